Context: an optimization exercise on an open-source flow, tuned for small area, a short achievable clock period and few clock cycles. The choices shown serve that exercise and are no tape-out recipe.
In this exercise RTL edits were held to simulation tests only and were not proved equivalent to the original.
Order is by start time. A run may have started before the one above it ended, and the first run may already hold edits.
Some runs may be left out. An edit can pass the tests and still lose a function that they never use.
Power and IR drop assume default switching activity.

**flow/run.sh**
```bash
#!/bin/bash
# synth_recipe.tcl (not shown) runs the flow's synth.tcl, then flattens the netlist and writes it again
# the make line also repeats each setting of config.mk as NAME=value (left out here)
make -C /OpenROAD-flow-scripts/flow DESIGN_CONFIG=/design/flow/config.mk WORK_HOME=/design/flow/orfs CLKGATE_MAP_FILE= SYNTH_SCRIPT=/design/flow/synth_recipe.tcl finish
```
**flow/design.v**
```verilog
module RegisterFile(  
  input         clock,  
  input         reset,  
  input  [4:0]  io_ReadAddr1,  
  input  [4:0]  io_ReadAddr2,  
  input         io_WriteEnable,  
  input  [4:0]  io_WriteAddr,  
  input  [31:0] io_WriteData,  
  output [31:0] io_ReadData1,  
  output [31:0] io_ReadData2,  
  input  [4:0]  io__DebugAddr,  
  output [31:0] io__DebugData  
);
  reg [31:0] RegFile_0;  
  reg [31:0] RegFile_1;  
  reg [31:0] RegFile_2;  
  reg [31:0] RegFile_3;  
  reg [31:0] RegFile_4;  
  reg [31:0] RegFile_5;  
  reg [31:0] RegFile_6;  
  reg [31:0] RegFile_7;  
  reg [31:0] RegFile_8;  
  reg [31:0] RegFile_9;  
  reg [31:0] RegFile_10;  
  reg [31:0] RegFile_11;  
  reg [31:0] RegFile_12;  
  reg [31:0] RegFile_13;  
  reg [31:0] RegFile_14;  
  reg [31:0] RegFile_15;  
  reg [31:0] RegFile_16;  
  reg [31:0] RegFile_17;  
  reg [31:0] RegFile_18;  
  reg [31:0] RegFile_19;  
  reg [31:0] RegFile_20;  
  reg [31:0] RegFile_21;  
  reg [31:0] RegFile_22;  
  reg [31:0] RegFile_23;  
  reg [31:0] RegFile_24;  
  reg [31:0] RegFile_25;  
  reg [31:0] RegFile_26;  
  reg [31:0] RegFile_27;  
  reg [31:0] RegFile_28;  
  reg [31:0] RegFile_29;  
  reg [31:0] RegFile_30;  
  reg [31:0] RegFile_31;  
  wire  _T_262;  
  wire [31:0] _GEN_0;  
  wire [31:0] _GEN_1;  
  wire [31:0] _GEN_2;  
  wire [31:0] _GEN_3;  
  wire [31:0] _GEN_4;  
  wire [31:0] _GEN_5;  
  wire [31:0] _GEN_6;  
  wire [31:0] _GEN_7;  
  wire [31:0] _GEN_8;  
  wire [31:0] _GEN_9;  
  wire [31:0] _GEN_10;  
  wire [31:0] _GEN_11;  
  wire [31:0] _GEN_12;  
  wire [31:0] _GEN_13;  
  wire [31:0] _GEN_14;  
  wire [31:0] _GEN_15;  
  wire [31:0] _GEN_16;  
  wire [31:0] _GEN_17;  
  wire [31:0] _GEN_18;  
  wire [31:0] _GEN_19;  
  wire [31:0] _GEN_20;  
  wire [31:0] _GEN_21;  
  wire [31:0] _GEN_22;  
  wire [31:0] _GEN_23;  
  wire [31:0] _GEN_24;  
  wire [31:0] _GEN_25;  
  wire [31:0] _GEN_26;  
  wire [31:0] _GEN_27;  
  wire [31:0] _GEN_28;  
  wire [31:0] _GEN_29;  
  wire [31:0] _GEN_30;  
  wire [31:0] _GEN_31;  
  wire [31:0] _GEN_32;  
  wire [31:0] _GEN_33;  
  wire [31:0] _GEN_34;  
  wire [31:0] _GEN_35;  
  wire [31:0] _GEN_36;  
  wire [31:0] _GEN_37;  
  wire [31:0] _GEN_38;  
  wire [31:0] _GEN_39;  
  wire [31:0] _GEN_40;  
  wire [31:0] _GEN_41;  
  wire [31:0] _GEN_42;  
  wire [31:0] _GEN_43;  
  wire [31:0] _GEN_44;  
  wire [31:0] _GEN_45;  
  wire [31:0] _GEN_46;  
  wire [31:0] _GEN_47;  
  wire [31:0] _GEN_48;  
  wire [31:0] _GEN_49;  
  wire [31:0] _GEN_50;  
  wire [31:0] _GEN_51;  
  wire [31:0] _GEN_52;  
  wire [31:0] _GEN_53;  
  wire [31:0] _GEN_54;  
  wire [31:0] _GEN_55;  
  wire [31:0] _GEN_56;  
  wire [31:0] _GEN_57;  
  wire [31:0] _GEN_58;  
  wire [31:0] _GEN_59;  
  wire [31:0] _GEN_60;  
  wire [31:0] _GEN_61;  
  wire [31:0] _GEN_62;  
  wire [31:0] _GEN_63;  
  wire [31:0] _GEN_64;  
  wire [31:0] _GEN_65;  
  wire [31:0] _GEN_66;  
  wire [31:0] _GEN_67;  
  wire [31:0] _GEN_68;  
  wire [31:0] _GEN_69;  
  wire [31:0] _GEN_70;  
  wire [31:0] _GEN_71;  
  wire [31:0] _GEN_72;  
  wire [31:0] _GEN_73;  
  wire [31:0] _GEN_74;  
  wire [31:0] _GEN_75;  
  wire [31:0] _GEN_76;  
  wire [31:0] _GEN_77;  
  wire [31:0] _GEN_78;  
  wire [31:0] _GEN_79;  
  wire [31:0] _GEN_80;  
  wire [31:0] _GEN_81;  
  wire [31:0] _GEN_82;  
  wire [31:0] _GEN_83;  
  wire [31:0] _GEN_84;  
  wire [31:0] _GEN_85;  
  wire [31:0] _GEN_86;  
  wire [31:0] _GEN_87;  
  wire [31:0] _GEN_88;  
  wire [31:0] _GEN_89;  
  wire [31:0] _GEN_90;  
  wire [31:0] _GEN_91;  
  wire [31:0] _GEN_92;  
  wire [31:0] _GEN_93;  
  wire [31:0] _GEN_94;  
  wire [31:0] _GEN_95;  
  wire  _T_267;  
  wire [31:0] _GEN_97;  
  wire [31:0] _GEN_98;  
  wire [31:0] _GEN_99;  
  wire [31:0] _GEN_100;  
  wire [31:0] _GEN_101;  
  wire [31:0] _GEN_102;  
  wire [31:0] _GEN_103;  
  wire [31:0] _GEN_104;  
  wire [31:0] _GEN_105;  
  wire [31:0] _GEN_106;  
  wire [31:0] _GEN_107;  
  wire [31:0] _GEN_108;  
  wire [31:0] _GEN_109;  
  wire [31:0] _GEN_110;  
  wire [31:0] _GEN_111;  
  wire [31:0] _GEN_112;  
  wire [31:0] _GEN_113;  
  wire [31:0] _GEN_114;  
  wire [31:0] _GEN_115;  
  wire [31:0] _GEN_116;  
  wire [31:0] _GEN_117;  
  wire [31:0] _GEN_118;  
  wire [31:0] _GEN_119;  
  wire [31:0] _GEN_120;  
  wire [31:0] _GEN_121;  
  wire [31:0] _GEN_122;  
  wire [31:0] _GEN_123;  
  wire [31:0] _GEN_124;  
  wire [31:0] _GEN_125;  
  wire [31:0] _GEN_126;  
  wire [31:0] _GEN_127;  
  wire  _T_273;  
  wire [31:0] _GEN_130;  
  wire [31:0] _GEN_131;  
  wire [31:0] _GEN_132;  
  wire [31:0] _GEN_133;  
  wire [31:0] _GEN_134;  
  wire [31:0] _GEN_135;  
  wire [31:0] _GEN_136;  
  wire [31:0] _GEN_137;  
  wire [31:0] _GEN_138;  
  wire [31:0] _GEN_139;  
  wire [31:0] _GEN_140;  
  wire [31:0] _GEN_141;  
  wire [31:0] _GEN_142;  
  wire [31:0] _GEN_143;  
  wire [31:0] _GEN_144;  
  wire [31:0] _GEN_145;  
  wire [31:0] _GEN_146;  
  wire [31:0] _GEN_147;  
  wire [31:0] _GEN_148;  
  wire [31:0] _GEN_149;  
  wire [31:0] _GEN_150;  
  wire [31:0] _GEN_151;  
  wire [31:0] _GEN_152;  
  wire [31:0] _GEN_153;  
  wire [31:0] _GEN_154;  
  wire [31:0] _GEN_155;  
  wire [31:0] _GEN_156;  
  wire [31:0] _GEN_157;  
  wire [31:0] _GEN_158;  
  wire [31:0] _GEN_159;  
  wire [31:0] _GEN_160;  
  wire [31:0] _GEN_163;  
  wire [31:0] _GEN_164;  
  wire [31:0] _GEN_165;  
  wire [31:0] _GEN_166;  
  wire [31:0] _GEN_167;  
  wire [31:0] _GEN_168;  
  wire [31:0] _GEN_169;  
  wire [31:0] _GEN_170;  
  wire [31:0] _GEN_171;  
  wire [31:0] _GEN_172;  
  wire [31:0] _GEN_173;  
  wire [31:0] _GEN_174;  
  wire [31:0] _GEN_175;  
  wire [31:0] _GEN_176;  
  wire [31:0] _GEN_177;  
  wire [31:0] _GEN_178;  
  wire [31:0] _GEN_179;  
  wire [31:0] _GEN_180;  
  wire [31:0] _GEN_181;  
  wire [31:0] _GEN_182;  
  wire [31:0] _GEN_183;  
  wire [31:0] _GEN_184;  
  wire [31:0] _GEN_185;  
  wire [31:0] _GEN_186;  
  wire [31:0] _GEN_187;  
  wire [31:0] _GEN_188;  
  wire [31:0] _GEN_189;  
  wire [31:0] _GEN_190;  
  wire [31:0] _GEN_191;  
  wire [31:0] _GEN_192;  
  assign _T_262 = io_WriteAddr != 5'h0;  
  assign _GEN_0 = 5'h0 == io_WriteAddr ? io_WriteData : RegFile_0;  
  assign _GEN_1 = 5'h1 == io_WriteAddr ? io_WriteData : RegFile_1;  
  assign _GEN_2 = 5'h2 == io_WriteAddr ? io_WriteData : RegFile_2;  
  assign _GEN_3 = 5'h3 == io_WriteAddr ? io_WriteData : RegFile_3;  
  assign _GEN_4 = 5'h4 == io_WriteAddr ? io_WriteData : RegFile_4;  
  assign _GEN_5 = 5'h5 == io_WriteAddr ? io_WriteData : RegFile_5;  
  assign _GEN_6 = 5'h6 == io_WriteAddr ? io_WriteData : RegFile_6;  
  assign _GEN_7 = 5'h7 == io_WriteAddr ? io_WriteData : RegFile_7;  
  assign _GEN_8 = 5'h8 == io_WriteAddr ? io_WriteData : RegFile_8;  
  assign _GEN_9 = 5'h9 == io_WriteAddr ? io_WriteData : RegFile_9;  
  assign _GEN_10 = 5'ha == io_WriteAddr ? io_WriteData : RegFile_10;  
  assign _GEN_11 = 5'hb == io_WriteAddr ? io_WriteData : RegFile_11;  
  assign _GEN_12 = 5'hc == io_WriteAddr ? io_WriteData : RegFile_12;  
  assign _GEN_13 = 5'hd == io_WriteAddr ? io_WriteData : RegFile_13;  
  assign _GEN_14 = 5'he == io_WriteAddr ? io_WriteData : RegFile_14;  
  assign _GEN_15 = 5'hf == io_WriteAddr ? io_WriteData : RegFile_15;  
  assign _GEN_16 = 5'h10 == io_WriteAddr ? io_WriteData : RegFile_16;  
  assign _GEN_17 = 5'h11 == io_WriteAddr ? io_WriteData : RegFile_17;  
  assign _GEN_18 = 5'h12 == io_WriteAddr ? io_WriteData : RegFile_18;  
  assign _GEN_19 = 5'h13 == io_WriteAddr ? io_WriteData : RegFile_19;  
  assign _GEN_20 = 5'h14 == io_WriteAddr ? io_WriteData : RegFile_20;  
  assign _GEN_21 = 5'h15 == io_WriteAddr ? io_WriteData : RegFile_21;  
  assign _GEN_22 = 5'h16 == io_WriteAddr ? io_WriteData : RegFile_22;  
  assign _GEN_23 = 5'h17 == io_WriteAddr ? io_WriteData : RegFile_23;  
  assign _GEN_24 = 5'h18 == io_WriteAddr ? io_WriteData : RegFile_24;  
  assign _GEN_25 = 5'h19 == io_WriteAddr ? io_WriteData : RegFile_25;  
  assign _GEN_26 = 5'h1a == io_WriteAddr ? io_WriteData : RegFile_26;  
  assign _GEN_27 = 5'h1b == io_WriteAddr ? io_WriteData : RegFile_27;  
  assign _GEN_28 = 5'h1c == io_WriteAddr ? io_WriteData : RegFile_28;  
  assign _GEN_29 = 5'h1d == io_WriteAddr ? io_WriteData : RegFile_29;  
  assign _GEN_30 = 5'h1e == io_WriteAddr ? io_WriteData : RegFile_30;  
  assign _GEN_31 = 5'h1f == io_WriteAddr ? io_WriteData : RegFile_31;  
  assign _GEN_32 = _T_262 ? _GEN_0 : RegFile_0;  
  assign _GEN_33 = _T_262 ? _GEN_1 : RegFile_1;  
  assign _GEN_34 = _T_262 ? _GEN_2 : RegFile_2;  
  assign _GEN_35 = _T_262 ? _GEN_3 : RegFile_3;  
  assign _GEN_36 = _T_262 ? _GEN_4 : RegFile_4;  
  assign _GEN_37 = _T_262 ? _GEN_5 : RegFile_5;  
  assign _GEN_38 = _T_262 ? _GEN_6 : RegFile_6;  
  assign _GEN_39 = _T_262 ? _GEN_7 : RegFile_7;  
  assign _GEN_40 = _T_262 ? _GEN_8 : RegFile_8;  
  assign _GEN_41 = _T_262 ? _GEN_9 : RegFile_9;  
  assign _GEN_42 = _T_262 ? _GEN_10 : RegFile_10;  
  assign _GEN_43 = _T_262 ? _GEN_11 : RegFile_11;  
  assign _GEN_44 = _T_262 ? _GEN_12 : RegFile_12;  
  assign _GEN_45 = _T_262 ? _GEN_13 : RegFile_13;  
  assign _GEN_46 = _T_262 ? _GEN_14 : RegFile_14;  
  assign _GEN_47 = _T_262 ? _GEN_15 : RegFile_15;  
  assign _GEN_48 = _T_262 ? _GEN_16 : RegFile_16;  
  assign _GEN_49 = _T_262 ? _GEN_17 : RegFile_17;  
  assign _GEN_50 = _T_262 ? _GEN_18 : RegFile_18;  
  assign _GEN_51 = _T_262 ? _GEN_19 : RegFile_19;  
  assign _GEN_52 = _T_262 ? _GEN_20 : RegFile_20;  
  assign _GEN_53 = _T_262 ? _GEN_21 : RegFile_21;  
  assign _GEN_54 = _T_262 ? _GEN_22 : RegFile_22;  
  assign _GEN_55 = _T_262 ? _GEN_23 : RegFile_23;  
  assign _GEN_56 = _T_262 ? _GEN_24 : RegFile_24;  
  assign _GEN_57 = _T_262 ? _GEN_25 : RegFile_25;  
  assign _GEN_58 = _T_262 ? _GEN_26 : RegFile_26;  
  assign _GEN_59 = _T_262 ? _GEN_27 : RegFile_27;  
  assign _GEN_60 = _T_262 ? _GEN_28 : RegFile_28;  
  assign _GEN_61 = _T_262 ? _GEN_29 : RegFile_29;  
  assign _GEN_62 = _T_262 ? _GEN_30 : RegFile_30;  
  assign _GEN_63 = _T_262 ? _GEN_31 : RegFile_31;  
  assign _GEN_64 = io_WriteEnable ? _GEN_32 : RegFile_0;  
  assign _GEN_65 = io_WriteEnable ? _GEN_33 : RegFile_1;  
  assign _GEN_66 = io_WriteEnable ? _GEN_34 : RegFile_2;  
  assign _GEN_67 = io_WriteEnable ? _GEN_35 : RegFile_3;  
  assign _GEN_68 = io_WriteEnable ? _GEN_36 : RegFile_4;  
  assign _GEN_69 = io_WriteEnable ? _GEN_37 : RegFile_5;  
  assign _GEN_70 = io_WriteEnable ? _GEN_38 : RegFile_6;  
  assign _GEN_71 = io_WriteEnable ? _GEN_39 : RegFile_7;  
  assign _GEN_72 = io_WriteEnable ? _GEN_40 : RegFile_8;  
  assign _GEN_73 = io_WriteEnable ? _GEN_41 : RegFile_9;  
  assign _GEN_74 = io_WriteEnable ? _GEN_42 : RegFile_10;  
  assign _GEN_75 = io_WriteEnable ? _GEN_43 : RegFile_11;  
  assign _GEN_76 = io_WriteEnable ? _GEN_44 : RegFile_12;  
  assign _GEN_77 = io_WriteEnable ? _GEN_45 : RegFile_13;  
  assign _GEN_78 = io_WriteEnable ? _GEN_46 : RegFile_14;  
  assign _GEN_79 = io_WriteEnable ? _GEN_47 : RegFile_15;  
  assign _GEN_80 = io_WriteEnable ? _GEN_48 : RegFile_16;  
  assign _GEN_81 = io_WriteEnable ? _GEN_49 : RegFile_17;  
  assign _GEN_82 = io_WriteEnable ? _GEN_50 : RegFile_18;  
  assign _GEN_83 = io_WriteEnable ? _GEN_51 : RegFile_19;  
  assign _GEN_84 = io_WriteEnable ? _GEN_52 : RegFile_20;  
  assign _GEN_85 = io_WriteEnable ? _GEN_53 : RegFile_21;  
  assign _GEN_86 = io_WriteEnable ? _GEN_54 : RegFile_22;  
  assign _GEN_87 = io_WriteEnable ? _GEN_55 : RegFile_23;  
  assign _GEN_88 = io_WriteEnable ? _GEN_56 : RegFile_24;  
  assign _GEN_89 = io_WriteEnable ? _GEN_57 : RegFile_25;  
  assign _GEN_90 = io_WriteEnable ? _GEN_58 : RegFile_26;  
  assign _GEN_91 = io_WriteEnable ? _GEN_59 : RegFile_27;  
  assign _GEN_92 = io_WriteEnable ? _GEN_60 : RegFile_28;  
  assign _GEN_93 = io_WriteEnable ? _GEN_61 : RegFile_29;  
  assign _GEN_94 = io_WriteEnable ? _GEN_62 : RegFile_30;  
  assign _GEN_95 = io_WriteEnable ? _GEN_63 : RegFile_31;  
  assign _T_267 = io_ReadAddr1 != 5'h0;  
  assign _GEN_97 = 5'h1 == io_ReadAddr1 ? RegFile_1 : RegFile_0;  
  assign _GEN_98 = 5'h2 == io_ReadAddr1 ? RegFile_2 : _GEN_97;  
  assign _GEN_99 = 5'h3 == io_ReadAddr1 ? RegFile_3 : _GEN_98;  
  assign _GEN_100 = 5'h4 == io_ReadAddr1 ? RegFile_4 : _GEN_99;  
  assign _GEN_101 = 5'h5 == io_ReadAddr1 ? RegFile_5 : _GEN_100;  
  assign _GEN_102 = 5'h6 == io_ReadAddr1 ? RegFile_6 : _GEN_101;  
  assign _GEN_103 = 5'h7 == io_ReadAddr1 ? RegFile_7 : _GEN_102;  
  assign _GEN_104 = 5'h8 == io_ReadAddr1 ? RegFile_8 : _GEN_103;  
  assign _GEN_105 = 5'h9 == io_ReadAddr1 ? RegFile_9 : _GEN_104;  
  assign _GEN_106 = 5'ha == io_ReadAddr1 ? RegFile_10 : _GEN_105;  
  assign _GEN_107 = 5'hb == io_ReadAddr1 ? RegFile_11 : _GEN_106;  
  assign _GEN_108 = 5'hc == io_ReadAddr1 ? RegFile_12 : _GEN_107;  
  assign _GEN_109 = 5'hd == io_ReadAddr1 ? RegFile_13 : _GEN_108;  
  assign _GEN_110 = 5'he == io_ReadAddr1 ? RegFile_14 : _GEN_109;  
  assign _GEN_111 = 5'hf == io_ReadAddr1 ? RegFile_15 : _GEN_110;  
  assign _GEN_112 = 5'h10 == io_ReadAddr1 ? RegFile_16 : _GEN_111;  
  assign _GEN_113 = 5'h11 == io_ReadAddr1 ? RegFile_17 : _GEN_112;  
  assign _GEN_114 = 5'h12 == io_ReadAddr1 ? RegFile_18 : _GEN_113;  
  assign _GEN_115 = 5'h13 == io_ReadAddr1 ? RegFile_19 : _GEN_114;  
  assign _GEN_116 = 5'h14 == io_ReadAddr1 ? RegFile_20 : _GEN_115;  
  assign _GEN_117 = 5'h15 == io_ReadAddr1 ? RegFile_21 : _GEN_116;  
  assign _GEN_118 = 5'h16 == io_ReadAddr1 ? RegFile_22 : _GEN_117;  
  assign _GEN_119 = 5'h17 == io_ReadAddr1 ? RegFile_23 : _GEN_118;  
  assign _GEN_120 = 5'h18 == io_ReadAddr1 ? RegFile_24 : _GEN_119;  
  assign _GEN_121 = 5'h19 == io_ReadAddr1 ? RegFile_25 : _GEN_120;  
  assign _GEN_122 = 5'h1a == io_ReadAddr1 ? RegFile_26 : _GEN_121;  
  assign _GEN_123 = 5'h1b == io_ReadAddr1 ? RegFile_27 : _GEN_122;  
  assign _GEN_124 = 5'h1c == io_ReadAddr1 ? RegFile_28 : _GEN_123;  
  assign _GEN_125 = 5'h1d == io_ReadAddr1 ? RegFile_29 : _GEN_124;  
  assign _GEN_126 = 5'h1e == io_ReadAddr1 ? RegFile_30 : _GEN_125;  
  assign _GEN_127 = 5'h1f == io_ReadAddr1 ? RegFile_31 : _GEN_126;  
  assign _T_273 = io_ReadAddr2 != 5'h0;  
  assign _GEN_130 = 5'h1 == io_ReadAddr2 ? RegFile_1 : RegFile_0;  
  assign _GEN_131 = 5'h2 == io_ReadAddr2 ? RegFile_2 : _GEN_130;  
  assign _GEN_132 = 5'h3 == io_ReadAddr2 ? RegFile_3 : _GEN_131;  
  assign _GEN_133 = 5'h4 == io_ReadAddr2 ? RegFile_4 : _GEN_132;  
  assign _GEN_134 = 5'h5 == io_ReadAddr2 ? RegFile_5 : _GEN_133;  
  assign _GEN_135 = 5'h6 == io_ReadAddr2 ? RegFile_6 : _GEN_134;  
  assign _GEN_136 = 5'h7 == io_ReadAddr2 ? RegFile_7 : _GEN_135;  
  assign _GEN_137 = 5'h8 == io_ReadAddr2 ? RegFile_8 : _GEN_136;  
  assign _GEN_138 = 5'h9 == io_ReadAddr2 ? RegFile_9 : _GEN_137;  
  assign _GEN_139 = 5'ha == io_ReadAddr2 ? RegFile_10 : _GEN_138;  
  assign _GEN_140 = 5'hb == io_ReadAddr2 ? RegFile_11 : _GEN_139;  
  assign _GEN_141 = 5'hc == io_ReadAddr2 ? RegFile_12 : _GEN_140;  
  assign _GEN_142 = 5'hd == io_ReadAddr2 ? RegFile_13 : _GEN_141;  
  assign _GEN_143 = 5'he == io_ReadAddr2 ? RegFile_14 : _GEN_142;  
  assign _GEN_144 = 5'hf == io_ReadAddr2 ? RegFile_15 : _GEN_143;  
  assign _GEN_145 = 5'h10 == io_ReadAddr2 ? RegFile_16 : _GEN_144;  
  assign _GEN_146 = 5'h11 == io_ReadAddr2 ? RegFile_17 : _GEN_145;  
  assign _GEN_147 = 5'h12 == io_ReadAddr2 ? RegFile_18 : _GEN_146;  
  assign _GEN_148 = 5'h13 == io_ReadAddr2 ? RegFile_19 : _GEN_147;  
  assign _GEN_149 = 5'h14 == io_ReadAddr2 ? RegFile_20 : _GEN_148;  
  assign _GEN_150 = 5'h15 == io_ReadAddr2 ? RegFile_21 : _GEN_149;  
  assign _GEN_151 = 5'h16 == io_ReadAddr2 ? RegFile_22 : _GEN_150;  
  assign _GEN_152 = 5'h17 == io_ReadAddr2 ? RegFile_23 : _GEN_151;  
  assign _GEN_153 = 5'h18 == io_ReadAddr2 ? RegFile_24 : _GEN_152;  
  assign _GEN_154 = 5'h19 == io_ReadAddr2 ? RegFile_25 : _GEN_153;  
  assign _GEN_155 = 5'h1a == io_ReadAddr2 ? RegFile_26 : _GEN_154;  
  assign _GEN_156 = 5'h1b == io_ReadAddr2 ? RegFile_27 : _GEN_155;  
  assign _GEN_157 = 5'h1c == io_ReadAddr2 ? RegFile_28 : _GEN_156;  
  assign _GEN_158 = 5'h1d == io_ReadAddr2 ? RegFile_29 : _GEN_157;  
  assign _GEN_159 = 5'h1e == io_ReadAddr2 ? RegFile_30 : _GEN_158;  
  assign _GEN_160 = 5'h1f == io_ReadAddr2 ? RegFile_31 : _GEN_159;  
  assign _GEN_163 = 5'h1 == io__DebugAddr ? RegFile_1 : RegFile_0;  
  assign _GEN_164 = 5'h2 == io__DebugAddr ? RegFile_2 : _GEN_163;  
  assign _GEN_165 = 5'h3 == io__DebugAddr ? RegFile_3 : _GEN_164;  
  assign _GEN_166 = 5'h4 == io__DebugAddr ? RegFile_4 : _GEN_165;  
  assign _GEN_167 = 5'h5 == io__DebugAddr ? RegFile_5 : _GEN_166;  
  assign _GEN_168 = 5'h6 == io__DebugAddr ? RegFile_6 : _GEN_167;  
  assign _GEN_169 = 5'h7 == io__DebugAddr ? RegFile_7 : _GEN_168;  
  assign _GEN_170 = 5'h8 == io__DebugAddr ? RegFile_8 : _GEN_169;  
  assign _GEN_171 = 5'h9 == io__DebugAddr ? RegFile_9 : _GEN_170;  
  assign _GEN_172 = 5'ha == io__DebugAddr ? RegFile_10 : _GEN_171;  
  assign _GEN_173 = 5'hb == io__DebugAddr ? RegFile_11 : _GEN_172;  
  assign _GEN_174 = 5'hc == io__DebugAddr ? RegFile_12 : _GEN_173;  
  assign _GEN_175 = 5'hd == io__DebugAddr ? RegFile_13 : _GEN_174;  
  assign _GEN_176 = 5'he == io__DebugAddr ? RegFile_14 : _GEN_175;  
  assign _GEN_177 = 5'hf == io__DebugAddr ? RegFile_15 : _GEN_176;  
  assign _GEN_178 = 5'h10 == io__DebugAddr ? RegFile_16 : _GEN_177;  
  assign _GEN_179 = 5'h11 == io__DebugAddr ? RegFile_17 : _GEN_178;  
  assign _GEN_180 = 5'h12 == io__DebugAddr ? RegFile_18 : _GEN_179;  
  assign _GEN_181 = 5'h13 == io__DebugAddr ? RegFile_19 : _GEN_180;  
  assign _GEN_182 = 5'h14 == io__DebugAddr ? RegFile_20 : _GEN_181;  
  assign _GEN_183 = 5'h15 == io__DebugAddr ? RegFile_21 : _GEN_182;  
  assign _GEN_184 = 5'h16 == io__DebugAddr ? RegFile_22 : _GEN_183;  
  assign _GEN_185 = 5'h17 == io__DebugAddr ? RegFile_23 : _GEN_184;  
  assign _GEN_186 = 5'h18 == io__DebugAddr ? RegFile_24 : _GEN_185;  
  assign _GEN_187 = 5'h19 == io__DebugAddr ? RegFile_25 : _GEN_186;  
  assign _GEN_188 = 5'h1a == io__DebugAddr ? RegFile_26 : _GEN_187;  
  assign _GEN_189 = 5'h1b == io__DebugAddr ? RegFile_27 : _GEN_188;  
  assign _GEN_190 = 5'h1c == io__DebugAddr ? RegFile_28 : _GEN_189;  
  assign _GEN_191 = 5'h1d == io__DebugAddr ? RegFile_29 : _GEN_190;  
  assign _GEN_192 = 5'h1e == io__DebugAddr ? RegFile_30 : _GEN_191;  
  assign io_ReadData1 = _T_267 ? _GEN_127 : 32'h0;  
  assign io_ReadData2 = _T_273 ? _GEN_160 : 32'h0;  
  assign io__DebugData = 5'h1f == io__DebugAddr ? RegFile_31 : _GEN_192;  
  always @(posedge clock) begin
    if (reset) begin
      RegFile_0 <= 32'h0;
    end else begin
      if (io_WriteEnable) begin
        if (_T_262) begin
          if (5'h0 == io_WriteAddr) begin
            RegFile_0 <= io_WriteData;
          end
        end
      end
    end
    if (reset) begin
      RegFile_1 <= 32'h0;
    end else begin
      if (io_WriteEnable) begin
        if (_T_262) begin
          if (5'h1 == io_WriteAddr) begin
            RegFile_1 <= io_WriteData;
          end
        end
      end
    end
    if (reset) begin
      RegFile_2 <= 32'h0;
    end else begin
      if (io_WriteEnable) begin
        if (_T_262) begin
          if (5'h2 == io_WriteAddr) begin
            RegFile_2 <= io_WriteData;
          end
        end
      end
    end
    if (reset) begin
      RegFile_3 <= 32'h0;
    end else begin
      if (io_WriteEnable) begin
        if (_T_262) begin
          if (5'h3 == io_WriteAddr) begin
            RegFile_3 <= io_WriteData;
          end
        end
      end
    end
    if (reset) begin
      RegFile_4 <= 32'h0;
    end else begin
      if (io_WriteEnable) begin
        if (_T_262) begin
          if (5'h4 == io_WriteAddr) begin
            RegFile_4 <= io_WriteData;
          end
        end
      end
    end
    if (reset) begin
      RegFile_5 <= 32'h0;
    end else begin
      if (io_WriteEnable) begin
        if (_T_262) begin
          if (5'h5 == io_WriteAddr) begin
            RegFile_5 <= io_WriteData;
          end
        end
      end
    end
    if (reset) begin
      RegFile_6 <= 32'h0;
    end else begin
      if (io_WriteEnable) begin
        if (_T_262) begin
          if (5'h6 == io_WriteAddr) begin
            RegFile_6 <= io_WriteData;
          end
        end
      end
    end
    if (reset) begin
      RegFile_7 <= 32'h0;
    end else begin
      if (io_WriteEnable) begin
        if (_T_262) begin
          if (5'h7 == io_WriteAddr) begin
            RegFile_7 <= io_WriteData;
          end
        end
      end
    end
    if (reset) begin
      RegFile_8 <= 32'h0;
    end else begin
      if (io_WriteEnable) begin
        if (_T_262) begin
          if (5'h8 == io_WriteAddr) begin
            RegFile_8 <= io_WriteData;
          end
        end
      end
    end
    if (reset) begin
      RegFile_9 <= 32'h0;
    end else begin
      if (io_WriteEnable) begin
        if (_T_262) begin
          if (5'h9 == io_WriteAddr) begin
            RegFile_9 <= io_WriteData;
          end
        end
      end
    end
    if (reset) begin
      RegFile_10 <= 32'h0;
    end else begin
      if (io_WriteEnable) begin
        if (_T_262) begin
          if (5'ha == io_WriteAddr) begin
            RegFile_10 <= io_WriteData;
          end
        end
      end
    end
    if (reset) begin
      RegFile_11 <= 32'h0;
    end else begin
      if (io_WriteEnable) begin
        if (_T_262) begin
          if (5'hb == io_WriteAddr) begin
            RegFile_11 <= io_WriteData;
          end
        end
      end
    end
    if (reset) begin
      RegFile_12 <= 32'h0;
    end else begin
      if (io_WriteEnable) begin
        if (_T_262) begin
          if (5'hc == io_WriteAddr) begin
            RegFile_12 <= io_WriteData;
          end
        end
      end
    end
    if (reset) begin
      RegFile_13 <= 32'h0;
    end else begin
      if (io_WriteEnable) begin
        if (_T_262) begin
          if (5'hd == io_WriteAddr) begin
            RegFile_13 <= io_WriteData;
          end
        end
      end
    end
    if (reset) begin
      RegFile_14 <= 32'h0;
    end else begin
      if (io_WriteEnable) begin
        if (_T_262) begin
          if (5'he == io_WriteAddr) begin
            RegFile_14 <= io_WriteData;
          end
        end
      end
    end
    if (reset) begin
      RegFile_15 <= 32'h0;
    end else begin
      if (io_WriteEnable) begin
        if (_T_262) begin
          if (5'hf == io_WriteAddr) begin
            RegFile_15 <= io_WriteData;
          end
        end
      end
    end
    if (reset) begin
      RegFile_16 <= 32'h0;
    end else begin
      if (io_WriteEnable) begin
        if (_T_262) begin
          if (5'h10 == io_WriteAddr) begin
            RegFile_16 <= io_WriteData;
          end
        end
      end
    end
    if (reset) begin
      RegFile_17 <= 32'h0;
    end else begin
      if (io_WriteEnable) begin
        if (_T_262) begin
          if (5'h11 == io_WriteAddr) begin
            RegFile_17 <= io_WriteData;
          end
        end
      end
    end
    if (reset) begin
      RegFile_18 <= 32'h0;
    end else begin
      if (io_WriteEnable) begin
        if (_T_262) begin
          if (5'h12 == io_WriteAddr) begin
            RegFile_18 <= io_WriteData;
          end
        end
      end
    end
    if (reset) begin
      RegFile_19 <= 32'h0;
    end else begin
      if (io_WriteEnable) begin
        if (_T_262) begin
          if (5'h13 == io_WriteAddr) begin
            RegFile_19 <= io_WriteData;
          end
        end
      end
    end
    if (reset) begin
      RegFile_20 <= 32'h0;
    end else begin
      if (io_WriteEnable) begin
        if (_T_262) begin
          if (5'h14 == io_WriteAddr) begin
            RegFile_20 <= io_WriteData;
          end
        end
      end
    end
    if (reset) begin
      RegFile_21 <= 32'h0;
    end else begin
      if (io_WriteEnable) begin
        if (_T_262) begin
          if (5'h15 == io_WriteAddr) begin
            RegFile_21 <= io_WriteData;
          end
        end
      end
    end
    if (reset) begin
      RegFile_22 <= 32'h0;
    end else begin
      if (io_WriteEnable) begin
        if (_T_262) begin
          if (5'h16 == io_WriteAddr) begin
            RegFile_22 <= io_WriteData;
          end
        end
      end
    end
    if (reset) begin
      RegFile_23 <= 32'h0;
    end else begin
      if (io_WriteEnable) begin
        if (_T_262) begin
          if (5'h17 == io_WriteAddr) begin
            RegFile_23 <= io_WriteData;
          end
        end
      end
    end
    if (reset) begin
      RegFile_24 <= 32'h0;
    end else begin
      if (io_WriteEnable) begin
        if (_T_262) begin
          if (5'h18 == io_WriteAddr) begin
            RegFile_24 <= io_WriteData;
          end
        end
      end
    end
    if (reset) begin
      RegFile_25 <= 32'h0;
    end else begin
      if (io_WriteEnable) begin
        if (_T_262) begin
          if (5'h19 == io_WriteAddr) begin
            RegFile_25 <= io_WriteData;
          end
        end
      end
    end
    if (reset) begin
      RegFile_26 <= 32'h0;
    end else begin
      if (io_WriteEnable) begin
        if (_T_262) begin
          if (5'h1a == io_WriteAddr) begin
            RegFile_26 <= io_WriteData;
          end
        end
      end
    end
    if (reset) begin
      RegFile_27 <= 32'h0;
    end else begin
      if (io_WriteEnable) begin
        if (_T_262) begin
          if (5'h1b == io_WriteAddr) begin
            RegFile_27 <= io_WriteData;
          end
        end
      end
    end
    if (reset) begin
      RegFile_28 <= 32'h0;
    end else begin
      if (io_WriteEnable) begin
        if (_T_262) begin
          if (5'h1c == io_WriteAddr) begin
            RegFile_28 <= io_WriteData;
          end
        end
      end
    end
    if (reset) begin
      RegFile_29 <= 32'h0;
    end else begin
      if (io_WriteEnable) begin
        if (_T_262) begin
          if (5'h1d == io_WriteAddr) begin
            RegFile_29 <= io_WriteData;
          end
        end
      end
    end
    if (reset) begin
      RegFile_30 <= 32'h0;
    end else begin
      if (io_WriteEnable) begin
        if (_T_262) begin
          if (5'h1e == io_WriteAddr) begin
            RegFile_30 <= io_WriteData;
          end
        end
      end
    end
    if (reset) begin
      RegFile_31 <= 32'h0;
    end else begin
      if (io_WriteEnable) begin
        if (_T_262) begin
          if (5'h1f == io_WriteAddr) begin
            RegFile_31 <= io_WriteData;
          end
        end
      end
    end
  end
endmodule
module ALU(  
  input  [3:0]  io_ALUCtl,  
  input  [31:0] io_ALUOp1,  
  input  [31:0] io_ALUOp2,  
  output [31:0] io_ALUOut,  
  output        io_Zero  
);
  wire [31:0] _T_17;  
  wire [31:0] _T_18;  
  wire [31:0] _T_20;  
  wire [31:0] _T_21;  
  wire [32:0] _T_23;  
  wire [31:0] _T_24;  
  wire [31:0] _T_25;  
  wire [32:0] _T_27;  
  wire [31:0] _T_28;  
  wire [31:0] _T_29;  
  wire  _T_32;  
  wire [31:0] _T_34;  
  wire [31:0] _T_35;  
  wire [31:0] _T_37;  
  wire [31:0] _T_38;  
  wire [31:0] _T_42;  
  wire [31:0] _T_43;  
  wire  _T_44;  
  wire [31:0] _T_45;  
  wire  _T_46;  
  wire [31:0] _T_47;  
  wire  _T_48;  
  wire [31:0] _T_49;  
  wire  _T_50;  
  wire [31:0] _T_51;  
  wire  _T_52;  
  wire [31:0] _T_53;  
  wire  _T_54;  
  wire [31:0] _T_55;  
  wire  _T_56;  
  assign _T_17 = $signed(io_ALUOp1) & $signed(io_ALUOp2);  
  assign _T_18 = $signed(_T_17);  
  assign _T_20 = $signed(io_ALUOp1) | $signed(io_ALUOp2);  
  assign _T_21 = $signed(_T_20);  
  assign _T_23 = $signed(io_ALUOp1) + $signed(io_ALUOp2);  
  assign _T_24 = $signed(io_ALUOp1) + $signed(io_ALUOp2);  
  assign _T_25 = $signed(_T_24);  
  assign _T_27 = $signed(io_ALUOp1) - $signed(io_ALUOp2);  
  assign _T_28 = $signed(io_ALUOp1) - $signed(io_ALUOp2);  
  assign _T_29 = $signed(_T_28);  
  assign _T_32 = $signed(io_ALUOp1) < $signed(io_ALUOp2);  
  assign _T_34 = {31'h0,_T_32};  
  assign _T_35 = $signed(_T_34);  
  assign _T_37 = $signed(io_ALUOp1) ^ $signed(io_ALUOp2);  
  assign _T_38 = $signed(_T_37);  
  assign _T_42 = ~ _T_21;  
  assign _T_43 = $signed(_T_42);  
  assign _T_44 = 4'hc == io_ALUCtl;  
  assign _T_45 = _T_44 ? $signed(_T_43) : $signed(32'sh0);  
  assign _T_46 = 4'ha == io_ALUCtl;  
  assign _T_47 = _T_46 ? $signed(_T_38) : $signed(_T_45);  
  assign _T_48 = 4'h7 == io_ALUCtl;  
  assign _T_49 = _T_48 ? $signed(_T_35) : $signed(_T_47);  
  assign _T_50 = 4'h6 == io_ALUCtl;  
  assign _T_51 = _T_50 ? $signed(_T_29) : $signed(_T_49);  
  assign _T_52 = 4'h2 == io_ALUCtl;  
  assign _T_53 = _T_52 ? $signed(_T_25) : $signed(_T_51);  
  assign _T_54 = 4'h1 == io_ALUCtl;  
  assign _T_55 = _T_54 ? $signed(_T_21) : $signed(_T_53);  
  assign _T_56 = 4'h0 == io_ALUCtl;  
  assign io_ALUOut = _T_56 ? $signed(_T_18) : $signed(_T_55);  
  assign io_Zero = $signed(io_ALUOut) == $signed(32'sh0);  
endmodule
module SignedExtend(  
  input  [15:0] io_in,  
  output [31:0] io_out  
);
  assign io_out = {{16{io_in[15]}},io_in};  
endmodule
module DataPath(  
  input         clock,  
  input         reset,  
  input         io_PCWrite,  
  input         io_PCWriteCond,  
  input  [1:0]  io_PCSrc,  
  input         io_IRWrite,  
  input         io_InstructionOrData,  
  input         io_RegDst,  
  input         io_MemOrALUOut,  
  input         io_MemWrite,  
  input         io_ALUSrc1,  
  input  [1:0]  io_ALUSrc2,  
  input  [3:0]  io_ALUCtl,  
  input         io_RegWrite,  
  input         io_BeqOrBne,  
  input         io_SignedOrZero,  
  input         io_SizeSel,  
  input  [31:0] io_MemRData,
  output [31:0] io_MemAddr,
  output [31:0] io_MemWData,
  output        io_MemWE,
  output [5:0]  io_OpCode,  
  output [5:0]  io_Funct  
);
  wire [31:0] Memory_io_Addr;
  wire [31:0] Memory_io_WriteData;
  wire  Memory_io_SizeSel;
  wire [31:0] Memory_ReadWord;
  wire [31:0] Memory_io_ReadData;
  wire [31:0] Memory_WriteWord;
  wire  RegFile_clock;  
  wire  RegFile_reset;  
  wire [4:0] RegFile_io_ReadAddr1;  
  wire [4:0] RegFile_io_ReadAddr2;  
  wire  RegFile_io_WriteEnable;  
  wire [4:0] RegFile_io_WriteAddr;  
  wire [31:0] RegFile_io_WriteData;  
  wire [31:0] RegFile_io_ReadData1;  
  wire [31:0] RegFile_io_ReadData2;  
  wire [4:0] RegFile_io__DebugAddr;  
  wire [31:0] RegFile_io__DebugData;  
  wire [3:0] ALU_io_ALUCtl;  
  wire [31:0] ALU_io_ALUOp1;  
  wire [31:0] ALU_io_ALUOp2;  
  wire [31:0] ALU_io_ALUOut;  
  wire  ALU_io_Zero;  
  wire [15:0] SignedExtend_io_in;  
  wire [31:0] SignedExtend_io_out;  
  reg [31:0] PCReg;  
  reg [31:0] RegRead1Reg;  
  reg [31:0] RegRead2Reg;  
  reg [31:0] ALUOut;  
  wire [31:0] _T_75;  
  reg [31:0] MemDataReg;  
  reg [31:0] InstructionReg;  
  wire [4:0] RT;  
  wire [4:0] RD;  
  wire [15:0] Immediate;  
  wire [25:0] JumpAddr;  
  wire [31:0] _GEN_0;  
  wire [33:0] _GEN_2;  
  wire [33:0] BeqOffset;  
  wire  _T_79;  
  wire  _T_80;  
  wire  _T_81;  
  wire  PCWriteEnable;  
  wire [32:0] _T_85;  
  wire [31:0] _T_86;  
  wire [3:0] _T_90;  
  wire [27:0] _GEN_3;  
  wire [27:0] _T_91;  
  wire [31:0] _T_92;  
  wire  _T_93;  
  wire [31:0] _T_94;  
  wire  _T_95;  
  wire [31:0] _T_96;  
  wire  _T_97;  
  wire [31:0] _T_98;  
  wire [31:0] _GEN_1;  
  wire [4:0] _T_103;  
  wire  _T_104;  
  wire [31:0] _T_111;  
  wire  _T_112;  
  wire [31:0] _T_117;  
  wire [31:0] _T_119;  
  wire  _T_120;  
  wire [31:0] _T_121;  
  wire [31:0] _T_125;  
  wire [31:0] _T_128;  
  wire [31:0] _T_129;  
  wire [31:0] _T_130;  
  wire  _T_132;  
  wire [33:0] _T_133;  
  wire  _T_134;  
  wire [33:0] _T_135;  
  wire  _T_136;  
  wire [33:0] _T_137;  
  wire [31:0] _GEN_4;  
  RegisterFile RegFile (  
    .clock(RegFile_clock),
    .reset(RegFile_reset),
    .io_ReadAddr1(RegFile_io_ReadAddr1),
    .io_ReadAddr2(RegFile_io_ReadAddr2),
    .io_WriteEnable(RegFile_io_WriteEnable),
    .io_WriteAddr(RegFile_io_WriteAddr),
    .io_WriteData(RegFile_io_WriteData),
    .io_ReadData1(RegFile_io_ReadData1),
    .io_ReadData2(RegFile_io_ReadData2),
    .io__DebugAddr(RegFile_io__DebugAddr),
    .io__DebugData(RegFile_io__DebugData)
  );
  ALU ALU (  
    .io_ALUCtl(ALU_io_ALUCtl),
    .io_ALUOp1(ALU_io_ALUOp1),
    .io_ALUOp2(ALU_io_ALUOp2),
    .io_ALUOut(ALU_io_ALUOut),
    .io_Zero(ALU_io_Zero)
  );
  SignedExtend SignedExtend (  
    .io_in(SignedExtend_io_in),
    .io_out(SignedExtend_io_out)
  );
  assign _T_75 = $unsigned(ALUOut);  
  assign RT = InstructionReg[20:16];  
  assign RD = InstructionReg[15:11];  
  assign Immediate = InstructionReg[15:0];  
  assign JumpAddr = InstructionReg[25:0];  
  assign _GEN_0 = io_IRWrite ? Memory_io_ReadData : InstructionReg;  
  assign _GEN_2 = {{2{SignedExtend_io_out[31]}},SignedExtend_io_out};  
  assign BeqOffset = $signed(_GEN_2) << 2;  
  assign _T_79 = ~ ALU_io_Zero;  
  assign _T_80 = io_BeqOrBne ? ALU_io_Zero : _T_79;  
  assign _T_81 = io_PCWriteCond & _T_80;  
  assign PCWriteEnable = _T_81 | io_PCWrite;  
  assign _T_85 = PCReg + 32'h4;  
  assign _T_86 = PCReg + 32'h4;  
  assign _T_90 = PCReg[31:28];  
  assign _GEN_3 = {{2'd0}, JumpAddr};  
  assign _T_91 = _GEN_3 << 2;  
  assign _T_92 = {_T_90,_T_91};  
  assign _T_93 = 2'h1 == io_PCSrc;  
  assign _T_94 = _T_93 ? _T_92 : 32'h0;  
  assign _T_95 = 2'h2 == io_PCSrc;  
  assign _T_96 = _T_95 ? _T_75 : _T_94;  
  assign _T_97 = 2'h0 == io_PCSrc;  
  assign _T_98 = _T_97 ? _T_86 : _T_96;  
  assign _GEN_1 = PCWriteEnable ? _T_98 : PCReg;  
  assign _T_103 = io_RegDst ? RD : 5'h0;  
  assign _T_104 = 1'h0 == io_RegDst;  
  assign _T_111 = io_MemOrALUOut ? MemDataReg : 32'h0;  
  assign _T_112 = 1'h0 == io_MemOrALUOut;  
  assign _T_117 = $signed(RegRead1Reg);  
  assign _T_119 = $signed(PCReg);  
  assign _T_120 = 1'h0 == io_ALUSrc1;  
  assign _T_121 = _T_120 ? $signed(_T_119) : $signed(32'sh0);  
  assign _T_125 = $signed(RegRead2Reg);  
  assign _T_128 = {16'h0,Immediate};  
  assign _T_129 = $signed(_T_128);  
  assign _T_130 = io_SignedOrZero ? $signed(SignedExtend_io_out) : $signed(_T_129);  
  assign _T_132 = 2'h3 == io_ALUSrc2;  
  assign _T_133 = _T_132 ? $signed(BeqOffset) : $signed({{2{SignedExtend_io_out[31]}},SignedExtend_io_out});  
  assign _T_134 = 2'h2 == io_ALUSrc2;  
  assign _T_135 = _T_134 ? $signed({{2{_T_130[31]}},_T_130}) : $signed(_T_133);  
  assign _T_136 = 2'h0 == io_ALUSrc2;  
  assign _T_137 = _T_136 ? $signed({{2{_T_125[31]}},_T_125}) : $signed(_T_135);  
  assign io_OpCode = InstructionReg[31:26];  
  assign io_Funct = InstructionReg[5:0];  
  assign RegFile_clock = clock;  
  assign RegFile_reset = reset;  
  assign RegFile_io_ReadAddr1 = InstructionReg[25:21];  
  assign RegFile_io_ReadAddr2 = InstructionReg[20:16];  
  assign RegFile_io_WriteEnable = io_RegWrite;  
  assign RegFile_io_WriteAddr = _T_104 ? RT : _T_103;  
  assign RegFile_io_WriteData = _T_112 ? _T_75 : _T_111;  
  assign RegFile_io__DebugAddr = 5'h0;
  assign Memory_io_Addr = io_InstructionOrData ? PCReg : _T_75;  
  assign Memory_io_WriteData = RegRead2Reg;  
  assign Memory_io_SizeSel = io_SizeSel;  
  assign Memory_ReadWord = io_MemRData;
  assign Memory_io_ReadData = Memory_io_SizeSel ? (Memory_io_Addr[1] ? {16'h0, Memory_ReadWord[31:16]} : {16'h0, Memory_ReadWord[15:0]}) : Memory_ReadWord;
  assign Memory_WriteWord = Memory_io_SizeSel ? (Memory_io_Addr[1] ? {Memory_io_WriteData[15:0], Memory_ReadWord[15:0]} : {Memory_ReadWord[31:16], Memory_io_WriteData[15:0]}) : Memory_io_WriteData;
  assign io_MemAddr = Memory_io_Addr;
  assign io_MemWData = Memory_WriteWord;
  assign io_MemWE = io_MemWrite;  
  assign ALU_io_ALUCtl = io_ALUCtl;  
  assign ALU_io_ALUOp1 = io_ALUSrc1 ? $signed(_T_117) : $signed(_T_121);  
  assign _GEN_4 = _T_137[31:0];  
  assign ALU_io_ALUOp2 = $signed(_GEN_4);  
  assign SignedExtend_io_in = $signed(Immediate);  
  always @(posedge clock) begin
    if (reset) begin
      PCReg <= 32'h0;
    end else begin
      if (PCWriteEnable) begin
        if (_T_97) begin
          PCReg <= _T_86;
        end else begin
          if (_T_95) begin
            PCReg <= _T_75;
          end else begin
            if (_T_93) begin
              PCReg <= _T_92;
            end else begin
              PCReg <= 32'h0;
            end
          end
        end
      end
    end
    if (reset) begin
      RegRead1Reg <= 32'h0;
    end else begin
      RegRead1Reg <= RegFile_io_ReadData1;
    end
    if (reset) begin
      RegRead2Reg <= 32'h0;
    end else begin
      RegRead2Reg <= RegFile_io_ReadData2;
    end
    if (reset) begin
      ALUOut <= 32'sh0;
    end else begin
      ALUOut <= ALU_io_ALUOut;
    end
    MemDataReg <= Memory_io_ReadData;
    if (reset) begin
      InstructionReg <= 32'h0;
    end else begin
      if (io_IRWrite) begin
        InstructionReg <= Memory_io_ReadData;
      end
    end
  end
endmodule
module ControlUnit(  
  input        clock,  
  input        reset,  
  input  [5:0] io_OpCode,  
  output       io_PCWrite,  
  output       io_PCWriteCond,  
  output [1:0] io_PCSrc,  
  output       io_IRWrite,  
  output       io_InstructionOrData,  
  output       io_RegDst,  
  output       io_MemOrALUOut,  
  output       io_MemWrite,  
  output [1:0] io_ALUOp,  
  output       io_ALUSrc1,  
  output [1:0] io_ALUSrc2,  
  output       io_RegWrite,  
  output       io_BeqOrBne,  
  output       io_SignedOrZero,  
  output       io_SizeSel  
);
  reg [2:0] State;  
  wire  _T_62;  
  wire [2:0] _T_63;  
  wire  _T_64;  
  wire [2:0] _T_65;  
  wire  _T_66;  
  wire [2:0] _T_67;  
  wire  _T_86;  
  wire [2:0] _T_87;  
  wire  _T_88;  
  wire [2:0] _T_89;  
  wire  _T_90;  
  wire [2:0] _T_91;  
  wire  _T_92;  
  wire [2:0] _T_93;  
  wire  _T_94;  
  wire [2:0] _T_95;  
  wire  _T_96;  
  wire [2:0] _T_97;  
  wire  _T_98;  
  wire [2:0] _T_99;  
  wire  _T_100;  
  wire [2:0] _T_101;  
  wire  _T_104;  
  wire [2:0] _T_105;  
  wire  _T_106;  
  wire [2:0] _T_107;  
  wire  _T_108;  
  wire [2:0] _T_109;  
  wire  _T_110;  
  wire [2:0] _T_111;  
  wire  _T_112;  
  wire [2:0] _T_113;  
  wire  _T_114;  
  wire [2:0] NextState;  
  wire  _T_151;  
  wire  _T_157;  
  wire [1:0] _GEN_0;  
  wire [1:0] _GEN_4;  
  wire  _GEN_5;  
  wire  _GEN_7;  
  wire [1:0] _GEN_8;  
  wire  _GEN_9;  
  wire  _GEN_11;  
  wire [1:0] _GEN_12;  
  wire  _GEN_13;  
  wire  _GEN_15;  
  wire [1:0] _GEN_16;  
  wire  _GEN_17;  
  wire  _GEN_19;  
  wire [1:0] _GEN_21;  
  wire  _GEN_22;  
  wire  _GEN_24;  
  wire  _GEN_25;  
  wire [1:0] _GEN_26;  
  wire [1:0] _GEN_28;  
  wire  _GEN_29;  
  wire [1:0] _GEN_30;  
  wire  _GEN_31;  
  wire  _GEN_32;  
  wire  _GEN_33;  
  wire [1:0] _GEN_34;  
  wire  _GEN_35;  
  wire [1:0] _GEN_36;  
  wire  _GEN_37;  
  wire [1:0] _GEN_38;  
  wire  _GEN_39;  
  wire  _GEN_40;  
  wire [1:0] _GEN_41;  
  wire  _GEN_42;  
  wire [1:0] _GEN_43;  
  wire  _GEN_45;  
  wire  _GEN_46;  
  wire [1:0] _GEN_47;  
  wire  _GEN_48;  
  wire  _GEN_49;  
  wire [1:0] _GEN_50;  
  wire  _GEN_51;  
  wire [1:0] _GEN_52;  
  wire  _GEN_53;  
  wire  _GEN_54;  
  wire  _GEN_55;  
  wire [1:0] _GEN_56;  
  wire  _GEN_57;  
  wire  _GEN_58;  
  wire [1:0] _GEN_59;  
  wire  _GEN_60;  
  wire [1:0] _GEN_61;  
  wire  _GEN_62;  
  wire  _GEN_63;  
  wire  _GEN_64;  
  wire [1:0] _GEN_65;  
  wire  _GEN_66;  
  wire  _GEN_67;  
  wire [1:0] _GEN_68;  
  wire  _GEN_69;  
  wire [1:0] _GEN_70;  
  wire  _GEN_71;  
  wire  _GEN_72;  
  wire  _GEN_73;  
  wire [1:0] _GEN_74;  
  wire  _GEN_75;  
  wire  _GEN_76;  
  wire [1:0] _GEN_77;  
  wire  _GEN_78;  
  wire [1:0] _GEN_79;  
  wire  _GEN_80;  
  wire  _GEN_81;  
  wire  _GEN_82;  
  wire [1:0] _GEN_83;  
  wire  _GEN_84;  
  wire  _GEN_85;  
  wire  _GEN_87;  
  wire  _GEN_89;  
  wire  _GEN_91;  
  wire  _GEN_93;  
  wire  _GEN_95;  
  wire  _GEN_96;  
  wire  _GEN_98;  
  wire  _GEN_99;  
  wire  _GEN_100;  
  wire  _GEN_101;  
  wire  _GEN_102;  
  wire  _GEN_103;  
  wire  _GEN_104;  
  wire  _GEN_105;  
  wire  _GEN_107;  
  wire  _GEN_108;  
  wire  _GEN_109;  
  wire  _GEN_110;  
  wire  _GEN_111;  
  wire  _GEN_112;  
  wire  _GEN_113;  
  wire  _GEN_114;  
  wire  _GEN_115;  
  wire  _GEN_116;  
  wire  _GEN_117;  
  wire  _GEN_118;  
  wire  _GEN_119;  
  wire  _GEN_120;  
  wire  _GEN_121;  
  wire  _GEN_122;  
  wire  _GEN_124;  
  wire  _GEN_125;  
  wire  _GEN_126;  
  wire  _GEN_127;  
  wire  _GEN_128;  
  wire  _GEN_129;  
  wire  _GEN_130;  
  wire [1:0] _GEN_131;  
  wire  _GEN_132;  
  wire [1:0] _GEN_133;  
  wire  _GEN_134;  
  wire  _GEN_135;  
  wire  _GEN_136;  
  wire [1:0] _GEN_137;  
  wire  _GEN_138;  
  wire  _GEN_139;  
  wire  _GEN_140;  
  wire  _GEN_141;  
  wire  _GEN_142;  
  wire  _GEN_143;  
  wire  _GEN_144;  
  wire [1:0] _GEN_145;  
  wire  _GEN_146;  
  wire [1:0] _GEN_147;  
  wire  _GEN_148;  
  wire  _GEN_149;  
  wire  _GEN_150;  
  wire  _GEN_151;  
  wire [1:0] _GEN_152;  
  wire  _GEN_153;  
  wire  _GEN_154;  
  wire  _GEN_155;  
  wire  _GEN_156;  
  wire  _GEN_157;  
  wire  _GEN_158;  
  assign _T_62 = 6'h2 == io_OpCode;  
  assign _T_63 = _T_62 ? 3'h1 : 3'h4;  
  assign _T_64 = 6'h5 == io_OpCode;  
  assign _T_65 = _T_64 ? 3'h1 : _T_63;  
  assign _T_66 = 6'h4 == io_OpCode;  
  assign _T_67 = _T_66 ? 3'h1 : _T_65;  
  assign _T_86 = 6'h29 == io_OpCode;  
  assign _T_87 = _T_86 ? 3'h1 : 3'h5;  
  assign _T_88 = 6'h2b == io_OpCode;  
  assign _T_89 = _T_88 ? 3'h1 : _T_87;  
  assign _T_90 = 6'ha == io_OpCode;  
  assign _T_91 = _T_90 ? 3'h1 : _T_89;  
  assign _T_92 = 6'he == io_OpCode;  
  assign _T_93 = _T_92 ? 3'h1 : _T_91;  
  assign _T_94 = 6'hd == io_OpCode;  
  assign _T_95 = _T_94 ? 3'h1 : _T_93;  
  assign _T_96 = 6'h8 == io_OpCode;  
  assign _T_97 = _T_96 ? 3'h1 : _T_95;  
  assign _T_98 = 6'hc == io_OpCode;  
  assign _T_99 = _T_98 ? 3'h1 : _T_97;  
  assign _T_100 = 6'h0 == io_OpCode;  
  assign _T_101 = _T_100 ? 3'h1 : _T_99;  
  assign _T_104 = 3'h5 == State;  
  assign _T_105 = _T_104 ? 3'h1 : 3'h0;  
  assign _T_106 = 3'h4 == State;  
  assign _T_107 = _T_106 ? _T_101 : _T_105;  
  assign _T_108 = 3'h3 == State;  
  assign _T_109 = _T_108 ? _T_67 : _T_107;  
  assign _T_110 = 3'h2 == State;  
  assign _T_111 = _T_110 ? 3'h3 : _T_109;  
  assign _T_112 = 3'h1 == State;  
  assign _T_113 = _T_112 ? 3'h2 : _T_111;  
  assign _T_114 = 3'h0 == State;  
  assign NextState = _T_114 ? 3'h1 : _T_113;  
  assign _T_151 = 6'h23 == io_OpCode;  
  assign _T_157 = 6'h21 == io_OpCode;  
  assign _GEN_0 = _T_90 ? 2'h3 : 2'h0;  
  assign _GEN_4 = _T_92 ? 2'h3 : _GEN_0;  
  assign _GEN_5 = _T_92 ? 1'h1 : _T_90;  
  assign _GEN_7 = _T_92 ? 1'h0 : 1'h1;  
  assign _GEN_8 = _T_94 ? 2'h3 : _GEN_4;  
  assign _GEN_9 = _T_94 ? 1'h1 : _GEN_5;  
  assign _GEN_11 = _T_94 ? 1'h0 : _GEN_7;  
  assign _GEN_12 = _T_98 ? 2'h3 : _GEN_8;  
  assign _GEN_13 = _T_98 ? 1'h1 : _GEN_9;  
  assign _GEN_15 = _T_98 ? 1'h0 : _GEN_11;  
  assign _GEN_16 = _T_96 ? 2'h3 : _GEN_12;  
  assign _GEN_17 = _T_96 ? 1'h1 : _GEN_13;  
  assign _GEN_19 = _T_96 ? 1'h1 : _GEN_15;  
  assign _GEN_21 = _T_62 ? 2'h0 : _GEN_16;  
  assign _GEN_22 = _T_62 ? 1'h0 : _GEN_17;  
  assign _GEN_24 = _T_62 ? 1'h1 : _GEN_19;  
  assign _GEN_25 = _T_64 ? 1'h0 : 1'h1;  
  assign _GEN_26 = _T_64 ? 2'h1 : _GEN_21;  
  assign _GEN_28 = _T_64 ? 2'h2 : {{1'd0}, _T_62};  
  assign _GEN_29 = _T_64 ? 1'h1 : _GEN_22;  
  assign _GEN_30 = _T_64 ? 2'h0 : 2'h2;  
  assign _GEN_31 = _T_64 ? 1'h0 : _T_62;  
  assign _GEN_32 = _T_64 ? 1'h1 : _GEN_24;  
  assign _GEN_33 = _T_66 ? 1'h1 : _GEN_25;  
  assign _GEN_34 = _T_66 ? 2'h1 : _GEN_26;  
  assign _GEN_35 = _T_66 ? 1'h1 : _T_64;  
  assign _GEN_36 = _T_66 ? 2'h2 : _GEN_28;  
  assign _GEN_37 = _T_66 ? 1'h1 : _GEN_29;  
  assign _GEN_38 = _T_66 ? 2'h0 : _GEN_30;  
  assign _GEN_39 = _T_66 ? 1'h0 : _GEN_31;  
  assign _GEN_40 = _T_66 ? 1'h1 : _GEN_32;  
  assign _GEN_41 = _T_86 ? 2'h0 : _GEN_34;  
  assign _GEN_42 = _T_86 ? 1'h1 : _GEN_37;  
  assign _GEN_43 = _T_86 ? 2'h2 : _GEN_38;  
  assign _GEN_45 = _T_86 ? 1'h1 : _GEN_33;  
  assign _GEN_46 = _T_86 ? 1'h0 : _GEN_35;  
  assign _GEN_47 = _T_86 ? 2'h0 : _GEN_36;  
  assign _GEN_48 = _T_86 ? 1'h0 : _GEN_39;  
  assign _GEN_49 = _T_86 ? 1'h1 : _GEN_40;  
  assign _GEN_50 = _T_88 ? 2'h0 : _GEN_41;  
  assign _GEN_51 = _T_88 ? 1'h1 : _GEN_42;  
  assign _GEN_52 = _T_88 ? 2'h2 : _GEN_43;  
  assign _GEN_53 = _T_88 ? 1'h0 : _T_86;  
  assign _GEN_54 = _T_88 ? 1'h1 : _GEN_45;  
  assign _GEN_55 = _T_88 ? 1'h0 : _GEN_46;  
  assign _GEN_56 = _T_88 ? 2'h0 : _GEN_47;  
  assign _GEN_57 = _T_88 ? 1'h0 : _GEN_48;  
  assign _GEN_58 = _T_88 ? 1'h1 : _GEN_49;  
  assign _GEN_59 = _T_157 ? 2'h0 : _GEN_50;  
  assign _GEN_60 = _T_157 ? 1'h1 : _GEN_51;  
  assign _GEN_61 = _T_157 ? 2'h2 : _GEN_52;  
  assign _GEN_62 = _T_157 ? 1'h1 : _GEN_53;  
  assign _GEN_63 = _T_157 ? 1'h1 : _GEN_54;  
  assign _GEN_64 = _T_157 ? 1'h0 : _GEN_55;  
  assign _GEN_65 = _T_157 ? 2'h0 : _GEN_56;  
  assign _GEN_66 = _T_157 ? 1'h0 : _GEN_57;  
  assign _GEN_67 = _T_157 ? 1'h1 : _GEN_58;  
  assign _GEN_68 = _T_151 ? 2'h0 : _GEN_59;  
  assign _GEN_69 = _T_151 ? 1'h1 : _GEN_60;  
  assign _GEN_70 = _T_151 ? 2'h2 : _GEN_61;  
  assign _GEN_71 = _T_151 ? 1'h0 : _GEN_62;  
  assign _GEN_72 = _T_151 ? 1'h1 : _GEN_63;  
  assign _GEN_73 = _T_151 ? 1'h0 : _GEN_64;  
  assign _GEN_74 = _T_151 ? 2'h0 : _GEN_65;  
  assign _GEN_75 = _T_151 ? 1'h0 : _GEN_66;  
  assign _GEN_76 = _T_151 ? 1'h1 : _GEN_67;  
  assign _GEN_77 = _T_100 ? 2'h2 : _GEN_68;  
  assign _GEN_78 = _T_100 ? 1'h1 : _GEN_69;  
  assign _GEN_79 = _T_100 ? 2'h0 : _GEN_70;  
  assign _GEN_80 = _T_100 ? 1'h0 : _GEN_71;  
  assign _GEN_81 = _T_100 ? 1'h1 : _GEN_72;  
  assign _GEN_82 = _T_100 ? 1'h0 : _GEN_73;  
  assign _GEN_83 = _T_100 ? 2'h0 : _GEN_74;  
  assign _GEN_84 = _T_100 ? 1'h0 : _GEN_75;  
  assign _GEN_85 = _T_100 ? 1'h1 : _GEN_76;  
  assign _GEN_87 = _T_90 ? 1'h0 : 1'h1;  
  assign _GEN_89 = _T_92 ? 1'h0 : _GEN_87;  
  assign _GEN_91 = _T_94 ? 1'h0 : _GEN_89;  
  assign _GEN_93 = _T_98 ? 1'h0 : _GEN_91;  
  assign _GEN_95 = _T_96 ? 1'h0 : _GEN_93;  
  assign _GEN_96 = _T_157 ? 1'h0 : 1'h1;  
  assign _GEN_98 = _T_157 ? 1'h0 : _GEN_17;  
  assign _GEN_99 = _T_157 ? 1'h1 : _GEN_95;  
  assign _GEN_100 = _T_151 ? 1'h0 : _GEN_96;  
  assign _GEN_101 = _T_151 ? 1'h1 : _T_157;  
  assign _GEN_102 = _T_151 ? 1'h0 : _T_157;  
  assign _GEN_103 = _T_151 ? 1'h0 : _GEN_98;  
  assign _GEN_104 = _T_151 ? 1'h1 : _GEN_99;  
  assign _GEN_105 = _T_86 ? 1'h0 : _GEN_100;  
  assign _GEN_107 = _T_86 ? 1'h1 : _GEN_102;  
  assign _GEN_108 = _T_86 ? 1'h0 : _GEN_101;  
  assign _GEN_109 = _T_86 ? 1'h0 : _GEN_103;  
  assign _GEN_110 = _T_86 ? 1'h1 : _GEN_104;  
  assign _GEN_111 = _T_88 ? 1'h0 : _GEN_105;  
  assign _GEN_112 = _T_88 ? 1'h1 : _T_86;  
  assign _GEN_113 = _T_88 ? 1'h0 : _GEN_107;  
  assign _GEN_114 = _T_88 ? 1'h0 : _GEN_108;  
  assign _GEN_115 = _T_88 ? 1'h0 : _GEN_109;  
  assign _GEN_116 = _T_88 ? 1'h1 : _GEN_110;  
  assign _GEN_117 = _T_100 ? 1'h1 : _GEN_115;  
  assign _GEN_118 = _T_100 ? 1'h1 : _GEN_116;  
  assign _GEN_119 = _T_100 ? 1'h0 : _GEN_114;  
  assign _GEN_120 = _T_100 ? 1'h1 : _GEN_111;  
  assign _GEN_121 = _T_100 ? 1'h0 : _GEN_112;  
  assign _GEN_122 = _T_100 ? 1'h0 : _GEN_113;  
  assign _GEN_124 = _T_104 ? 1'h0 : 1'h1;  
  assign _GEN_125 = _T_106 ? _GEN_117 : _T_104;  
  assign _GEN_126 = _T_106 ? _GEN_118 : _GEN_124;  
  assign _GEN_127 = _T_106 ? _GEN_119 : _T_104;  
  assign _GEN_128 = _T_106 ? _GEN_120 : 1'h1;  
  assign _GEN_129 = _T_106 ? _GEN_121 : 1'h0;  
  assign _GEN_130 = _T_106 ? _GEN_122 : 1'h0;  
  assign _GEN_131 = _T_108 ? _GEN_77 : 2'h0;  
  assign _GEN_132 = _T_108 ? _GEN_78 : 1'h0;  
  assign _GEN_133 = _T_108 ? _GEN_79 : 2'h2;  
  assign _GEN_134 = _T_108 ? _GEN_80 : _GEN_130;  
  assign _GEN_135 = _T_108 ? _GEN_81 : 1'h1;  
  assign _GEN_136 = _T_108 ? _GEN_82 : 1'h0;  
  assign _GEN_137 = _T_108 ? _GEN_83 : 2'h0;  
  assign _GEN_138 = _T_108 ? _GEN_84 : 1'h0;  
  assign _GEN_139 = _T_108 ? _GEN_85 : 1'h1;  
  assign _GEN_140 = _T_108 ? 1'h0 : _GEN_125;  
  assign _GEN_141 = _T_108 ? 1'h1 : _GEN_126;  
  assign _GEN_142 = _T_108 ? 1'h0 : _GEN_127;  
  assign _GEN_143 = _T_108 ? 1'h1 : _GEN_128;  
  assign _GEN_144 = _T_108 ? 1'h0 : _GEN_129;  
  assign _GEN_145 = _T_110 ? 2'h0 : _GEN_131;  
  assign _GEN_146 = _T_110 ? 1'h0 : _GEN_132;  
  assign _GEN_147 = _T_110 ? 2'h3 : _GEN_133;  
  assign _GEN_148 = _T_110 ? 1'h1 : _GEN_139;  
  assign _GEN_149 = _T_110 ? 1'h0 : _GEN_134;  
  assign _GEN_150 = _T_110 ? 1'h1 : _GEN_135;  
  assign _GEN_151 = _T_110 ? 1'h0 : _GEN_136;  
  assign _GEN_152 = _T_110 ? 2'h0 : _GEN_137;  
  assign _GEN_153 = _T_110 ? 1'h0 : _GEN_138;  
  assign _GEN_154 = _T_110 ? 1'h0 : _GEN_140;  
  assign _GEN_155 = _T_110 ? 1'h1 : _GEN_141;  
  assign _GEN_156 = _T_110 ? 1'h0 : _GEN_142;  
  assign _GEN_157 = _T_110 ? 1'h1 : _GEN_143;  
  assign _GEN_158 = _T_110 ? 1'h0 : _GEN_144;  
  assign io_PCWrite = _T_112 ? 1'h1 : _GEN_153;  
  assign io_PCWriteCond = _T_112 ? 1'h0 : _GEN_151;  
  assign io_PCSrc = _T_112 ? 2'h0 : _GEN_152;  
  assign io_IRWrite = 3'h1 == State;  
  assign io_InstructionOrData = _T_112 ? 1'h1 : _GEN_157;  
  assign io_RegDst = _T_112 ? 1'h1 : _GEN_155;  
  assign io_MemOrALUOut = _T_112 ? 1'h0 : _GEN_156;  
  assign io_MemWrite = _T_112 ? 1'h0 : _GEN_158;  
  assign io_ALUOp = _T_112 ? 2'h0 : _GEN_145;  
  assign io_ALUSrc1 = _T_112 ? 1'h0 : _GEN_146;  
  assign io_ALUSrc2 = _T_112 ? 2'h2 : _GEN_147;  
  assign io_RegWrite = _T_112 ? 1'h0 : _GEN_154;  
  assign io_BeqOrBne = _T_112 ? 1'h1 : _GEN_150;  
  assign io_SignedOrZero = _T_112 ? 1'h1 : _GEN_148;  
  assign io_SizeSel = _T_112 ? 1'h0 : _GEN_149;  
  always @(posedge clock) begin
    if (reset) begin
      State <= 3'h0;
    end else begin
      if (_T_114) begin
        State <= 3'h1;
      end else begin
        if (_T_112) begin
          State <= 3'h2;
        end else begin
          if (_T_110) begin
            State <= 3'h3;
          end else begin
            if (_T_108) begin
              if (_T_66) begin
                State <= 3'h1;
              end else begin
                if (_T_64) begin
                  State <= 3'h1;
                end else begin
                  if (_T_62) begin
                    State <= 3'h1;
                  end else begin
                    State <= 3'h4;
                  end
                end
              end
            end else begin
              if (_T_106) begin
                if (_T_100) begin
                  State <= 3'h1;
                end else begin
                  if (_T_98) begin
                    State <= 3'h1;
                  end else begin
                    if (_T_96) begin
                      State <= 3'h1;
                    end else begin
                      if (_T_94) begin
                        State <= 3'h1;
                      end else begin
                        if (_T_92) begin
                          State <= 3'h1;
                        end else begin
                          if (_T_90) begin
                            State <= 3'h1;
                          end else begin
                            if (_T_88) begin
                              State <= 3'h1;
                            end else begin
                              if (_T_86) begin
                                State <= 3'h1;
                              end else begin
                                State <= 3'h5;
                              end
                            end
                          end
                        end
                      end
                    end
                  end
                end
              end else begin
                if (_T_104) begin
                  State <= 3'h1;
                end else begin
                  State <= 3'h0;
                end
              end
            end
          end
        end
      end
    end
  end
endmodule
module ALUControl(  
  input  [1:0] io_ALUOp,  
  input  [5:0] io_OpCode,  
  input  [5:0] io_Funct,  
  output [3:0] io_ALUCtl  
);
  wire  _T_34;  
  wire [3:0] _T_35;  
  wire  _T_36;  
  wire [3:0] _T_37;  
  wire  _T_38;  
  wire [3:0] _T_39;  
  wire  _T_40;  
  wire [3:0] _T_41;  
  wire  _T_42;  
  wire [3:0] _T_43;  
  wire  _T_44;  
  wire [3:0] _T_45;  
  wire  _T_46;  
  wire [3:0] _T_47;  
  wire  _T_60;  
  wire [3:0] _T_61;  
  wire  _T_62;  
  wire [3:0] _T_63;  
  wire  _T_64;  
  wire [3:0] _T_65;  
  wire  _T_66;  
  wire [3:0] _T_67;  
  wire  _T_68;  
  wire [3:0] _T_69;  
  wire  _T_70;  
  wire [3:0] _T_71;  
  wire  _T_72;  
  wire [3:0] _T_73;  
  wire  _T_74;  
  wire [3:0] _T_75;  
  wire  _T_76;  
  assign _T_34 = 6'h27 == io_Funct;  
  assign _T_35 = _T_34 ? 4'hc : 4'h2;  
  assign _T_36 = 6'h26 == io_Funct;  
  assign _T_37 = _T_36 ? 4'ha : _T_35;  
  assign _T_38 = 6'h2a == io_Funct;  
  assign _T_39 = _T_38 ? 4'h7 : _T_37;  
  assign _T_40 = 6'h25 == io_Funct;  
  assign _T_41 = _T_40 ? 4'h1 : _T_39;  
  assign _T_42 = 6'h24 == io_Funct;  
  assign _T_43 = _T_42 ? 4'h0 : _T_41;  
  assign _T_44 = 6'h22 == io_Funct;  
  assign _T_45 = _T_44 ? 4'h6 : _T_43;  
  assign _T_46 = 6'h20 == io_Funct;  
  assign _T_47 = _T_46 ? 4'h2 : _T_45;  
  assign _T_60 = 6'he == io_OpCode;  
  assign _T_61 = _T_60 ? 4'ha : 4'h0;  
  assign _T_62 = 6'ha == io_OpCode;  
  assign _T_63 = _T_62 ? 4'h7 : _T_61;  
  assign _T_64 = 6'h8 == io_OpCode;  
  assign _T_65 = _T_64 ? 4'h2 : _T_63;  
  assign _T_66 = 6'hd == io_OpCode;  
  assign _T_67 = _T_66 ? 4'h1 : _T_65;  
  assign _T_68 = 6'hc == io_OpCode;  
  assign _T_69 = _T_68 ? 4'h0 : _T_67;  
  assign _T_70 = 2'h3 == io_ALUOp;  
  assign _T_71 = _T_70 ? _T_69 : 4'h2;  
  assign _T_72 = 2'h2 == io_ALUOp;  
  assign _T_73 = _T_72 ? _T_47 : _T_71;  
  assign _T_74 = 2'h1 == io_ALUOp;  
  assign _T_75 = _T_74 ? 4'h6 : _T_73;  
  assign _T_76 = 2'h0 == io_ALUOp;  
  assign io_ALUCtl = _T_76 ? 4'h2 : _T_75;  
endmodule
module mips_mc (
  input         clock,
  input         reset,
  input  [31:0] mem_rdata,
  output [31:0] mem_addr,
  output [31:0] mem_wdata,
  output        mem_we
);
  wire [5:0] OpCode;
  wire [5:0] Funct;
  wire       PCWrite, PCWriteCond, IRWrite, InstructionOrData, RegDst;
  wire       MemOrALUOut, MemWrite, ALUSrc1, RegWrite, BeqOrBne;
  wire       SignedOrZero, SizeSel;
  wire [1:0] PCSrc, ALUSrc2, ALUOp;
  wire [3:0] ALUCtl;
  DataPath DP (
    .clock(clock),
    .reset(reset),
    .io_PCWrite(PCWrite),
    .io_PCWriteCond(PCWriteCond),
    .io_PCSrc(PCSrc),
    .io_IRWrite(IRWrite),
    .io_InstructionOrData(InstructionOrData),
    .io_RegDst(RegDst),
    .io_MemOrALUOut(MemOrALUOut),
    .io_MemWrite(MemWrite),
    .io_ALUSrc1(ALUSrc1),
    .io_ALUSrc2(ALUSrc2),
    .io_ALUCtl(ALUCtl),
    .io_RegWrite(RegWrite),
    .io_BeqOrBne(BeqOrBne),
    .io_SignedOrZero(SignedOrZero),
    .io_SizeSel(SizeSel),
    .io_MemRData(mem_rdata),
    .io_MemAddr(mem_addr),
    .io_MemWData(mem_wdata),
    .io_MemWE(mem_we),
    .io_OpCode(OpCode),
    .io_Funct(Funct)
  );
  ControlUnit CU (
    .clock(clock),
    .reset(reset),
    .io_OpCode(OpCode),
    .io_PCWrite(PCWrite),
    .io_PCWriteCond(PCWriteCond),
    .io_PCSrc(PCSrc),
    .io_IRWrite(IRWrite),
    .io_InstructionOrData(InstructionOrData),
    .io_RegDst(RegDst),
    .io_MemOrALUOut(MemOrALUOut),
    .io_MemWrite(MemWrite),
    .io_ALUOp(ALUOp),
    .io_ALUSrc1(ALUSrc1),
    .io_ALUSrc2(ALUSrc2),
    .io_RegWrite(RegWrite),
    .io_BeqOrBne(BeqOrBne),
    .io_SignedOrZero(SignedOrZero),
    .io_SizeSel(SizeSel)
  );
  ALUControl ALUCU (
    .io_ALUOp(ALUOp),
    .io_OpCode(OpCode),
    .io_Funct(Funct),
    .io_ALUCtl(ALUCtl)
  );
endmodule
```
**flow/config.mk**
```make
export PLATFORM = sky130hd
export DESIGN_NAME = mips_mc
export DESIGN_NICKNAME = mips_mc
export VERILOG_FILES = /design/flow/design.v
export SDC_FILE = /design/flow/constraint.sdc
export NUM_CORES = 4
export LEC_CHECK = 0
export CAP_MARGIN = 20
export CORE_MARGIN = 2
export CORE_UTILIZATION = 40
export SLEW_MARGIN = 20
```
**flow/constraint.sdc**
```tcl
create_clock -name core_clock -period 12.0 [get_ports {clock}]
set_input_delay 2.4000 -clock core_clock [delete_from_list [all_inputs] [get_ports {clock}]]
set_output_delay 2.4000 -clock core_clock [all_outputs]
set_load 0.01 [all_outputs]
```
==> results.sh, run 1 <==
export IMPL_status="finished clean"
export IMPL_drtIter0Drc=9761
export IMPL_grt_setup_unrepaired="false"
export IMPL_drt_pass1_iterations=10
export IMPL_cp_end_kind="flop"
export IMPL_setup_viol=0
export IMPL_fill_cells=15200
export IMPL_worst_pin_slew_ps=1290
export IMPL_max_freq_ghz=0.115
export IMPL_criticalPathCategory="flop to flop"
export IMPL_synth_top_cell_by_area="dfxtp_1"
export IMPL_die_w_um=396
export IMPL_min_period_over_period=0.725
export IMPL_r2r_start="DP.InstructionReg[26]"
export IMPL_cts_resized_gates=0
export IMPL_worstSetupStartpointType="flop"
export IMPL_finalWeightedCongestion=1.02
export IMPL_cts_buffer_depth=3
export IMPL_power_density_nw_per_um2=147
export IMPL_path_delay_family="compound AO/OA/AOI/OAI gates"
export IMPL_vias_per_cell=6.72
export IMPL_regToRegSetupSlack_ps=3300
export IMPL_hpwl_um=203000
export IMPL_cpPeakStageDelay_ps=1150
export IMPL_cts_sinks=1187
export IMPL_drive_above_1_share=0.0961
export IMPL_pin_count=99
export IMPL_crit_chain="nor4_2, nand2b_2, a41oi_4, buf_4, mux2i_1, inv_1, ha_1, nor2_1, nand2_1, a211o_1, a2111oi_1, o21ai_0, o2bb2ai_1, xnor2_1, o21bai_1, or4b_2, nor4_2, and4b_1, a2111oi_1, nor3_4, buf_4, mux2i_1, nor2_1"
export IMPL_cp_data_required_time_ps=12630
export IMPL_synth_area_per_cell_um2=8.08
export IMPL_total_power_mw=10.2
export IMPL_synth_top_area_frac=0.386
export IMPL_worst_r2r_endpoint="DP.PCReg[10]"
export IMPL_synth_cell_type_count=91
export IMPL_ir_drop_v=0.000111
export IMPL_clock_latency_ps=800
export IMPL_synth_warnings=3
export IMPL_area_growth_pct=12.6
export IMPL_cp_slowest_cell="a2111oi_1"
export IMPL_ctsHoldBuffers=0
export IMPL_grt_pass1_vias=58100
export IMPL_cts_setup_buffers=0
export IMPL_ant_nets=0
export IMPL_clkSlewWorstSetupHoldPaths_ps=60
export IMPL_cts_root_buf="clkbuf_16"
export IMPL_synth_common_cells="nor2_1 (1,421), dfxtp_1 (1,187), a211oi_1 (1,047)"
export IMPL_cp_num_buf_inv=3
export IMPL_ys_flop_type="dfxtp_1"
export IMPL_synth_edff_count=0
export IMPL_nNetsFinal=7454
export IMPL_relSlewSlack=0.137
export IMPL_track_usage=0.368
export IMPL_io_buffer_count=98
export IMPL_die_area_um2=157000
export IMPL_hold_end="DP.RegRead1Reg[30]"
export IMPL_rows=144
export IMPL_cts_buffers=132
export IMPL_antenna_found_initial=11
export IMPL_synth_seq_cells=1187
export IMPL_drv_cap=0
export IMPL_synthTopCellsByArea="dfxtp_1 (39%), a211oi_1 (13%), nor2_1 (8.7%), clkbuf_1 (4.3%), a21oi_1 (3.2%)"
export IMPL_reg2reg_depth=23
export IMPL_yosysSeqAreaShare=0.386
export IMPL_hold_depth=2
export IMPL_hp_class="flop to flop"
export IMPL_synth_most_common_cell="nor2_1"
export IMPL_htreeDepth=4
export IMPL_die_y_um=396
export IMPL_setup_tns_ps=0
export IMPL_vias=63600
export IMPL_wl_per_cell_um=31.8
export IMPL_critPathArrivalTime_ps=9330
export IMPL_grt_pass1_wl_um=429000
export IMPL_fin_crit_ps=8700
export IMPL_grt_start_max_net_pins=206
export IMPL_finClkSkew_ps=31.1
export IMPL_p_leak_nw=22.4
export IMPL_netlist_area_um2=61600
export IMPL_crit_fanout=40
export IMPL_slew_violations=0
export IMPL_drt_wl_total_um=301000
export IMPL_drc_errors=0
export IMPL_globalRouteOverflowTotal=0
export IMPL_cts_tree="built"
export IMPL_coreArea_um2=154000
export IMPL_netlist_instances=7622
export IMPL_finalHoldViolCount=0
export IMPL_initial_core_util=0.401
export IMPL_synthArstFlopShare=0
export IMPL_hp_start="DP.RegFile.RegFile_31[30]"
-- layout by cell type (no fill, tap or decap), types with 58 or more instances in the layout --
cell             count
dfxtp_1           1183
buf_4              217
a21oi_1            397
o221ai_1            58
mux2i_1            149
o22ai_1            177
inv_1              107
ha_1                97
o21ai_0            334
nor2_1            1348
a222oi_1            65
mux2_2             113
nand3_1            106
clkdlybuf4s50_1     97
a22o_1              70
a211oi_1          1046
a31oi_1             64
nand2_1            384
nor3_1              86
a221oi_1           119
a22oi_1            255
clkbuf_16          134
-- routing by layer --
layer | vias to the layer above | part of all wire | GRT usage
met2 | 4415 | 0.42 | 0.547
li1 | 27900 | - | -
met5 | - | 0.000076 | 0
met1 | 30200 | 0.39 | 0.474
met4 | 4 | 0.080 | 0.243
met3 | 1094 | 0.11 | 0.0862
-- layout make-up --
cell class	count	area, um2	area share
timing repair buffer	326	2870	0.0413
clock buffer	202	3870	0.0557
multi-input combinational	5565	35400	0.510
antenna	5	12.5	0.000180
sequential	1187	23800	0.343
tap	2044	2560	0.0369
inverter	109	409	0.00590
clock inverter	33	482	0.00694
-- per-stage QoR --
| step | hold WS [ps] | setup WS [ps] | utilization | std cells | cell area, um2 |
|---|---|---|---|---|---|
| after detailed placement | 478 | 3610 | 0.423 | 9228 | 65000 |
| after floorplan | 445 | 5350 | - | 7622 | 61600 |
| after CTS | 489 | 3600 | 0.451 | 9463 | 69300 |
| after global placement | 480 | 3730 | 0.423 | 9225 | 64900 |
| after global routing | 521 | 3130 | 0.452 | 9469 | 69400 |
| final | 492 | 3300 | 0.452 | 9471 | 69400 |
-- how the worst max path moves through the flow --
stage,from,to,slack (ps),depth (start not counted)
3_5_place_dp,DP.InstructionReg[26],DP.PCReg[12],3610,23
3_3_place_gp,DP.InstructionReg[26],DP.PCReg[14],3730,23
5_1_grt,DP.InstructionReg[26],DP.PCReg[12],3130,25
6_report,DP.InstructionReg[26],DP.PCReg[10],3300,23
2_1_floorplan,DP.InstructionReg[29],DP.PCReg[10],5350,26
4_1_cts,DP.InstructionReg[26],DP.PCReg[12],3600,23
-- where the power goes --
group | internal (mW) | leakage (nW) | switching (mW)
Combinational | 0.509 | 10.6 | 1.38
Clock | 2.37 | 2.12 | 1.78
Sequential | 3.99 | 9.58 | 0.133
Total | 6.88 | 22.4 | 3.29
-- cell families after synthesis --
logic type | after synthesis | synth area share
buffers and inverters | 870 | 0.0534
and+or+nand+nor | 2285 | 0.157
muxes | 312 | 0.0564
DFF | 1187 | 0.386
AOI/OAI and AO/OA | 2831 | 0.322
adders and majority gates | 99 | 0.0204
xor gates and xnor gates | 38 | 0.00540
-- worst register-to-register path: cells and delay by family (launching register included) --
| kind | cells | cell delay (ps) |
|---|---|---|
| fa+ha+maj | 1 | 460 |
| xor+xnor | 1 | 80 |
| compound gates | 7 | 2930 |
| flops | 1 | 460 |
| simple gates | 9 | 2910 |
| buf+inv | 3 | 1120 |
| mux | 2 | 610 |
Testbench counts, summed over its fixed seeds: cycles 211,209.
==> inputs of run 2 (changes only) <==
==> flow/design.v (replaced) <==
module mips_mc (
  input         clock,
  input         reset,
  input  [31:0] mem_rdata,
  output [31:0] mem_addr,
  output [31:0] mem_wdata,
  output        mem_we
);
  reg  [31:2] pc;           
  reg         v;            
  reg  [25:0] ir;           
  reg  [31:1] rs_oh, rt_oh;
  reg         c_sub, c_slt, c_and, c_or, c_xor, c_nor, c_imm, c_zext;
  reg         c_ld, c_lh, c_st, c_sh, c_beq, c_bne, c_j, c_wr;
  reg  [4:0]  dst;
  reg  [1:0]  mph;          
  reg  [31:0] maddr;
  reg  [31:0] wdat;
  reg         m_ld, m_lh, m_sh;
  reg  [4:0]  m_dst;
  reg  [1023:32] rf;        
  wire [31:0] in = mem_rdata;
  wire [5:0]  f_op = in[31:26];
  wire [5:0]  f_fn = in[5:0];
  wire        f_r  = (f_op == 6'h00);
  wire        f_slt = (f_r & (f_fn == 6'h2a)) | (f_op == 6'h0a);
  wire        f_sub = (f_r & (f_fn == 6'h22)) | f_slt;
  wire        f_and = (f_r & (f_fn == 6'h24)) | (f_op == 6'h0c);
  wire        f_or  = (f_r & (f_fn == 6'h25)) | (f_op == 6'h0d);
  wire        f_xor = (f_r & (f_fn == 6'h26)) | (f_op == 6'h0e);
  wire        f_nor = (f_r & (f_fn == 6'h27));
  wire        f_ld  = (f_op == 6'h23) | (f_op == 6'h21);
  wire        f_st  = (f_op == 6'h2b) | (f_op == 6'h29);
  wire        f_wr  = f_r | (f_op == 6'h08) | (f_op == 6'h0a) | (f_op == 6'h0c) |
                      (f_op == 6'h0d) | (f_op == 6'h0e);
  wire [31:0] f_rs_dec = 32'd1 << in[25:21];
  wire [31:0] f_rt_dec = 32'd1 << in[20:16];
  reg  [31:0] a, b;
  integer k;
  always @* begin
    a = 32'd0;
    b = 32'd0;
    for (k = 1; k < 32; k = k + 1) begin
      a = a | ({32{rs_oh[k]}} & rf[k*32 +: 32]);
      b = b | ({32{rt_oh[k]}} & rf[k*32 +: 32]);
    end
  end
  wire [31:0] imm  = {{16{ir[15] & ~c_zext}}, ir[15:0]};
  wire [31:0] opb  = c_imm ? imm : b;
  wire [31:0] sum  = a + (c_sub ? ~opb : opb) + {31'd0, c_sub};
  wire        lt   = (a[31] ^ opb[31]) ? a[31] : sum[31];
  wire [31:0] lres = ({32{c_and}} & (a & opb)) | ({32{c_or}} & (a | opb)) |
                     ({32{c_xor}} & (a ^ opb)) | ({32{c_nor}} & ~(a | opb));
  wire        c_log = c_and | c_or | c_xor | c_nor;
  wire [31:0] res  = c_slt ? {31'd0, lt} : c_log ? lres : sum;
  wire        mem_phase = (mph != 2'd0);
  wire        xgo   = v & ~mem_phase;           
  wire        eq    = (a == b);
  wire        taken = xgo & ((c_beq & eq) | (c_bne & ~eq));
  wire        jmp   = xgo & c_j;
  wire [31:2] jtgt  = {pc[31:28], ir[25:0]};
  wire [31:2] btgt  = pc + {{14{ir[15]}}, ir[15:0]};
  wire [31:2] faddr = jmp ? jtgt : pc;
  wire        wen_x = xgo & c_wr;
  wire        wen_m = (mph == 2'd1) & m_ld;
  wire [31:0] ldat  = m_lh ? (maddr[1] ? {16'd0, mem_rdata[31:16]} : {16'd0, mem_rdata[15:0]})
                           : mem_rdata;
  wire [31:0] wd    = reset ? 32'd0 : (mem_phase ? ldat : res);
  wire [4:0]  wdst  = mem_phase ? m_dst : dst;
  wire        wen   = wen_x | wen_m;
  integer i;
  always @(posedge clock) begin
    for (i = 1; i < 32; i = i + 1)
      if (reset | (wen & (wdst == i))) rf[i*32 +: 32] <= wd;
  end
  always @(posedge clock) begin
    if (reset) begin
      pc  <= 30'd0;
      v   <= 1'b0;
      mph <= 2'd0;
    end else if (mem_phase) begin
      if (mph == 2'd1 & m_sh) begin
        wdat <= maddr[1] ? {wdat[15:0], mem_rdata[15:0]} : {mem_rdata[31:16], wdat[15:0]};
        mph  <= 2'd2;
      end else begin
        mph  <= 2'd0;
      end
    end else begin
      pc    <= taken ? btgt : faddr + 30'd1;
      v     <= ~taken;
      ir    <= in[25:0];
      rs_oh <= f_rs_dec[31:1];
      rt_oh <= f_rt_dec[31:1];
      c_sub <= f_sub;  c_slt <= f_slt;
      c_and <= f_and;  c_or  <= f_or;  c_xor <= f_xor;  c_nor <= f_nor;
      c_imm <= ~f_r;
      c_zext <= (f_op == 6'h0c) | (f_op == 6'h0d) | (f_op == 6'h0e);
      c_ld  <= f_ld;   c_lh <= (f_op == 6'h21);
      c_st  <= f_st;   c_sh <= (f_op == 6'h29);
      c_beq <= (f_op == 6'h04);  c_bne <= (f_op == 6'h05);
      c_j   <= (f_op == 6'h02);
      c_wr  <= f_wr;
      dst   <= f_r ? in[15:11] : in[20:16];
      if (xgo & (c_ld | c_st)) begin
        mph   <= 2'd1;
        maddr <= sum;
        wdat  <= b;
        m_ld  <= c_ld;
        m_lh  <= c_lh;
        m_sh  <= c_sh;
        m_dst <= ir[20:16];
      end
    end
  end
  assign mem_addr  = mem_phase ? maddr : {faddr, 2'b00};
  assign mem_wdata = wdat;
  assign mem_we    = ((mph == 2'd1) & ~m_ld & ~m_sh) | (mph == 2'd2);
endmodule
==> run 2 against run 1 <==
Compared with the run above: still clean; flip-flop and latch count increased by 19; wire length decreased by 11%; hold slack got worse by 65 ps; register-to-register slack improved by 1600 ps; setup slack better by 1600 ps; die area shrank 7.4%; combinational power up about 20%; final cell count down 32%; sequential share of layout area grew 21 points; count of clock-buffer cells in the layout fell by 72; critical path depth decreased by 2.
==> results.sh, run 2 <==
export IMPL_slew_violations=0
export IMPL_grt_pass1_vias=43500
export IMPL_vias=47300
export IMPL_ant_nets=0
export IMPL_p_sw_frac=0.314
export IMPL_antenna_found_initial=6
export IMPL_nNetsFinal=4569
export IMPL_pin_count=99
export IMPL_drt_wl_total_um=268000
export IMPL_globalRouteOverflowTotal=0
export IMPL_io_buffer_count=98
export IMPL_placed_cell_area_um2=60900
export IMPL_placed_cells=6174
export IMPL_regToRegSetupSlack_ps=4880
export IMPL_synth_warnings=1
export IMPL_fin_crit_ps=7120
export IMPL_switching_power_mw=3.68
export IMPL_die_area_um2=146000
export IMPL_drtIter0Drc=11700
export IMPL_grt_setup_unrepaired="false"
export IMPL_fill_cells=12600
export IMPL_setup_viol=0
export IMPL_drt_pass1_iterations=12
export IMPL_rows=138
export IMPL_relSlewSlack=0.228
export IMPL_min_period_over_period=0.594
export IMPL_final_cell_mix="edfxtp_1 (1,173), a22oi_1 (640), nand3_1 (259)"
export IMPL_initial_core_util=0.403
export IMPL_cts_sinks=1206
export IMPL_cp_end_kind="flop"
export IMPL_ys_flop_type="edfxtp_1"
export IMPL_synthArstFlopShare=0
export IMPL_critPathArrivalTime_ps=7750
export IMPL_area_growth_pct=14.0
export IMPL_coreArea_um2=142000
export IMPL_worstSetupStartpointType="flop"
export IMPL_netlist_instances=4303
export IMPL_top_regs="rf: 992 flops, maddr: 32 flops, wdat: 32 flops"
export IMPL_drc_errors=0
export IMPL_wl_per_cell_um=41.8
export IMPL_ctsHoldBuffers=0
export IMPL_netlist_area_um2=57000
export IMPL_status="finished clean"
export IMPL_grt_start_max_net_pins=147
export IMPL_synthTopCellsByArea="edfxtp_1 (62%), a22oi_1 (8.4%), ha_1 (2.7%), nand3_1 (2.3%), a22o_1 (2.2%)"
export IMPL_worst_pin_slew_ps=1160
export IMPL_synth_cell_type_count=74
export IMPL_synth_area_per_cell_um2=13.2
export IMPL_p_comb_frac=0.194
export IMPL_track_usage=0.355
export IMPL_criticalPathCategory="flop to flop"
export IMPL_p_leak_nw=22.7
export IMPL_instances_no_fill=6408
export IMPL_clkSlewWorstSetupHoldPaths_ps=60
export IMPL_cts_tree="built"
export IMPL_cts_root_buf="clkbuf_16"
export IMPL_finClkSkew_ps=74.8
export IMPL_finalHoldViolCount=0
export IMPL_yosysSeqAreaShare=0.630
export IMPL_synth_top_area_frac=0.618
export IMPL_p_clk_frac=0.330
export IMPL_htreeDepth=3
export IMPL_cts_setup_buffers=0
export IMPL_p_seq_frac=0.476
export IMPL_drive_above_1_share=0.122
export IMPL_p_int_mw=8.03
export IMPL_die_y_um=382
export IMPL_fin_area_um2=65000
export IMPL_synth_edff_count=1173
export IMPL_total_power_mw=11.7
export IMPL_hp_class="flop to flop"
export IMPL_synth_common_cells="edfxtp_1 (1,173), a22oi_1 (640), nand3_1 (259)"
export IMPL_die_w_um=382
export IMPL_ir_drop_v=0.000142
export IMPL_largest_register="rf"
export IMPL_mostFrequentLayoutCell="edfxtp_1"
export IMPL_synth_seq_cells=1206
export IMPL_power_density_nw_per_um2=180
export IMPL_max_freq_ghz=0.140
export IMPL_cts_buffers=121
export IMPL_finalWeightedCongestion=0.977
export IMPL_largest_register_ffs=992
export IMPL_clock_latency_ps=800
export IMPL_vias_per_cell=7.39
export IMPL_synth_most_common_cell="edfxtp_1"
export IMPL_whs_ps=427
export IMPL_grt_pass1_wl_um=358000
export IMPL_drv_cap=0
export IMPL_cts_resized_gates=0
export IMPL_cp_data_required_time_ps=12630
export IMPL_setup_tns_ps=0
export IMPL_hpwl_um=153000
export IMPL_crit_fanout=21
export IMPL_synth_top_cell_by_area="edfxtp_1"
export IMPL_cts_buffer_depth=3
==> run 2: changes by cell type in the layout (fill, tap and decap cells not counted), moves of 153 or more <==
cell	change
a211oi_1	-1005
a21oi_1	-307
a22oi_1	+385
dfxtp_1	-1150
edfxtp_1	+1173
nand2_1	-189
nand3_1	+153
nor2_1	-1181
o21ai_0	-226
o22ai_1	-174
==> run 2: worst max-delay path, stage by stage, from the launching register on <==
cell,delay (ps)
edfxtp_1,850
buf_4,520
a222oi_1,330
nand3_1,120
or4_1,690
mux2_2,370
xor2_1,160
ha_1,390
nor2b_1,150
o21a_1,180
o21ai_0,200
a31oi_1,180
a211oi_1,270
buf_4,180
o21ai_0,180
o31ai_1,490
a211oi_1,160
o21ai_0,180
nand2b_1,110
and3_1,220
o31ai_4,750
buf_6,270
==> run 2: path summary, 6_finish.rpt <==
check | endpoint | depth (start not counted) | start
worst max-delay path | rf[158] | 21 | rt_oh[26]
worst min-delay path | m_sh | 0 | c_sh
worst max register to register | rf[158] | 21 | rt_oh[26]
worst min register to register | m_sh | 0 | c_sh
==> run 2: kinds of logic (layout without fill, tap and decap cells) <==
group | Yosys count | in the layout | share of synthesized area
flip-flops | 1206 | 1206 | 0.630
AO/OA/AOI/OAI | 1425 | 1425 | 0.191
multiplexers | 105 | 105 | 0.0190
other | 0 | 4 | 0
XOR/XNOR | 133 | 133 | 0.0204
buffers and inverters | 398 | 609 | 0.0308
adder cells (fa/ha/maj) | 126 | 126 | 0.0279
AND/OR/NAND/NOR | 910 | 910 | 0.0812
==> run 2: area by class of cell <==
| cell class | count | area (um2) | area share |
|---|---|---|---|
| inverters | 97 | 367 | 0.00564 |
| repair buffers | 284 | 2420 | 0.0372 |
| multi-input cells | 2699 | 19900 | 0.307 |
| well taps | 1890 | 2360 | 0.0364 |
| diodes | 4 | 10.0 | 0.000154 |
| clock inverters | 98 | 938 | 0.0144 |
| clock buffers | 130 | 3080 | 0.0474 |
| flip-flops and latches | 1206 | 35900 | 0.552 |
==> run 2: routing by layer <==
metal | track usage | up-vias | share of wire
met3 | 0.154 | 1472 | 0.18
met2 | 0.513 | 5219 | 0.41
li1 | - | 17800 | -
met4 | 0.202 | 2 | 0.079
met1 | 0.442 | 22800 | 0.34
met5 | 0.000992 | - | 0.000056
==> run 2: power groups by stage <==
stage / clock, mW / combinational [mW] / sequential, mW
detailed placement: 0 / 2.14 / 5.62
global route: 4.03 / 2.34 / 5.58
floorplan: 0 / 1.27 / 5.48
finish: 3.86 / 2.27 / 5.58
CTS: 3.86 / 2.14 / 5.54
global placement: 0 / 2.13 / 5.63
==> run 2: per-stage QoR <==
stage	setup slack [ps]	utilization
floorplan	4560	-
global placement	4970	0.430
detailed placement	4910	0.430
CTS	4910	0.459
global route	4740	0.459
finish	4880	0.459
Testbench counts for the RTL of run 2, summed over its fixed seeds: cycles 77,890.
==> inputs of run 3 (changes only) <==
==> flow/design.v (replaced) <==
module mips_mc (
  input         clock,
  input         reset,
  input  [31:0] mem_rdata,
  output [31:0] mem_addr,
  output [31:0] mem_wdata,
  output        mem_we
);
  reg  [31:2] pc;           
  reg  [31:2] ma;           
  reg         we_r;         
  reg         dv;
  reg  [31:0] d_ir;
  reg         xv;
  reg  [31:0] xa, xb, xsd;  
  reg  [31:2] x_bt;         
  reg  [4:0]  x_rs, x_rt, x_dst;
  reg         x_sub, x_slt, x_log, x_and, x_or, x_xor, x_nor, x_imm;
  reg         x_ld, x_lh, x_st, x_sh, x_beq, x_bne, x_wr, x_pt;
  reg  [1:0]  mph;          
  reg         ma1;          
  reg  [31:0] wdat;
  reg         m_ld, m_lh, m_sh;
  reg  [4:0]  m_dst;
  reg  [1023:32] rf;        
  reg         rst_q;        
  wire        stall = (mph != 2'd0);
  wire [5:0]  d_op  = d_ir[31:26];
  wire [5:0]  d_fn  = d_ir[5:0];
  wire [4:0]  d_rs  = d_ir[25:21];
  wire [4:0]  d_rt  = d_ir[20:16];
  wire        d_r   = (d_op == 6'h00);
  wire        d_slt = (d_r & (d_fn == 6'h2a)) | (d_op == 6'h0a);
  wire        d_sub = (d_r & (d_fn == 6'h22)) | d_slt;
  wire        d_and = (d_r & (d_fn == 6'h24)) | (d_op == 6'h0c);
  wire        d_or  = (d_r & (d_fn == 6'h25)) | (d_op == 6'h0d);
  wire        d_xor = (d_r & (d_fn == 6'h26)) | (d_op == 6'h0e);
  wire        d_nor = (d_r & (d_fn == 6'h27));
  wire        d_ld  = (d_op == 6'h23) | (d_op == 6'h21);
  wire        d_st  = (d_op == 6'h2b) | (d_op == 6'h29);
  wire        d_beq = (d_op == 6'h04);
  wire        d_bne = (d_op == 6'h05);
  wire        d_j   = (d_op == 6'h02);
  wire        d_zext = (d_op == 6'h0c) | (d_op == 6'h0d) | (d_op == 6'h0e);
  wire        d_imm = ~d_r & ~d_beq & ~d_bne;
  wire [4:0]  d_dst = d_r ? d_ir[15:11] : d_rt;
  wire        d_wr  = (d_r | (d_op == 6'h08) | (d_op == 6'h0a) | d_zext) & (d_dst != 5'd0);
  wire        d_pt  = (d_beq | d_bne) & (d_ir[15:4] == 12'hFFF);   
  wire [31:0] d_rs_dec = 32'd1 << d_rs;
  wire [31:0] d_rt_dec = 32'd1 << d_rt;
  reg  [31:0] ra, rb;
  integer k;
  always @* begin
    ra = 32'd0;
    rb = 32'd0;
    for (k = 1; k < 32; k = k + 1) begin
      ra = ra | ({32{d_rs_dec[k]}} & rf[k*32 +: 32]);
      rb = rb | ({32{d_rt_dec[k]}} & rf[k*32 +: 32]);
    end
  end
  wire [31:0] opbx = xb ^ {32{x_sub}};
  wire [32:0] s33  = {xa, 1'b1} + {opbx, x_sub};    
  wire [31:0] sum  = s33[32:1];
  wire        lt   = (xa[31] ^ xb[31]) ? xa[31] : sum[31];
  wire [31:0] lres = ({32{x_and}} & (xa & xb)) | ({32{x_or}} & (xa | xb)) |
                     ({32{x_xor}} & (xa ^ xb)) | ({32{x_nor}} & ~(xa | xb));
  wire [31:0] res  = x_slt ? {31'd0, lt} : x_log ? lres : sum;
  wire        xgo   = xv & ~stall;              
  wire        x_mem = xgo & (x_ld | x_st);      
  wire        eq    = (xa == xb);
  wire        btake = (x_beq & eq) | (x_bne & ~eq);
  wire        taken = xgo & (x_beq | x_bne) & (btake != x_pt);    
  wire        xwr   = xv & x_wr;                
  wire        byp_a  = xwr & (x_dst == d_rs);
  wire        byp_b  = xwr & (x_dst == d_rt);
  wire [31:0] imm    = {{16{d_ir[15] & ~d_zext}}, d_ir[15:0]};
  wire [31:0] da     = byp_a ? res : ra;
  wire [31:0] dsd    = byp_b ? res : rb;
  wire [31:0] db     = d_imm ? imm : dsd;
  wire [31:2] d_tgt  = pc + {{14{d_ir[15]}}, d_ir[15:0]};
  wire [31:2] d_alt  = d_pt ? pc : d_tgt;
  wire [31:2] resume = (dv & d_j)  ? {pc[31:28], d_ir[25:0]} :
                       (dv & d_pt) ? d_tgt : pc;
  wire [31:0] in    = mem_rdata;
  wire        f_j   = (in[31:26] == 6'h02);
  wire        f_pt  = ((in[31:26] == 6'h04) | (in[31:26] == 6'h05)) & (in[15:4] == 12'hFFF);
  wire [31:2] pc_seq = ma + 30'd1;
  wire [5:0]  f_lo   = {1'b0, ma[5:2], 1'b1} + {1'b0, in[3:0], 1'b1};
  wire [31:6] ma_hm1 = ma[31:6] - 26'd1;
  wire [31:2] f_tgt  = {f_lo[5] ? ma[31:6] : ma_hm1, f_lo[4:1]};
  wire [31:2] f_dest = f_j ? {pc_seq[31:28], in[25:0]} : f_tgt;
  wire        o_sel  = x_mem | taken;
  wire [31:2] o_addr = x_mem ? sum[31:2] : x_bt;
  wire [31:2] f_next = (f_j | f_pt) ? f_dest : pc_seq;
  wire [31:2] ma_nx  = o_sel ? o_addr : f_next;
  wire        wen_x = xgo & x_wr;
  wire        wen_m = (mph == 2'd1) & m_ld;
  wire [31:0] ldat  = m_lh ? (ma1 ? {16'd0, mem_rdata[31:16]} : {16'd0, mem_rdata[15:0]})
                           : mem_rdata;
  wire [31:0] wd    = rst_q ? 32'd0 : (stall ? ldat : res);
  wire [4:0]  wdst  = stall ? m_dst : x_dst;
  wire        wen   = wen_x | wen_m;
  integer i;
  always @(posedge clock) begin
    rst_q <= reset;
    for (i = 1; i < 32; i = i + 1)
      if (rst_q | (wen & (wdst == i))) rf[i*32 +: 32] <= wd;
  end
  wire        m_fix = (mph == 2'd1) & m_ld & (m_dst != 5'd0);
  always @(posedge clock) begin
    if (reset) begin
      pc   <= 30'd0;
      dv   <= 1'b0;
      xv   <= 1'b0;
      mph  <= 2'd0;
      ma   <= 30'd0;
      we_r <= 1'b0;
    end else if (stall) begin
      mph  <= (mph == 2'd1 & m_sh) ? 2'd2 : 2'd0;
      we_r <= (mph == 2'd1 & m_sh);
      if (~(mph == 2'd1 & m_sh)) ma <= resume;
    end else begin
      we_r <= x_mem & x_st & ~x_sh;
      ma   <= ma_nx;
      pc   <= pc_seq;
      dv   <= ~taken;
      xv   <= dv & ~taken & ~d_j;
      if (x_mem) mph <= 2'd1;
    end
  end
  always @(posedge clock) begin
    if (stall) begin
      if (mph == 2'd1 & m_sh)
        wdat <= ma1 ? {wdat[15:0], mem_rdata[15:0]} : {mem_rdata[31:16], wdat[15:0]};
      if (m_fix & (x_rs == m_dst)) xa <= ldat;
      if (m_fix & (x_rt == m_dst) & ~x_imm) xb <= ldat;
      if (m_fix & (x_rt == m_dst)) xsd <= ldat;
    end else begin
      d_ir  <= in;
      xa    <= da;
      xb    <= db;
      xsd   <= dsd;
      x_bt  <= d_alt;
      x_pt  <= d_pt;
      x_rs  <= d_rs;  x_rt <= d_rt;  x_dst <= d_dst;
      x_sub <= d_sub; x_slt <= d_slt;
      x_log <= d_and | d_or | d_xor | d_nor;
      x_and <= d_and; x_or <= d_or; x_xor <= d_xor; x_nor <= d_nor;
      x_imm <= d_imm;
      x_ld  <= d_ld;  x_lh <= (d_op == 6'h21); x_st <= d_st; x_sh <= (d_op == 6'h29);
      x_beq <= d_beq; x_bne <= d_bne;
      x_wr  <= d_wr;
      ma1   <= sum[1];
      wdat  <= xsd;
      m_ld  <= x_ld;
      m_lh  <= x_lh;
      m_sh  <= x_sh;
      m_dst <= x_rt;
    end
  end
  assign mem_addr  = {ma, 2'b00};
  assign mem_wdata = wdat;
  assign mem_we    = we_r;
endmodule
==> flow/flow/run.sh (new file) <==
#!/bin/bash
# Own flow: the standard ORFS layout (standard.sh: unchanged synthesis
# script, SDC and flow scripts), run with a tighter repair target so that
# the layout is optimised below the 12 ns constraint (repair_timing aims
# for SETUP_SLACK_MARGIN ns of setup slack), a denser core and larger clock
# tree clusters. make's full output goes to flow_make.log; ORFS keeps each
# step's log under orfs/logs/.
set -euo pipefail
cd "$(dirname "$0")/.."
bash standard.sh SETUP_SLACK_MARGIN=8 ABC_CLOCK_PERIOD_IN_PS=3500 \
  CORE_UTILIZATION=50 CTS_CLUSTER_SIZE=30 CTS_CLUSTER_DIAMETER=80 \
  finish > flow_make.log 2>&1
==> flow/standard.sh (new file) <==
#!/bin/bash
# synth_recipe.tcl (not shown) runs the flow's synth.tcl, then flattens the netlist and writes it again
# the make line also repeats each setting of config.mk as NAME=value (left out here)
make -C /OpenROAD-flow-scripts/flow DESIGN_CONFIG=/design/flow/config.mk WORK_HOME=/design/flow/orfs CLKGATE_MAP_FILE= SYNTH_SCRIPT=/design/flow/synth_recipe.tcl "${@:-finish}"
removed: flow/run.sh
==> run 3 against run 2 <==
Compared with the run above: highest routed layer unchanged; global-route usage grew 12 points; setup slack gained 2900 ps; critical endpoint is now xb[21]; sequential power is 28% higher; flip-flop and latch count is 82 higher; non-clock buffer count increased by 90.
==> results.sh, run 3 <==
export IMPL_clock_latency_ps=760
export IMPL_mostFrequentLayoutCell="edfxtp_1"
export IMPL_cp_end_kind="flop"
export IMPL_synth_top_cell_by_area="edfxtp_1"
export IMPL_ir_drop_v=0.000126
export IMPL_io_buffer_count=96
export IMPL_synth_common_cells="edfxtp_1 (1,222), a22oi_1 (878), nand2_1 (551)"
export IMPL_hp_class="flop to flop"
export IMPL_regToRegSetupSlack_ps=7820
export IMPL_max_freq_ghz=0.239
export IMPL_area_growth_pct=12.8
export IMPL_track_usage=0.475
export IMPL_drtIter0Drc=13300
export IMPL_p_seq_frac=0.538
export IMPL_cts_sinks=1288
export IMPL_setup_viol=0
export IMPL_drt_pass1_iterations=12
export IMPL_p_clk_frac=0.214
export IMPL_cts_buffers=67
export IMPL_antenna_found_initial=20
export IMPL_final_cell_mix="edfxtp_1 (1,222), a22oi_1 (878), nand2_1 (543)"
export IMPL_clkSlewWorstSetupHoldPaths_ps=100
export IMPL_cts_tree="built"
export IMPL_nNetsFinal=5576
export IMPL_crit_end="xb[21]"
export IMPL_synth_cell_type_count=93
export IMPL_pin_count=99
export IMPL_synth_area_per_cell_um2=11.9
export IMPL_initial_core_util=0.504
export IMPL_drv_cap=0
export IMPL_drive_above_1_share=0.135
export IMPL_crit_fanout=25
export IMPL_grt_pass1_wl_um=423000
export IMPL_hpwl_um=174000
export IMPL_timing_critical_path_from="d_ir[16]"
export IMPL_largest_register_ffs=992
export IMPL_synth_most_common_cell="edfxtp_1"
export IMPL_power_density_nw_per_um2=186
export IMPL_ant_nets=0
export IMPL_reg2reg_depth=11
export IMPL_synth_top_area_frac=0.580
export IMPL_placed_cell_area_um2=67100
export IMPL_vias_per_cell=7.92
export IMPL_largest_register="rf"
export IMPL_r2r_start="d_ir[16]"
export IMPL_globalRouteOverflowTotal=0
export IMPL_p_comb_frac=0.248
export IMPL_die_y_um=360
export IMPL_drt_wl_total_um=318000
export IMPL_cts_buffer_depth=3
export IMPL_min_period_over_period=0.348
export IMPL_netlist_instances=5331
export IMPL_wl_per_cell_um=44.6
export IMPL_fill_cells=10400
export IMPL_p_int_mw=8.55
export IMPL_vias=56400
export IMPL_grt_setup_unrepaired="true"
export IMPL_worstSetupStartpointType="flop"
export IMPL_setup_tns_ps=0
export IMPL_synth_edff_count=1222
export IMPL_ctsHoldBuffers=0
export IMPL_multi_input_area_um2=25000
export IMPL_ys_flop_type="edfxtp_1"
export IMPL_p_sw_frac=0.355
export IMPL_cp_data_required_time_ps=12430
export IMPL_rows=130
export IMPL_finClkSkew_ps=66.7
export IMPL_finalHoldViolCount=0
export IMPL_netlist_area_um2=63200
export IMPL_synth_warnings=1
export IMPL_regArea_um2=38100
export IMPL_slew_violations=0
export IMPL_relSlewSlack=0.190
export IMPL_fin_area_um2=71300
export IMPL_total_power_mw=13.2
export IMPL_fin_crit_ps=4180
export IMPL_worst_pin_slew_ps=1210
export IMPL_coreArea_um2=126000
export IMPL_worst_r2r_endpoint="xb[21]"
export IMPL_htreeDepth=3
export IMPL_die_area_um2=129000
export IMPL_die_w_um=360
export IMPL_finalWeightedCongestion=0.997
export IMPL_switching_power_mw=4.70
export IMPL_status="finished clean"
export IMPL_drc_errors=0
export IMPL_p_leak_nw=26.2
export IMPL_grt_start_max_net_pins=157
export IMPL_yosysSeqAreaShare=0.601
export IMPL_synth_seq_cells=1288
export IMPL_grt_pass1_vias=51000
export IMPL_synthTopCellsByArea="edfxtp_1 (58%), a22oi_1 (10%), nand2_1 (3.3%), ha_1 (2.6%), dfxtp_1 (2.1%)"
export IMPL_cts_root_buf="clkbuf_16"
export IMPL_criticalPathCategory="flop to flop"
export IMPL_synthArstFlopShare=0
export IMPL_critPathArrivalTime_ps=4610
## run 3: cell count changes after synthesis, sizes merged, moves of 67 or more
| cell | change |
|---|---|
| nand2 | +354 |
| a21oi | +67 |
| a221oi | -107 |
| a22oi | +238 |
| clkbuf | +122 |
| nand3 | -96 |
| a22o | -115 |
| nor2 | +69 |
| o21ai | +112 |
## run 3: what timing repair did
| item | CTS | global route |
|---|---|---|
| setup endpoints to repair | 1837 | 760 |
| cloned | 13 | 3 |
| buffers inserted | 95 | 14 |
| gates resized for setup | 255 | 92 |
| pin swaps | 37 | 17 |
## run 3: worst max-delay path: stages, from the launching register on
cell	delay (ps)
edfxtp_1	420
buf_12	170
or3b_2	570
nor2_4	440
buf_6	550
a22oi_1	220
nand3_1	140
nor3_1	70
a31oi_1	460
o21a_1	200
o21ai_0	110
o211ai_1	500
## run 3: area by class of cell
cell class / instances / share of cell area
sequential: 1288 / 0.534
multi-input combinational: 3558 / 0.350
timing repair buffer: 374 / 0.0472
tap: 1650 / 0.0289
clock buffer: 76 / 0.0253
inverter: 120 / 0.00686
clock inverter: 38 / 0.00637
antenna: 15 / 0.000526
## run 3: per-layer routing
layer / wire, um / up-vias / track usage
met5: 556 / - / 0.0141
met4: 29600 / 24 / 0.336
met3: 54400 / 1642 / 0.204
met2: 129000 / 6181 / 0.671
met1: 104000 / 27200 / 0.581
li1: - / 21400 / -
## run 3: worst min path at each step
stage	startpoint	end	slack [ps]	cells after the start
finish	x_lh	m_lh	440	0
global route	x_lh	m_lh	450	0
CTS	x_lh	m_lh	430	0
detailed placement	x_lh	m_lh	410	0
global placement	x_lh	m_lh	400	0
floorplan	x_lh	m_lh	400	0
## run 3: power by group through the flow
stage	clock network [mW]	registers, mW	logic [mW]
4_1_cts	2.81	7.06	2.99
3_5_place_dp	0	7.17	2.81
6_report	2.84	7.12	3.29
5_1_grt	2.96	7.17	3.34
3_3_place_gp	0	7.17	2.79
2_1_floorplan	0	6.93	1.47
## run 3: kinds of logic (layout without fill, tap and decap cells)
family | count (synthesis) | count (layout) | synth area share
mux | 76 | 76 | 0.0124
fa+ha+maj | 133 | 133 | 0.0266
flops | 1288 | 1288 | 0.601
compound gates | 1800 | 1806 | 0.204
simple gates | 1389 | 1395 | 0.105
other cells | 1 | 17 | 0.0000593
xor+xnor | 146 | 146 | 0.0202
buf+inv | 498 | 608 | 0.0309
## run 3: through the flow
stage                     hold slack, ps  setup WS [ps]  std cells   util
after floorplan                      400           7650       5332      -
after global placement               401           6320       6864  0.534
after detailed placement             412           6350       6865  0.534
after CTS                            434           7960       7087  0.564
after global routing                 449           7930       7107  0.568
final                                442           7820       7119  0.568
Testbench counts for the RTL of run 3, summed over its fixed seeds: cycles 80,319.
==> inputs of run 4 (changes only) <==
==> flow/flow/run.sh (replaced) <==
#!/bin/bash
# Own flow: the standard ORFS layout (standard.sh: unchanged synthesis
# script, SDC and flow scripts), run with a tighter repair target so that
# the layout is optimised below the 12 ns constraint (repair_timing aims
# for SETUP_SLACK_MARGIN ns of setup slack), a denser core, larger clock
# tree clusters and wider max-cap/max-slew margins for repair_design.
# make's full output goes to flow_make.log; ORFS keeps each step's log
# under orfs/logs/.
set -euo pipefail
cd "$(dirname "$0")/.."
bash standard.sh SETUP_SLACK_MARGIN=8 ABC_CLOCK_PERIOD_IN_PS=3500 \
  CORE_UTILIZATION=50 CTS_CLUSTER_SIZE=30 CTS_CLUSTER_DIAMETER=80 \
  CAP_MARGIN=40 SLEW_MARGIN=30 \
  finish > flow_make.log 2>&1
==> run 4 against run 3 <==
Compared with the run above: non-clock buffer count increased by 53; die area did not move; first-iteration DRC count is 1.5% higher; count of clock-buffer cells in the layout fell by 2; still clean; critical path type unchanged; setup slack lost 50 ps.
==> results.sh, run 4 <==
export IMPL_initial_core_util=0.504
export IMPL_wl_per_cell_um=44.5
export IMPL_synthTopCellsByArea="edfxtp_1 (58%), a22oi_1 (10%), nand2_1 (3.3%), ha_1 (2.6%), dfxtp_1 (2.1%)"
export IMPL_max_freq_ghz=0.237
export IMPL_ys_flop_type="edfxtp_1"
export IMPL_drt_pass1_iterations=12
export IMPL_multi_input_area_um2=24900
export IMPL_p_leak_nw=26.7
export IMPL_power_density_nw_per_um2=184
export IMPL_die_area_um2=129000
export IMPL_total_power_mw=13.3
export IMPL_ir_drop_v=0.000121
export IMPL_grt_start_max_net_pins=157
export IMPL_whs_ps=444
export IMPL_synth_common_cells="edfxtp_1 (1,222), a22oi_1 (878), nand2_1 (551)"
export IMPL_finClkSkew_ps=54.5
export IMPL_hold_depth=0
export IMPL_cts_sinks=1288
export IMPL_cts_root_buf="clkbuf_16"
export IMPL_hp_class="flop to flop"
export IMPL_drc_errors=0
export IMPL_globalRouteOverflowTotal=0
export IMPL_status="finished clean"
export IMPL_grt_pass1_wl_um=425000
export IMPL_reg2reg_depth=9
export IMPL_cp_slowest_cell="nor2_4"
export IMPL_yosys_area_share_simple=0.105
export IMPL_vias_per_cell=7.90
export IMPL_drt_wl_total_um=319000
export IMPL_grt_pass1_vias=51400
export IMPL_placed_cell_area_um2=68100
export IMPL_io_buffer_count=96
export IMPL_synthXorXnorAreaFrac=0.0202
export IMPL_cp_data_required_time_ps=12480
export IMPL_drtIter0Drc=13500
export IMPL_htreeDepth=3
export IMPL_path_delay_family="simple AND/OR/NAND/NOR gates"
export IMPL_clkSlewWorstSetupHoldPaths_ps=110
export IMPL_mostFrequentLayoutCell="edfxtp_1"
export IMPL_worst_pin_slew_ps=1090
export IMPL_vias=56700
export IMPL_criticalPathCategory="flop to flop"
export IMPL_critPathArrivalTime_ps=4700
export IMPL_crit_fanout=16
export IMPL_finalHoldViolCount=0
export IMPL_coreArea_um2=126000
export IMPL_synth_area_per_cell_um2=11.9
export IMPL_clock_latency_ps=750
export IMPL_synth_top_area_frac=0.580
export IMPL_synth_compound_area_frac=0.204
export IMPL_synth_seq_cells=1288
export IMPL_synth_most_common_cell="edfxtp_1"
export IMPL_fill_cells=10400
export IMPL_post_route_util=0.576
export IMPL_synth_edff_count=1222
export IMPL_hpwl_um=186000
export IMPL_cp_end_kind="flop"
export IMPL_drv_cap=0
export IMPL_antenna_found_initial=25
export IMPL_largest_register_ffs=992
export IMPL_synthArstFlopShare=0
export IMPL_fin_crit_ps=4230
export IMPL_cts_tree="built"
export IMPL_hold_end="m_lh"
export IMPL_cts_buffer_depth=3
export IMPL_pin_count=99
export IMPL_hp_start="x_lh"
export IMPL_die_y_um=360
export IMPL_placed_cells=6910
export IMPL_synth_cell_type_count=93
export IMPL_instances_no_fill=7170
export IMPL_cp_num_buf_inv=1
export IMPL_fin_area_um2=72300
export IMPL_rows=130
export IMPL_synthMuxAreaShare=0.0124
export IMPL_regToRegSetupSlack_ps=7770
export IMPL_ant_nets=0
export IMPL_setup_tns_ps=0
export IMPL_netlist_area_um2=63200
export IMPL_regArea_um2=38100
export IMPL_finalWeightedCongestion=0.997
export IMPL_min_period_over_period=0.352
export IMPL_ctsHoldBuffers=0
export IMPL_track_usage=0.476
export IMPL_drive_above_1_share=0.141
export IMPL_slew_violations=0
export IMPL_nNetsFinal=5627
export IMPL_crit_chain="nand2b_2, nor2_4, buf_4, a22oi_1, nand4_1, nor3_1, a21oi_2, o21ai_0, o21ai_0"
export IMPL_setup_viol=0
export IMPL_largest_register="rf"
export IMPL_grt_setup_unrepaired="true"
export IMPL_r2r_start="d_ir[25]"
export IMPL_synth_top_cell_by_area="edfxtp_1"
export IMPL_cts_buffers=68
export IMPL_worstSetupStartpointType="flop"
export IMPL_final_cell_mix="edfxtp_1 (1,222), a22oi_1 (878), nand2_1 (545)"
export IMPL_worst_r2r_endpoint="xa[10]"
export IMPL_synth_top_family_by_area="compound AO/OA/AOI/OAI gates"
export IMPL_cpPeakStageDelay_ps=730
export IMPL_fin_ws_ps=7770
export IMPL_area_growth_pct=14.3
export IMPL_synth_warnings=1
export IMPL_relSlewSlack=0.272
export IMPL_pre_cts_ws_ps=6390
export IMPL_die_w_um=360
export IMPL_worst_path_most_repeated_cell="o21ai_0"
export IMPL_synth_adder_area_share=0.0266
export IMPL_netlist_instances=5331
export IMPL_yosysSeqAreaShare=0.601
run 4: cell counts after synthesis:
No cell type changed its count.
run 4: repair_timing:
item / in CTS / in global routing
resized for setup: 232 / 75
pin swaps: 32 / 20
setup endpoints to repair: 1289 / 754
setup buffers: 86 / 20
cloned: 8 / 5
run 4: worst max-delay path by stage:
stage                  start  endpoint  slack (ps)  cells past startpoint
2_1_floorplan   mem_rdata[0]    ma[28]        7650                     12
3_3_place_gp   mem_rdata[27]    ma[13]        6320                     10
3_5_place_dp   mem_rdata[27]    ma[13]        6390                     10
4_1_cts         mem_rdata[0]    ma[28]        7980                     14
5_1_grt         mem_rdata[0]    ma[28]        7870                     14
6_report            d_ir[25]    xa[10]        7770                      9
run 4: cell type report:
type / instances / share of cell area
diodes: 13 / 0.000450
clock inverters: 43 / 0.00760
multi-input cells: 3555 / 0.345
inverters: 120 / 0.00677
clock buffers: 74 / 0.0249
flip-flops and latches: 1288 / 0.527
well taps: 1650 / 0.0286
repair buffers: 427 / 0.0598
run 4: routing by layer:
| layer | vias up | routed length, um | track usage |
|---|---|---|---|
| met5 | - | 555 | 0.0155 |
| li1 | 21500 | - | - |
| met2 | 6150 | 129000 | 0.675 |
| met3 | 1714 | 54600 | 0.202 |
| met1 | 27300 | 104000 | 0.580 |
| met4 | 32 | 30900 | 0.341 |
run 4: kinds of logic after synthesis:
| logic type | Yosys count |
|---|---|
| AOI/OAI and AO/OA | 1800 |
| adders and majority gates | 133 |
| xor gates and xnor gates | 146 |
| DFF | 1288 |
| and+or+nand+nor | 1389 |
| other | 1 |
| muxes | 76 |
| buffers and inverters | 498 |
run 4: report_power, final:
group | internal, mW | leakage [nW] | total [mW] | switching (mW)
clock network | 1.25 | 1.14 | 2.90 | 1.66
logic | 0.959 | 12.3 | 3.31 | 2.35
registers | 6.43 | 13.2 | 7.12 | 0.689
==> inputs of run 5 (changes only) <==
--- a/flow/flow/run.sh
+++ b/flow/flow/run.sh
@@ -11,3 +11,3 @@
 bash standard.sh SETUP_SLACK_MARGIN=8 ABC_CLOCK_PERIOD_IN_PS=3500 \
-  CORE_UTILIZATION=50 CTS_CLUSTER_SIZE=30 CTS_CLUSTER_DIAMETER=80 \
+  CORE_UTILIZATION=60 CTS_CLUSTER_SIZE=30 CTS_CLUSTER_DIAMETER=80 \
   CAP_MARGIN=40 SLEW_MARGIN=30 \
==> run 5 against run 4 <==
Compared with the run above: via count shrank 0.16%; critical path depth grew 1; sequential share of layout area grew 0.95 points; critical endpoint is now xa[5]; flip-flop and latch count is the same; critical path type unchanged; area after synthesis is the same; clock skew grew 17 ps; core utilization grew 10 points.
==> results.sh, run 5 <==
export IMPL_netlist_area_um2=63200
export IMPL_die_y_um=329
export IMPL_die_w_um=329
export IMPL_rows=119
export IMPL_synth_compound_area_frac=0.204
export IMPL_status="finished clean"
export IMPL_ir_drop_v=0.000172
export IMPL_globalRouteOverflowTotal=0
export IMPL_slew_violations=0
export IMPL_setup_viol=0
export IMPL_criticalPathCategory="flop to flop"
export IMPL_grt_pass1_vias=50800
export IMPL_grt_setup_unrepaired="true"
export IMPL_finClkSkew_ps=71.0
export IMPL_cp_data_required_time_ps=12600
export IMPL_drive_above_1_share=0.137
export IMPL_synth_seq_cells=1288
export IMPL_drt_pass1_iterations=10
export IMPL_vias=56600
export IMPL_finalHoldViolCount=0
export IMPL_synth_top_area_frac=0.580
export IMPL_cpPeakStageDelay_ps=820
export IMPL_cts_buffers=56
export IMPL_worst_path_most_repeated_cell="nand2_1"
export IMPL_fin_crit_ps=4130
export IMPL_relSlewSlack=0.285
export IMPL_cp_slowest_cell="a21oi_1"
export IMPL_total_power_mw=12.9
export IMPL_crit_fanout=22
export IMPL_pre_cts_ws_ps=6160
export IMPL_grt_start_max_net_pins=138
export IMPL_setup_tns_ps=0
export IMPL_die_area_um2=108000
export IMPL_worst_pin_slew_ps=1070
export IMPL_grt_pass1_wl_um=401000
export IMPL_wl_per_cell_um=43.8
export IMPL_coreArea_um2=105000
export IMPL_synthTopCellsByArea="edfxtp_1 (58%), a22oi_1 (10%), nand2_1 (3.3%), ha_1 (2.6%), dfxtp_1 (2.1%)"
export IMPL_hpwl_um=169000
export IMPL_min_period_over_period=0.344
export IMPL_synthArstFlopShare=0
export IMPL_cts_buffer_depth=3
export IMPL_ctsHoldBuffers=0
export IMPL_vias_per_cell=8.25
export IMPL_cts_root_buf="clkbuf_16"
export IMPL_clock_latency_ps=780
export IMPL_pin_count=99
export IMPL_synth_top_family_by_area="compound AO/OA/AOI/OAI gates"
export IMPL_area_growth_pct=12.4
export IMPL_netlist_instances=5331
export IMPL_yosys_area_share_simple=0.105
export IMPL_synth_most_common_cell="edfxtp_1"
export IMPL_htreeDepth=2
export IMPL_io_buffer_count=96
export IMPL_max_freq_ghz=0.242
export IMPL_antenna_found_initial=27
export IMPL_fin_ws_ps=7870
export IMPL_final_cell_mix="edfxtp_1 (1,222), a22oi_1 (878), nand2_1 (545)"
export IMPL_synthMuxAreaShare=0.0124
export IMPL_synth_area_per_cell_um2=11.9
export IMPL_synth_cell_type_count=93
export IMPL_drc_errors=0
export IMPL_synth_top_cell_by_area="edfxtp_1"
export IMPL_track_usage=0.540
export IMPL_power_density_nw_per_um2=182
export IMPL_finalWeightedCongestion=1.01
export IMPL_clkSlewWorstSetupHoldPaths_ps=120
export IMPL_regToRegSetupSlack_ps=7870
export IMPL_hp_class="flop to flop"
export IMPL_largest_register_ffs=992
export IMPL_synthXorXnorAreaFrac=0.0202
export IMPL_largest_register="rf"
export IMPL_mostFrequentLayoutCell="edfxtp_1"
export IMPL_cts_tree="built"
export IMPL_fin_area_um2=71000
export IMPL_cts_sinks=1288
export IMPL_cp_end_kind="flop"
export IMPL_nNetsFinal=5591
export IMPL_drt_wl_total_um=300000
export IMPL_synth_warnings=1
export IMPL_initial_core_util=0.602
export IMPL_yosysSeqAreaShare=0.601
export IMPL_synth_adder_area_share=0.0266
export IMPL_drv_cap=0
export IMPL_placed_cell_area_um2=67400
export IMPL_drtIter0Drc=14000
export IMPL_ant_nets=0
export IMPL_synth_edff_count=1222
export IMPL_p_leak_nw=26.2
export IMPL_worstSetupStartpointType="flop"
export IMPL_ys_flop_type="edfxtp_1"
export IMPL_crit_chain="or3b_2, nor2_4, buf_4, a22oi_1, nand2_1, or4_1, nor3_1, a21oi_1, o21ai_0, nand2_1"
export IMPL_critPathArrivalTime_ps=4730
export IMPL_synth_common_cells="edfxtp_1 (1,222), a22oi_1 (878), nand2_1 (551)"
## run 5: cell counts after synthesis
Identical to the previous run, type by type.
## run 5: cell families (layout without fill, tap and decap cells)
group / Yosys count / count (layout)
compound gates: 1800 / 1805
buf+inv: 498 / 607
flops: 1288 / 1288
other cells: 1 / 18
xor+xnor: 146 / 146
fa+ha+maj: 133 / 133
simple gates: 1389 / 1393
mux: 76 / 76
## run 5: final cells by class
class	instances	area (um2)
fill	7817	33900
multi-input combinational	3555	24900
tap	1391	1740
clock inverter	23	330
antenna	16	40.0
clock buffer	61	1450
timing repair buffer	403	3910
inverter	120	492
sequential	1288	38100
## run 5: through the flow
stage,utilization,hold WS (ps),instances
floorplan,-,400,5332
global placement,0.635,403,6601
detailed placement,0.642,407,6640
CTS,0.667,434,6781
global route,0.676,443,6842
finish,0.677,436,6857
## run 5: path summary, 6_finish.rpt
path | startpoint | endpoint | depth (start not counted)
worst min-delay path | x_lh | m_lh | 0
worst max register to register | d_ir[21] | xa[5] | 10
worst max-delay path | d_ir[21] | xa[5] | 10
worst min register to register | x_lh | m_lh | 0
## run 5: repair_timing
action / 4_1_cts / 5_1_grt
setup buffers: 50 / 42
endpoints found under the setup margin: 1578 / 878
pin swaps: 26 / 36
resized for setup: 213 / 136
cloned: 7 / 4
## run 5: worst max-delay path, delay by kind of cell, from the launching register on
family	cells	cell delay, ps
buffers and inverters	1	670
flip-flops	1	660
AND/OR/NAND/NOR	6	1420
AO/OA/AOI/OAI	3	1220
## run 5: where the power goes
part / internal (mW) / total (mW) / switching [mW] / leakage, nW
Clock: 0.956 / 2.47 / 1.52 / 0.867
Sequential: 6.43 / 7.10 / 0.676 / 13.2
Combinational: 0.981 / 3.34 / 2.36 / 12.1
Total: 8.36 / 12.9 / 4.55 / 26.2
## run 5: routing by layer
layer | vias to the layer above | global-route usage | wire length (um)
li1 | 21400 | - | -
met1 | 26600 | 0.659 | 93600
met3 | 2003 | 0.269 | 57800
met2 | 6539 | 0.737 | 116000
met4 | 36 | 0.387 | 31500
met5 | - | 0.0271 | 731
==> inputs of run 6 (changes only) <==
--- a/flow/design.v
+++ b/flow/design.v
@@ -13,2 +13,3 @@
   reg  [31:0] d_ir;
+  reg  [31:1] d_rs_oh, d_rt_oh;    
   reg         xv;
@@ -48,4 +49,2 @@
   wire        d_pt  = (d_beq | d_bne) & (d_ir[15:4] == 12'hFFF);   
-  wire [31:0] d_rs_dec = 32'd1 << d_rs;
-  wire [31:0] d_rt_dec = 32'd1 << d_rt;
   reg  [31:0] ra, rb;
@@ -56,4 +55,4 @@
     for (k = 1; k < 32; k = k + 1) begin
-      ra = ra | ({32{d_rs_dec[k]}} & rf[k*32 +: 32]);
-      rb = rb | ({32{d_rt_dec[k]}} & rf[k*32 +: 32]);
+      ra = ra | ({32{d_rs_oh[k]}} & rf[k*32 +: 32]);
+      rb = rb | ({32{d_rt_oh[k]}} & rf[k*32 +: 32]);
     end
@@ -86,2 +85,4 @@
   wire        f_pt  = ((in[31:26] == 6'h04) | (in[31:26] == 6'h05)) & (in[15:4] == 12'hFFF);
+  wire [31:0] f_rs_dec = 32'd1 << in[25:21];
+  wire [31:0] f_rt_dec = 32'd1 << in[20:16];
   wire [31:2] pc_seq = ma + 30'd1;
@@ -139,2 +140,4 @@
       d_ir  <= in;
+      d_rs_oh <= f_rs_dec[31:1];
+      d_rt_oh <= f_rt_dec[31:1];
       xa    <= da;
--- a/flow/flow/run.sh
+++ b/flow/flow/run.sh
@@ -11,3 +11,3 @@
 bash standard.sh SETUP_SLACK_MARGIN=8 ABC_CLOCK_PERIOD_IN_PS=3500 \
-  CORE_UTILIZATION=60 CTS_CLUSTER_SIZE=30 CTS_CLUSTER_DIAMETER=80 \
+  CORE_UTILIZATION=60 CTS_CLUSTER_SIZE=24 CTS_CLUSTER_DIAMETER=60 \
   CAP_MARGIN=40 SLEW_MARGIN=30 \
==> run 6 against run 5 <==
Compared with the run above: highest routed layer unchanged; area after synthesis is 2.2% higher; count of clock-buffer cells in the layout is 47 higher; still clean; cell area is 4.3% higher; non-clock buffer count is 25 higher; flip-flop and latch count is 62 higher; via count is 2.1% higher; power is 25% higher; first-iteration DRC count is 5.0% higher; core utilization is 1.7 points higher; combinational power is 27% higher.
==> results.sh, run 6 <==
export IMPL_hold_end="m_lh"
export IMPL_pre_cts_ws_ps=6260
export IMPL_netlist_area_um2=64600
export IMPL_crit_fanout=24
export IMPL_drc_errors=0
export IMPL_netlist_instances=5135
export IMPL_cpPeakStageDelay_ps=580
export IMPL_synth_area_per_cell_um2=12.6
export IMPL_cp_data_required_time_ps=12460
export IMPL_initial_core_util=0.605
export IMPL_hold_depth=0
export IMPL_finalWeightedCongestion=1.01
export IMPL_cts_sinks=1350
export IMPL_ys_flop_type="edfxtp_1"
export IMPL_drt_wl_total_um=310000
export IMPL_area_growth_pct=14.7
export IMPL_antenna_found_initial=20
export IMPL_rows=120
export IMPL_synth_top_area_frac=0.596
export IMPL_worst_r2r_endpoint="rf[399]"
export IMPL_mostFrequentLayoutCell="edfxtp_1"
export IMPL_reg2reg_depth=11
export IMPL_grt_setup_unrepaired="true"
export IMPL_pin_count=99
export IMPL_status="finished clean"
export IMPL_synthTopCellsByArea="edfxtp_1 (60%), a22oi_1 (5.0%), a221oi_1 (3.5%), a22o_1 (3.5%), ha_1 (2.5%)"
export IMPL_cts_buffer_depth=3
export IMPL_largest_register="rf"
export IMPL_fin_ws_ps=7770
export IMPL_p_sw_frac=0.365
export IMPL_relSlewSlack=0.230
export IMPL_worst_pin_slew_ps=1150
export IMPL_critPathArrivalTime_ps=4690
export IMPL_coreArea_um2=107000
export IMPL_fin_crit_ps=4230
export IMPL_min_period_over_period=0.353
export IMPL_max_freq_ghz=0.236
export IMPL_largest_register_ffs=992
export IMPL_globalRouteOverflowTotal=0
export IMPL_ant_nets=0
export IMPL_p_leak_nw=27.0
export IMPL_ir_drop_v=0.000199
export IMPL_synth_common_cells="edfxtp_1 (1,284), a22oi_1 (431), nand2_1 (318)"
export IMPL_cts_tree="built"
export IMPL_crit_chain="buf_12, xor2_1, ha_1, o211ai_1, o21ai_0, a21o_1, a31oi_1, xnor2_1, o21a_1, nand2_1, a21oi_4"
export IMPL_nNetsFinal=5471
export IMPL_finalHoldViolCount=0
export IMPL_drt_pass1_iterations=13
export IMPL_synth_top_cell_by_area="edfxtp_1"
export IMPL_setup_tns_ps=0
export IMPL_track_usage=0.544
export IMPL_slew_violations=0
export IMPL_clkSlewWorstSetupHoldPaths_ps=80
export IMPL_die_w_um=332
export IMPL_regToRegSetupSlack_ps=7770
export IMPL_grt_start_max_net_pins=100
export IMPL_cts_root_buf="clkbuf_16"
export IMPL_hpwl_um=179000
export IMPL_synth_most_common_cell="edfxtp_1"
export IMPL_p_comb_frac=0.263
export IMPL_cp_slowest_cell="a21oi_4"
export IMPL_vias_per_cell=8.48
export IMPL_cp_end_kind="flop"
export IMPL_final_cell_mix="edfxtp_1 (1,284), a22oi_1 (430), nand2_1 (312)"
export IMPL_worstSetupStartpointType="flop"
export IMPL_synth_edff_count=1284
export IMPL_drv_cap=0
export IMPL_switching_power_mw=5.89
export IMPL_hp_class="flop to flop"
export IMPL_io_buffer_count=96
export IMPL_synth_seq_cells=1350
export IMPL_setup_viol=0
export IMPL_hp_start="x_lh"
export IMPL_p_seq_frac=0.492
export IMPL_grt_pass1_vias=52400
export IMPL_clock_latency_ps=770
export IMPL_r2r_start="x_sub"
export IMPL_synth_cell_type_count=93
export IMPL_drive_above_1_share=0.145
export IMPL_p_int_mw=10.2
export IMPL_p_clk_frac=0.245
export IMPL_die_area_um2=110000
export IMPL_synth_warnings=1
export IMPL_finClkSkew_ps=58.1
export IMPL_htreeDepth=3
export IMPL_synthArstFlopShare=0
export IMPL_criticalPathCategory="flop to flop"
export IMPL_wl_per_cell_um=45.6
export IMPL_yosysSeqAreaShare=0.617
export IMPL_drtIter0Drc=14700
export IMPL_power_density_nw_per_um2=218
export IMPL_grt_pass1_wl_um=416000
export IMPL_die_y_um=332
export IMPL_cts_buffers=105
export IMPL_vias=57800
-- run 6: critical path: cells and delay by family (launching register included) --
kind / cells / cell delay (ps)
AO/OA/AOI/OAI: 6 / 1870
XOR/XNOR: 2 / 600
adder cells (fa/ha/maj): 1 / 430
buffers and inverters: 1 / 210
flip-flops: 1 / 450
AND/OR/NAND/NOR: 1 / 350
-- run 6: worst max-delay path by stage --
| stage | from | to | slack (ps) | cells after the start |
|---|---|---|---|---|
| 6_report | x_sub | rf[399] | 7770 | 11 |
| 5_1_grt | x_sub | rf[572] | 7840 | 14 |
| 4_1_cts | mem_rdata[28] | ma[28] | 7990 | 12 |
| 3_5_place_dp | mem_rdata[0] | ma[13] | 6260 | 12 |
| 3_3_place_gp | mem_rdata[0] | ma[12] | 6330 | 13 |
| 2_1_floorplan | mem_rdata[29] | ma[28] | 7760 | 9 |
-- run 6: layout make-up --
class	count	area (um2)
well taps	1403	1760
inverters	108	434
multi-input cells	3311	24100
fillers	7605	32800
diodes	16	40.0
clock inverters	87	1140
repair buffers	428	3940
flip-flops and latches	1350	40000
clock buffers	108	2680
-- run 6: kinds of logic after synthesis --
group / after synthesis / synth area share
xor+xnor: 152 / 0.0206
simple gates: 1149 / 0.0869
buf+inv: 489 / 0.0296
mux: 81 / 0.0129
flops: 1350 / 0.617
other cells: 1 / 0.0000580
compound gates: 1780 / 0.207
fa+ha+maj: 133 / 0.0260
-- run 6: through the flow --
step	cell area, um2	total power, mW	cells	hold slack, ps	util
floorplan	65000	9.50	5136	400	-
global placement	68000	11.3	6457	406	0.636
CTS	73200	15.4	6736	441	0.684
detailed placement	68500	11.4	6487	413	0.641
finish	74100	16.1	6811	443	0.693
global route	74100	16.3	6798	441	0.693
-- run 6: timing repair --
action,in CTS,in global routing
endpoints found under the hold margin,0,0
setup buffers,43,32
cloned,11,8
gates resized for setup,227,82
endpoints found under the setup margin,1217,660
hold buffers,0,0
pin swaps,33,41
-- run 6: power groups by stage --
stage | logic [mW] | clock network (mW) | registers [mW]
3_5_place_dp | 3.48 | 0 | 7.95
5_1_grt | 4.26 | 4.08 | 8.00
4_1_cts | 3.70 | 3.90 | 7.85
6_report | 4.24 | 3.94 | 7.94
2_1_floorplan | 1.84 | 0 | 7.66
3_3_place_gp | 3.36 | 0 | 7.94
-- run 6: layer usage --
| metal | routed length [um] | GRT usage | part of all wire | vias up |
|---|---|---|---|---|
| met4 | 34700 | 0.431 | 0.11 | 28 |
| met2 | 121000 | 0.737 | 0.39 | 6932 |
| met1 | 94500 | 0.647 | 0.30 | 27200 |
| met5 | 485 | 0.00564 | 0.0016 | - |
| li1 | - | - | - | 21400 |
| met3 | 59800 | 0.281 | 0.19 | 2213 |
Testbench counts for the RTL of run 6, summed over its fixed seeds: cycles 80,319.
==> inputs of run 7 (changes only) <==
--- a/flow/flow/run.sh
+++ b/flow/flow/run.sh
@@ -11,4 +11,4 @@
 bash standard.sh SETUP_SLACK_MARGIN=8 ABC_CLOCK_PERIOD_IN_PS=3500 \
-  CORE_UTILIZATION=60 CTS_CLUSTER_SIZE=24 CTS_CLUSTER_DIAMETER=60 \
-  CAP_MARGIN=40 SLEW_MARGIN=30 \
+  CORE_UTILIZATION=50 CTS_CLUSTER_SIZE=24 CTS_CLUSTER_DIAMETER=60 \
+  CAP_MARGIN=30 \
   finish > flow_make.log 2>&1
==> run 7 against run 6 <==
Compared with the run above: clock power grew 5.6%; cell area grew 1.1%; core utilization shrank 11 points; flip-flop and latch count is the same; fmax grew 2.8%; final cell count grew 4.0%; wire length grew 1.3%; via count shrank 2.0%; global-route usage shrank 8.3 points; setup slack gained 120 ps.
==> results.sh, run 7 <==
export IMPL_status="finished clean"
export IMPL_hp_class="flop to flop"
export IMPL_grt_setup_unrepaired="true"
export IMPL_ir_drop_v=0.000142
export IMPL_worstSetupStartpointType="flop"
export IMPL_ys_flop_type="edfxtp_1"
export IMPL_die_w_um=364
export IMPL_synth_seq_cells=1350
export IMPL_regToRegSetupSlack_ps=7880
export IMPL_synthArstFlopShare=0
export IMPL_setup_viol=0
export IMPL_synth_cell_type_count=93
export IMPL_cp_slowest_cell="edfxtp_1"
export IMPL_drt_wl_total_um=314000
export IMPL_p_leak_nw=27.1
export IMPL_synth_common_cells="edfxtp_1 (1,284), a22oi_1 (431), nand2_1 (318)"
export IMPL_cp_end_kind="flop"
export IMPL_cts_root_buf="clkbuf_16"
export IMPL_grt_pass1_wl_um=419000
export IMPL_drc_errors=0
export IMPL_final_cell_mix="edfxtp_1 (1,284), a22oi_1 (430), nand2_1 (312)"
export IMPL_cts_tree="built"
export IMPL_finClkSkew_ps=76.8
export IMPL_drt_pass1_iterations=10
export IMPL_clock_latency_ps=810
export IMPL_worst_r2r_endpoint="rf[508]"
export IMPL_pin_count=99
export IMPL_slew_violations=0
export IMPL_pre_cts_ws_ps=6220
export IMPL_min_period_over_period=0.343
export IMPL_nNetsFinal=5475
export IMPL_fin_crit_ps=4120
export IMPL_cts_buffers=113
export IMPL_rows=131
export IMPL_die_y_um=364
export IMPL_cp_data_required_time_ps=12660
export IMPL_area_growth_pct=15.9
export IMPL_cpPeakStageDelay_ps=440
export IMPL_synth_edff_count=1284
export IMPL_finalHoldViolCount=0
export IMPL_mostFrequentLayoutCell="edfxtp_1"
export IMPL_synth_most_common_cell="edfxtp_1"
export IMPL_antenna_found_initial=17
export IMPL_initial_core_util=0.506
export IMPL_max_freq_ghz=0.243
export IMPL_grt_pass1_vias=51400
export IMPL_ant_nets=0
export IMPL_synth_area_per_cell_um2=12.6
export IMPL_reg2reg_depth=14
export IMPL_crit_fanout=18
export IMPL_io_buffer_count=96
export IMPL_drv_cap=0
export IMPL_timing_critical_path_from="x_sub"
export IMPL_whs_ps=452
export IMPL_grt_start_max_net_pins=100
export IMPL_finalWeightedCongestion=0.998
export IMPL_synth_warnings=1
export IMPL_vias_per_cell=7.99
export IMPL_crit_end="rf[508]"
export IMPL_total_power_mw=16.4
export IMPL_synthTopCellsByArea="edfxtp_1 (60%), a22oi_1 (5.0%), a221oi_1 (3.5%), a22o_1 (3.5%), ha_1 (2.5%)"
export IMPL_largest_register="rf"
export IMPL_drtIter0Drc=13000
export IMPL_die_area_um2=132000
export IMPL_htreeDepth=3
export IMPL_setup_tns_ps=0
export IMPL_worst_path_most_repeated_cell="clkbuf_16"
export IMPL_ctsHoldBuffers=0
export IMPL_critPathArrivalTime_ps=4780
export IMPL_clkSlewWorstSetupHoldPaths_ps=80
export IMPL_netlist_area_um2=64600
export IMPL_vias=56600
export IMPL_relSlewSlack=0.229
export IMPL_netlist_instances=5135
export IMPL_drive_above_1_share=0.152
export IMPL_r2r_start="x_sub"
export IMPL_hpwl_um=182000
export IMPL_fin_ws_ps=7880
export IMPL_largest_register_ffs=992
export IMPL_hold_depth=0
export IMPL_criticalPathCategory="flop to flop"
export IMPL_synth_top_cell_by_area="edfxtp_1"
export IMPL_cts_buffer_depth=3
export IMPL_yosysSeqAreaShare=0.617
export IMPL_synth_top_area_frac=0.596
export IMPL_crit_chain="buf_4, clkbuf_16, xor2_1, ha_4, nand4_1, nor3b_2, o2111ai_2, a211oi_4, nor2_2, a21oi_2, mux2_4, or3_4, a21oi_4, clkbuf_16"
export IMPL_cts_sinks=1350
export IMPL_power_density_nw_per_um2=219
export IMPL_track_usage=0.461
export IMPL_worst_pin_slew_ps=1160
export IMPL_globalRouteOverflowTotal=0
export IMPL_coreArea_um2=128000
export IMPL_wl_per_cell_um=44.4
## run 7: cell counts after synthesis
No cell type changed its count.
## run 7: metrics by stage
stage          cell area (um2)  utilization  cells
6_report                 74900        0.586   7083
5_1_grt                  74900        0.586   7072
4_1_cts                  73800        0.578   7015
3_5_place_dp             68800        0.538   6757
3_3_place_gp             68500        0.536   6738
2_1_floorplan            65000            -   5136
## run 7: cell families (layout without fill, tap and decap cells)
kind of cell,count (synthesis),count (layout),synth area share
AO/OA/AOI/OAI,1780,1787,0.207
XOR/XNOR,152,152,0.0206
multiplexers,81,81,0.0129
AND/OR/NAND/NOR,1149,1149,0.0869
other,1,16,0.0000580
adder cells (fa/ha/maj),133,133,0.0260
buffers and inverters,489,753,0.0296
flip-flops,1350,1350,0.617
## run 7: how the worst min path moves through the flow
stage	startpoint	end
2_1_floorplan	x_lh	m_lh
3_3_place_gp	x_lh	m_lh
3_5_place_dp	x_sh	m_sh
4_1_cts	x_lh	m_lh
5_1_grt	x_lh	m_lh
6_report	x_lh	m_lh
## run 7: layout make-up
cell class,instances,area (um2)
Tap cell,1662,2080
Antenna cell,14,35.0
Clock inverter,95,1290
Inverter,108,434
Multi-Input combinational cell,3304,24300
Fill cell,10300,52900
Sequential cell,1350,40000
Clock buffer,119,2890
Timing Repair Buffer,431,3930
## run 7: what timing repair did
| item | 4_1_cts | 5_1_grt |
|---|---|---|
| gates resized for setup | 234 | 114 |
| pin swaps | 31 | 55 |
| setup endpoints to repair | 990 | 695 |
| buffers inserted | 35 | 42 |
| gates cloned | 9 | 5 |
## run 7: power breakdown
group          internal (mW)  leakage, nW  switching [mW]
sequential              7.07         13.9           0.867
combinational           1.39         11.2            2.97
clock                   2.07         2.02            2.09
## run 7: metal layers
metal | share of wire | wire, um | global-route usage
met5 | 0.0022 | 699 | 0.0203
met4 | 0.095 | 29900 | 0.330
met3 | 0.17 | 54400 | 0.195
met2 | 0.40 | 126000 | 0.644
met1 | 0.33 | 103000 | 0.573
## run 7: critical path, delay by kind of cell (launching register included)
family	cells	cell delay, ps
AOI/OAI and AO/OA	4	1130
xor gates and xnor gates	1	190
adders and majority gates	1	330
buffers and inverters	3	640
DFF	1	440
muxes	1	340
and+or+nand+nor	4	920

-- port drivers added, routing unchanged --
Ports are ideal in the flow. The routed layouts listed here were re-timed in OpenROAD.
Step 1: set_driving_cell puts a clkbuf_16 on clock and a buf_2 on each other input, an assumption about the parent block.
Step 2, shift: input delay + t, output delay - t, t = (earliest + latest rising clock arrival at the registers) / 2. This alone moves slack from input paths to output paths.
a / b / c = ideal / step 1 / step 2; a / b = the first two.
run	t, ns	slack for setup (ns)	slew at the worst register clock pin (ns)	worst slew at a driven data input, ns	pins driven straight from the clock port
run 1	0.861	3.300 / 3.300 / 3.300	0.07 / 0.07	0.05	1
run 2	0.836	4.878 / 4.878 / 4.878	0.07 / 0.07	0.04	1
run 3	0.800	7.822 / 7.822 / 7.157	0.12 / 0.12	0.08	1
run 4	0.799	7.772 / 7.772 / 7.060	0.12 / 0.12	0.07	1
run 5	0.825	7.869 / 7.869 / 7.078	0.12 / 0.12	0.08	1
run 6	0.818	7.768 / 7.768 / 7.276	0.10 / 0.10	0.12	1
run 7	0.852	7.885 / 7.885 / 7.222	0.10 / 0.10	0.11	1
After both steps setup and hold are still met in every run listed. For run 5, which loses most, drivers alone change the setup slack by 0.000 ns; drivers and shift together by -0.791 ns.
